From an optimization exercise on the open Yosys and OpenROAD flow, aimed at small area; shortcuts taken in it are not production practice.
At most, simulation tests tie the RTL to the original design; equivalence was not proved.
Order is by start time. A run may have started before the one above it ended, and the first run may already hold edits.
Not every run is shown, and edits may drop behaviour that the tests do not exercise.
For runs 1 and 3, only the layout was checked, not whether the RTL still works.

`run.sh`:
```
#!/bin/bash
# synth_recipe.tcl (not shown) runs the flow's synth.tcl, then flattens the netlist and writes it again
# the make line also repeats each setting of config.mk as NAME=value (left out here)
make -C /OpenROAD-flow-scripts/flow DESIGN_CONFIG=/design/flow/config.mk WORK_HOME=/design/flow/orfs CLKGATE_MAP_FILE= SYNTH_SCRIPT=/design/flow/synth_recipe.tcl finish
```
`config.mk`:
```
export PLATFORM = sky130hd
export DESIGN_NAME = salu
export DESIGN_NICKNAME = salu
export VERILOG_FILES = /design/flow/design.v
export SDC_FILE = /design/flow/constraint.sdc
export NUM_CORES = 4
export LEC_CHECK = 0
export CAP_MARGIN = 20
export CORE_MARGIN = 2
export CORE_UTILIZATION = 35
export SLEW_MARGIN = 20
```
`constraint.sdc`:
```
create_clock -name core_clock -period 11.0 [get_ports {clk}]
set_input_delay 2.2000 -clock core_clock [delete_from_list [all_inputs] [get_ports {clk}]]
set_output_delay 2.2000 -clock core_clock [all_outputs]
set_load 0.01 [all_outputs]
```
`design.v`:
```
module dff (q, d, clk, rst);
   output         q;
   input          d;
   input          clk;
   input          rst;
   reg            state;
   assign q = state;
   always @(posedge clk or posedge rst)
   begin
      if (rst)
         state <= 1'b0;
      else
         state <= d;
   end
endmodule
module not1 (in1,out);
input in1;
output out;
assign out = ~in1;
endmodule
module nand2 (in1,in2,out);
input in1,in2;
output out;
assign out = ~(in1 & in2);
endmodule
module mux2_1(InA,InB,S,out);
input InA,InB,S;
output out;
wire a1,a2,n1;
not1 n5(S,n1);
nand2 n4(InA,n1,a1);
nand2 n2(InB,S,a2);
nand2 n3(a1,a2,out);
endmodule
module regfile(
	d_in, 
	wr_en, 
	d_out, 
	clk, 
	rst
);  
parameter BITWIDTH = 11;
input [BITWIDTH-1:0] d_in;
input wr_en, clk, rst;
output [BITWIDTH-1:0] d_out;
wire [BITWIDTH-1:0] out;
dff d1[BITWIDTH-1:0](.q(d_out), .d(out), .clk(clk), .rst(rst));
mux2_1 m1[BITWIDTH-1:0](.InA(d_out), .InB(d_in), .out(out), .S(wr_en));
endmodule
module salu_controller(
	control_en,
	dst_reg,
	opcode,
	alu_control,
	branch_on_cc,
	exec_en,
	vcc_en,
	scc_en,
	m0_en,
	sgpr_en,
	vcc_wordsel,
	exec_wordsel,
	exec_sgpr_cpy,
	snd_src_imm,
	bit64_op,
	rst
);
input [11:0] dst_reg;
input [31:0] opcode;
input control_en, rst;
output exec_en, vcc_en, scc_en, m0_en, exec_sgpr_cpy,
		snd_src_imm, bit64_op;
output [1:0] vcc_wordsel, exec_wordsel, sgpr_en;
output [5:0] branch_on_cc;
output [31:0] alu_control;
reg exec_en_dreg, vcc_en, scc_en, m0_en, exec_sgpr_cpy,
	snd_src_imm, bit64_op;
reg [1:0] vcc_ws_dreg, exec_ws_dreg, vcc_ws_op, exec_ws_op, sgpr_en;
reg [5:0] branch_on_cc;
reg [31:0] alu_control;
always@(*) begin
	if(~control_en | rst) begin
		alu_control <= 'd0;
		scc_en <= 1'b0;
		vcc_ws_op <= 2'b00;
		exec_ws_op <= 2'b00;
		exec_sgpr_cpy <= 1'b0;
		branch_on_cc <= 6'b000000;
		snd_src_imm <= 1'b0;
		bit64_op <= 1'b0;
	end
	else begin  
		alu_control <= opcode;
		casex(opcode[31:24])
			{8'h01} : begin
				scc_en <= 1'b0;
				vcc_ws_op <= 2'b00;
				exec_ws_op <= 2'b00;
				exec_sgpr_cpy <= 1'b0;
				branch_on_cc <= 6'b000000;
				snd_src_imm <= 1'b1;
				bit64_op <= 1'b0;
				casex(opcode[23:0])
					24'h000002 : begin branch_on_cc <= 6'b111111; end
					24'h000004 : begin branch_on_cc <= 6'b000001; end
					24'h000005 : begin branch_on_cc <= 6'b000010; end
					24'h000006 : begin branch_on_cc <= 6'b000100; end
					24'h000007 : begin branch_on_cc <= 6'b001000; end
					24'h000008 : begin branch_on_cc <= 6'b010000; end
					24'h000009 : begin branch_on_cc <= 6'b100000; end
					default : begin branch_on_cc <= 6'b000000; end
				endcase
			end
			{8'h02} : begin
				vcc_ws_op <= 2'b00;
				branch_on_cc <= 6'b000000;
				snd_src_imm <= 1'b0;
				casex(opcode[23:0])
					24'h000003 : begin
						scc_en <= 1'b0;
						exec_ws_op <= 2'b00;
						exec_sgpr_cpy <= 1'b0;
						bit64_op <= 1'b0;
					end
					24'h000004 : begin
						scc_en <= 1'b0;
						exec_ws_op <= 2'b00;
						exec_sgpr_cpy <= 1'b0;
						bit64_op <= 1'b1;
					end
					24'h000007 : begin
						scc_en <= 1'b1;
						exec_ws_op <= 2'b00;
						exec_sgpr_cpy <= 1'b0;
						bit64_op <= 1'b0;
					end
					24'h000024 : begin
						scc_en <= 1'b1;
						exec_ws_op <= 2'b11;
						exec_sgpr_cpy <= 1'b1;
						bit64_op <= 1'b1;
					end
					default : begin
						scc_en <= 1'b0;
						exec_ws_op <= 2'b00;
						exec_sgpr_cpy <= 1'b0;
						bit64_op <= 1'b0;
					end
				endcase
			end
			{8'h08} : begin
				vcc_ws_op <= 2'b00;
				exec_ws_op <= 2'b00;
				exec_sgpr_cpy <= 1'b0;
				branch_on_cc <= 6'b000000;
				snd_src_imm <= 1'b0;
				casex(opcode[23:0])
					24'h000000 : begin
						scc_en <= 1'b1;
						bit64_op <= 1'b0;
					end
					24'h000001 : begin
						scc_en <= 1'b1;
						bit64_op <= 1'b0;
					end
					24'h000002 : begin
						scc_en <= 1'b1;
						bit64_op <= 1'b0;
					end
					24'h000003 : begin
						scc_en <= 1'b1;
						bit64_op <= 1'b0;
					end
					24'h000007 : begin
						scc_en <= 1'b1;
						bit64_op <= 1'b0;
					end
					24'h000009 : begin
						scc_en <= 1'b1;
						bit64_op <= 1'b0;
					end
					24'h000008 : begin
						scc_en <= 1'b1;
						bit64_op <= 1'b0;
					end
					24'h00000E : begin
						scc_en <= 1'b1;
						bit64_op <= 1'b0;
					end
					24'h00000F : begin
						scc_en <= 1'b1;
						bit64_op <= 1'b1;
					end
					24'h000011 : begin
						scc_en <= 1'b1;
						bit64_op <= 1'b1;
					end
					24'h000010 : begin
						scc_en <= 1'b1;
						bit64_op <= 1'b0;
					end
					24'h000015 : begin
						scc_en <= 1'b1;
						bit64_op <= 1'b1;
					end
					24'h00001E : begin
						scc_en <= 1'b1;
						bit64_op <= 1'b0;
					end
					24'h000020 : begin
						scc_en <= 1'b1;
						bit64_op <= 1'b0;
					end
					24'h000022 : begin
						scc_en <= 1'b1;
						bit64_op <= 1'b0;
					end
					24'h000026 : begin
						scc_en <= 1'b0;
						bit64_op <= 1'b0;
					end
					default : begin
						scc_en <= 1'b0;
						bit64_op <= 1'b0;
					end
				endcase
			end
			{8'h04} : begin
				vcc_ws_op <= 2'b00;
				exec_ws_op <= 2'b00;
				exec_sgpr_cpy <= 1'b0;
				branch_on_cc <= 6'b000000;
				snd_src_imm <= 1'b0;
				bit64_op <= 1'b0;
				casex(opcode[23:0])
					24'h000000 : begin scc_en <= 1'b1; end
					24'h000001 : begin scc_en <= 1'b1; end
					24'h000002 : begin scc_en <= 1'b1; end
					24'h000003 : begin scc_en <= 1'b1; end
					24'h000004 : begin scc_en <= 1'b1; end
					24'h000005 : begin scc_en <= 1'b1; end
					24'h000006 : begin scc_en <= 1'b1; end
					24'h000007 : begin scc_en <= 1'b1; end
					24'h000008 : begin scc_en <= 1'b1; end
					24'h000009 : begin scc_en <= 1'b1; end
					24'h00000A : begin scc_en <= 1'b1; end
					24'h00000B : begin scc_en <= 1'b1; end
					default : begin scc_en <= 1'b0; end
				endcase
			end
			{8'h10} : begin
				vcc_ws_op <= 2'b00;
				exec_ws_op <= 2'b00;
				exec_sgpr_cpy <= 1'b0;
				branch_on_cc <= 6'b000000;
				snd_src_imm <= 1'b1;
				bit64_op <= 1'b0;
				casex(opcode[23:0])
					24'h000000 : begin scc_en <= 1'b0; end
					24'h00000F : begin scc_en <= 1'b1; end
					24'h000010 : begin scc_en <= 1'b1; end
					default : begin scc_en <= 1'b0; end
				endcase
			end
			default : begin
				scc_en <= 1'b0;
				vcc_ws_op <= 2'b00;
				exec_ws_op <= 2'b00;
				exec_sgpr_cpy <= 1'b0;
				branch_on_cc <= 6'b000000;
				snd_src_imm <= 1'b0;
				bit64_op <= 1'b0;
			end
		endcase
	end
end
always@(*) begin
	casex({control_en, dst_reg})
		{1'b1, 12'b110xxxxxxxxx} : begin
			sgpr_en <= bit64_op ? 2'b11 : 2'b01;
			exec_en_dreg <= 1'b0;
			exec_ws_dreg <= 2'b00;
			vcc_en  <= 1'b0;
			vcc_ws_dreg  <= 2'b00;
			m0_en   <= 1'b0;
		end
		{1'b1, 12'b111000000001} : begin
			sgpr_en <= 2'b00;
			exec_en_dreg <= 1'b0;
			exec_ws_dreg <= 2'b00;
			vcc_en  <= 1'b1;
			vcc_ws_dreg <= bit64_op ? 2'b11 : 2'b01;
			m0_en   <= 1'b0;
		end
		{1'b1, 12'b111000000010} : begin
			sgpr_en <= 2'b00;
			exec_en_dreg <= 1'b0;
			exec_ws_dreg <= 2'b00;
			vcc_en  <= 1'b1;
			vcc_ws_dreg <= bit64_op ? 2'b11 : 2'b10;
			m0_en   <= 1'b0;
		end
		{1'b1, 12'b111000001000} : begin
			sgpr_en <= 2'b00;
			exec_en_dreg <= 1'b1;
			exec_ws_dreg <= bit64_op ? 2'b11 : 2'b01;
			vcc_en  <= 1'b0;
			vcc_ws_dreg  <= 2'b00;
			m0_en   <= 1'b0;
		end
		{1'b1, 12'b111000010000} : begin
			sgpr_en <= 2'b00;
			exec_en_dreg <= 1'b1;
			exec_ws_dreg <= bit64_op ? 2'b11 : 2'b10;
			vcc_en  <= 1'b0;
			vcc_ws_dreg  <= 2'b00;
			m0_en   <= 1'b0;
		end
		{1'b1, 12'b111000000100} : begin
			sgpr_en <= 2'b00;
			exec_en_dreg <= 1'b0;
			exec_ws_dreg <= 2'b00;
			vcc_en  <= 1'b0;
			vcc_ws_dreg  <= 2'b00;
			m0_en <= 1'b1;
		end
		default : begin
			sgpr_en <= 2'b00;
			exec_en_dreg <= 1'b0;
			exec_ws_dreg <= 2'b00;
			vcc_en  <= 1'b0;
			vcc_ws_dreg  <= 2'b00;
			m0_en   <= 1'b0;
		end
	endcase
end
assign exec_wordsel = exec_ws_dreg | exec_ws_op;
assign vcc_wordsel = vcc_ws_dreg | vcc_ws_op;
assign exec_en = |exec_wordsel;
endmodule
module scalar_alu(
    s1,
    s2,
    exec,
    control,
    b64_op,
    out,
    scc_val
);
input[63:0] s1, s2, exec;
input[31:0] control;
input b64_op;
output[63:0] out;
output scc_val;
reg scc_val;
reg infogen;
reg [31:0] partial_sum, out_low, out_hi;
wire [31:0] s1_low, s2_low;
assign s1_low = s1[31:0];
assign s2_low = s2[31:0];
assign out = b64_op ? {out_hi, out_low} : {32'b0, out_low};
always@(*)
begin
    casex(control[31:24])
        {8'h01} : begin
            infogen     = 1'b0;
            partial_sum = 32'b0;
            out_hi = 32'b0;
            casex(control[23:0])
                24'h000002 : begin out_low = s1_low + s2_low*4 + 4; end
                24'h000004 : begin out_low = s1_low + s2_low*4 + 4; end
                24'h000005 : begin out_low = s1_low + s2_low*4 + 4; end
                24'h000006 : begin out_low = s1_low + s2_low*4 + 4; end
                24'h000008 : begin out_low = s1_low + s2_low*4 + 4; end
                default : begin out_low = 32'b0; end
            endcase
        end
        {8'h02} : begin
            infogen     = 1'b0;
            partial_sum = 32'b0;
            casex(control[23:0])
                24'h000003 : begin
                               out_low = s1_low;
                               out_hi = 32'b0;
                             end
                24'h000004 : begin {out_hi, out_low} = s1; end
                24'h000007 : begin
                               out_low = ~s1_low;
                               out_hi = 32'b0;
                             end
                24'h000024 : begin {out_hi, out_low} = s1 & exec; end
                default : begin
                               out_low = 32'b0;
                               out_hi = 32'b0;
                          end
            endcase
        end
        {8'h08} : begin
            casex(control[23:0])
                24'h000000 : begin
                    {infogen, out_low} = s1_low + s2_low;
                    partial_sum = 32'b0;
                    out_hi = 32'b0;
                end
                24'h000001 : begin
                    {infogen, out_low} = s1_low - s2_low;
                    partial_sum = 32'b0;
                    out_hi = 32'b0;
                end
                24'h000002 : begin
                    {infogen, out_low} = s1_low + s2_low;
                    partial_sum = s1_low[30:0] + s2_low[30:0];
                    out_hi = 32'b0;
                end
                24'h000003 : begin
                    {infogen, out_low} = s1_low - s2_low;
                    partial_sum = s1_low[30:0] + (~(s2_low[30:0])) + 31'b1;
                    out_hi = 32'b0;
                end
                24'h000007 : begin
                    out_low     = (s1_low < s2_low) ? s1_low : s2_low;
                    infogen     = s1_low < s2_low;
                    partial_sum = 32'b0;
                    out_hi = 32'b0;
                end
                24'h000008 : begin
                    out_low     = (s1_low > s2_low) ? s1_low : s2_low;
                    infogen     = s1_low > s2_low;
                    partial_sum = 32'b0;
                    out_hi = 32'b0;
                end
                24'h000009 : begin
                    out_low     = (s1_low > s2_low) ? s1_low : s2_low;
                    infogen     = s1_low > s2_low;
                    partial_sum = 32'b0;
                    out_hi = 32'b0;
                end
                24'h00000e : begin
                    out_low     = s1_low & s2_low;
                    infogen     = 1'b0;
                    partial_sum = 32'b0;
                    out_hi = 32'b0;
                end
                24'h00000f : begin
                    {out_hi, out_low} = s1 & s2;
                    infogen           = 1'b0;
                    partial_sum       = 32'b0;
                end
                24'h000011 : begin
                    {out_hi, out_low} = s1 | s2;
                    infogen           = 1'b0;
                    partial_sum       = 32'b0;
                end
                24'h000010 : begin
                    out_low     = s1_low | s2_low;
                    infogen     = 1'b0;
                    partial_sum = 32'b0;
                    out_hi = 32'b0;
                end
                24'h000015 : begin
                    {out_hi, out_low} = s1 & ~s2;
                    infogen           = 1'b0;
                    partial_sum       = 32'b0;
                end
                24'h00001e : begin
                    out_low     = s1_low << s2_low[4:0];
                    infogen     = 1'b0;
                    partial_sum = 32'b0;
                    out_hi = 32'b0;
                end
                24'h000020 : begin
                    out_low     = s1_low >> s2_low[4:0];
                    infogen     = 1'b0;
                    partial_sum = 32'b0;
                    out_hi = 32'b0;
                end
                24'h000022 : begin
                    out_low     = s1_low >>> s2_low[4:0];
                    infogen     = 1'b0;
                    partial_sum = 32'b0;
                    out_hi = 32'b0;
                end
                24'h000026 : begin
                    out_low     = s1_low * s2_low;
                    infogen     = 1'b0;
                    partial_sum = 32'b0;
                    out_hi = 32'b0;
                end
                default : begin
                    out_low     = 32'b0;
                    infogen     = 1'b0;
                    partial_sum = 32'b0;
                    out_hi = 32'b0;
                end
            endcase
        end
        {8'h04} : begin
            out_low     = 32'b0;
            partial_sum = 32'b0;
            casex(control[23:0])
                24'h000000 : begin infogen = s1_low == s2_low;
                                   out_hi = 32'b0;
                             end
                24'h000001 : begin infogen = s1_low != s2_low;
                                   out_hi = 32'b0;
                             end
                24'h000002 : begin
										if(s1_low[31] == 1'b1 & s2_low[31] == 1'b1)
											begin
												infogen = s1_low < s2_low;
                        out_hi = 32'b0;
                      end
										else if(s1_low[31] == 1'b1)
											begin
												infogen = 1'b0;
                        out_hi = 32'b0;
										  end
										else if(s2_low[31] == 1'b1)
											begin
												infogen = 1'b1;
                        out_hi = 32'b0;
											end
										else
											begin
												infogen = s1_low > s2_low;
                        out_hi = 32'b0;
											end
								end
                24'h000003 : begin
										if(s1_low[31] == 1'b1 & s2_low[31] == 1'b1)
											begin
												infogen = s1_low <= s2_low;
                        out_hi = 32'b0;
                      end
										else if(s1_low[31] == 1'b1)
											begin
												infogen = 1'b0;
                        out_hi = 32'b0;
										  end
										else if(s2_low[31] == 1'b1)
											begin
												infogen = 1'b1;
                        out_hi = 32'b0;
											end
										else
											begin
												infogen = s1_low >= s2_low;
                        out_hi = 32'b0;
											end
								end
                24'h000004 : begin
                    if (s1_low[31] == 1'b1 & s2_low[31] == 1'b1)
                      begin
                        infogen = s1_low > s2_low;
                        out_hi = 32'b0;
                      end
                    else if (s1_low[31] == 1'b1)
                      begin
                        infogen = 1'b1;
                        out_hi = 32'b0;
                      end
                    else if (s2_low[31] == 1'b1)
                      begin
                        infogen = 1'b0;
                        out_hi = 32'b0;
                      end
                    else
                      begin
                        infogen = s1_low < s2_low;
                        out_hi = 32'b0;
                      end
                end
                24'h000005 : begin
                    if (s1_low[31] == 1'b1 & s2_low[31] == 1'b1)
                      begin
                        infogen = s1_low >= s2_low;
                        out_hi = 32'b0;
                      end
                    else if (s1_low[31] == 1'b1)
                      begin
                        infogen = 1'b1;
                        out_hi = 32'b0;
                      end
                    else if (s2_low[31] == 1'b1)
                      begin
                        infogen = 1'b0;
                        out_hi = 32'b0;
                      end
                    else
                      begin
                        infogen = s1_low <= s2_low;
                        out_hi = 32'b0;
                      end
                end
                24'h000006 : begin infogen = s1_low == s2_low;
                                   out_hi = 32'b0;
														 end
                24'h000007 : begin infogen = s1_low != s2_low;
                                   out_hi = 32'b0;
														 end
                24'h000008 : begin infogen = s1_low > s2_low;
                                   out_hi = 32'b0;
														 end
                24'h000009 : begin infogen = s1_low >= s2_low;
                                   out_hi = 32'b0;
														 end
                24'h00000A : begin infogen = s1_low < s2_low;
                                   out_hi = 32'b0;
                             end
                24'h00000B : begin infogen = s1_low <= s2_low;
                                   out_hi = 32'b0;
                             end
                default : begin infogen = 1'b0;
                                out_hi = 32'b0;
                          end
            endcase
        end
        {8'h10} : begin
            casex(control[23:0])
                24'h000000 : begin
                    out_low = s2_low;
                    infogen = 1'b0;
                    partial_sum = 32'b0;
                    out_hi = 32'b0;
                end
                24'h00000F : begin
                    {infogen, out_low} = s1_low + s2_low;
                    partial_sum = s1_low[30:0] + s2_low[30:0];
                    out_hi = 32'b0;
                end
                24'h000010 : begin
                    {infogen, out_low} = s1_low * s2_low;
                    partial_sum = 32'b0;
                    out_hi = 32'b0;
                end
                default : begin
                    out_low = 32'b0;
                    infogen = 1'b0;
                    partial_sum = 32'b0;
                    out_hi = 32'b0;
                end
            endcase
        end
        default : begin
            out_low     = 32'b0;
            infogen     = 1'b0;
            partial_sum = 32'b0;
            out_hi = 32'b0;
        end
    endcase
end
always@(*)
begin
    scc_val = 1'b0;
    casex(control[31:24])
        {8'h02} : begin
            casex(control[23:0])
                24'h000007 : begin scc_val = (|out_low); end
                24'h000024 : begin scc_val = (|out); end
                default : begin scc_val = 1'b0; end
            endcase
        end
        {8'h08} : begin
            casex(control[23:0])
                24'h000000 : begin scc_val = infogen; end
                24'h000001 : begin scc_val = infogen; end
                24'h000002 : begin scc_val = partial_sum[31] ^ infogen; end
                24'h000003 : begin scc_val = partial_sum[31] ^ infogen; end
                24'h000007 : begin scc_val = infogen; end
                24'h000008 : begin scc_val = infogen; end
                24'h000009 : begin scc_val = infogen; end
                24'h00000E : begin scc_val = |out_low; end
                24'h00000F : begin scc_val = |out; end
                24'h000010 : begin scc_val = |out_low; end
                24'h000011 : begin scc_val = |out; end
                24'h000015 : begin scc_val = |out; end
                24'h00001E : begin scc_val = |out_low; end
                24'h000020 : begin scc_val = |out_low; end
                24'h000022 : begin scc_val = |out_low; end
                default : begin scc_val = 1'b0; end
            endcase
        end
        {8'h04} : begin
            casex(control[23:0])
                24'h000000 : begin scc_val = infogen; end
                24'h000005 : begin scc_val = infogen; end
                24'h000009 : begin scc_val = infogen; end
                24'h00000B : begin scc_val = infogen; end
                default : begin scc_val = 1'b0; end
            endcase
        end
        {8'h10} : begin
            casex(control[23:0])
                24'h00000F : begin scc_val = partial_sum[31] ^ infogen; end
                24'h000010 : begin scc_val = infogen; end
                default : begin scc_val = 1'b0; end
            endcase
        end
    endcase
end
endmodule
module salu(
      issue_source_reg1,
      issue_source_reg2,
      issue_dest_reg,
      issue_imm_value0,
      issue_imm_value1,
      issue_opcode,
      issue_wfid,
      issue_alu_select,
      exec_rd_exec_value,
      exec_rd_vcc_value,
      exec_rd_m0_value,
      exec_rd_scc_value,
      sgpr_source2_data,
      sgpr_source1_data,
      issue_instr_pc,
      exec_wr_exec_en,
      exec_wr_vcc_en,
      exec_wr_m0_en,
      exec_wr_scc_en,
      exec_wr_exec_value,
      exec_wr_vcc_value,
      exec_wr_m0_value,
      exec_wr_scc_value,
      exec_wr_wfid,
      exec_rd_en,
      exec_rd_wfid,
      sgpr_dest_data,
      sgpr_dest_addr,
      sgpr_dest_wr_en,
      sgpr_source2_addr,
      sgpr_source1_addr,
      sgpr_source1_rd_en,
      sgpr_source2_rd_en,
      issue_alu_ready,
      sgpr_instr_done_wfid,
      sgpr_instr_done,
      fetchwaveissue_branch_wfid,
      fetchwaveissue_branch_en,
      fetchwaveissue_branch_taken,
      fetch_branch_pc_value,
      tracemon_retire_pc,
      tracemon_exec_word_sel,
      tracemon_vcc_word_sel,
      clk,
      rst
 );
input clk;
input rst;
input issue_alu_select, exec_rd_scc_value;
input[5:0] issue_wfid;
input[11:0] issue_source_reg1, issue_source_reg2, issue_dest_reg;
input[15:0] issue_imm_value0;
input[31:0] issue_imm_value1, exec_rd_m0_value, issue_instr_pc, issue_opcode;
input[63:0] sgpr_source2_data, sgpr_source1_data,
            exec_rd_exec_value, exec_rd_vcc_value;
output exec_wr_exec_en, exec_wr_vcc_en, exec_wr_m0_en, exec_wr_scc_en,
         exec_wr_scc_value, exec_rd_en, sgpr_source1_rd_en, sgpr_source2_rd_en, issue_alu_ready, sgpr_instr_done,
         fetchwaveissue_branch_en, fetchwaveissue_branch_taken;
output [1:0] sgpr_dest_wr_en, tracemon_exec_word_sel, tracemon_vcc_word_sel;
output[5:0] exec_wr_wfid, exec_rd_wfid, sgpr_instr_done_wfid, fetchwaveissue_branch_wfid;
output[8:0] sgpr_dest_addr, sgpr_source2_addr, sgpr_source1_addr;
output[31:0] exec_wr_m0_value, fetch_branch_pc_value, tracemon_retire_pc;
output[63:0] exec_wr_exec_value, exec_wr_vcc_value, sgpr_dest_data;
wire alu_select_i, alu_select_ii, exec_en_i, vcc_en_i, scc_en_i,
      m0_en_i, branch_en, branch_taken, branch_taken_i, branch_en_i,
      branch_taken_ii, branch_en_ii, bit64_op, bit64_op_i;
wire [1:0] sgpr_en_i, vcc_wordsel, exec_wordsel, vcc_wordsel_i,
      exec_wordsel_i, vcc_wordsel_ii, exec_wordsel_ii;
wire [5:0] wfid_i, wfid_ii;
wire [5:0] branch_on_cc;
wire [11:0] source_reg1_i, source_reg2_i, dest_reg_i,
            dest_reg_ii, salu_dst_reg;
wire [15:0] imm_value0_i;
wire [31:0] exec_rd_val1, exec_rd_val2, instr_pc_i,
      instr_pc_ii, opcode_i, imm_value1_i;
wire [63:0] source2_value, source1_value, source1_value_i,
      source2_value_i, dest_data;
wire [63:0] exec_val_i, vcc_val_i, exec_val_ii, vcc_val_ii, alu_out;
wire [31:0] alu_control, alu_control_i;  
wire vccz, execz, exec_en, vcc_en, scc_en, m0_en, scc_data,
  exec_sgpr_cpy, exec_sgpr_cpy_i, exec_sgpr_cpy_ii, snd_src_imm;
wire [1:0] sgpr_en;
wire exec_rd1, vcc_rd1, sgpr_rd1, exec_rd2, vcc_rd2, sgpr_rd2;
assign sgpr_source1_addr = source_reg1_i[8:0];
assign sgpr_source2_addr = source_reg2_i[8:0];
assign sgpr_source1_rd_en = alu_select_i;
assign sgpr_source2_rd_en = alu_select_i;
assign exec_rd_wfid = wfid_i;
assign vccz  = ~(|exec_rd_vcc_value);
assign execz = ~(|exec_rd_exec_value);
assign branch_en = (|branch_on_cc);
assign branch_taken = (branch_on_cc[0] & ~exec_rd_scc_value) |
                      (branch_on_cc[1] & exec_rd_scc_value) |
                      (branch_on_cc[2] & vccz) |
                      (branch_on_cc[3] & ~vccz) |
                      (branch_on_cc[4] & execz) |
                      (branch_on_cc[5] & ~execz);
assign exec_rd_en =
      alu_select_i &&
      ((source_reg1_i[11] && source_reg1_i[10]) |
       (source_reg2_i[11] && source_reg2_i[10]) |
       branch_en);
assign sgpr_rd1 = ~source_reg1_i[9];
assign vcc_rd1 = (source_reg1_i[7:0] == 8'h01);
assign exec_rd1 = (source_reg1_i[7:0] == 8'h08);
assign source1_value[63:32] = bit64_op ?
      sgpr_rd1 ? sgpr_source1_data[63:32] :
               ((exec_rd1 ? exec_rd_exec_value[63:32] :
                         (vcc_rd1 ? exec_rd_vcc_value[63:32] : 32'b0)))
               : 32'b0;
assign source1_value[31:0] =
      branch_en ? instr_pc_i :
        source_reg1_i[11] ?
          (
            source_reg1_i[10] ?
            (source_reg1_i[9] ? exec_rd_val1 : sgpr_source1_data[31:0]) :
            32'b0
          ) : (source_reg1_i[10:0]==11'h7FF) ?
          imm_value1_i : { {22{source_reg1_i[9]}}, source_reg1_i[9:0] };
assign sgpr_rd2 = ~source_reg2_i[9];
assign vcc_rd2 = (source_reg2_i[7:0] == 8'h01);
assign exec_rd2 = (source_reg2_i[7:0] == 8'h08);
assign source2_value[63:32] = bit64_op ?
      sgpr_rd2 ? sgpr_source2_data[63:32] :
               ((exec_rd2 ? exec_rd_exec_value[63:32] :
                         (vcc_rd2 ? exec_rd_vcc_value[63:32] : 32'b0)))
               : 32'b0;
assign source2_value[31:0] =
      snd_src_imm ? { {16{imm_value0_i[15]}}, imm_value0_i } :
        source_reg2_i[11] ?
          (
            source_reg2_i[10] ?
            (source_reg2_i[9] ? exec_rd_val2 : sgpr_source2_data[31:0]) :
            32'b0
          ) : (source_reg2_i[10:0]==11'h7FF) ?
          imm_value1_i : { {22{source_reg2_i[9]}}, source_reg2_i[9:0] };
assign exec_rd_val1 =
      (source_reg1_i[7:0] == 8'h01) ? exec_rd_vcc_value[31:0]    :
      (source_reg1_i[7:0] == 8'h02) ? exec_rd_vcc_value[63:32]   :
      (source_reg1_i[7:0] == 8'h04) ? exec_rd_m0_value           :
      (source_reg1_i[7:0] == 8'h08) ? exec_rd_exec_value[31:0]   :
      (source_reg1_i[7:0] == 8'h10) ? exec_rd_exec_value[63:32]  :
      (source_reg1_i[7:0] == 8'h20) ? {31'b0, vccz}              :
      (source_reg1_i[7:0] == 8'h40) ? {31'b0, execz}             :
      (source_reg1_i[7:0] == 8'h80) ? {31'b0, exec_rd_scc_value} : 32'b0;
assign exec_rd_val2 =
      (source_reg2_i[7:0] == 8'h01) ? exec_rd_vcc_value[31:0]    :
      (source_reg2_i[7:0] == 8'h02) ? exec_rd_vcc_value[63:32]   :
      (source_reg2_i[7:0] == 8'h04) ? exec_rd_m0_value           :
      (source_reg2_i[7:0] == 8'h08) ? exec_rd_exec_value[31:0]   :
      (source_reg2_i[7:0] == 8'h10) ? exec_rd_exec_value[63:32]  :
      (source_reg2_i[7:0] == 8'h20) ? {31'b0, vccz}              :
      (source_reg2_i[7:0] == 8'h40) ? {31'b0, execz}             :
      (source_reg2_i[7:0] == 8'h80) ? {31'b0, exec_rd_scc_value} : 32'b0;
regfile #(155) salu_instr(
   { issue_alu_select, issue_wfid, issue_source_reg1,
     issue_source_reg2, issue_dest_reg, issue_imm_value0,
     issue_imm_value1, issue_opcode, issue_instr_pc },
   1'b1,
   { alu_select_i, wfid_i, source_reg1_i,
     source_reg2_i, dest_reg_i, imm_value0_i,
     imm_value1_i, opcode_i, instr_pc_i },
   clk, rst
);
regfile #(97) salu_decode(
   { alu_select_i, dest_reg_i, wfid_i,
     instr_pc_i, alu_control, exec_en, vcc_en, scc_en,
     m0_en, sgpr_en, vcc_wordsel, exec_wordsel,
     branch_en, branch_taken, exec_sgpr_cpy, bit64_op },
   1'b1,
   { alu_select_ii, dest_reg_ii, wfid_ii,
     instr_pc_ii, alu_control_i, exec_en_i, vcc_en_i, scc_en_i,
     m0_en_i, sgpr_en_i, vcc_wordsel_i, exec_wordsel_i,
     branch_en_i, branch_taken_i, exec_sgpr_cpy_i, bit64_op_i },
   clk, rst
);
regfile #(256) source_input(
    { source1_value, source2_value, exec_rd_exec_value, exec_rd_vcc_value },
    1'b1,
    { source1_value_i, source2_value_i, exec_val_i, vcc_val_i },
    clk, rst
);
regfile #(256) writeback(
    { instr_pc_ii, exec_en_i, vcc_en_i, scc_en_i, m0_en_i,
      sgpr_en_i, dest_reg_ii, wfid_ii, alu_out, scc_data,
      vcc_wordsel_i, exec_wordsel_i, exec_val_i, vcc_val_i,
      branch_en_i, branch_taken_i, exec_sgpr_cpy_i },
    1'b1,
    { tracemon_retire_pc, exec_wr_exec_en, exec_wr_vcc_en,
      exec_wr_scc_en, exec_wr_m0_en, sgpr_dest_wr_en,
      salu_dst_reg, sgpr_instr_done_wfid, dest_data,
      exec_wr_scc_value, vcc_wordsel_ii, exec_wordsel_ii,
      exec_val_ii, vcc_val_ii, fetchwaveissue_branch_en,
      fetchwaveissue_branch_taken, exec_sgpr_cpy_ii },
    clk, rst
);
salu_controller scontrol(
   alu_select_i, dest_reg_i, opcode_i, alu_control,
   branch_on_cc, exec_en, vcc_en, scc_en, m0_en, sgpr_en,
   vcc_wordsel, exec_wordsel, exec_sgpr_cpy, snd_src_imm,
   bit64_op, rst
);
scalar_alu salu_gpu(
   source1_value_i, source2_value_i, exec_val_i, alu_control_i,
   bit64_op_i, alu_out, scc_data
);
assign sgpr_dest_addr = salu_dst_reg[8:0];
assign sgpr_dest_data = exec_sgpr_cpy_ii ? exec_val_ii : dest_data;
assign exec_wr_exec_value = (exec_wordsel_ii == 2'b11) ?
          dest_data : (exec_wordsel_ii == 2'b10) ?
          {dest_data[31:0], exec_val_ii[31:0]} : (exec_wordsel_ii == 2'b01) ?
          {exec_val_ii[63:32], dest_data[31:0]} : exec_val_ii;
assign exec_wr_vcc_value = (vcc_wordsel_ii == 2'b11) ?
          dest_data : (vcc_wordsel_ii == 2'b10) ?
          {dest_data[31:0], vcc_val_ii[31:0]} : (vcc_wordsel_ii == 2'b01) ?
          {vcc_val_ii[63:32], dest_data[31:0]} : vcc_val_ii;
assign exec_wr_m0_value = dest_data[31:0];
assign exec_wr_wfid = sgpr_instr_done_wfid;
assign fetch_branch_pc_value = dest_data[31:0];
assign fetchwaveissue_branch_wfid = sgpr_instr_done_wfid;
assign sgpr_instr_done = exec_wr_exec_en | exec_wr_vcc_en | exec_wr_m0_en | exec_wr_scc_en | (|sgpr_dest_wr_en);
assign tracemon_exec_word_sel = exec_wordsel_ii;
assign tracemon_vcc_word_sel  = vcc_wordsel_ii;
assign issue_alu_ready = 1'b1;
endmodule
```
==> results of run 1 <==
## cell usage after synthesis, drive strengths merged, types with 132 or more instances
master	count
a21oi	417
a22oi	147
buf	239
clkbuf	377
dfrtp	757
fa	441
ha	279
inv	585
mux2	147
mux2i	132
nand2	566
nor2	730
o21ai	225
## flip-flops by register name, indices dropped and copies added (netlist names)
register / flops
salu_instr.d1.state: 155
salu_decode.d1.state: 93
source_input.d1.state: 256
writeback.d1.state: 253
## metal layers
metal / global-route usage / wire length, um / up-vias
met5: 0.00672 / 588 / -
met4: 0.292 / 32800 / 54
met3: 0.202 / 58700 / 1255
met2: 0.604 / 161000 / 5166
met1: 0.560 / 153000 / 31500
li1: - / - / 24100
## per-stage QoR
step	cell area [sq um]	cells	hold WS [ns]
CTS	74700	9554	0.336
finish	74900	9619	0.335
global route	74800	9580	0.349
detailed placement	71500	9397	0.335
global placement	71400	9394	0.331
floorplan	61300	6629	0.331
## logic make-up after synthesis
logic type / Yosys count
simple gates: 1885
compound gates: 1552
buf+inv: 1218
flops: 757
fa+ha+maj: 720
mux: 341
xor+xnor: 155
other cells: 1
## cell usage in the layout, fill, tap and decap left out, types with 37 or more instances in the layout
master / instances
a211oi_1: 72
a21o_1: 37
a21oi_1: 416
a221oi_1: 68
a222oi_1: 82
a22oi_1: 146
a31oi_1: 50
and3_1: 48
buf_4: 252
clkbuf_16: 90
clkdlybuf4s50_1: 801
dfrtp_1: 743
diode_2: 64
fa_1: 441
ha_1: 279
inv_1: 578
mux2_2: 146
mux2i_1: 130
mux4_2: 62
nand2_1: 565
nand2b_1: 39
nand3_1: 79
nand4_1: 55
nor2_1: 725
nor2b_1: 43
nor3_1: 100
nor4_1: 76
o211ai_1: 48
o21a_1: 55
o21ai_0: 222
o221ai_1: 56
o22ai_1: 57
xnor2_1: 124
## how the worst min path moves through the flow
| stage | from | end | cells after the start |
|---|---|---|---|
| after global placement | source_input.d1[63].state | writeback.d1[66].state | 0 |
| after detailed placement | source_input.d1[9].state | writeback.d1[12].state | 0 |
| final | source_input.d1[83].state | writeback.d1[86].state | 0 |
| after CTS | source_input.d1[83].state | writeback.d1[86].state | 0 |
| after global routing | source_input.d1[16].state | writeback.d1[19].state | 0 |
| after floorplan | salu_decode.d1[1].state | writeback.d1[0].state | 0 |
## layout make-up
class,instances,share of cell area
inverter,602,0.0303
clock inverter,37,0.00754
clock buffer,120,0.0348
tap,2325,0.0388
sequential,757,0.253
multi-input combinational,4654,0.499
timing repair buffer,1060,0.134
antenna,64,0.00214
## worst register-to-register path, delay by kind of cell (launching register included)
kind            cells  cell delay [ns]
simple gates        7             1.72
compound gates      5             1.97
xor+xnor            1             0.19
fa+ha+maj           9             4.29
buf+inv             6             1.07
flops               1             0.70
==> impl_metrics.env, run 1 <==
export IMPL_muxShareOfSynthArea=0.0715
export IMPL_syn_inst=6629
export IMPL_cts_root_buf="clkbuf_16"
export IMPL_fin_nets=8329
export IMPL_synth_edf_count=0
export IMPL_area_growth_pct=22.2
export IMPL_syn_area_per_cell_sq_um=9.24
export IMPL_gp_congestion=1.12
export IMPL_clkLatencyLatePin_ns=0.78
export IMPL_critPathRequiredTime_ns=11.65
export IMPL_vias=62100
export IMPL_antenna_found_initial=116
export IMPL_drt_pass1_iter_count=14
export IMPL_hp_class="flop to flop"
export IMPL_initial_core_util=0.352
export IMPL_num_rows=153
export IMPL_ctsResizeCount=0
export IMPL_hold_viol=0
export IMPL_drive_gt1_frac=0.102
export IMPL_drt_iter0_drc=10600
export IMPL_critPathLaunch="source_input.d1[140].state"
export IMPL_clkTransAtPathRegs_ns=0.08
export IMPL_endpoint="writeback.d1[135].state"
export IMPL_cp_num_cells=28
export IMPL_synth_xor_xnor_area_share=0.0222
export IMPL_grt_usage=0.444
export IMPL_cts_tree="built"
export IMPL_synth_seq_cells=757
export IMPL_timing_final_crit_share=0.913
export IMPL_rr_worst_depth=28
export IMPL_synth_distinct_cells=91
export IMPL_reg2reg_from="source_input.d1[140].state"
export IMPL_finalWirelength_um=406000
export IMPL_synth_seq_area_share=0.309
export IMPL_post_route_util=0.431
export IMPL_status="finished clean"
export IMPL_hold_buffers=0
export IMPL_crit_arrival_ns=10.70
export IMPL_regArea_sq_um=19000
export IMPL_synth_fa_ha_area_frac=0.201
export IMPL_fillers=17200
export IMPL_skew_ns=0.0654
export IMPL_die_area_sq_um=178000
export IMPL_wire_per_inst_um=42.2
export IMPL_worst_pin_slew_ns=1.44
export IMPL_core_area_sq_um=174000
export IMPL_cpLargestDelayFamily="adder cells"
export IMPL_cts_setup_buffers=0
export IMPL_io_pins=803
export IMPL_end_kind="flop"
export IMPL_r2r_setup_slack_ns=0.95
export IMPL_max_clock_freq_mhz=99.5
export IMPL_crit_fanout=10
export IMPL_synth_simple_gate_area_share=0.138
export IMPL_multi_input_area_sq_um=37400
export IMPL_grt_max_degree=149
export IMPL_criticalPathCategory="flop to flop"
export IMPL_synth_top_family_by_area="adder cells"
export IMPL_detailed_place_hpwl_um=323000
export IMPL_setup_slack_ns=0.954
export IMPL_fin_tns_setup_ns=0
export IMPL_netlist_area_leader_share=0.309
export IMPL_chipHeight_um=422
export IMPL_syn_nets=7795
export IMPL_start_kind="flop"
export IMPL_final_max_slew_viol_count=0
export IMPL_drc=0
export IMPL_grt_pass1_wl_um=538000
export IMPL_critPathMostFrequentCell="fa_1"
export IMPL_slowest_stage="o211ai_1"
export IMPL_slowest_delay_ns=0.83
export IMPL_die_x_um=422
export IMPL_min_period_ns=10.05
export IMPL_vias_per_cell=6.46
export IMPL_detail_route_antenna_nets=0
export IMPL_synthTopCellsByArea="dfrtp_1 31%, fa_1 14%, ha_1 5.7%"
export IMPL_synth_area_sq_um=61300
export IMPL_grt_pass1_vias=59600
export IMPL_clock_sinks=757
export IMPL_grt_overflow=0
export IMPL_cts_max_level=3
export IMPL_synth_top_cell_by_area="dfrtp_1"
export IMPL_slew_headroom=0.0412
export IMPL_path_buf_inv=6
export IMPL_r2r_end="writeback.d1[135].state"
export IMPL_cts_path_max_buffers=3
export IMPL_finalSetupViolCount=0
export IMPL_rsz0062_at_grt="false"
export IMPL_cap_violations=0
export IMPL_synth_warning_count=3
export IMPL_synthArstFlopShare=1.00
export IMPL_pre_cts_slack_ns=1.27
export IMPL_numPortBuffers=801
export IMPL_cts_made_buffers=88
export IMPL_synth_compound_area_frac=0.173
export IMPL_synth_ff_type="dfrtp_1"
Power of run 1 is not shown: the default activity estimate is doubtful for this run.
==> run 2: changes to the inputs <==
==> design.v (replaced) <==
module salu_mac(a, b, c, force_p1, force_m1, force_r1, force_k4, m);
input  [31:0] a, b, c;
input         force_p1, force_m1, force_r1, force_k4;
output [32:0] m;
wire [33:0] bx = {2'b00, b};
wire [34:0] ax = {2'b00, a, 1'b0};    
wire [16:0] one, two, neg;
wire [32:0] row [0:16];
genvar k, j;
generate
  for (k = 0; k <= 16; k = k + 1) begin : g_row
    wire b_hi = bx[2*k+1];
    wire b_md = bx[2*k];
    wire b_lo = (k == 0) ? 1'b0 : bx[2*k-1];
    wire e_one = b_md ^ b_lo;
    wire e_two = (b_hi & ~b_md & ~b_lo) | (~b_hi & b_md & b_lo);
    if (k == 0) begin : g_o0
      assign one[k] = e_one | force_p1 | force_m1;
      assign neg[k] = b_hi | force_m1;
    end else if (k == 1) begin : g_o1
      assign one[k] = e_one | force_r1;
      assign neg[k] = b_hi;
    end else begin : g_on
      assign one[k] = e_one;
      assign neg[k] = b_hi;
    end
    assign two[k] = e_two;
    for (j = 0; j <= 32; j = j + 1) begin : g_bit
      if (j < 2*k) begin : g_z
        assign row[k][j] = 1'b0;
      end else begin : g_pp
        assign row[k][j] = ((one[k] & ax[j-2*k+1]) | (two[k] & ax[j-2*k])) ^ neg[k];
      end
    end
  end
endgenerate
wire [32:0] negv;
generate
  for (j = 0; j <= 32; j = j + 1) begin : g_neg
    if (j % 2 == 0 && j < 32) begin : g_n
      if (j == 2) begin : g_n2
        assign negv[j] = neg[j/2] | force_k4;
      end else begin : g_nn
        assign negv[j] = neg[j/2];
      end
    end else begin : g_nz
      assign negv[j] = 1'b0;
    end
  end
endgenerate
assign m = row[0] + row[1] + row[2] + row[3] + row[4] + row[5] + row[6] + row[7] +
           row[8] + row[9] + row[10] + row[11] + row[12] + row[13] + row[14] +
           row[15] + row[16] + negv + {1'b0, c};
endmodule
module salu(
      issue_source_reg1,
      issue_source_reg2,
      issue_dest_reg,
      issue_imm_value0,
      issue_imm_value1,
      issue_opcode,
      issue_wfid,
      issue_alu_select,
      exec_rd_exec_value,
      exec_rd_vcc_value,
      exec_rd_m0_value,
      exec_rd_scc_value,
      sgpr_source2_data,
      sgpr_source1_data,
      issue_instr_pc,
      exec_wr_exec_en,
      exec_wr_vcc_en,
      exec_wr_m0_en,
      exec_wr_scc_en,
      exec_wr_exec_value,
      exec_wr_vcc_value,
      exec_wr_m0_value,
      exec_wr_scc_value,
      exec_wr_wfid,
      exec_rd_en,
      exec_rd_wfid,
      sgpr_dest_data,
      sgpr_dest_addr,
      sgpr_dest_wr_en,
      sgpr_source2_addr,
      sgpr_source1_addr,
      sgpr_source1_rd_en,
      sgpr_source2_rd_en,
      issue_alu_ready,
      sgpr_instr_done_wfid,
      sgpr_instr_done,
      fetchwaveissue_branch_wfid,
      fetchwaveissue_branch_en,
      fetchwaveissue_branch_taken,
      fetch_branch_pc_value,
      tracemon_retire_pc,
      tracemon_exec_word_sel,
      tracemon_vcc_word_sel,
      clk,
      rst
 );
input clk;
input rst;
input issue_alu_select, exec_rd_scc_value;
input[5:0] issue_wfid;
input[11:0] issue_source_reg1, issue_source_reg2, issue_dest_reg;
input[15:0] issue_imm_value0;
input[31:0] issue_imm_value1, exec_rd_m0_value, issue_instr_pc, issue_opcode;
input[63:0] sgpr_source2_data, sgpr_source1_data,
            exec_rd_exec_value, exec_rd_vcc_value;
output exec_wr_exec_en, exec_wr_vcc_en, exec_wr_m0_en, exec_wr_scc_en,
         exec_wr_scc_value, exec_rd_en, sgpr_source1_rd_en, sgpr_source2_rd_en, issue_alu_ready, sgpr_instr_done,
         fetchwaveissue_branch_en, fetchwaveissue_branch_taken;
output [1:0] sgpr_dest_wr_en, tracemon_exec_word_sel, tracemon_vcc_word_sel;
output[5:0] exec_wr_wfid, exec_rd_wfid, sgpr_instr_done_wfid, fetchwaveissue_branch_wfid;
output[8:0] sgpr_dest_addr, sgpr_source2_addr, sgpr_source1_addr;
output[31:0] exec_wr_m0_value, fetch_branch_pc_value, tracemon_retire_pc;
output[63:0] exec_wr_exec_value, exec_wr_vcc_value, sgpr_dest_data;
localparam [5:0]
  OP_NOP = 6'd0,
  OP_BR = 6'd1, OP_BR_SCC0 = 6'd2, OP_BR_SCC1 = 6'd3, OP_BR_VCCZ = 6'd4,
  OP_BR_VCCNZ = 6'd5, OP_BR_EXECZ = 6'd6, OP_BR_EXECNZ = 6'd7,
  OP_MOV32 = 6'd8, OP_MOV64 = 6'd9, OP_NOT32 = 6'd10, OP_SAVEEXEC = 6'd11,
  OP_ADD_U = 6'd12, OP_SUB_U = 6'd13, OP_ADD_I = 6'd14, OP_SUB_I = 6'd15,
  OP_MIN = 6'd16, OP_MAX = 6'd17, OP_AND32 = 6'd18, OP_AND64 = 6'd19,
  OP_OR32 = 6'd20, OP_OR64 = 6'd21, OP_ANDN2 = 6'd22, OP_SHL = 6'd23,
  OP_SHR = 6'd24, OP_MUL = 6'd25, OP_CMP_EQ = 6'd26, OP_CMP_LEI = 6'd27,
  OP_CMP_GEU = 6'd28, OP_CMP_LEU = 6'd29, OP_CMP_Z = 6'd30, OP_MOVK = 6'd31,
  OP_ADDK = 6'd32, OP_MULK = 6'd33;
localparam [2:0] D_NONE = 3'd0, D_SGPR = 3'd1, D_VLO = 3'd2, D_VHI = 3'd3,
                 D_ELO = 3'd4, D_EHI = 3'd5, D_M0 = 3'd6;
reg [5:0] op_dec;
wire [23:0] opn = issue_opcode[23:0];
always @(*) begin
  op_dec = OP_NOP;
  case (issue_opcode[31:24])
    8'h01: case (opn)
      24'h000002: op_dec = OP_BR;
      24'h000004: op_dec = OP_BR_SCC0;
      24'h000005: op_dec = OP_BR_SCC1;
      24'h000006: op_dec = OP_BR_VCCZ;
      24'h000007: op_dec = OP_BR_VCCNZ;
      24'h000008: op_dec = OP_BR_EXECZ;
      24'h000009: op_dec = OP_BR_EXECNZ;
      default:    op_dec = OP_NOP;
    endcase
    8'h02: case (opn)
      24'h000003: op_dec = OP_MOV32;
      24'h000004: op_dec = OP_MOV64;
      24'h000007: op_dec = OP_NOT32;
      24'h000024: op_dec = OP_SAVEEXEC;
      default:    op_dec = OP_NOP;
    endcase
    8'h08: case (opn)
      24'h000000: op_dec = OP_ADD_U;
      24'h000001: op_dec = OP_SUB_U;
      24'h000002: op_dec = OP_ADD_I;
      24'h000003: op_dec = OP_SUB_I;
      24'h000007: op_dec = OP_MIN;
      24'h000008: op_dec = OP_MAX;
      24'h000009: op_dec = OP_MAX;
      24'h00000E: op_dec = OP_AND32;
      24'h00000F: op_dec = OP_AND64;
      24'h000010: op_dec = OP_OR32;
      24'h000011: op_dec = OP_OR64;
      24'h000015: op_dec = OP_ANDN2;
      24'h00001E: op_dec = OP_SHL;
      24'h000020: op_dec = OP_SHR;
      24'h000022: op_dec = OP_SHR;
      24'h000026: op_dec = OP_MUL;
      default:    op_dec = OP_NOP;
    endcase
    8'h04: case (opn)
      24'h000000: op_dec = OP_CMP_EQ;
      24'h000005: op_dec = OP_CMP_LEI;
      24'h000009: op_dec = OP_CMP_GEU;
      24'h00000B: op_dec = OP_CMP_LEU;
      24'h000001, 24'h000002, 24'h000003, 24'h000004,
      24'h000006, 24'h000007, 24'h000008, 24'h00000A: op_dec = OP_CMP_Z;
      default:    op_dec = OP_NOP;
    endcase
    8'h10: case (opn)
      24'h000000: op_dec = OP_MOVK;
      24'h00000F: op_dec = OP_ADDK;
      24'h000010: op_dec = OP_MULK;
      default:    op_dec = OP_NOP;
    endcase
    default: op_dec = OP_NOP;
  endcase
end
reg [2:0] dk_dec;
always @(*) begin
  casez (issue_dest_reg)
    12'b110?????????: dk_dec = D_SGPR;
    12'hE01: dk_dec = D_VLO;
    12'hE02: dk_dec = D_VHI;
    12'hE08: dk_dec = D_ELO;
    12'hE10: dk_dec = D_EHI;
    12'hE04: dk_dec = D_M0;
    default: dk_dec = D_NONE;
  endcase
end
reg        v1;
reg [5:0]  op1, wfid1;
reg [2:0]  dk1;
reg [8:0]  da1;
reg [11:0] sr1, sr2;
reg [15:0] imm0_1;
reg [31:0] imm1_1, pc1;
always @(posedge clk or posedge rst)
  if (rst) v1 <= 1'b0;
  else     v1 <= issue_alu_select;
always @(posedge clk) begin
  op1    <= op_dec;
  dk1    <= dk_dec;
  da1    <= issue_dest_reg[8:0];
  wfid1  <= issue_wfid;
  sr1    <= issue_source_reg1;
  sr2    <= issue_source_reg2;
  imm0_1 <= issue_imm_value0;
  imm1_1 <= issue_imm_value1;
  pc1    <= issue_instr_pc;
end
assign sgpr_source1_addr  = sr1[8:0];
assign sgpr_source2_addr  = sr2[8:0];
assign sgpr_source1_rd_en = v1;
assign sgpr_source2_rd_en = v1;
assign exec_rd_wfid       = wfid1;
wire is_br1 = (op1[5:3] == 3'b000) & (op1 != OP_NOP);
assign exec_rd_en = v1 & ((sr1[11] & sr1[10]) | (sr2[11] & sr2[10]) | is_br1);
wire vccz  = ~(|exec_rd_vcc_value);
wire execz = ~(|exec_rd_exec_value);
wire sndimm1  = is_br1 | (op1 == OP_MOVK) | (op1 == OP_ADDK) | (op1 == OP_MULK);
wire bit64_1  = (op1 == OP_MOV64) | (op1 == OP_SAVEEXEC) | (op1 == OP_AND64) |
                (op1 == OP_OR64) | (op1 == OP_ANDN2);
wire saveex1  = (op1 == OP_SAVEEXEC);
wire xzero1   = (op1 == OP_MOVK);
wire yzero1   = (op1 == OP_MOV32) | (op1 == OP_MOV64);
function [31:0] special;
  input [7:0] s;
  input [63:0] vcc, exec;
  input [31:0] m0;
  input vz, ez, scc;
  begin
    case (s)
      8'h01: special = vcc[31:0];
      8'h02: special = vcc[63:32];
      8'h04: special = m0;
      8'h08: special = exec[31:0];
      8'h10: special = exec[63:32];
      8'h20: special = {31'b0, vz};
      8'h40: special = {31'b0, ez};
      8'h80: special = {31'b0, scc};
      default: special = 32'b0;
    endcase
  end
endfunction
function [31:0] srclo;
  input [11:0] s;
  input [31:0] sg, imm1, sp;
  begin
    if (s[11])
      srclo = s[10] ? (s[9] ? sp : sg) : 32'b0;
    else if (s[10:0] == 11'h7FF)
      srclo = imm1;
    else
      srclo = {{22{s[9]}}, s[9:0]};
  end
endfunction
function [31:0] srchi;
  input [11:0] s;
  input [31:0] sg, vcc, exec;
  begin
    if (~s[9])                srchi = sg;
    else if (s[7:0] == 8'h08) srchi = exec;
    else if (s[7:0] == 8'h01) srchi = vcc;
    else                      srchi = 32'b0;
  end
endfunction
wire [31:0] sp1 = special(sr1[7:0], exec_rd_vcc_value, exec_rd_exec_value,
                          exec_rd_m0_value, vccz, execz, exec_rd_scc_value);
wire [31:0] sp2 = special(sr2[7:0], exec_rd_vcc_value, exec_rd_exec_value,
                          exec_rd_m0_value, vccz, execz, exec_rd_scc_value);
wire [31:0] x_lo = is_br1 ? pc1 :
                   xzero1 ? 32'b0 :
                   srclo(sr1, sgpr_source1_data[31:0], imm1_1, sp1);
reg [31:0] x_hi;
always @(*) begin
  if (bit64_1)
    x_hi = srchi(sr1, sgpr_source1_data[63:32], exec_rd_vcc_value[63:32],
                 exec_rd_exec_value[63:32]);
  else case (dk1)
    D_VLO:   x_hi = exec_rd_vcc_value[63:32];
    D_VHI:   x_hi = exec_rd_vcc_value[31:0];
    D_ELO:   x_hi = exec_rd_exec_value[63:32];
    D_EHI:   x_hi = exec_rd_exec_value[31:0];
    default: x_hi = 32'b0;
  endcase
end
wire [31:0] y_lo = saveex1 ? exec_rd_exec_value[31:0] :
                   yzero1 ? 32'b0 :
                   sndimm1 ? {{16{imm0_1[15]}}, imm0_1} :
                   srclo(sr2, sgpr_source2_data[31:0], imm1_1, sp2);
wire [31:0] y_hi = saveex1 ? exec_rd_exec_value[63:32] :
                   (bit64_1 & ~yzero1) ?
                     srchi(sr2, sgpr_source2_data[63:32], exec_rd_vcc_value[63:32],
                           exec_rd_exec_value[63:32]) : 32'b0;
reg taken1;
always @(*) begin
  case (op1)
    OP_BR:        taken1 = 1'b1;
    OP_BR_SCC0:   taken1 = ~exec_rd_scc_value;
    OP_BR_SCC1:   taken1 = exec_rd_scc_value;
    OP_BR_VCCZ:   taken1 = vccz;
    OP_BR_VCCNZ:  taken1 = ~vccz;
    OP_BR_EXECZ:  taken1 = execz;
    OP_BR_EXECNZ: taken1 = ~execz;
    default:      taken1 = 1'b0;
  endcase
end
reg [5:0]  op2, wfid2;
reg [2:0]  dk2;
reg [8:0]  da2;
reg        taken2;
reg [31:0] pc2;
reg [63:0] x2, y2;
always @(posedge clk or posedge rst)
  if (rst) begin
    op2 <= OP_NOP;
    dk2 <= D_NONE;
  end else begin
    op2 <= v1 ? op1 : OP_NOP;
    dk2 <= v1 ? dk1 : D_NONE;
  end
always @(posedge clk) begin
  wfid2  <= wfid1;
  da2    <= da1;
  taken2 <= taken1;
  pc2    <= pc1;
  x2     <= {x_hi, x_lo};
  y2     <= {y_hi, y_lo};
end
wire [31:0] xl = x2[31:0], yl = y2[31:0];
wire o_br_t   = (op2 == OP_BR) | (op2 == OP_BR_SCC0) | (op2 == OP_BR_SCC1) |
                (op2 == OP_BR_VCCZ) | (op2 == OP_BR_EXECZ);
wire o_is_br  = (op2[5:3] == 3'b000) & (op2 != OP_NOP);
wire o_add    = (op2 == OP_ADD_U) | (op2 == OP_ADD_I) | (op2 == OP_ADDK);
wire o_sub    = (op2 == OP_SUB_U) | (op2 == OP_SUB_I) | (op2 == OP_MIN) |
                (op2 == OP_MAX) | (op2 == OP_CMP_EQ) | (op2 == OP_CMP_LEI) |
                (op2 == OP_CMP_GEU) | (op2 == OP_CMP_LEU) | (op2 == OP_CMP_Z);
wire o_mul    = (op2 == OP_MUL) | (op2 == OP_MULK);
wire o_shl    = (op2 == OP_SHL);
wire o_shr    = (op2 == OP_SHR);
wire o_bit64  = (op2 == OP_MOV64) | (op2 == OP_SAVEEXEC) | (op2 == OP_AND64) |
                (op2 == OP_OR64) | (op2 == OP_ANDN2);
wire o_saveex = (op2 == OP_SAVEEXEC);
wire o_and    = (op2 == OP_AND32) | (op2 == OP_AND64) | (op2 == OP_SAVEEXEC);
wire o_or     = (op2 == OP_OR32) | (op2 == OP_OR64) | (op2 == OP_MOV32) |
                (op2 == OP_MOV64) | (op2 == OP_MOVK);
wire o_andn   = (op2 == OP_ANDN2);
wire o_not    = (op2 == OP_NOT32);
wire o_minmax = (op2 == OP_MIN) | (op2 == OP_MAX);
wire o_mac_r  = o_br_t | o_add | (op2 == OP_SUB_U) | (op2 == OP_SUB_I) | o_mul | o_shl | o_shr;
wire [31:0] shdec = 32'b1 << yl[4:0];
wire [31:0] xrev;
genvar i;
generate
  for (i = 0; i < 32; i = i + 1) begin : g_rev
    assign xrev[i] = xl[31-i];
  end
endgenerate
wire [31:0] mac_a = (o_shl | o_shr) ? shdec : yl;
wire [31:0] mac_b = (o_mul | o_shl) ? xl : o_shr ? xrev : 32'b0;
wire [31:0] mac_c = (o_add | o_sub | o_br_t) ? xl : 32'b0;
wire [32:0] m;
salu_mac mac(
  .a(mac_a), .b(mac_b), .c(mac_c),
  .force_p1(o_add), .force_m1(o_sub), .force_r1(o_br_t), .force_k4(o_br_t),
  .m(m)
);
wire [31:0] mrev;
generate
  for (i = 0; i < 32; i = i + 1) begin : g_mrev
    assign mrev[i] = m[31-i];
  end
endgenerate
wire lt = m[32];                  
wire eq = ~(|m[31:0]);
wire ovf = m[31] ^ xl[31] ^ yl[31] ^ m[32];
wire pick_x = (op2 == OP_MIN) ? lt : ~lt;
reg [63:0] lg;
always @(*) begin
  if (o_and)       lg = x2 & y2;
  else if (o_or)   lg = x2 | y2;
  else if (o_andn) lg = x2 & ~y2;
  else if (o_not)  lg = ~x2;
  else if (o_minmax) lg = pick_x ? x2 : y2;
  else             lg = 64'b0;
end
wire [31:0] r_lo = o_mac_r ? (o_shr ? mrev : m[31:0]) : lg[31:0];
wire [31:0] r_hi = lg[63:32];
wire zlo = ~(|r_lo);
wire zhi = ~(|r_hi);
reg scc2, scc_en2;
always @(*) begin
  scc2 = 1'b0;
  scc_en2 = 1'b1;
  case (op2)
    OP_NOT32, OP_AND32, OP_OR32, OP_SHL, OP_SHR: scc2 = ~zlo;
    OP_AND64, OP_OR64, OP_ANDN2, OP_SAVEEXEC:    scc2 = ~(zlo & zhi);
    OP_ADD_U, OP_SUB_U, OP_MULK:                 scc2 = m[32];
    OP_ADD_I, OP_SUB_I, OP_ADDK:                 scc2 = ovf;
    OP_MIN:     scc2 = lt;
    OP_MAX:     scc2 = ~lt & ~eq;
    OP_CMP_EQ:  scc2 = eq;
    OP_CMP_LEI: scc2 = (xl[31] & yl[31]) ? ~lt :
                       xl[31] ? 1'b1 :
                       yl[31] ? 1'b0 : (lt | eq);
    OP_CMP_GEU: scc2 = ~lt;
    OP_CMP_LEU: scc2 = lt | eq;
    OP_CMP_Z:   scc2 = 1'b0;
    default:    scc_en2 = 1'b0;
  endcase
end
wire lo32 = ~o_bit64 & ((dk2 == D_VLO) | (dk2 == D_ELO));
wire hi32 = ~o_bit64 & ((dk2 == D_VHI) | (dk2 == D_EHI));
wire [63:0] wa = { lo32 ? x2[63:32] : hi32 ? r_lo : r_hi,
                   hi32 ? x2[63:32] : r_lo };
wire [63:0] wb = o_saveex ? y2 : {r_hi, r_lo};
wire [1:0] ws_full = o_bit64 ? 2'b11 : 2'b01;
wire [1:0] ws_high = o_bit64 ? 2'b11 : 2'b10;
wire [1:0] sgpr_en2 = (dk2 == D_SGPR) ? ws_full : 2'b00;
wire [1:0] vcc_ws2  = (dk2 == D_VLO) ? ws_full : (dk2 == D_VHI) ? ws_high : 2'b00;
wire [1:0] exec_ws2 = ((dk2 == D_ELO) ? ws_full : (dk2 == D_EHI) ? ws_high : 2'b00) |
                      {2{o_saveex}};
wire m0_en2 = (dk2 == D_M0);
reg [1:0]  sgpr_en3, vcc_ws3, exec_ws3;
reg        m0_en3, scc_en3, br_en3;
reg        scc3, taken3;
reg [5:0]  wfid3;
reg [8:0]  da3;
reg [31:0] pc3;
reg [63:0] wa3, wb3;
always @(posedge clk or posedge rst)
  if (rst) begin
    sgpr_en3 <= 2'b00;
    vcc_ws3  <= 2'b00;
    exec_ws3 <= 2'b00;
    m0_en3   <= 1'b0;
    scc_en3  <= 1'b0;
    br_en3   <= 1'b0;
  end else begin
    sgpr_en3 <= sgpr_en2;
    vcc_ws3  <= vcc_ws2;
    exec_ws3 <= exec_ws2;
    m0_en3   <= m0_en2;
    scc_en3  <= scc_en2;
    br_en3   <= o_is_br;
  end
always @(posedge clk) begin
  scc3   <= scc2;
  taken3 <= taken2;
  wfid3  <= wfid2;
  da3    <= da2;
  pc3    <= pc2;
  wa3    <= wa;
  wb3    <= wb;
end
assign exec_wr_exec_en = |exec_ws3;
assign exec_wr_vcc_en  = |vcc_ws3;
assign exec_wr_m0_en   = m0_en3;
assign exec_wr_scc_en  = scc_en3;
assign sgpr_dest_wr_en = sgpr_en3;
assign exec_wr_exec_value = wa3;
assign exec_wr_vcc_value  = wa3;
assign exec_wr_m0_value   = wa3[31:0];
assign exec_wr_scc_value  = scc3;
assign sgpr_dest_data     = wb3;
assign sgpr_dest_addr     = da3;
assign fetch_branch_pc_value = wb3[31:0];
assign exec_wr_wfid = wfid3;
assign sgpr_instr_done_wfid = wfid3;
assign fetchwaveissue_branch_wfid = wfid3;
assign sgpr_instr_done = (|exec_ws3) | (|vcc_ws3) | m0_en3 | scc_en3 | (|sgpr_en3);
assign fetchwaveissue_branch_en = br_en3;
assign fetchwaveissue_branch_taken = taken3;
assign tracemon_retire_pc = pc3;
assign tracemon_exec_word_sel = exec_ws3;
assign tracemon_vcc_word_sel = vcc_ws3;
assign issue_alu_ready = 1'b1;
endmodule
==> impl_metrics.env, run 2 <==
export IMPL_status="finished clean"
export IMPL_end_kind="flop"
export IMPL_synth_top_cell_by_area="dfxtp_1"
export IMPL_crit_arrival_ns=11.13
export IMPL_detail_route_antenna_nets=0
export IMPL_final_cell_area_sq_um=55900
export IMPL_wl_met3_um=30200
export IMPL_chipHeight_um=354
export IMPL_initial_core_util=0.353
export IMPL_cts_max_level=2
export IMPL_layout_common_cells="801 x clkdlybuf4s50_1, 558 x a21oi_1, 544 x o21ai_0"
export IMPL_hp_class="flop to flop"
export IMPL_synth_most_common_cell="a21oi_1"
export IMPL_syn_inst=5561
export IMPL_worst_pin_slew_ns=1.26
export IMPL_fin_nets=7008
export IMPL_timing_final_crit_share=0.963
export IMPL_synthTopCellsByArea="dfxtp_1 22%, fa_1 11%, a21oi_1 6.5%"
export IMPL_cts_tree="built"
export IMPL_routed_top_layer="met5"
export IMPL_path_buf_inv=9
export IMPL_grt_usage=0.417
export IMPL_cts_made_buffers=54
export IMPL_cts_path_max_buffers=3
export IMPL_synthArstFlopShare=0.0380
export IMPL_synth_seq_area_share=0.235
export IMPL_vias=50300
export IMPL_synth_ff_type="dfxtp_1"
export IMPL_crit_fanout=35
export IMPL_final_max_slew_viol_count=0
export IMPL_core_area_sq_um=122000
export IMPL_criticalPathCategory="flop to flop"
export IMPL_die_area_sq_um=126000
export IMPL_synth_edf_count=0
export IMPL_wire_per_inst_um=34.4
export IMPL_gp_congestion=1.05
export IMPL_detailed_place_hpwl_um=216000
export IMPL_ys_top_cells_by_count="562 x a21oi_1, 545 x o21ai_0, 499 x nor2_1"
export IMPL_wl_met1_um=104000
export IMPL_max_clock_freq_mhz=94.4
export IMPL_critPathRequiredTime_ns=11.53
export IMPL_clkTransAtPathRegs_ns=0.07
export IMPL_synth_distinct_cells=96
export IMPL_synth_seq_cells=500
export IMPL_die_x_um=354
export IMPL_grt_overflow=0
export IMPL_drc=0
export IMPL_hold_viol=0
export IMPL_critPathMostFrequentCell="fa_1"
export IMPL_syn_area_per_cell_sq_um=7.73
export IMPL_slowest_delay_ns=0.58
export IMPL_cpLargestDelayFamily="adder cells"
export IMPL_grt_pass1_wl_um=374000
export IMPL_grt_pass1_vias=47200
export IMPL_antenna_found_initial=42
export IMPL_grt_max_degree=83
export IMPL_dr_wl_met2_um=116000
export IMPL_hold_slack_ns=0.321
export IMPL_drt_pass1_iter_count=13
export IMPL_area_growth_pct=30.0
export IMPL_min_period_ns=10.59
export IMPL_vias_per_cell=6.37
export IMPL_cts_root_buf="clkbuf_16"
export IMPL_syn_nets=6354
export IMPL_synth_area_sq_um=43000
export IMPL_drive_gt1_frac=0.112
export IMPL_cap_violations=0
export IMPL_slew_headroom=0.151
export IMPL_dpl_cell_area_sq_um=53900
export IMPL_synth_warning_count=2
export IMPL_clock_sinks=500
export IMPL_skew_ns=0.0213
export IMPL_final_common_cell="clkdlybuf4s50_1"
export IMPL_num_rows=128
export IMPL_start_kind="flop"
export IMPL_numPortBuffers=801
export IMPL_netlist_area_leader_share=0.224
export IMPL_io_pins=803
export IMPL_slowest_stage="fa_1"
export IMPL_drt_iter0_drc=7738
export IMPL_clkLatencyLatePin_ns=0.66
export IMPL_finalSetupViolCount=0
export IMPL_finalWirelength_um=272000
export IMPL_hold_buffers=0
==> run 2: cell types whose count changed in the layout (fill, tap and decap cells not counted), moves of 142 or more <==
cell,previous run,this run
dfrtp_1,743,18
dfxtp_1,0,479
o21ai_0,222,544
inv_1,578,273
nor2_1,725,489
buf_4,252,459
fa_1,441,246
nand2_1,565,377
ha_1,279,101
o22ai_1,57,227
a21oi_1,416,558
==> run 2: final cells by class <==
class / count / area, sq um
Clock inverter: 23 / 225
Clock buffer: 76 / 1560
Tap cell: 1625 / 2030
Sequential cell: 500 / 10100
Inverter: 277 / 1040
Antenna cell: 21 / 52.6
Fill cell: 12300 / 65800
Multi-Input combinational cell: 4094 / 28900
Timing Repair Buffer: 1288 / 12000
==> run 2: worst reg2reg max path: cells and delay by family, from the launching register on <==
kind	cells	cell delay, ns
muxes	1	0.30
and+or+nand+nor	9	2.27
adders and majority gates	7	3.27
buffers and inverters	9	1.40
xor gates and xnor gates	2	0.37
DFF	1	0.44
AOI/OAI and AO/OA	11	2.42
==> run 2: final timing paths <==
| path | to | slack [ns] | depth (start not counted) | start |
|---|---|---|---|---|
| max | scc3 | 0.41 | 39 | op2[4] |
| min | pc3[4] | 0.32 | 0 | pc2[4] |
| max reg2reg | scc3 | 0.41 | 39 | op2[4] |
| min reg2reg | pc3[4] | 0.32 | 0 | pc2[4] |
| max in group asynchronous | op2[0] | 8.31 | 2 | rst |
| min in group asynchronous | v1 | 2.05 | 2 | rst |
==> run 2: what timing repair did <==
item,4_1_cts,5_1_grt
setup buffers,0,0
hold endpoints to repair,0,0
gates resized for setup,0,33
endpoints found under the setup margin,0,5
==> run 2: stage by stage <==
stage                     worst slack, ns  std cells  utilization  setup TNS, ns
final                               0.405       7904        0.459              0
after global routing             -0.00816       7886        0.459       -0.00816
after global placement              0.384       7784        0.443              0
after CTS                           0.293       7883        0.457              0
after detailed placement            0.355       7784        0.443              0
after floorplan                     0.767       5561            -              0
==> run 2: logic make-up after synthesis <==
| family | synth area share |
|---|---|
| AO/OA/AOI/OAI | 0.313 |
| XOR/XNOR | 0.0389 |
| adder cells (fa/ha/maj) | 0.144 |
| buffers and inverters | 0.100 |
| flip-flops | 0.235 |
| multiplexers | 0.0233 |
| other | 0.0000873 |
| AND/OR/NAND/NOR | 0.145 |
==> run 2: routing by layer <==
layer  GRT usage  vias up
met5           0        -
met4       0.266       32
met3       0.106      791
met2       0.622     3726
met1       0.535    24500
li1            -    21300
Power of run 2 is not shown: the default activity estimate is doubtful for this run.
==> run 3: changes to the inputs <==
--- a/design.v
+++ b/design.v
@@ -3,53 +3,941 @@
 input         force_p1, force_m1, force_r1, force_k4;
 output [32:0] m;
-wire [33:0] bx = {2'b00, b};
-wire [34:0] ax = {2'b00, a, 1'b0};    
-wire [16:0] one, two, neg;
-wire [32:0] row [0:16];
-genvar k, j;
-generate
-  for (k = 0; k <= 16; k = k + 1) begin : g_row
-    wire b_hi = bx[2*k+1];
-    wire b_md = bx[2*k];
-    wire b_lo = (k == 0) ? 1'b0 : bx[2*k-1];
-    wire e_one = b_md ^ b_lo;
-    wire e_two = (b_hi & ~b_md & ~b_lo) | (~b_hi & b_md & b_lo);
-    if (k == 0) begin : g_o0
-      assign one[k] = e_one | force_p1 | force_m1;
-      assign neg[k] = b_hi | force_m1;
-    end else if (k == 1) begin : g_o1
-      assign one[k] = e_one | force_r1;
-      assign neg[k] = b_hi;
-    end else begin : g_on
-      assign one[k] = e_one;
-      assign neg[k] = b_hi;
-    end
-    assign two[k] = e_two;
-    for (j = 0; j <= 32; j = j + 1) begin : g_bit
-      if (j < 2*k) begin : g_z
-        assign row[k][j] = 1'b0;
-      end else begin : g_pp
-        assign row[k][j] = ((one[k] & ax[j-2*k+1]) | (two[k] & ax[j-2*k])) ^ neg[k];
-      end
-    end
-  end
-endgenerate
-wire [32:0] negv;
-generate
-  for (j = 0; j <= 32; j = j + 1) begin : g_neg
-    if (j % 2 == 0 && j < 32) begin : g_n
-      if (j == 2) begin : g_n2
-        assign negv[j] = neg[j/2] | force_k4;
-      end else begin : g_nn
-        assign negv[j] = neg[j/2];
-      end
-    end else begin : g_nz
-      assign negv[j] = 1'b0;
-    end
-  end
-endgenerate
-assign m = row[0] + row[1] + row[2] + row[3] + row[4] + row[5] + row[6] + row[7] +
-           row[8] + row[9] + row[10] + row[11] + row[12] + row[13] + row[14] +
-           row[15] + row[16] + negv + {1'b0, c};
+wire e_one0 = b[0] ^ 1'b0;
+wire two0 = (b[1] & ~b[0] & ~1'b0) | (~b[1] & b[0] & 1'b0);
+wire e_neg0 = b[1] & ~(b[0] & 1'b0);
+wire one0 = e_one0 | force_p1 | force_m1;
+wire neg0 = e_neg0 | force_m1;
+wire e_one1 = b[2] ^ b[1];
+wire two1 = (b[3] & ~b[2] & ~b[1]) | (~b[3] & b[2] & b[1]);
+wire e_neg1 = b[3] & ~(b[2] & b[1]);
+wire one1 = e_one1 | force_r1;
+wire neg1 = e_neg1;
+wire e_one2 = b[4] ^ b[3];
+wire two2 = (b[5] & ~b[4] & ~b[3]) | (~b[5] & b[4] & b[3]);
+wire e_neg2 = b[5] & ~(b[4] & b[3]);
+wire one2 = e_one2;
+wire neg2 = e_neg2;
+wire e_one3 = b[6] ^ b[5];
+wire two3 = (b[7] & ~b[6] & ~b[5]) | (~b[7] & b[6] & b[5]);
+wire e_neg3 = b[7] & ~(b[6] & b[5]);
+wire one3 = e_one3;
+wire neg3 = e_neg3;
+wire e_one4 = b[8] ^ b[7];
+wire two4 = (b[9] & ~b[8] & ~b[7]) | (~b[9] & b[8] & b[7]);
+wire e_neg4 = b[9] & ~(b[8] & b[7]);
+wire one4 = e_one4;
+wire neg4 = e_neg4;
+wire e_one5 = b[10] ^ b[9];
+wire two5 = (b[11] & ~b[10] & ~b[9]) | (~b[11] & b[10] & b[9]);
+wire e_neg5 = b[11] & ~(b[10] & b[9]);
+wire one5 = e_one5;
+wire neg5 = e_neg5;
+wire e_one6 = b[12] ^ b[11];
+wire two6 = (b[13] & ~b[12] & ~b[11]) | (~b[13] & b[12] & b[11]);
+wire e_neg6 = b[13] & ~(b[12] & b[11]);
+wire one6 = e_one6;
+wire neg6 = e_neg6;
+wire e_one7 = b[14] ^ b[13];
+wire two7 = (b[15] & ~b[14] & ~b[13]) | (~b[15] & b[14] & b[13]);
+wire e_neg7 = b[15] & ~(b[14] & b[13]);
+wire one7 = e_one7;
+wire neg7 = e_neg7;
+wire e_one8 = b[16] ^ b[15];
+wire two8 = (b[17] & ~b[16] & ~b[15]) | (~b[17] & b[16] & b[15]);
+wire e_neg8 = b[17] & ~(b[16] & b[15]);
+wire one8 = e_one8;
+wire neg8 = e_neg8;
+wire e_one9 = b[18] ^ b[17];
+wire two9 = (b[19] & ~b[18] & ~b[17]) | (~b[19] & b[18] & b[17]);
+wire e_neg9 = b[19] & ~(b[18] & b[17]);
+wire one9 = e_one9;
+wire neg9 = e_neg9;
+wire e_one10 = b[20] ^ b[19];
+wire two10 = (b[21] & ~b[20] & ~b[19]) | (~b[21] & b[20] & b[19]);
+wire e_neg10 = b[21] & ~(b[20] & b[19]);
+wire one10 = e_one10;
+wire neg10 = e_neg10;
+wire e_one11 = b[22] ^ b[21];
+wire two11 = (b[23] & ~b[22] & ~b[21]) | (~b[23] & b[22] & b[21]);
+wire e_neg11 = b[23] & ~(b[22] & b[21]);
+wire one11 = e_one11;
+wire neg11 = e_neg11;
+wire e_one12 = b[24] ^ b[23];
+wire two12 = (b[25] & ~b[24] & ~b[23]) | (~b[25] & b[24] & b[23]);
+wire e_neg12 = b[25] & ~(b[24] & b[23]);
+wire one12 = e_one12;
+wire neg12 = e_neg12;
+wire e_one13 = b[26] ^ b[25];
+wire two13 = (b[27] & ~b[26] & ~b[25]) | (~b[27] & b[26] & b[25]);
+wire e_neg13 = b[27] & ~(b[26] & b[25]);
+wire one13 = e_one13;
+wire neg13 = e_neg13;
+wire e_one14 = b[28] ^ b[27];
+wire two14 = (b[29] & ~b[28] & ~b[27]) | (~b[29] & b[28] & b[27]);
+wire e_neg14 = b[29] & ~(b[28] & b[27]);
+wire one14 = e_one14;
+wire neg14 = e_neg14;
+wire e_one15 = b[30] ^ b[29];
+wire two15 = (b[31] & ~b[30] & ~b[29]) | (~b[31] & b[30] & b[29]);
+wire e_neg15 = b[31] & ~(b[30] & b[29]);
+wire one15 = e_one15;
+wire neg15 = e_neg15;
+wire e_one16 = 1'b0 ^ b[31];
+wire two16 = (1'b0 & ~1'b0 & ~b[31]) | (~1'b0 & 1'b0 & b[31]);
+wire e_neg16 = 1'b0 & ~(1'b0 & b[31]);
+wire one16 = e_one16;
+wire neg16 = e_neg16;
+wire pp0_0 = ((one0 & a[0])) ^ neg0;
+wire pp0_1 = ((one0 & a[1]) | (two0 & a[0])) ^ neg0;
+wire pp0_2 = ((one0 & a[2]) | (two0 & a[1])) ^ neg0;
+wire pp0_3 = ((one0 & a[3]) | (two0 & a[2])) ^ neg0;
+wire pp0_4 = ((one0 & a[4]) | (two0 & a[3])) ^ neg0;
+wire pp0_5 = ((one0 & a[5]) | (two0 & a[4])) ^ neg0;
+wire pp0_6 = ((one0 & a[6]) | (two0 & a[5])) ^ neg0;
+wire pp0_7 = ((one0 & a[7]) | (two0 & a[6])) ^ neg0;
+wire pp0_8 = ((one0 & a[8]) | (two0 & a[7])) ^ neg0;
+wire pp0_9 = ((one0 & a[9]) | (two0 & a[8])) ^ neg0;
+wire pp0_10 = ((one0 & a[10]) | (two0 & a[9])) ^ neg0;
+wire pp0_11 = ((one0 & a[11]) | (two0 & a[10])) ^ neg0;
+wire pp0_12 = ((one0 & a[12]) | (two0 & a[11])) ^ neg0;
+wire pp0_13 = ((one0 & a[13]) | (two0 & a[12])) ^ neg0;
+wire pp0_14 = ((one0 & a[14]) | (two0 & a[13])) ^ neg0;
+wire pp0_15 = ((one0 & a[15]) | (two0 & a[14])) ^ neg0;
+wire pp0_16 = ((one0 & a[16]) | (two0 & a[15])) ^ neg0;
+wire pp0_17 = ((one0 & a[17]) | (two0 & a[16])) ^ neg0;
+wire pp0_18 = ((one0 & a[18]) | (two0 & a[17])) ^ neg0;
+wire pp0_19 = ((one0 & a[19]) | (two0 & a[18])) ^ neg0;
+wire pp0_20 = ((one0 & a[20]) | (two0 & a[19])) ^ neg0;
+wire pp0_21 = ((one0 & a[21]) | (two0 & a[20])) ^ neg0;
+wire pp0_22 = ((one0 & a[22]) | (two0 & a[21])) ^ neg0;
+wire pp0_23 = ((one0 & a[23]) | (two0 & a[22])) ^ neg0;
+wire pp0_24 = ((one0 & a[24]) | (two0 & a[23])) ^ neg0;
+wire pp0_25 = ((one0 & a[25]) | (two0 & a[24])) ^ neg0;
+wire pp0_26 = ((one0 & a[26]) | (two0 & a[25])) ^ neg0;
+wire pp0_27 = ((one0 & a[27]) | (two0 & a[26])) ^ neg0;
+wire pp0_28 = ((one0 & a[28]) | (two0 & a[27])) ^ neg0;
+wire pp0_29 = ((one0 & a[29]) | (two0 & a[28])) ^ neg0;
+wire pp0_30 = ((one0 & a[30]) | (two0 & a[29])) ^ neg0;
+wire pp0_31 = ((one0 & a[31]) | (two0 & a[30])) ^ neg0;
+wire pp0_32 = ((two0 & a[31])) ^ neg0;
+wire pp1_0 = ((one1 & a[0])) ^ neg1;
+wire pp1_1 = ((one1 & a[1]) | (two1 & a[0])) ^ neg1;
+wire pp1_2 = ((one1 & a[2]) | (two1 & a[1])) ^ neg1;
+wire pp1_3 = ((one1 & a[3]) | (two1 & a[2])) ^ neg1;
+wire pp1_4 = ((one1 & a[4]) | (two1 & a[3])) ^ neg1;
+wire pp1_5 = ((one1 & a[5]) | (two1 & a[4])) ^ neg1;
+wire pp1_6 = ((one1 & a[6]) | (two1 & a[5])) ^ neg1;
+wire pp1_7 = ((one1 & a[7]) | (two1 & a[6])) ^ neg1;
+wire pp1_8 = ((one1 & a[8]) | (two1 & a[7])) ^ neg1;
+wire pp1_9 = ((one1 & a[9]) | (two1 & a[8])) ^ neg1;
+wire pp1_10 = ((one1 & a[10]) | (two1 & a[9])) ^ neg1;
+wire pp1_11 = ((one1 & a[11]) | (two1 & a[10])) ^ neg1;
+wire pp1_12 = ((one1 & a[12]) | (two1 & a[11])) ^ neg1;
+wire pp1_13 = ((one1 & a[13]) | (two1 & a[12])) ^ neg1;
+wire pp1_14 = ((one1 & a[14]) | (two1 & a[13])) ^ neg1;
+wire pp1_15 = ((one1 & a[15]) | (two1 & a[14])) ^ neg1;
+wire pp1_16 = ((one1 & a[16]) | (two1 & a[15])) ^ neg1;
+wire pp1_17 = ((one1 & a[17]) | (two1 & a[16])) ^ neg1;
+wire pp1_18 = ((one1 & a[18]) | (two1 & a[17])) ^ neg1;
+wire pp1_19 = ((one1 & a[19]) | (two1 & a[18])) ^ neg1;
+wire pp1_20 = ((one1 & a[20]) | (two1 & a[19])) ^ neg1;
+wire pp1_21 = ((one1 & a[21]) | (two1 & a[20])) ^ neg1;
+wire pp1_22 = ((one1 & a[22]) | (two1 & a[21])) ^ neg1;
+wire pp1_23 = ((one1 & a[23]) | (two1 & a[22])) ^ neg1;
+wire pp1_24 = ((one1 & a[24]) | (two1 & a[23])) ^ neg1;
+wire pp1_25 = ((one1 & a[25]) | (two1 & a[24])) ^ neg1;
+wire pp1_26 = ((one1 & a[26]) | (two1 & a[25])) ^ neg1;
+wire pp1_27 = ((one1 & a[27]) | (two1 & a[26])) ^ neg1;
+wire pp1_28 = ((one1 & a[28]) | (two1 & a[27])) ^ neg1;
+wire pp1_29 = ((one1 & a[29]) | (two1 & a[28])) ^ neg1;
+wire pp1_30 = ((one1 & a[30]) | (two1 & a[29])) ^ neg1;
+wire pp2_0 = ((one2 & a[0])) ^ neg2;
+wire pp2_1 = ((one2 & a[1]) | (two2 & a[0])) ^ neg2;
+wire pp2_2 = ((one2 & a[2]) | (two2 & a[1])) ^ neg2;
+wire pp2_3 = ((one2 & a[3]) | (two2 & a[2])) ^ neg2;
+wire pp2_4 = ((one2 & a[4]) | (two2 & a[3])) ^ neg2;
+wire pp2_5 = ((one2 & a[5]) | (two2 & a[4])) ^ neg2;
+wire pp2_6 = ((one2 & a[6]) | (two2 & a[5])) ^ neg2;
+wire pp2_7 = ((one2 & a[7]) | (two2 & a[6])) ^ neg2;
+wire pp2_8 = ((one2 & a[8]) | (two2 & a[7])) ^ neg2;
+wire pp2_9 = ((one2 & a[9]) | (two2 & a[8])) ^ neg2;
+wire pp2_10 = ((one2 & a[10]) | (two2 & a[9])) ^ neg2;
+wire pp2_11 = ((one2 & a[11]) | (two2 & a[10])) ^ neg2;
+wire pp2_12 = ((one2 & a[12]) | (two2 & a[11])) ^ neg2;
+wire pp2_13 = ((one2 & a[13]) | (two2 & a[12])) ^ neg2;
+wire pp2_14 = ((one2 & a[14]) | (two2 & a[13])) ^ neg2;
+wire pp2_15 = ((one2 & a[15]) | (two2 & a[14])) ^ neg2;
+wire pp2_16 = ((one2 & a[16]) | (two2 & a[15])) ^ neg2;
+wire pp2_17 = ((one2 & a[17]) | (two2 & a[16])) ^ neg2;
+wire pp2_18 = ((one2 & a[18]) | (two2 & a[17])) ^ neg2;
+wire pp2_19 = ((one2 & a[19]) | (two2 & a[18])) ^ neg2;
+wire pp2_20 = ((one2 & a[20]) | (two2 & a[19])) ^ neg2;
+wire pp2_21 = ((one2 & a[21]) | (two2 & a[20])) ^ neg2;
+wire pp2_22 = ((one2 & a[22]) | (two2 & a[21])) ^ neg2;
+wire pp2_23 = ((one2 & a[23]) | (two2 & a[22])) ^ neg2;
+wire pp2_24 = ((one2 & a[24]) | (two2 & a[23])) ^ neg2;
+wire pp2_25 = ((one2 & a[25]) | (two2 & a[24])) ^ neg2;
+wire pp2_26 = ((one2 & a[26]) | (two2 & a[25])) ^ neg2;
+wire pp2_27 = ((one2 & a[27]) | (two2 & a[26])) ^ neg2;
+wire pp2_28 = ((one2 & a[28]) | (two2 & a[27])) ^ neg2;
+wire pp3_0 = ((one3 & a[0])) ^ neg3;
+wire pp3_1 = ((one3 & a[1]) | (two3 & a[0])) ^ neg3;
+wire pp3_2 = ((one3 & a[2]) | (two3 & a[1])) ^ neg3;
+wire pp3_3 = ((one3 & a[3]) | (two3 & a[2])) ^ neg3;
+wire pp3_4 = ((one3 & a[4]) | (two3 & a[3])) ^ neg3;
+wire pp3_5 = ((one3 & a[5]) | (two3 & a[4])) ^ neg3;
+wire pp3_6 = ((one3 & a[6]) | (two3 & a[5])) ^ neg3;
+wire pp3_7 = ((one3 & a[7]) | (two3 & a[6])) ^ neg3;
+wire pp3_8 = ((one3 & a[8]) | (two3 & a[7])) ^ neg3;
+wire pp3_9 = ((one3 & a[9]) | (two3 & a[8])) ^ neg3;
+wire pp3_10 = ((one3 & a[10]) | (two3 & a[9])) ^ neg3;
+wire pp3_11 = ((one3 & a[11]) | (two3 & a[10])) ^ neg3;
+wire pp3_12 = ((one3 & a[12]) | (two3 & a[11])) ^ neg3;
+wire pp3_13 = ((one3 & a[13]) | (two3 & a[12])) ^ neg3;
+wire pp3_14 = ((one3 & a[14]) | (two3 & a[13])) ^ neg3;
+wire pp3_15 = ((one3 & a[15]) | (two3 & a[14])) ^ neg3;
+wire pp3_16 = ((one3 & a[16]) | (two3 & a[15])) ^ neg3;
+wire pp3_17 = ((one3 & a[17]) | (two3 & a[16])) ^ neg3;
+wire pp3_18 = ((one3 & a[18]) | (two3 & a[17])) ^ neg3;
+wire pp3_19 = ((one3 & a[19]) | (two3 & a[18])) ^ neg3;
+wire pp3_20 = ((one3 & a[20]) | (two3 & a[19])) ^ neg3;
+wire pp3_21 = ((one3 & a[21]) | (two3 & a[20])) ^ neg3;
+wire pp3_22 = ((one3 & a[22]) | (two3 & a[21])) ^ neg3;
+wire pp3_23 = ((one3 & a[23]) | (two3 & a[22])) ^ neg3;
+wire pp3_24 = ((one3 & a[24]) | (two3 & a[23])) ^ neg3;
+wire pp3_25 = ((one3 & a[25]) | (two3 & a[24])) ^ neg3;
+wire pp3_26 = ((one3 & a[26]) | (two3 & a[25])) ^ neg3;
+wire pp4_0 = ((one4 & a[0])) ^ neg4;
+wire pp4_1 = ((one4 & a[1]) | (two4 & a[0])) ^ neg4;
+wire pp4_2 = ((one4 & a[2]) | (two4 & a[1])) ^ neg4;
+wire pp4_3 = ((one4 & a[3]) | (two4 & a[2])) ^ neg4;
+wire pp4_4 = ((one4 & a[4]) | (two4 & a[3])) ^ neg4;
+wire pp4_5 = ((one4 & a[5]) | (two4 & a[4])) ^ neg4;
+wire pp4_6 = ((one4 & a[6]) | (two4 & a[5])) ^ neg4;
+wire pp4_7 = ((one4 & a[7]) | (two4 & a[6])) ^ neg4;
+wire pp4_8 = ((one4 & a[8]) | (two4 & a[7])) ^ neg4;
+wire pp4_9 = ((one4 & a[9]) | (two4 & a[8])) ^ neg4;
+wire pp4_10 = ((one4 & a[10]) | (two4 & a[9])) ^ neg4;
+wire pp4_11 = ((one4 & a[11]) | (two4 & a[10])) ^ neg4;
+wire pp4_12 = ((one4 & a[12]) | (two4 & a[11])) ^ neg4;
+wire pp4_13 = ((one4 & a[13]) | (two4 & a[12])) ^ neg4;
+wire pp4_14 = ((one4 & a[14]) | (two4 & a[13])) ^ neg4;
+wire pp4_15 = ((one4 & a[15]) | (two4 & a[14])) ^ neg4;
+wire pp4_16 = ((one4 & a[16]) | (two4 & a[15])) ^ neg4;
+wire pp4_17 = ((one4 & a[17]) | (two4 & a[16])) ^ neg4;
+wire pp4_18 = ((one4 & a[18]) | (two4 & a[17])) ^ neg4;
+wire pp4_19 = ((one4 & a[19]) | (two4 & a[18])) ^ neg4;
+wire pp4_20 = ((one4 & a[20]) | (two4 & a[19])) ^ neg4;
+wire pp4_21 = ((one4 & a[21]) | (two4 & a[20])) ^ neg4;
+wire pp4_22 = ((one4 & a[22]) | (two4 & a[21])) ^ neg4;
+wire pp4_23 = ((one4 & a[23]) | (two4 & a[22])) ^ neg4;
+wire pp4_24 = ((one4 & a[24]) | (two4 & a[23])) ^ neg4;
+wire pp5_0 = ((one5 & a[0])) ^ neg5;
+wire pp5_1 = ((one5 & a[1]) | (two5 & a[0])) ^ neg5;
+wire pp5_2 = ((one5 & a[2]) | (two5 & a[1])) ^ neg5;
+wire pp5_3 = ((one5 & a[3]) | (two5 & a[2])) ^ neg5;
+wire pp5_4 = ((one5 & a[4]) | (two5 & a[3])) ^ neg5;
+wire pp5_5 = ((one5 & a[5]) | (two5 & a[4])) ^ neg5;
+wire pp5_6 = ((one5 & a[6]) | (two5 & a[5])) ^ neg5;
+wire pp5_7 = ((one5 & a[7]) | (two5 & a[6])) ^ neg5;
+wire pp5_8 = ((one5 & a[8]) | (two5 & a[7])) ^ neg5;
+wire pp5_9 = ((one5 & a[9]) | (two5 & a[8])) ^ neg5;
+wire pp5_10 = ((one5 & a[10]) | (two5 & a[9])) ^ neg5;
+wire pp5_11 = ((one5 & a[11]) | (two5 & a[10])) ^ neg5;
+wire pp5_12 = ((one5 & a[12]) | (two5 & a[11])) ^ neg5;
+wire pp5_13 = ((one5 & a[13]) | (two5 & a[12])) ^ neg5;
+wire pp5_14 = ((one5 & a[14]) | (two5 & a[13])) ^ neg5;
+wire pp5_15 = ((one5 & a[15]) | (two5 & a[14])) ^ neg5;
+wire pp5_16 = ((one5 & a[16]) | (two5 & a[15])) ^ neg5;
+wire pp5_17 = ((one5 & a[17]) | (two5 & a[16])) ^ neg5;
+wire pp5_18 = ((one5 & a[18]) | (two5 & a[17])) ^ neg5;
+wire pp5_19 = ((one5 & a[19]) | (two5 & a[18])) ^ neg5;
+wire pp5_20 = ((one5 & a[20]) | (two5 & a[19])) ^ neg5;
+wire pp5_21 = ((one5 & a[21]) | (two5 & a[20])) ^ neg5;
+wire pp5_22 = ((one5 & a[22]) | (two5 & a[21])) ^ neg5;
+wire pp6_0 = ((one6 & a[0])) ^ neg6;
+wire pp6_1 = ((one6 & a[1]) | (two6 & a[0])) ^ neg6;
+wire pp6_2 = ((one6 & a[2]) | (two6 & a[1])) ^ neg6;
+wire pp6_3 = ((one6 & a[3]) | (two6 & a[2])) ^ neg6;
+wire pp6_4 = ((one6 & a[4]) | (two6 & a[3])) ^ neg6;
+wire pp6_5 = ((one6 & a[5]) | (two6 & a[4])) ^ neg6;
+wire pp6_6 = ((one6 & a[6]) | (two6 & a[5])) ^ neg6;
+wire pp6_7 = ((one6 & a[7]) | (two6 & a[6])) ^ neg6;
+wire pp6_8 = ((one6 & a[8]) | (two6 & a[7])) ^ neg6;
+wire pp6_9 = ((one6 & a[9]) | (two6 & a[8])) ^ neg6;
+wire pp6_10 = ((one6 & a[10]) | (two6 & a[9])) ^ neg6;
+wire pp6_11 = ((one6 & a[11]) | (two6 & a[10])) ^ neg6;
+wire pp6_12 = ((one6 & a[12]) | (two6 & a[11])) ^ neg6;
+wire pp6_13 = ((one6 & a[13]) | (two6 & a[12])) ^ neg6;
+wire pp6_14 = ((one6 & a[14]) | (two6 & a[13])) ^ neg6;
+wire pp6_15 = ((one6 & a[15]) | (two6 & a[14])) ^ neg6;
+wire pp6_16 = ((one6 & a[16]) | (two6 & a[15])) ^ neg6;
+wire pp6_17 = ((one6 & a[17]) | (two6 & a[16])) ^ neg6;
+wire pp6_18 = ((one6 & a[18]) | (two6 & a[17])) ^ neg6;
+wire pp6_19 = ((one6 & a[19]) | (two6 & a[18])) ^ neg6;
+wire pp6_20 = ((one6 & a[20]) | (two6 & a[19])) ^ neg6;
+wire pp7_0 = ((one7 & a[0])) ^ neg7;
+wire pp7_1 = ((one7 & a[1]) | (two7 & a[0])) ^ neg7;
+wire pp7_2 = ((one7 & a[2]) | (two7 & a[1])) ^ neg7;
+wire pp7_3 = ((one7 & a[3]) | (two7 & a[2])) ^ neg7;
+wire pp7_4 = ((one7 & a[4]) | (two7 & a[3])) ^ neg7;
+wire pp7_5 = ((one7 & a[5]) | (two7 & a[4])) ^ neg7;
+wire pp7_6 = ((one7 & a[6]) | (two7 & a[5])) ^ neg7;
+wire pp7_7 = ((one7 & a[7]) | (two7 & a[6])) ^ neg7;
+wire pp7_8 = ((one7 & a[8]) | (two7 & a[7])) ^ neg7;
+wire pp7_9 = ((one7 & a[9]) | (two7 & a[8])) ^ neg7;
+wire pp7_10 = ((one7 & a[10]) | (two7 & a[9])) ^ neg7;
+wire pp7_11 = ((one7 & a[11]) | (two7 & a[10])) ^ neg7;
+wire pp7_12 = ((one7 & a[12]) | (two7 & a[11])) ^ neg7;
+wire pp7_13 = ((one7 & a[13]) | (two7 & a[12])) ^ neg7;
+wire pp7_14 = ((one7 & a[14]) | (two7 & a[13])) ^ neg7;
+wire pp7_15 = ((one7 & a[15]) | (two7 & a[14])) ^ neg7;
+wire pp7_16 = ((one7 & a[16]) | (two7 & a[15])) ^ neg7;
+wire pp7_17 = ((one7 & a[17]) | (two7 & a[16])) ^ neg7;
+wire pp7_18 = ((one7 & a[18]) | (two7 & a[17])) ^ neg7;
+wire pp8_0 = ((one8 & a[0])) ^ neg8;
+wire pp8_1 = ((one8 & a[1]) | (two8 & a[0])) ^ neg8;
+wire pp8_2 = ((one8 & a[2]) | (two8 & a[1])) ^ neg8;
+wire pp8_3 = ((one8 & a[3]) | (two8 & a[2])) ^ neg8;
+wire pp8_4 = ((one8 & a[4]) | (two8 & a[3])) ^ neg8;
+wire pp8_5 = ((one8 & a[5]) | (two8 & a[4])) ^ neg8;
+wire pp8_6 = ((one8 & a[6]) | (two8 & a[5])) ^ neg8;
+wire pp8_7 = ((one8 & a[7]) | (two8 & a[6])) ^ neg8;
+wire pp8_8 = ((one8 & a[8]) | (two8 & a[7])) ^ neg8;
+wire pp8_9 = ((one8 & a[9]) | (two8 & a[8])) ^ neg8;
+wire pp8_10 = ((one8 & a[10]) | (two8 & a[9])) ^ neg8;
+wire pp8_11 = ((one8 & a[11]) | (two8 & a[10])) ^ neg8;
+wire pp8_12 = ((one8 & a[12]) | (two8 & a[11])) ^ neg8;
+wire pp8_13 = ((one8 & a[13]) | (two8 & a[12])) ^ neg8;
+wire pp8_14 = ((one8 & a[14]) | (two8 & a[13])) ^ neg8;
+wire pp8_15 = ((one8 & a[15]) | (two8 & a[14])) ^ neg8;
+wire pp8_16 = ((one8 & a[16]) | (two8 & a[15])) ^ neg8;
+wire pp9_0 = ((one9 & a[0])) ^ neg9;
+wire pp9_1 = ((one9 & a[1]) | (two9 & a[0])) ^ neg9;
+wire pp9_2 = ((one9 & a[2]) | (two9 & a[1])) ^ neg9;
+wire pp9_3 = ((one9 & a[3]) | (two9 & a[2])) ^ neg9;
+wire pp9_4 = ((one9 & a[4]) | (two9 & a[3])) ^ neg9;
+wire pp9_5 = ((one9 & a[5]) | (two9 & a[4])) ^ neg9;
+wire pp9_6 = ((one9 & a[6]) | (two9 & a[5])) ^ neg9;
+wire pp9_7 = ((one9 & a[7]) | (two9 & a[6])) ^ neg9;
+wire pp9_8 = ((one9 & a[8]) | (two9 & a[7])) ^ neg9;
+wire pp9_9 = ((one9 & a[9]) | (two9 & a[8])) ^ neg9;
+wire pp9_10 = ((one9 & a[10]) | (two9 & a[9])) ^ neg9;
+wire pp9_11 = ((one9 & a[11]) | (two9 & a[10])) ^ neg9;
+wire pp9_12 = ((one9 & a[12]) | (two9 & a[11])) ^ neg9;
+wire pp9_13 = ((one9 & a[13]) | (two9 & a[12])) ^ neg9;
+wire pp9_14 = ((one9 & a[14]) | (two9 & a[13])) ^ neg9;
+wire pp10_0 = ((one10 & a[0])) ^ neg10;
+wire pp10_1 = ((one10 & a[1]) | (two10 & a[0])) ^ neg10;
+wire pp10_2 = ((one10 & a[2]) | (two10 & a[1])) ^ neg10;
+wire pp10_3 = ((one10 & a[3]) | (two10 & a[2])) ^ neg10;
+wire pp10_4 = ((one10 & a[4]) | (two10 & a[3])) ^ neg10;
+wire pp10_5 = ((one10 & a[5]) | (two10 & a[4])) ^ neg10;
+wire pp10_6 = ((one10 & a[6]) | (two10 & a[5])) ^ neg10;
+wire pp10_7 = ((one10 & a[7]) | (two10 & a[6])) ^ neg10;
+wire pp10_8 = ((one10 & a[8]) | (two10 & a[7])) ^ neg10;
+wire pp10_9 = ((one10 & a[9]) | (two10 & a[8])) ^ neg10;
+wire pp10_10 = ((one10 & a[10]) | (two10 & a[9])) ^ neg10;
+wire pp10_11 = ((one10 & a[11]) | (two10 & a[10])) ^ neg10;
+wire pp10_12 = ((one10 & a[12]) | (two10 & a[11])) ^ neg10;
+wire pp11_0 = ((one11 & a[0])) ^ neg11;
+wire pp11_1 = ((one11 & a[1]) | (two11 & a[0])) ^ neg11;
+wire pp11_2 = ((one11 & a[2]) | (two11 & a[1])) ^ neg11;
+wire pp11_3 = ((one11 & a[3]) | (two11 & a[2])) ^ neg11;
+wire pp11_4 = ((one11 & a[4]) | (two11 & a[3])) ^ neg11;
+wire pp11_5 = ((one11 & a[5]) | (two11 & a[4])) ^ neg11;
+wire pp11_6 = ((one11 & a[6]) | (two11 & a[5])) ^ neg11;
+wire pp11_7 = ((one11 & a[7]) | (two11 & a[6])) ^ neg11;
+wire pp11_8 = ((one11 & a[8]) | (two11 & a[7])) ^ neg11;
+wire pp11_9 = ((one11 & a[9]) | (two11 & a[8])) ^ neg11;
+wire pp11_10 = ((one11 & a[10]) | (two11 & a[9])) ^ neg11;
+wire pp12_0 = ((one12 & a[0])) ^ neg12;
+wire pp12_1 = ((one12 & a[1]) | (two12 & a[0])) ^ neg12;
+wire pp12_2 = ((one12 & a[2]) | (two12 & a[1])) ^ neg12;
+wire pp12_3 = ((one12 & a[3]) | (two12 & a[2])) ^ neg12;
+wire pp12_4 = ((one12 & a[4]) | (two12 & a[3])) ^ neg12;
+wire pp12_5 = ((one12 & a[5]) | (two12 & a[4])) ^ neg12;
+wire pp12_6 = ((one12 & a[6]) | (two12 & a[5])) ^ neg12;
+wire pp12_7 = ((one12 & a[7]) | (two12 & a[6])) ^ neg12;
+wire pp12_8 = ((one12 & a[8]) | (two12 & a[7])) ^ neg12;
+wire pp13_0 = ((one13 & a[0])) ^ neg13;
+wire pp13_1 = ((one13 & a[1]) | (two13 & a[0])) ^ neg13;
+wire pp13_2 = ((one13 & a[2]) | (two13 & a[1])) ^ neg13;
+wire pp13_3 = ((one13 & a[3]) | (two13 & a[2])) ^ neg13;
+wire pp13_4 = ((one13 & a[4]) | (two13 & a[3])) ^ neg13;
+wire pp13_5 = ((one13 & a[5]) | (two13 & a[4])) ^ neg13;
+wire pp13_6 = ((one13 & a[6]) | (two13 & a[5])) ^ neg13;
+wire pp14_0 = ((one14 & a[0])) ^ neg14;
+wire pp14_1 = ((one14 & a[1]) | (two14 & a[0])) ^ neg14;
+wire pp14_2 = ((one14 & a[2]) | (two14 & a[1])) ^ neg14;
+wire pp14_3 = ((one14 & a[3]) | (two14 & a[2])) ^ neg14;
+wire pp14_4 = ((one14 & a[4]) | (two14 & a[3])) ^ neg14;
+wire pp15_0 = ((one15 & a[0])) ^ neg15;
+wire pp15_1 = ((one15 & a[1]) | (two15 & a[0])) ^ neg15;
+wire pp15_2 = ((one15 & a[2]) | (two15 & a[1])) ^ neg15;
+wire pp16_0 = one16 & a[0];
+wire s0, c0;
+salu_ha ha1(pp0_22, pp1_20, s0, c0);
+wire s1, c1;
+salu_ha ha2(pp0_23, pp1_21, s1, c1);
+wire s2, c2;
+salu_fa fa3(pp0_24, pp1_22, pp2_20, s2, c2);
+wire s3, c3;
+salu_ha ha4(pp3_18, pp4_16, s3, c3);
+wire s4, c4;
+salu_fa fa5(pp0_25, pp1_23, pp2_21, s4, c4);
+wire s5, c5;
+salu_ha ha6(pp3_19, pp4_17, s5, c5);
+wire s6, c6;
+salu_fa fa7(pp0_26, pp1_24, pp2_22, s6, c6);
+wire s7, c7;
+salu_fa fa8(pp3_20, pp4_18, pp5_16, s7, c7);
+wire s8, c8;
+salu_ha ha9(pp6_14, pp7_12, s8, c8);
+wire s9, c9;
+salu_fa fa10(pp0_27, pp1_25, pp2_23, s9, c9);
+wire s10, c10;
+salu_fa fa11(pp3_21, pp4_19, pp5_17, s10, c10);
+wire s11, c11;
+salu_ha ha12(pp6_15, pp7_13, s11, c11);
+wire s12, c12;
+salu_fa fa13(pp0_28, pp1_26, pp2_24, s12, c12);
+wire s13, c13;
+salu_fa fa14(pp3_22, pp4_20, pp5_18, s13, c13);
+wire s14, c14;
+salu_fa fa15(pp6_16, pp7_14, pp8_12, s14, c14);
+wire s15, c15;
+salu_ha ha16(pp9_10, pp10_8, s15, c15);
+wire s16, c16;
+salu_fa fa17(pp0_29, pp1_27, pp2_25, s16, c16);
+wire s17, c17;
+salu_fa fa18(pp3_23, pp4_21, pp5_19, s17, c17);
+wire s18, c18;
+salu_fa fa19(pp6_17, pp7_15, pp8_13, s18, c18);
+wire s19, c19;
+salu_ha ha20(pp9_11, pp10_9, s19, c19);
+wire s20, c20;
+salu_fa fa21(pp0_30, pp1_28, pp2_26, s20, c20);
+wire s21, c21;
+salu_fa fa22(pp3_24, pp4_22, pp5_20, s21, c21);
+wire s22, c22;
+salu_fa fa23(pp6_18, pp7_16, pp8_14, s22, c22);
+wire s23, c23;
+salu_fa fa24(pp9_12, pp10_10, pp11_8, s23, c23);
+wire s24, c24;
+salu_ha ha25(pp12_6, pp13_4, s24, c24);
+wire s25, c25;
+salu_fa fa26(pp0_31, pp1_29, pp2_27, s25, c25);
+wire s26, c26;
+salu_fa fa27(pp3_25, pp4_23, pp5_21, s26, c26);
+wire s27, c27;
+salu_fa fa28(pp6_19, pp7_17, pp8_15, s27, c27);
+wire s28, c28;
+salu_fa fa29(pp9_13, pp10_11, pp11_9, s28, c28);
+wire s29, c29;
+salu_ha ha30(pp12_7, pp13_5, s29, c29);
+wire s30, c30;
+salu_ha ha31(pp0_14, pp1_12, s30, c30);
+wire s31, c31;
+salu_ha ha32(pp0_15, pp1_13, s31, c31);
+wire s32, c32;
+salu_fa fa33(pp0_16, pp1_14, pp2_12, s32, c32);
+wire s33, c33;
+salu_ha ha34(pp3_10, pp4_8, s33, c33);
+wire s34, c34;
+salu_fa fa35(pp0_17, pp1_15, pp2_13, s34, c34);
+wire s35, c35;
+salu_ha ha36(pp3_11, pp4_9, s35, c35);
+wire s36, c36;
+salu_fa fa37(pp0_18, pp1_16, pp2_14, s36, c36);
+wire s37, c37;
+salu_fa fa38(pp3_12, pp4_10, pp5_8, s37, c37);
+wire s38, c38;
+salu_ha ha39(pp6_6, pp7_4, s38, c38);
+wire s39, c39;
+salu_fa fa40(pp0_19, pp1_17, pp2_15, s39, c39);
+wire s40, c40;
+salu_fa fa41(pp3_13, pp4_11, pp5_9, s40, c40);
+wire s41, c41;
+salu_ha ha42(pp6_7, pp7_5, s41, c41);
+wire s42, c42;
+salu_fa fa43(pp0_20, pp1_18, pp2_16, s42, c42);
+wire s43, c43;
+salu_fa fa44(pp3_14, pp4_12, pp5_10, s43, c43);
+wire s44, c44;
+salu_fa fa45(pp6_8, pp7_6, pp8_4, s44, c44);
+wire s45, c45;
+salu_ha ha46(pp9_2, pp10_0, s45, c45);
+wire s46, c46;
+salu_fa fa47(pp0_21, pp1_19, pp2_17, s46, c46);
+wire s47, c47;
+salu_fa fa48(pp3_15, pp4_13, pp5_11, s47, c47);
+wire s48, c48;
+salu_fa fa49(pp6_9, pp7_7, pp8_5, s48, c48);
+wire s49, c49;
+salu_ha ha50(pp9_3, pp10_1, s49, c49);
+wire s50, c50;
+salu_fa fa51(pp2_18, pp3_16, pp4_14, s50, c50);
+wire s51, c51;
+salu_fa fa52(pp5_12, pp6_10, pp7_8, s51, c51);
+wire s52, c52;
+salu_fa fa53(pp8_6, pp9_4, pp10_2, s52, c52);
+wire s53, c53;
+salu_fa fa54(pp11_0, neg11, c[22], s53, c53);
+wire s54, c54;
+salu_fa fa55(pp2_19, pp3_17, pp4_15, s54, c54);
+wire s55, c55;
+salu_fa fa56(pp5_13, pp6_11, pp7_9, s55, c55);
+wire s56, c56;
+salu_fa fa57(pp8_7, pp9_5, pp10_3, s56, c56);
+wire s57, c57;
+salu_fa fa58(pp11_1, c[23], c0, s57, c57);
+wire s58, c58;
+salu_fa fa59(pp5_14, pp6_12, pp7_10, s58, c58);
+wire s59, c59;
+salu_fa fa60(pp8_8, pp9_6, pp10_4, s59, c59);
+wire s60, c60;
+salu_fa fa61(pp11_2, pp12_0, neg12, s60, c60);
+wire s61, c61;
+salu_fa fa62(c[24], c1, s2, s61, c61);
+wire s62, c62;
+salu_fa fa63(pp5_15, pp6_13, pp7_11, s62, c62);
+wire s63, c63;
+salu_fa fa64(pp8_9, pp9_7, pp10_5, s63, c63);
+wire s64, c64;
+salu_fa fa65(pp11_3, pp12_1, c[25], s64, c64);
+wire s65, c65;
+salu_fa fa66(c2, c3, s4, s65, c65);
+wire s66, c66;
+salu_fa fa67(pp8_10, pp9_8, pp10_6, s66, c66);
+wire s67, c67;
+salu_fa fa68(pp11_4, pp12_2, pp13_0, s67, c67);
+wire s68, c68;
+salu_fa fa69(neg13, c[26], c4, s68, c68);
+wire s69, c69;
+salu_fa fa70(c5, s6, s7, s69, c69);
+wire s70, c70;
+salu_fa fa71(pp8_11, pp9_9, pp10_7, s70, c70);
+wire s71, c71;
+salu_fa fa72(pp11_5, pp12_3, pp13_1, s71, c71);
+wire s72, c72;
+salu_fa fa73(c[27], c6, c7, s72, c72);
+wire s73, c73;
+salu_fa fa74(c8, s9, s10, s73, c73);
+wire s74, c74;
+salu_fa fa75(pp11_6, pp12_4, pp13_2, s74, c74);
+wire s75, c75;
+salu_fa fa76(pp14_0, neg14, c[28], s75, c75);
+wire s76, c76;
+salu_fa fa77(c9, c10, c11, s76, c76);
+wire s77, c77;
+salu_fa fa78(s12, s13, s14, s77, c77);
+wire s78, c78;
+salu_fa fa79(pp11_7, pp12_5, pp13_3, s78, c78);
+wire s79, c79;
+salu_fa fa80(pp14_1, c[29], c12, s79, c79);
+wire s80, c80;
+salu_fa fa81(c13, c14, c15, s80, c80);
+wire s81, c81;
+salu_fa fa82(s16, s17, s18, s81, c81);
+wire s82, c82;
+salu_fa fa83(pp14_2, pp15_0, neg15, s82, c82);
+wire s83, c83;
+salu_fa fa84(c[30], c16, c17, s83, c83);
+wire s84, c84;
+salu_fa fa85(c18, c19, s20, s84, c84);
+wire s85, c85;
+salu_fa fa86(s21, s22, s23, s85, c85);
+wire s86, c86;
+salu_fa fa87(pp14_3, pp15_1, c[31], s86, c86);
+wire s87, c87;
+salu_fa fa88(c20, c21, c22, s87, c87);
+wire s88, c88;
+salu_fa fa89(c23, c24, s25, s88, c88);
+wire s89, c89;
+salu_fa fa90(s26, s27, s28, s89, c89);
+wire s90, c90;
+salu_ha ha91(pp0_8, pp1_6, s90, c90);
+wire s91, c91;
+salu_ha ha92(pp0_9, pp1_7, s91, c91);
+wire s92, c92;
+salu_fa fa93(pp0_10, pp1_8, pp2_6, s92, c92);
+wire s93, c93;
+salu_ha ha94(pp3_4, pp4_2, s93, c93);
+wire s94, c94;
+salu_fa fa95(pp0_11, pp1_9, pp2_7, s94, c94);
+wire s95, c95;
+salu_ha ha96(pp3_5, pp4_3, s95, c95);
+wire s96, c96;
+salu_fa fa97(pp0_12, pp1_10, pp2_8, s96, c96);
+wire s97, c97;
+salu_fa fa98(pp3_6, pp4_4, pp5_2, s97, c97);
+wire s98, c98;
+salu_ha ha99(pp6_0, neg6, s98, c98);
+wire s99, c99;
+salu_fa fa100(pp0_13, pp1_11, pp2_9, s99, c99);
+wire s100, c100;
+salu_fa fa101(pp3_7, pp4_5, pp5_3, s100, c100);
+wire s101, c101;
+salu_ha ha102(pp6_1, c[13], s101, c101);
+wire s102, c102;
+salu_fa fa103(pp2_10, pp3_8, pp4_6, s102, c102);
+wire s103, c103;
+salu_fa fa104(pp5_4, pp6_2, pp7_0, s103, c103);
+wire s104, c104;
+salu_fa fa105(neg7, c[14], s30, s104, c104);
+wire s105, c105;
+salu_fa fa106(pp2_11, pp3_9, pp4_7, s105, c105);
+wire s106, c106;
+salu_fa fa107(pp5_5, pp6_3, pp7_1, s106, c106);
+wire s107, c107;
+salu_fa fa108(c[15], c30, s31, s107, c107);
+wire s108, c108;
+salu_fa fa109(pp5_6, pp6_4, pp7_2, s108, c108);
+wire s109, c109;
+salu_fa fa110(pp8_0, neg8, c[16], s109, c109);
+wire s110, c110;
+salu_fa fa111(c31, s32, s33, s110, c110);
+wire s111, c111;
+salu_fa fa112(pp5_7, pp6_5, pp7_3, s111, c111);
+wire s112, c112;
+salu_fa fa113(pp8_1, c[17], c32, s112, c112);
+wire s113, c113;
+salu_fa fa114(c33, s34, s35, s113, c113);
+wire s114, c114;
+salu_fa fa115(pp8_2, pp9_0, neg9, s114, c114);
+wire s115, c115;
+salu_fa fa116(c[18], c34, c35, s115, c115);
+wire s116, c116;
+salu_fa fa117(s36, s37, s38, s116, c116);
+wire s117, c117;
+salu_fa fa118(pp8_3, pp9_1, c[19], s117, c117);
+wire s118, c118;
+salu_fa fa119(c36, c37, c38, s118, c118);
+wire s119, c119;
+salu_fa fa120(s39, s40, s41, s119, c119);
+wire s120, c120;
+salu_fa fa121(neg10, c[20], c39, s120, c120);
+wire s121, c121;
+salu_fa fa122(c40, c41, s42, s121, c121);
+wire s122, c122;
+salu_fa fa123(s43, s44, s45, s122, c122);
+wire s123, c123;
+salu_fa fa124(c[21], c42, c43, s123, c123);
+wire s124, c124;
+salu_fa fa125(c44, c45, s46, s124, c124);
+wire s125, c125;
+salu_fa fa126(s47, s48, s49, s125, c125);
+wire s126, c126;
+salu_fa fa127(s0, c46, c47, s126, c126);
+wire s127, c127;
+salu_fa fa128(c48, c49, s50, s127, c127);
+wire s128, c128;
+salu_fa fa129(s51, s52, s53, s128, c128);
+wire s129, c129;
+salu_fa fa130(s1, c50, c51, s129, c129);
+wire s130, c130;
+salu_fa fa131(c52, c53, s54, s130, c130);
+wire s131, c131;
+salu_fa fa132(s55, s56, s57, s131, c131);
+wire s132, c132;
+salu_fa fa133(s3, c54, c55, s132, c132);
+wire s133, c133;
+salu_fa fa134(c56, c57, s58, s133, c133);
+wire s134, c134;
+salu_fa fa135(s59, s60, s61, s134, c134);
+wire s135, c135;
+salu_fa fa136(s5, c58, c59, s135, c135);
+wire s136, c136;
+salu_fa fa137(c60, c61, s62, s136, c136);
+wire s137, c137;
+salu_fa fa138(s63, s64, s65, s137, c137);
+wire s138, c138;
+salu_fa fa139(s8, c62, c63, s138, c138);
+wire s139, c139;
+salu_fa fa140(c64, c65, s66, s139, c139);
+wire s140, c140;
+salu_fa fa141(s67, s68, s69, s140, c140);
+wire s141, c141;
+salu_fa fa142(s11, c66, c67, s141, c141);
+wire s142, c142;
+salu_fa fa143(c68, c69, s70, s142, c142);
+wire s143, c143;
+salu_fa fa144(s71, s72, s73, s143, c143);
+wire s144, c144;
+salu_fa fa145(s15, c70, c71, s144, c144);
+wire s145, c145;
+salu_fa fa146(c72, c73, s74, s145, c145);
+wire s146, c146;
+salu_fa fa147(s75, s76, s77, s146, c146);
+wire s147, c147;
+salu_fa fa148(s19, c74, c75, s147, c147);
+wire s148, c148;
+salu_fa fa149(c76, c77, s78, s148, c148);
+wire s149, c149;
+salu_fa fa150(s79, s80, s81, s149, c149);
+wire s150, c150;
+salu_fa fa151(s24, c78, c79, s150, c150);
+wire s151, c151;
+salu_fa fa152(c80, c81, s82, s151, c151);
+wire s152, c152;
+salu_fa fa153(s83, s84, s85, s152, c152);
+wire s153, c153;
+salu_fa fa154(s29, c82, c83, s153, c153);
+wire s154, c154;
+salu_fa fa155(c84, c85, s86, s154, c154);
+wire s155, c155;
+salu_fa fa156(s87, s88, s89, s155, c155);
+wire s156, c156;
+salu_ha ha157(pp0_2, pp1_0, s156, c156);
+wire s157, c157;
+salu_ha ha158(pp0_4, pp1_2, s157, c157);
+wire s158, c158;
+salu_ha ha159(pp0_5, pp1_3, s158, c158);
+wire s159, c159;
+salu_fa fa160(pp0_6, pp1_4, pp2_2, s159, c159);
+wire s160, c160;
+salu_ha ha161(pp3_0, neg3, s160, c160);
+wire s161, c161;
+salu_fa fa162(pp0_7, pp1_5, pp2_3, s161, c161);
+wire s162, c162;
+salu_ha ha163(pp3_1, c[7], s162, c162);
+wire s163, c163;
+salu_fa fa164(pp2_4, pp3_2, pp4_0, s163, c163);
+wire s164, c164;
+salu_fa fa165(neg4, c[8], s90, s164, c164);
+wire s165, c165;
+salu_fa fa166(pp2_5, pp3_3, pp4_1, s165, c165);
+wire s166, c166;
+salu_fa fa167(c[9], c90, s91, s166, c166);
+wire s167, c167;
+salu_fa fa168(pp5_0, neg5, c[10], s167, c167);
+wire s168, c168;
+salu_fa fa169(c91, s92, s93, s168, c168);
+wire s169, c169;
+salu_fa fa170(pp5_1, c[11], c92, s169, c169);
+wire s170, c170;
+salu_fa fa171(c93, s94, s95, s170, c170);
+wire s171, c171;
+salu_fa fa172(c[12], c94, c95, s171, c171);
+wire s172, c172;
+salu_fa fa173(s96, s97, s98, s172, c172);
+wire s173, c173;
+salu_fa fa174(c96, c97, c98, s173, c173);
+wire s174, c174;
+salu_fa fa175(s99, s100, s101, s174, c174);
+wire s175, c175;
+salu_fa fa176(c99, c100, c101, s175, c175);
+wire s176, c176;
+salu_fa fa177(s102, s103, s104, s176, c176);
+wire s177, c177;
+salu_fa fa178(c102, c103, c104, s177, c177);
+wire s178, c178;
+salu_fa fa179(s105, s106, s107, s178, c178);
+wire s179, c179;
+salu_fa fa180(c105, c106, c107, s179, c179);
+wire s180, c180;
+salu_fa fa181(s108, s109, s110, s180, c180);
+wire s181, c181;
+salu_fa fa182(c108, c109, c110, s181, c181);
+wire s182, c182;
+salu_fa fa183(s111, s112, s113, s182, c182);
+wire s183, c183;
+salu_fa fa184(c111, c112, c113, s183, c183);
+wire s184, c184;
+salu_fa fa185(s114, s115, s116, s184, c184);
+wire s185, c185;
+salu_fa fa186(c114, c115, c116, s185, c185);
+wire s186, c186;
+salu_fa fa187(s117, s118, s119, s186, c186);
+wire s187, c187;
+salu_fa fa188(c117, c118, c119, s187, c187);
+wire s188, c188;
+salu_fa fa189(s120, s121, s122, s188, c188);
+wire s189, c189;
+salu_fa fa190(c120, c121, c122, s189, c189);
+wire s190, c190;
+salu_fa fa191(s123, s124, s125, s190, c190);
+wire s191, c191;
+salu_fa fa192(c123, c124, c125, s191, c191);
+wire s192, c192;
+salu_fa fa193(s126, s127, s128, s192, c192);
+wire s193, c193;
+salu_fa fa194(c126, c127, c128, s193, c193);
+wire s194, c194;
+salu_fa fa195(s129, s130, s131, s194, c194);
+wire s195, c195;
+salu_fa fa196(c129, c130, c131, s195, c195);
+wire s196, c196;
+salu_fa fa197(s132, s133, s134, s196, c196);
+wire s197, c197;
+salu_fa fa198(c132, c133, c134, s197, c197);
+wire s198, c198;
+salu_fa fa199(s135, s136, s137, s198, c198);
+wire s199, c199;
+salu_fa fa200(c135, c136, c137, s199, c199);
+wire s200, c200;
+salu_fa fa201(s138, s139, s140, s200, c200);
+wire s201, c201;
+salu_fa fa202(c138, c139, c140, s201, c201);
+wire s202, c202;
+salu_fa fa203(s141, s142, s143, s202, c202);
+wire s203, c203;
+salu_fa fa204(c141, c142, c143, s203, c203);
+wire s204, c204;
+salu_fa fa205(s144, s145, s146, s204, c204);
+wire s205, c205;
+salu_fa fa206(c144, c145, c146, s205, c205);
+wire s206, c206;
+salu_fa fa207(s147, s148, s149, s206, c206);
+wire s207, c207;
+salu_fa fa208(c147, c148, c149, s207, c207);
+wire s208, c208;
+salu_fa fa209(s150, s151, s152, s208, c208);
+wire s209, c209;
+salu_fa fa210(c150, c151, c152, s209, c209);
+wire s210, c210;
+salu_fa fa211(s153, s154, s155, s210, c210);
+wire s211, c211;
+salu_ha ha212(neg1, force_k4, s211, c211);
+wire s212, c212;
+salu_fa fa213(pp0_3, pp1_1, c[3], s212, c212);
+wire s213, c213;
+salu_fa fa214(pp2_0, neg2, c[4], s213, c213);
+wire s214, c214;
+salu_fa fa215(pp2_1, c[5], c157, s214, c214);
+wire s215, c215;
+salu_fa fa216(c[6], c158, s159, s215, c215);
+wire s216, c216;
+salu_fa fa217(c159, c160, s161, s216, c216);
+wire s217, c217;
+salu_fa fa218(c161, c162, s163, s217, c217);
+wire s218, c218;
+salu_fa fa219(c163, c164, s165, s218, c218);
+wire s219, c219;
+salu_fa fa220(c165, c166, s167, s219, c219);
+wire s220, c220;
+salu_fa fa221(c167, c168, s169, s220, c220);
+wire s221, c221;
+salu_fa fa222(c169, c170, s171, s221, c221);
+wire s222, c222;
+salu_fa fa223(c171, c172, s173, s222, c222);
+wire s223, c223;
+salu_fa fa224(c173, c174, s175, s223, c223);
+wire s224, c224;
+salu_fa fa225(c175, c176, s177, s224, c224);
+wire s225, c225;
+salu_fa fa226(c177, c178, s179, s225, c225);
+wire s226, c226;
+salu_fa fa227(c179, c180, s181, s226, c226);
+wire s227, c227;
+salu_fa fa228(c181, c182, s183, s227, c227);
+wire s228, c228;
+salu_fa fa229(c183, c184, s185, s228, c228);
+wire s229, c229;
+salu_fa fa230(c185, c186, s187, s229, c229);
+wire s230, c230;
+salu_fa fa231(c187, c188, s189, s230, c230);
+wire s231, c231;
+salu_fa fa232(c189, c190, s191, s231, c231);
+wire s232, c232;
+salu_fa fa233(c191, c192, s193, s232, c232);
+wire s233, c233;
+salu_fa fa234(c193, c194, s195, s233, c233);
+wire s234, c234;
+salu_fa fa235(c195, c196, s197, s234, c234);
+wire s235, c235;
+salu_fa fa236(c197, c198, s199, s235, c235);
+wire s236, c236;
+salu_fa fa237(c199, c200, s201, s236, c236);
+wire s237, c237;
+salu_fa fa238(c201, c202, s203, s237, c237);
+wire s238, c238;
+salu_fa fa239(c203, c204, s205, s238, c238);
+wire s239, c239;
+salu_fa fa240(c205, c206, s207, s239, c239);
+wire s240, c240;
+salu_fa fa241(c207, c208, s209, s240, c240);
+wire s241, c241;
+salu_ha ha242(pp0_0, neg0, s241, c241);
+wire s242, c242;
+salu_ha ha243(pp0_1, c[1], s242, c242);
+wire s243, c243;
+salu_fa fa244(c[2], s156, s211, s243, c243);
+wire s244, c244;
+salu_fa fa245(c156, c211, s212, s244, c244);
+wire s245, c245;
+salu_fa fa246(s157, c212, s213, s245, c245);
+wire s246, c246;
+salu_fa fa247(s158, c213, s214, s246, c246);
+wire s247, c247;
+salu_fa fa248(s160, c214, s215, s247, c247);
+wire s248, c248;
+salu_fa fa249(s162, c215, s216, s248, c248);
+wire s249, c249;
+salu_fa fa250(s164, c216, s217, s249, c249);
+wire s250, c250;
+salu_fa fa251(s166, c217, s218, s250, c250);
+wire s251, c251;
+salu_fa fa252(s168, c218, s219, s251, c251);
+wire s252, c252;
+salu_fa fa253(s170, c219, s220, s252, c252);
+wire s253, c253;
+salu_fa fa254(s172, c220, s221, s253, c253);
+wire s254, c254;
+salu_fa fa255(s174, c221, s222, s254, c254);
+wire s255, c255;
+salu_fa fa256(s176, c222, s223, s255, c255);
+wire s256, c256;
+salu_fa fa257(s178, c223, s224, s256, c256);
+wire s257, c257;
+salu_fa fa258(s180, c224, s225, s257, c257);
+wire s258, c258;
+salu_fa fa259(s182, c225, s226, s258, c258);
+wire s259, c259;
+salu_fa fa260(s184, c226, s227, s259, c259);
+wire s260, c260;
+salu_fa fa261(s186, c227, s228, s260, c260);
+wire s261, c261;
+salu_fa fa262(s188, c228, s229, s261, c261);
+wire s262, c262;
+salu_fa fa263(s190, c229, s230, s262, c262);
+wire s263, c263;
+salu_fa fa264(s192, c230, s231, s263, c263);
+wire s264, c264;
+salu_fa fa265(s194, c231, s232, s264, c264);
+wire s265, c265;
+salu_fa fa266(s196, c232, s233, s265, c265);
+wire s266, c266;
+salu_fa fa267(s198, c233, s234, s266, c266);
+wire s267, c267;
+salu_fa fa268(s200, c234, s235, s267, c267);
+wire s268, c268;
+salu_fa fa269(s202, c235, s236, s268, c268);
+wire s269, c269;
+salu_fa fa270(s204, c236, s237, s269, c269);
+wire s270, c270;
+salu_fa fa271(s206, c237, s238, s270, c270);
+wire s271, c271;
+salu_fa fa272(s208, c238, s239, s271, c271);
+wire s272, c272;
+salu_fa fa273(s210, c239, s240, s272, c272);
+wire [31:0] r1 = {c271, c270, c269, c268, c267, c266, c265, c264, c263, c262, c261, c260, c259, c258, c257, c256, c255, c254, c253, c252, c251, c250, c249, c248, c247, c246, c245, c244, c243, c242, c241, c[0]};
+wire [31:0] r2 = {s272, s271, s270, s269, s268, s267, s266, s265, s264, s263, s262, s261, s260, s259, s258, s257, s256, s255, s254, s253, s252, s251, s250, s249, s248, s247, s246, s245, s244, s243, s242, s241};
+wire [32:0] fs = r1 + r2;
+assign m[31:0] = fs[31:0];
+assign m[32] = fs[32] ^ pp0_32 ^ pp1_30 ^ pp2_28 ^ pp3_26 ^ pp4_24 ^ pp5_22 ^ pp6_20 ^ pp7_18 ^ pp8_16 ^ pp9_14 ^ pp10_12 ^ pp11_10 ^ pp12_8 ^ pp13_6 ^ pp14_4 ^ pp15_2 ^ pp16_0 ^ c25 ^ c26 ^ c27 ^ c28 ^ c29 ^ c86 ^ c87 ^ c88 ^ c89 ^ c153 ^ c154 ^ c155 ^ c209 ^ c210 ^ c240 ^ c272;
+endmodule
+module salu_fa(a, b, c, s, co);
+input a, b, c;
+output s, co;
+assign s = a ^ b ^ c;
+assign co = (a & b) | (a & c) | (b & c);
+endmodule
+module salu_ha(a, b, s, co);
+input a, b;
+output s, co;
+assign s = a ^ b;
+assign co = a & b;
 endmodule
 module salu(
@@ -237,73 +1125,67 @@
 wire xzero1   = (op1 == OP_MOVK);
 wire yzero1   = (op1 == OP_MOV32) | (op1 == OP_MOV64);
-function [31:0] special;
-  input [7:0] s;
-  input [63:0] vcc, exec;
-  input [31:0] m0;
-  input vz, ez, scc;
-  begin
-    case (s)
-      8'h01: special = vcc[31:0];
-      8'h02: special = vcc[63:32];
-      8'h04: special = m0;
-      8'h08: special = exec[31:0];
-      8'h10: special = exec[63:32];
-      8'h20: special = {31'b0, vz};
-      8'h40: special = {31'b0, ez};
-      8'h80: special = {31'b0, scc};
-      default: special = 32'b0;
-    endcase
-  end
-endfunction
-function [31:0] srclo;
-  input [11:0] s;
-  input [31:0] sg, imm1, sp;
-  begin
-    if (s[11])
-      srclo = s[10] ? (s[9] ? sp : sg) : 32'b0;
-    else if (s[10:0] == 11'h7FF)
-      srclo = imm1;
-    else
-      srclo = {{22{s[9]}}, s[9:0]};
-  end
-endfunction
-function [31:0] srchi;
-  input [11:0] s;
-  input [31:0] sg, vcc, exec;
-  begin
-    if (~s[9])                srchi = sg;
-    else if (s[7:0] == 8'h08) srchi = exec;
-    else if (s[7:0] == 8'h01) srchi = vcc;
-    else                      srchi = 32'b0;
-  end
-endfunction
-wire [31:0] sp1 = special(sr1[7:0], exec_rd_vcc_value, exec_rd_exec_value,
-                          exec_rd_m0_value, vccz, execz, exec_rd_scc_value);
-wire [31:0] sp2 = special(sr2[7:0], exec_rd_vcc_value, exec_rd_exec_value,
-                          exec_rd_m0_value, vccz, execz, exec_rd_scc_value);
-wire [31:0] x_lo = is_br1 ? pc1 :
-                   xzero1 ? 32'b0 :
-                   srclo(sr1, sgpr_source1_data[31:0], imm1_1, sp1);
-reg [31:0] x_hi;
-always @(*) begin
-  if (bit64_1)
-    x_hi = srchi(sr1, sgpr_source1_data[63:32], exec_rd_vcc_value[63:32],
-                 exec_rd_exec_value[63:32]);
-  else case (dk1)
-    D_VLO:   x_hi = exec_rd_vcc_value[63:32];
-    D_VHI:   x_hi = exec_rd_vcc_value[31:0];
-    D_ELO:   x_hi = exec_rd_exec_value[63:32];
-    D_EHI:   x_hi = exec_rd_exec_value[31:0];
-    default: x_hi = 32'b0;
-  endcase
-end
-wire [31:0] y_lo = saveex1 ? exec_rd_exec_value[31:0] :
-                   yzero1 ? 32'b0 :
-                   sndimm1 ? {{16{imm0_1[15]}}, imm0_1} :
-                   srclo(sr2, sgpr_source2_data[31:0], imm1_1, sp2);
-wire [31:0] y_hi = saveex1 ? exec_rd_exec_value[63:32] :
-                   (bit64_1 & ~yzero1) ?
-                     srchi(sr2, sgpr_source2_data[63:32], exec_rd_vcc_value[63:32],
-                           exec_rd_exec_value[63:32]) : 32'b0;
+wire [31:0] vcc_lo = exec_rd_vcc_value[31:0],  vcc_hi = exec_rd_vcc_value[63:32];
+wire [31:0] exe_lo = exec_rd_exec_value[31:0], exe_hi = exec_rd_exec_value[63:32];
+wire [31:0] m0v = exec_rd_m0_value;
+wire s1_sg  = (sr1[11:9] == 3'b110);
+wire s1_sp  = (sr1[11:9] == 3'b111);
+wire s1_lit = ~sr1[11] & (sr1[10:0] == 11'h7FF);
+wire s1_inl = ~sr1[11] & ~s1_lit;
+wire s2_sg  = (sr2[11:9] == 3'b110);
+wire s2_sp  = (sr2[11:9] == 3'b111);
+wire s2_lit = ~sr2[11] & (sr2[10:0] == 11'h7FF);
+wire s2_inl = ~sr2[11] & ~s2_lit;
+wire xn = ~is_br1 & ~xzero1;
+wire xs_pc  = is_br1;
+wire xs_sg  = xn & s1_sg;
+wire xs_imm = xn & s1_lit;
+wire xs_inl = xn & s1_inl;
+wire xs_vl  = xn & s1_sp & (sr1[7:0] == 8'h01);
+wire xs_vh  = xn & s1_sp & (sr1[7:0] == 8'h02);
+wire xs_m0  = xn & s1_sp & (sr1[7:0] == 8'h04);
+wire xs_el  = xn & s1_sp & (sr1[7:0] == 8'h08);
+wire xs_eh  = xn & s1_sp & (sr1[7:0] == 8'h10);
+wire xs_vz  = xn & s1_sp & (sr1[7:0] == 8'h20);
+wire xs_ez  = xn & s1_sp & (sr1[7:0] == 8'h40);
+wire xs_sc  = xn & s1_sp & (sr1[7:0] == 8'h80);
+wire [31:0] inl1 = {{22{sr1[9]}}, sr1[9:0]};
+wire [31:0] x_lo = ({32{xs_pc}} & pc1) | ({32{xs_sg}} & sgpr_source1_data[31:0]) |
+                   ({32{xs_imm}} & imm1_1) | ({32{xs_inl}} & inl1) |
+                   ({32{xs_vl}} & vcc_lo) | ({32{xs_vh}} & vcc_hi) | ({32{xs_m0}} & m0v) |
+                   ({32{xs_el}} & exe_lo) | ({32{xs_eh}} & exe_hi) |
+                   {31'b0, (xs_vz & vccz) | (xs_ez & execz) | (xs_sc & exec_rd_scc_value)};
+wire xh_sg = bit64_1 & ~sr1[9];
+wire xh_eh = (bit64_1 & sr1[9] & (sr1[7:0] == 8'h08)) | (~bit64_1 & (dk1 == D_ELO));
+wire xh_vh = (bit64_1 & sr1[9] & (sr1[7:0] == 8'h01)) | (~bit64_1 & (dk1 == D_VLO));
+wire xh_vl = ~bit64_1 & (dk1 == D_VHI);
+wire xh_el = ~bit64_1 & (dk1 == D_EHI);
+wire [31:0] x_hi = ({32{xh_sg}} & sgpr_source1_data[63:32]) | ({32{xh_eh}} & exe_hi) |
+                   ({32{xh_vh}} & vcc_hi) | ({32{xh_vl}} & vcc_lo) | ({32{xh_el}} & exe_lo);
+wire yn = ~saveex1 & ~yzero1 & ~sndimm1;
+wire ys_k   = sndimm1;
+wire ys_sg  = yn & s2_sg;
+wire ys_imm = yn & s2_lit;
+wire ys_inl = yn & s2_inl;
+wire ys_vl  = yn & s2_sp & (sr2[7:0] == 8'h01);
+wire ys_vh  = yn & s2_sp & (sr2[7:0] == 8'h02);
+wire ys_m0  = yn & s2_sp & (sr2[7:0] == 8'h04);
+wire ys_el  = (yn & s2_sp & (sr2[7:0] == 8'h08)) | saveex1;
+wire ys_eh  = yn & s2_sp & (sr2[7:0] == 8'h10);
+wire ys_vz  = yn & s2_sp & (sr2[7:0] == 8'h20);
+wire ys_ez  = yn & s2_sp & (sr2[7:0] == 8'h40);
+wire ys_sc  = yn & s2_sp & (sr2[7:0] == 8'h80);
+wire [31:0] inl2 = {{22{sr2[9]}}, sr2[9:0]};
+wire [31:0] y_lo = ({32{ys_k}} & {{16{imm0_1[15]}}, imm0_1}) |
+                   ({32{ys_sg}} & sgpr_source2_data[31:0]) |
+                   ({32{ys_imm}} & imm1_1) | ({32{ys_inl}} & inl2) |
+                   ({32{ys_vl}} & vcc_lo) | ({32{ys_vh}} & vcc_hi) | ({32{ys_m0}} & m0v) |
+                   ({32{ys_el}} & exe_lo) | ({32{ys_eh}} & exe_hi) |
+                   {31'b0, (ys_vz & vccz) | (ys_ez & execz) | (ys_sc & exec_rd_scc_value)};
+wire yhn = bit64_1 & ~yzero1 & ~saveex1;
+wire yh_sg = yhn & ~sr2[9];
+wire yh_eh = (yhn & sr2[9] & (sr2[7:0] == 8'h08)) | saveex1;
+wire yh_vh = yhn & sr2[9] & (sr2[7:0] == 8'h01);
+wire [31:0] y_hi = ({32{yh_sg}} & sgpr_source2_data[63:32]) | ({32{yh_eh}} & exe_hi) |
+                   ({32{yh_vh}} & vcc_hi);
 reg taken1;
 always @(*) begin
@@ -370,7 +1252,7 @@
   end
 endgenerate
-wire [31:0] mac_a = (o_shl | o_shr) ? shdec : yl;
-wire [31:0] mac_b = (o_mul | o_shl) ? xl : o_shr ? xrev : 32'b0;
-wire [31:0] mac_c = (o_add | o_sub | o_br_t) ? xl : 32'b0;
+wire [31:0] mac_a = ({32{o_shl | o_shr}} & shdec) | ({32{~(o_shl | o_shr)}} & yl);
+wire [31:0] mac_b = ({32{o_mul | o_shl}} & xl) | ({32{o_shr}} & xrev);
+wire [31:0] mac_c = {32{o_add | o_sub | o_br_t}} & xl;
 wire [32:0] m;
 salu_mac mac(
@@ -389,15 +1271,20 @@
 wire ovf = m[31] ^ xl[31] ^ yl[31] ^ m[32];
 wire pick_x = (op2 == OP_MIN) ? lt : ~lt;
-reg [63:0] lg;
-always @(*) begin
-  if (o_and)       lg = x2 & y2;
-  else if (o_or)   lg = x2 | y2;
-  else if (o_andn) lg = x2 & ~y2;
-  else if (o_not)  lg = ~x2;
-  else if (o_minmax) lg = pick_x ? x2 : y2;
-  else             lg = 64'b0;
-end
-wire [31:0] r_lo = o_mac_r ? (o_shr ? mrev : m[31:0]) : lg[31:0];
-wire [31:0] r_hi = lg[63:32];
+wire o_or_hi = o_or | ~o_bit64;
+wire t11_lo = o_and | o_or | o_minmax;
+wire t10_lo = o_or | o_andn | (o_minmax & pick_x);
+wire t01_lo = o_or | o_not | (o_minmax & ~pick_x);
+wire t00_lo = o_not;
+wire t11_hi = o_and | o_or_hi;
+wire t10_hi = o_or_hi | o_andn;
+wire t01_hi = o_or_hi;
+wire [31:0] xh = x2[63:32], yh = y2[63:32];
+wire [31:0] l_lo = ({32{t11_lo}} & xl & yl) | ({32{t10_lo}} & xl & ~yl) |
+                   ({32{t01_lo}} & ~xl & yl) | ({32{t00_lo}} & ~xl & ~yl);
+wire [31:0] l_hi = ({32{t11_hi}} & xh & yh) | ({32{t10_hi}} & xh & ~yh) |
+                   ({32{t01_hi}} & ~xh & yh);
+wire [31:0] r_lo = ({32{o_mac_r & ~o_shr}} & m[31:0]) | ({32{o_shr}} & mrev) |
+                   ({32{~o_mac_r}} & l_lo);
+wire [31:0] r_hi = l_hi;
 wire zlo = ~(|r_lo);
 wire zhi = ~(|r_hi);
@@ -423,9 +1310,7 @@
   endcase
 end
-wire lo32 = ~o_bit64 & ((dk2 == D_VLO) | (dk2 == D_ELO));
 wire hi32 = ~o_bit64 & ((dk2 == D_VHI) | (dk2 == D_EHI));
-wire [63:0] wa = { lo32 ? x2[63:32] : hi32 ? r_lo : r_hi,
-                   hi32 ? x2[63:32] : r_lo };
-wire [63:0] wb = o_saveex ? y2 : {r_hi, r_lo};
+wire [63:0] wa = ({64{hi32}} & {r_lo, r_hi}) | ({64{~hi32}} & {r_hi, r_lo});
+wire [63:0] wb = ({64{o_saveex}} & y2) | ({64{~o_saveex}} & {r_hi, r_lo});
 wire [1:0] ws_full = o_bit64 ? 2'b11 : 2'b01;
 wire [1:0] ws_high = o_bit64 ? 2'b11 : 2'b10;
==> flow/run.sh (new file) <==
#!/bin/bash
# The standard layout, with the smallest buffer on the ports instead of
# ORFS's default choice; each step's full log stays in orfs/logs/.
set -euo pipefail
export BUFFER_PORTS_ARGS="-buffer_cell sky130_fd_sc_hd__buf_1"
bash standard.sh finish > standard_make.log 2>&1
==> standard.sh (new file) <==
#!/bin/bash
# synth_recipe.tcl (not shown) runs the flow's synth.tcl, then flattens the netlist and writes it again
# the make line also repeats each setting of config.mk as NAME=value (left out here)
make -C /OpenROAD-flow-scripts/flow DESIGN_CONFIG=/design/flow/config.mk WORK_HOME=/design/flow/orfs CLKGATE_MAP_FILE= SYNTH_SCRIPT=/design/flow/synth_recipe.tcl "${@:-finish}"
--- a/config.mk
+++ b/config.mk
@@ -10,2 +10,4 @@
 export CORE_UTILIZATION = 35
 export SLEW_MARGIN = 20
+export SYNTH_HIERARCHICAL = 1
+export SYNTH_MINIMUM_KEEP_SIZE = 0
removed: run.sh
==> impl_metrics.env, run 3 <==
export IMPL_chipHeight_um=325
export IMPL_wire_per_inst_um=35.7
export IMPL_cts_path_max_buffers=3
export IMPL_min_period_ns=10.48
export IMPL_synth_edf_count=0
export IMPL_min_path_cells=0
export IMPL_num_rows=117
export IMPL_finalSetupViolCount=0
export IMPL_syn_inst=3966
export IMPL_routed_top_layer="met5"
export IMPL_synth_warning_count=7
export IMPL_area_growth_pct=18.5
export IMPL_cts_made_buffers=56
export IMPL_drt_iter0_drc=6437
export IMPL_netlist_area_leader_share=0.268
export IMPL_cts_tree="built"
export IMPL_cpLargestDelayFamily="adder cells"
export IMPL_synth_seq_area_share=0.281
export IMPL_wl_met1_um=78500
export IMPL_criticalPathCategory="flop to flop"
export IMPL_wl_met3_um=28000
export IMPL_slew_headroom=0.156
export IMPL_detailed_place_hpwl_um=174000
export IMPL_synth_seq_cells=500
export IMPL_end_kind="flop"
export IMPL_grt_max_degree=106
export IMPL_max_clock_freq_mhz=95.4
export IMPL_die_x_um=325
export IMPL_initial_core_util=0.353
export IMPL_rr_worst_depth=35
export IMPL_fin_nets=5350
export IMPL_crit_fanout=13
export IMPL_io_pins=803
export IMPL_path_buf_inv=4
export IMPL_slowest_stage="fa_1"
export IMPL_vias_per_cell=6.28
export IMPL_grt_overflow=0
export IMPL_clkLatencyLatePin_ns=0.70
export IMPL_worst_pin_slew_ns=1.26
export IMPL_start_kind="flop"
export IMPL_ys_top_cells_by_count="481 x dfxtp_1, 387 x a22oi_1, 357 x nand2_1"
export IMPL_final_max_slew_viol_count=0
export IMPL_cp_num_cells=35
export IMPL_regArea_sq_um=10100
export IMPL_cap_violations=0
export IMPL_synth_top_cell_by_area="dfxtp_1"
export IMPL_synth_area_sq_um=36000
export IMPL_grt_usage=0.391
export IMPL_critPathRequiredTime_ns=11.55
export IMPL_cts_root_buf="clkbuf_16"
export IMPL_clock_sinks=500
export IMPL_clkTransAtPathRegs_ns=0.07
export IMPL_core_area_sq_um=102000
export IMPL_rsz0062_at_grt="false"
export IMPL_die_area_sq_um=105000
export IMPL_hp_class="flop to flop"
export IMPL_fin_tns_setup_ns=0
export IMPL_numPortBuffers=801
export IMPL_status="finished clean"
export IMPL_critPathMostFrequentCell="xnor2_1"
export IMPL_fillers=10500
export IMPL_synth_distinct_cells=103
export IMPL_antenna_found_initial=82
export IMPL_hold_buffers=0
export IMPL_crit_arrival_ns=11.03
export IMPL_vias=38000
export IMPL_synth_ff_type="dfxtp_1"
export IMPL_skew_ns=0.0498
export IMPL_gp_congestion=1.04
export IMPL_layout_common_cells="801 x buf_1, 481 x dfxtp_1, 386 x a22oi_1"
export IMPL_finalWirelength_um=216000
export IMPL_synthTopCellsByArea="dfxtp_1 27%, fa_1 13%, a22oi_1 8.1%"
export IMPL_dr_wl_met2_um=91800
export IMPL_drive_gt1_frac=0.0990
export IMPL_drc=0
export IMPL_grt_pass1_wl_um=289000
export IMPL_timing_final_crit_share=0.953
export IMPL_syn_nets=4735
export IMPL_slowest_delay_ns=0.58
export IMPL_synthArstFlopShare=0.0380
export IMPL_detail_route_antenna_nets=0
export IMPL_final_common_cell="buf_1"
export IMPL_multi_input_area_sq_um=23400
export IMPL_grt_pass1_vias=35500
export IMPL_hold_viol=0
export IMPL_syn_area_per_cell_sq_um=9.07
export IMPL_drt_pass1_iter_count=14
export IMPL_synth_most_common_cell="dfxtp_1"
export IMPL_cts_max_level=2
-- run 3: cell count changes in the layout (fill, tap and decap cells not counted), moves of 196 or more --
cell | previous run | this run
a22oi_1 | 163 | 386
xnor2_1 | 120 | 316
a21oi_1 | 558 | 187
buf_1 | 0 | 801
inv_1 | 273 | 70
o22ai_1 | 227 | 3
o21ai_0 | 544 | 152
clkdlybuf4s50_1 | 801 | 0
buf_4 | 459 | 235
nor2_1 | 489 | 214
-- run 3: cell families (layout without fill, tap and decap cells) --
family	after synthesis	after routing	share of synthesized area
other	1	51	0.000104
xor gates and xnor gates	353	353	0.0869
buffers and inverters	574	1233	0.0798
and+or+nand+nor	1002	1003	0.139
AOI/OAI and AO/OA	1193	1193	0.245
adders and majority gates	323	323	0.163
muxes	20	20	0.00560
DFF	500	500	0.281
-- run 3: layer usage --
metal  vias up  GRT usage
met5         -          0
met4        42      0.261
met3       687      0.146
met2      2946      0.582
met1     18600      0.468
li1      15700          -
-- run 3: metrics by stage --
step / area, sq um / worst slack (ns) / util / cells / hold WS, ns
detailed placement: 40400 / 0.183 / 0.396 / 5888 / 0.312
global route: 42600 / 0.00766 / 0.418 / 6019 / 0.327
global placement: 40400 / 0.194 / 0.396 / 5888 / 0.310
CTS: 42400 / 0.0987 / 0.416 / 5991 / 0.324
finish: 42600 / 0.521 / 0.418 / 6044 / 0.292
floorplan: 36000 / 0.572 / - / 3966 / 0.310
-- run 3: worst paths after layout --
kind                       startpoint  endpoint  slack, ns
setup / recovery               op2[3]      scc3       0.52
hold / removal                 pc2[0]    pc3[0]       0.29
setup reg to reg               op2[3]      scc3       0.52
hold reg to reg                pc2[0]    pc3[0]       0.29
max in group asynchronous         rst    op2[5]       8.80
min in group asynchronous         rst        v1       1.65
-- run 3: timing repair --
item | CTS | global route
endpoints found under the setup margin | 0 | 15
endpoints found under the hold margin | 0 | 0
gates resized for setup | 0 | 18
buffers inserted | 0 | 2
-- run 3: modules after synthesis, one instance, submodules excluded --
module	cells inside	cell area, sq um	flip-flops and latches	times used
salu	2636	23100	500	1
salu_ha	1	12.5	0	32
salu_fa	1	20.0	0	241
salu_mac	1057	7700	0	1
-- run 3: layout make-up --
type,count,share of cell area
Tap cell,1368,0.0402
Clock inverter,24,0.00922
Multi-Input combinational cell,2893,0.548
Timing Repair Buffer,1047,0.117
Sequential cell,500,0.237
Inverter,83,0.00740
Clock buffer,79,0.0382
Antenna cell,50,0.00294
Power of run 3 is not shown: the default activity estimate is doubtful for this run.
==> run 4: changes to the inputs <==
--- a/design.v
+++ b/design.v
@@ -925,7 +925,123 @@
 wire [31:0] r1 = {c271, c270, c269, c268, c267, c266, c265, c264, c263, c262, c261, c260, c259, c258, c257, c256, c255, c254, c253, c252, c251, c250, c249, c248, c247, c246, c245, c244, c243, c242, c241, c[0]};
 wire [31:0] r2 = {s272, s271, s270, s269, s268, s267, s266, s265, s264, s263, s262, s261, s260, s259, s258, s257, s256, s255, s254, s253, s252, s251, s250, s249, s248, s247, s246, s245, s244, s243, s242, s241};
-wire [32:0] fs = r1 + r2;
-assign m[31:0] = fs[31:0];
-assign m[32] = fs[32] ^ pp0_32 ^ pp1_30 ^ pp2_28 ^ pp3_26 ^ pp4_24 ^ pp5_22 ^ pp6_20 ^ pp7_18 ^ pp8_16 ^ pp9_14 ^ pp10_12 ^ pp11_10 ^ pp12_8 ^ pp13_6 ^ pp14_4 ^ pp15_2 ^ pp16_0 ^ c25 ^ c26 ^ c27 ^ c28 ^ c29 ^ c86 ^ c87 ^ c88 ^ c89 ^ c153 ^ c154 ^ c155 ^ c209 ^ c210 ^ c240 ^ c272;
+wire [31:0] gp = r1 & r2;
+wire [31:0] pp = r1 ^ r2;
+wire g_1_0 = gp[1] | (pp[1] & gp[0]);
+wire p_1_0 = pp[1] & pp[0];
+wire g_3_2 = gp[3] | (pp[3] & gp[2]);
+wire p_3_2 = pp[3] & pp[2];
+wire g_5_4 = gp[5] | (pp[5] & gp[4]);
+wire p_5_4 = pp[5] & pp[4];
+wire g_7_6 = gp[7] | (pp[7] & gp[6]);
+wire p_7_6 = pp[7] & pp[6];
+wire g_9_8 = gp[9] | (pp[9] & gp[8]);
+wire p_9_8 = pp[9] & pp[8];
+wire g_11_10 = gp[11] | (pp[11] & gp[10]);
+wire p_11_10 = pp[11] & pp[10];
+wire g_13_12 = gp[13] | (pp[13] & gp[12]);
+wire p_13_12 = pp[13] & pp[12];
+wire g_15_14 = gp[15] | (pp[15] & gp[14]);
+wire p_15_14 = pp[15] & pp[14];
+wire g_17_16 = gp[17] | (pp[17] & gp[16]);
+wire p_17_16 = pp[17] & pp[16];
+wire g_19_18 = gp[19] | (pp[19] & gp[18]);
+wire p_19_18 = pp[19] & pp[18];
+wire g_21_20 = gp[21] | (pp[21] & gp[20]);
+wire p_21_20 = pp[21] & pp[20];
+wire g_23_22 = gp[23] | (pp[23] & gp[22]);
+wire p_23_22 = pp[23] & pp[22];
+wire g_25_24 = gp[25] | (pp[25] & gp[24]);
+wire p_25_24 = pp[25] & pp[24];
+wire g_27_26 = gp[27] | (pp[27] & gp[26]);
+wire p_27_26 = pp[27] & pp[26];
+wire g_29_28 = gp[29] | (pp[29] & gp[28]);
+wire p_29_28 = pp[29] & pp[28];
+wire g_31_30 = gp[31] | (pp[31] & gp[30]);
+wire p_31_30 = pp[31] & pp[30];
+wire g_3_0 = g_3_2 | (p_3_2 & g_1_0);
+wire p_3_0 = p_3_2 & p_1_0;
+wire g_7_4 = g_7_6 | (p_7_6 & g_5_4);
+wire p_7_4 = p_7_6 & p_5_4;
+wire g_11_8 = g_11_10 | (p_11_10 & g_9_8);
+wire p_11_8 = p_11_10 & p_9_8;
+wire g_15_12 = g_15_14 | (p_15_14 & g_13_12);
+wire p_15_12 = p_15_14 & p_13_12;
+wire g_19_16 = g_19_18 | (p_19_18 & g_17_16);
+wire p_19_16 = p_19_18 & p_17_16;
+wire g_23_20 = g_23_22 | (p_23_22 & g_21_20);
+wire p_23_20 = p_23_22 & p_21_20;
+wire g_27_24 = g_27_26 | (p_27_26 & g_25_24);
+wire p_27_24 = p_27_26 & p_25_24;
+wire g_31_28 = g_31_30 | (p_31_30 & g_29_28);
+wire p_31_28 = p_31_30 & p_29_28;
+wire g_7_0 = g_7_4 | (p_7_4 & g_3_0);
+wire p_7_0 = p_7_4 & p_3_0;
+wire g_15_8 = g_15_12 | (p_15_12 & g_11_8);
+wire p_15_8 = p_15_12 & p_11_8;
+wire g_23_16 = g_23_20 | (p_23_20 & g_19_16);
+wire p_23_16 = p_23_20 & p_19_16;
+wire g_31_24 = g_31_28 | (p_31_28 & g_27_24);
+wire p_31_24 = p_31_28 & p_27_24;
+wire g_15_0 = g_15_8 | (p_15_8 & g_7_0);
+wire p_15_0 = p_15_8 & p_7_0;
+wire g_31_16 = g_31_24 | (p_31_24 & g_23_16);
+wire p_31_16 = p_31_24 & p_23_16;
+wire g_31_0 = g_31_16 | (p_31_16 & g_15_0);
+wire p_31_0 = p_31_16 & p_15_0;
+wire g_23_0 = g_23_16 | (p_23_16 & g_15_0);
+wire p_23_0 = p_23_16 & p_15_0;
+wire g_11_0 = g_11_8 | (p_11_8 & g_7_0);
+wire p_11_0 = p_11_8 & p_7_0;
+wire g_19_0 = g_19_16 | (p_19_16 & g_15_0);
+wire p_19_0 = p_19_16 & p_15_0;
+wire g_27_0 = g_27_24 | (p_27_24 & g_23_0);
+wire p_27_0 = p_27_24 & p_23_0;
+wire g_5_0 = g_5_4 | (p_5_4 & g_3_0);
+wire p_5_0 = p_5_4 & p_3_0;
+wire g_9_0 = g_9_8 | (p_9_8 & g_7_0);
+wire p_9_0 = p_9_8 & p_7_0;
+wire g_13_0 = g_13_12 | (p_13_12 & g_11_0);
+wire p_13_0 = p_13_12 & p_11_0;
+wire g_17_0 = g_17_16 | (p_17_16 & g_15_0);
+wire p_17_0 = p_17_16 & p_15_0;
+wire g_21_0 = g_21_20 | (p_21_20 & g_19_0);
+wire p_21_0 = p_21_20 & p_19_0;
+wire g_25_0 = g_25_24 | (p_25_24 & g_23_0);
+wire p_25_0 = p_25_24 & p_23_0;
+wire g_29_0 = g_29_28 | (p_29_28 & g_27_0);
+wire p_29_0 = p_29_28 & p_27_0;
+wire g_2_0 = gp[2] | (pp[2] & g_1_0);
+wire p_2_0 = pp[2] & p_1_0;
+wire g_4_0 = gp[4] | (pp[4] & g_3_0);
+wire p_4_0 = pp[4] & p_3_0;
+wire g_6_0 = gp[6] | (pp[6] & g_5_0);
+wire p_6_0 = pp[6] & p_5_0;
+wire g_8_0 = gp[8] | (pp[8] & g_7_0);
+wire p_8_0 = pp[8] & p_7_0;
+wire g_10_0 = gp[10] | (pp[10] & g_9_0);
+wire p_10_0 = pp[10] & p_9_0;
+wire g_12_0 = gp[12] | (pp[12] & g_11_0);
+wire p_12_0 = pp[12] & p_11_0;
+wire g_14_0 = gp[14] | (pp[14] & g_13_0);
+wire p_14_0 = pp[14] & p_13_0;
+wire g_16_0 = gp[16] | (pp[16] & g_15_0);
+wire p_16_0 = pp[16] & p_15_0;
+wire g_18_0 = gp[18] | (pp[18] & g_17_0);
+wire p_18_0 = pp[18] & p_17_0;
+wire g_20_0 = gp[20] | (pp[20] & g_19_0);
+wire p_20_0 = pp[20] & p_19_0;
+wire g_22_0 = gp[22] | (pp[22] & g_21_0);
+wire p_22_0 = pp[22] & p_21_0;
+wire g_24_0 = gp[24] | (pp[24] & g_23_0);
+wire p_24_0 = pp[24] & p_23_0;
+wire g_26_0 = gp[26] | (pp[26] & g_25_0);
+wire p_26_0 = pp[26] & p_25_0;
+wire g_28_0 = gp[28] | (pp[28] & g_27_0);
+wire p_28_0 = pp[28] & p_27_0;
+wire g_30_0 = gp[30] | (pp[30] & g_29_0);
+wire p_30_0 = pp[30] & p_29_0;
+wire [32:0] cy = {g_31_0, g_30_0, g_29_0, g_28_0, g_27_0, g_26_0, g_25_0, g_24_0, g_23_0, g_22_0, g_21_0, g_20_0, g_19_0, g_18_0, g_17_0, g_16_0, g_15_0, g_14_0, g_13_0, g_12_0, g_11_0, g_10_0, g_9_0, g_8_0, g_7_0, g_6_0, g_5_0, g_4_0, g_3_0, g_2_0, g_1_0, gp[0], 1'b0};
+assign m[31:0] = pp ^ cy[31:0];
+assign m[32] = cy[32] ^ pp0_32 ^ pp1_30 ^ pp2_28 ^ pp3_26 ^ pp4_24 ^ pp5_22 ^ pp6_20 ^ pp7_18 ^ pp8_16 ^ pp9_14 ^ pp10_12 ^ pp11_10 ^ pp12_8 ^ pp13_6 ^ pp14_4 ^ pp15_2 ^ pp16_0 ^ c25 ^ c26 ^ c27 ^ c28 ^ c29 ^ c86 ^ c87 ^ c88 ^ c89 ^ c153 ^ c154 ^ c155 ^ c209 ^ c210 ^ c240 ^ c272;
 endmodule
 module salu_fa(a, b, c, s, co);
@@ -1188,4 +1304,27 @@
 wire [31:0] y_hi = ({32{yh_sg}} & sgpr_source2_data[63:32]) | ({32{yh_eh}} & exe_hi) |
                    ({32{yh_vh}} & vcc_hi);
+wire br_t1   = (op1 == OP_BR) | (op1 == OP_BR_SCC0) | (op1 == OP_BR_SCC1) |
+               (op1 == OP_BR_VCCZ) | (op1 == OP_BR_EXECZ);
+wire add1    = (op1 == OP_ADD_U) | (op1 == OP_ADD_I) | (op1 == OP_ADDK);
+wire sub1    = (op1 == OP_SUB_U) | (op1 == OP_SUB_I) | (op1 == OP_MIN) |
+               (op1 == OP_MAX) | (op1 == OP_CMP_EQ) | (op1 == OP_CMP_LEI) |
+               (op1 == OP_CMP_GEU) | (op1 == OP_CMP_LEU) | (op1 == OP_CMP_Z);
+wire shl1    = (op1 == OP_SHL);
+wire shr1    = (op1 == OP_SHR);
+wire mul1    = (op1 == OP_MUL) | (op1 == OP_MULK);
+wire macr1   = br_t1 | add1 | (op1 == OP_SUB_U) | (op1 == OP_SUB_I) | mul1 | shl1 | shr1;
+wire [10:0] mc1 = {
+  shr1,                                                       
+  saveex1,                                                    
+  ~bit64_1 & ((dk1 == D_VHI) | (dk1 == D_EHI)),               
+  ~macr1,                                                     
+  macr1 & ~shr1,                                              
+  br_t1,                                                      
+  sub1,                                                       
+  add1,                                                       
+  add1 | sub1 | br_t1,                                        
+  shl1 | shr1,                                                
+  mul1 | shl1                                                 
+};
 reg taken1;
 always @(*) begin
@@ -1207,4 +1346,5 @@
 reg [31:0] pc2;
 reg [63:0] x2, y2;
+reg [10:0] mc2;
 always @(posedge clk or posedge rst)
   if (rst) begin
@@ -1221,4 +1361,5 @@
   pc2    <= pc1;
   x2     <= {x_hi, x_lo};
+  mc2    <= mc1;
   y2     <= {y_hi, y_lo};
 end
@@ -1237,5 +1378,5 @@
                 (op2 == OP_OR64) | (op2 == OP_ANDN2);
 wire o_saveex = (op2 == OP_SAVEEXEC);
-wire o_and    = (op2 == OP_AND32) | (op2 == OP_AND64) | (op2 == OP_SAVEEXEC);
+wire o_and    = (op2 == OP_AND32) | (op2 == OP_AND64);
 wire o_or     = (op2 == OP_OR32) | (op2 == OP_OR64) | (op2 == OP_MOV32) |
                 (op2 == OP_MOV64) | (op2 == OP_MOVK);
@@ -1252,11 +1393,11 @@
   end
 endgenerate
-wire [31:0] mac_a = ({32{o_shl | o_shr}} & shdec) | ({32{~(o_shl | o_shr)}} & yl);
-wire [31:0] mac_b = ({32{o_mul | o_shl}} & xl) | ({32{o_shr}} & xrev);
-wire [31:0] mac_c = {32{o_add | o_sub | o_br_t}} & xl;
+wire [31:0] mac_a = ({32{mc2[1]}} & shdec) | ({32{~mc2[1]}} & yl);
+wire [31:0] mac_b = ({32{mc2[0]}} & xl) | ({32{mc2[10]}} & xrev);
+wire [31:0] mac_c = {32{mc2[2]}} & xl;
 wire [32:0] m;
 salu_mac mac(
   .a(mac_a), .b(mac_b), .c(mac_c),
-  .force_p1(o_add), .force_m1(o_sub), .force_r1(o_br_t), .force_k4(o_br_t),
+  .force_p1(mc2[3]), .force_m1(mc2[4]), .force_r1(mc2[5]), .force_k4(mc2[5]),
   .m(m)
 );
@@ -1272,11 +1413,11 @@
 wire pick_x = (op2 == OP_MIN) ? lt : ~lt;
 wire o_or_hi = o_or | ~o_bit64;
-wire t11_lo = o_and | o_or | o_minmax;
+wire t11_lo = o_and | o_or | o_minmax | o_saveex;
 wire t10_lo = o_or | o_andn | (o_minmax & pick_x);
-wire t01_lo = o_or | o_not | (o_minmax & ~pick_x);
+wire t01_lo = o_or | o_not | (o_minmax & ~pick_x) | o_saveex;
 wire t00_lo = o_not;
-wire t11_hi = o_and | o_or_hi;
+wire t11_hi = o_and | o_or_hi | o_saveex;
 wire t10_hi = o_or_hi | o_andn;
-wire t01_hi = o_or_hi;
+wire t01_hi = o_or_hi | o_saveex;
 wire [31:0] xh = x2[63:32], yh = y2[63:32];
 wire [31:0] l_lo = ({32{t11_lo}} & xl & yl) | ({32{t10_lo}} & xl & ~yl) |
@@ -1284,9 +1425,14 @@
 wire [31:0] l_hi = ({32{t11_hi}} & xh & yh) | ({32{t10_hi}} & xh & ~yh) |
                    ({32{t01_hi}} & ~xh & yh);
-wire [31:0] r_lo = ({32{o_mac_r & ~o_shr}} & m[31:0]) | ({32{o_shr}} & mrev) |
-                   ({32{~o_mac_r}} & l_lo);
+wire [31:0] r_lo = ({32{mc2[6]}} & m[31:0]) | ({32{mc2[10]}} & mrev) |
+                   ({32{mc2[7]}} & l_lo);
 wire [31:0] r_hi = l_hi;
-wire zlo = ~(|r_lo);
-wire zhi = ~(|r_hi);
+wire hi32 = mc2[8];
+wire [63:0] wa = ({64{hi32}} & {r_lo, r_hi}) | ({64{~hi32 & ~mc2[9]}} & {r_hi, r_lo}) |
+                ({64{mc2[9]}} & x2 & y2);
+wire [63:0] wb = {r_hi, r_lo};
+wire zlo = ~(|wa[31:0]);
+wire zhi = ~(|wa[63:32]);
+wire z32 = hi32 ? zhi : zlo;
 reg scc2, scc_en2;
 always @(*) begin
@@ -1294,5 +1440,6 @@
   scc_en2 = 1'b1;
   case (op2)
-    OP_NOT32, OP_AND32, OP_OR32, OP_SHL, OP_SHR: scc2 = ~zlo;
+    OP_NOT32, OP_AND32, OP_OR32: scc2 = ~z32;
+    OP_SHL, OP_SHR: scc2 = ~eq;
     OP_AND64, OP_OR64, OP_ANDN2, OP_SAVEEXEC:    scc2 = ~(zlo & zhi);
     OP_ADD_U, OP_SUB_U, OP_MULK:                 scc2 = m[32];
@@ -1310,7 +1457,4 @@
   endcase
 end
-wire hi32 = ~o_bit64 & ((dk2 == D_VHI) | (dk2 == D_EHI));
-wire [63:0] wa = ({64{hi32}} & {r_lo, r_hi}) | ({64{~hi32}} & {r_hi, r_lo});
-wire [63:0] wb = ({64{o_saveex}} & y2) | ({64{~o_saveex}} & {r_hi, r_lo});
 wire [1:0] ws_full = o_bit64 ? 2'b11 : 2'b01;
 wire [1:0] ws_high = o_bit64 ? 2'b11 : 2'b10;
==> flow/run.sh (replaced) <==
#!/bin/bash
# The standard layout (standard.sh), with these changes to how it is made:
#  - ABC maps the logic with an area-oriented recipe (flow/abc_area_map.script)
#    in place of ORFS's speed recipe; everything else in synthesis is unchanged;
#  - the port buffers that global placement inserts use the smallest buffer;
#  - clock tree synthesis uses clkbuf_8 with smaller sink clusters and no
#    dummy loads.
# Each step's full log stays in orfs/logs/; make's own output goes to
# standard_make.log.
set -euo pipefail
here=$(pwd)
rm -rf "$here/scripts"
cp -r "$FLOW_HOME/scripts" "$here/scripts"
cp "$here/flow/abc_area_map.script" "$here/scripts/abc_speed.script"
export BUFFER_PORTS_ARGS="-buffer_cell sky130_fd_sc_hd__buf_1"
export CTS_ARGS="-sink_clustering_enable -repair_clock_nets -dont_use_dummy_load -buf_list sky130_fd_sc_hd__clkbuf_8 -sink_clustering_size 14 -sink_clustering_max_diameter 50"
bash standard.sh SCRIPTS_DIR="$here/scripts" finish > standard_make.log 2>&1
==> flow/abc_area_map.script (new file) <==
&get -n
&st
&dch
&nf -a
&st
&syn2
&dch
&nf -a
&st
&syn2
&dch
&nf -a
&put
topo
stime -c
==> impl_metrics.env, run 4 <==
export IMPL_numPortBuffers=801
export IMPL_cts_path_max_buffers=3
export IMPL_synth_area_sq_um=33700
export IMPL_fin_tns_setup_ns=0
export IMPL_crit_arrival_ns=11.03
export IMPL_end_kind="flop"
export IMPL_use_met1=0.489
export IMPL_cts_max_level=3
export IMPL_slowest_stage="fa_1"
export IMPL_initial_core_util=0.354
export IMPL_synth_edf_count=0
export IMPL_gp_congestion=1.07
export IMPL_skew_ns=0.122
export IMPL_start_kind="flop"
export IMPL_io_pins=803
export IMPL_critPathLaunch="mc2[0]"
export IMPL_timing_final_crit_share=0.953
export IMPL_layout_common_cells="801 x buf_1, 488 x dfxtp_1, 433 x a22oi_1"
export IMPL_drt_iter0_drc=6057
export IMPL_synth_distinct_cells=63
export IMPL_syn_inst=3443
export IMPL_ys_top_cells_by_count="492 x dfxtp_1, 433 x a22oi_1, 304 x xnor2_1"
export IMPL_grt_pass1_wl_um=268000
export IMPL_min_from="pc2[8]"
export IMPL_finalSetupViolCount=0
export IMPL_finalWirelength_um=196000
export IMPL_core_area_sq_um=95200
export IMPL_met2_usage=0.566
export IMPL_grtUsageMet3=0.117
export IMPL_synth_most_common_cell="dfxtp_1"
export IMPL_final_common_cell="buf_1"
export IMPL_hold_viol=0
export IMPL_wire_per_inst_um=34.6
export IMPL_antenna_found_initial=41
export IMPL_setup_slack_ns=0.520
export IMPL_synth_seq_area_share=0.307
export IMPL_worst_pin_slew_ns=1.23
export IMPL_cts_setup_buffers=0
export IMPL_hold_buffers=0
export IMPL_vias=36200
export IMPL_die_x_um=314
export IMPL_final_max_slew_viol_count=0
export IMPL_crit_fanout=21
export IMPL_synth_top_cell_by_area="dfxtp_1"
export IMPL_reg2reg_from="mc2[0]"
export IMPL_cts_tree="built"
export IMPL_synth_ff_type="dfxtp_1"
export IMPL_critPathRequiredTime_ns=11.55
export IMPL_slew_headroom=0.175
export IMPL_rsz0062_at_grt="false"
export IMPL_cap_violations=0
export IMPL_clkTransAtPathRegs_ns=0.07
export IMPL_grt_pass1_vias=34300
export IMPL_synthTopCellsByArea="dfxtp_1 29%, fa_1 15%, a22oi_1 9.7%"
export IMPL_slowest_delay_ns=0.59
export IMPL_top_usage_layer="met2"
export IMPL_num_rows=113
export IMPL_synthArstFlopShare=0.0372
export IMPL_fillers=9647
export IMPL_pre_cts_slack_ns=0.283
export IMPL_status="finished clean"
export IMPL_clkLatencyLatePin_ns=0.76
export IMPL_hp_class="flop to flop"
export IMPL_max_clock_freq_mhz=95.4
export IMPL_netlist_area_leader_share=0.292
export IMPL_chipHeight_um=314
export IMPL_fin_nets=5166
export IMPL_synth_seq_cells=511
export IMPL_detailed_place_hpwl_um=156000
export IMPL_grt_usage=0.385
export IMPL_critPathMostFrequentCell="xnor2_1"
export IMPL_syn_area_per_cell_sq_um=9.78
export IMPL_syn_nets=4226
export IMPL_criticalPathCategory="flop to flop"
export IMPL_min_period_ns=10.48
export IMPL_vias_per_cell=6.38
export IMPL_cts_made_buffers=69
export IMPL_grt_overflow=0
export IMPL_area_growth_pct=18.9
export IMPL_cts_root_buf="clkbuf_8"
export IMPL_drive_gt1_frac=0.0769
export IMPL_synth_warning_count=7
export IMPL_clock_sinks=511
export IMPL_drt_pass1_iter_count=11
export IMPL_die_area_sq_um=98700
export IMPL_grt_max_degree=67
export IMPL_detail_route_antenna_nets=0
export IMPL_drc=0
run 4: routing by layer:
metal,wire [um],vias to the layer above
li1,-,14800
met1,73800,17700
met2,82500,3076
met3,24700,619
met4,14900,14
met5,186,-
run 4: timing repair:
| action | in CTS | in global routing |
|---|---|---|
| gates resized for setup | 0 | 4 |
| endpoints found under the hold margin | 0 | 0 |
| endpoints found under the setup margin | 0 | 1 |
run 4: cells by family (layout without fill, tap and decap cells):
group,Yosys count,in the layout,synth area share
xor gates and xnor gates,340,340,0.0888
AOI/OAI and AO/OA,1089,1089,0.241
muxes,8,8,0.00238
DFF,511,511,0.307
other,1,26,0.000111
buffers and inverters,273,1211,0.0483
and+or+nand+nor,884,884,0.130
adders and majority gates,337,337,0.182
run 4: Yosys stat by module (local to each module, per instance):
module    flops+latches  cells
salu                511   2327
salu_ha               0      1
salu_mac              0    843
salu_fa               0      1
run 4: path summary, 6_finish.rpt:
path                       slack (ns)  cells after the start    endpoint
min reg2reg                      0.32                      0      pc3[8]
max                              0.52                     32        scc3
max reg2reg                      0.52                     32        scc3
min in group asynchronous        1.45                      2     scc_en3
min                              0.32                      0      pc3[8]
max in group asynchronous        9.12                      2  vcc_ws3[0]
run 4: cell type report:
type / count / area [sq um] / area share
Clock buffer: 69 / 950 / 0.0237
Multi-Input combinational cell: 2659 / 21900 / 0.548
Tap cell: 1265 / 1580 / 0.0395
Inverter: 113 / 424 / 0.0106
Sequential cell: 511 / 10300 / 0.258
Antenna cell: 25 / 62.6 / 0.00156
Timing Repair Buffer: 1029 / 4740 / 0.118
run 4: critical path, delay by kind of cell (launching register included):
kind / cells / cell delay, ns
flip-flops: 1 / 0.56
buffers and inverters: 5 / 1.83
XOR/XNOR: 8 / 1.76
adder cells (fa/ha/maj): 7 / 2.95
AO/OA/AOI/OAI: 7 / 1.80
AND/OR/NAND/NOR: 5 / 1.44
run 4: through the flow:
stage	std cells	cell area, sq um	utilization	hold WS (ns)
2_1_floorplan	3443	33700	-	0.310
3_3_place_gp	5576	39000	0.410	0.310
3_5_place_dp	5576	39000	0.410	0.312
4_1_cts	5645	39900	0.420	0.319
5_1_grt	5667	40000	0.421	0.316
6_report	5671	40000	0.421	0.318
Power of run 4 is not shown: the default activity estimate is doubtful for this run.
==> run 5: changes to the inputs <==
--- a/config.mk
+++ b/config.mk
@@ -8,5 +8,5 @@
 export CAP_MARGIN = 20
 export CORE_MARGIN = 2
-export CORE_UTILIZATION = 35
+export CORE_UTILIZATION = 50
 export SLEW_MARGIN = 20
 export SYNTH_HIERARCHICAL = 1
==> impl_metrics.env, run 5 <==
export IMPL_netlist_area_leader_share=0.292
export IMPL_syn_nets=4226
export IMPL_min_path_cells=0
export IMPL_cts_made_buffers=59
export IMPL_worst_pin_slew_ns=1.17
export IMPL_cpLargestDelayFamily="compound AO/OA/AOI/OAI gates"
export IMPL_synthArstFlopShare=0.0372
export IMPL_rr_worst_depth=29
export IMPL_chipHeight_um=264
export IMPL_skew_ns=0.103
export IMPL_cap_violations=0
export IMPL_clock_sinks=511
export IMPL_timing_final_crit_share=0.976
export IMPL_antenna_found_initial=41
export IMPL_grt_max_degree=68
export IMPL_grt_pass1_wl_um=252000
export IMPL_finalSetupViolCount=0
export IMPL_min_period_ns=10.74
export IMPL_cts_max_level=2
export IMPL_detail_route_antenna_nets=0
export IMPL_final_max_slew_viol_count=0
export IMPL_io_pins=803
export IMPL_clkLatencyLatePin_ns=0.75
export IMPL_core_area_sq_um=66900
export IMPL_synth_area_sq_um=33700
export IMPL_cts_setup_buffers=0
export IMPL_ys_top_cells_by_count="492 x dfxtp_1, 433 x a22oi_1, 304 x xnor2_1"
export IMPL_status="finished clean"
export IMPL_syn_inst=3443
export IMPL_grt_usage=0.509
export IMPL_die_x_um=264
export IMPL_critPathMostFrequentCell="fa_1"
export IMPL_crit_arrival_ns=11.28
export IMPL_grt_pass1_vias=33100
export IMPL_numPortBuffers=801
export IMPL_fillers=6224
export IMPL_area_growth_pct=16.0
export IMPL_cts_tree="built"
export IMPL_synth_top_cell_by_area="dfxtp_1"
export IMPL_synth_ff_type="dfxtp_1"
export IMPL_hold_viol=0
export IMPL_wire_per_inst_um=35.2
export IMPL_synth_seq_cells=511
export IMPL_drt_iter0_drc=7220
export IMPL_grt_overflow=0
export IMPL_hp_class="flop to flop"
export IMPL_synth_seq_area_share=0.307
export IMPL_slowest_stage="o22ai_2"
export IMPL_final_common_cell="buf_1"
export IMPL_synth_most_common_cell="dfxtp_1"
export IMPL_synth_distinct_cells=63
export IMPL_max_clock_freq_mhz=93.1
export IMPL_synth_edf_count=0
export IMPL_vias_per_cell=6.95
export IMPL_pre_cts_slack_ns=-0.125
export IMPL_drt_pass1_iter_count=18
export IMPL_cts_path_max_buffers=3
export IMPL_rsz0062_at_grt="false"
export IMPL_drc=0
export IMPL_crit_fanout=23
export IMPL_fin_nets=5107
export IMPL_slowest_delay_ns=0.87
export IMPL_synth_warning_count=7
export IMPL_path_buf_inv=1
export IMPL_layout_common_cells="801 x buf_1, 489 x dfxtp_1, 433 x a22oi_1"
export IMPL_hold_slack_ns=0.296
export IMPL_vias=36300
export IMPL_num_rows=95
export IMPL_end_kind="flop"
export IMPL_initial_core_util=0.503
export IMPL_clkTransAtPathRegs_ns=0.09
export IMPL_start_kind="flop"
export IMPL_syn_area_per_cell_sq_um=9.78
export IMPL_criticalPathCategory="flop to flop"
export IMPL_finalWirelength_um=184000
export IMPL_cp_num_cells=29
export IMPL_drive_gt1_frac=0.0655
export IMPL_die_area_sq_um=69500
export IMPL_cts_root_buf="clkbuf_8"
export IMPL_setup_slack_ns=0.259
export IMPL_synthTopCellsByArea="dfxtp_1 29%, fa_1 15%, a22oi_1 9.7%"
export IMPL_slew_headroom=0.223
export IMPL_critPathRequiredTime_ns=11.53
export IMPL_detailed_place_hpwl_um=148000
export IMPL_gp_congestion=1.11
==> run 5: metal layers <==
metal	global-route usage	vias to the layer above	routed length, um
li1	-	14700	-
met1	0.654	17500	66800
met2	0.713	3341	74100
met3	0.254	707	32000
met4	0.225	28	10600
met5	0.0173	-	375
==> run 5: logic make-up after synthesis <==
family          count (synthesis)  synth area share
xor+xnor                      340            0.0888
other cells                     1          0.000111
buf+inv                       273            0.0483
mux                             8           0.00238
simple gates                  884             0.130
compound gates               1089             0.241
flops                         511             0.307
fa+ha+maj                     337             0.182
==> run 5: final timing paths <==
check | from | end | slack [ns]
worst max-delay path | mc2[1] | scc3 | 0.26
worst min-delay path | da1[0] | da2[0] | 0.30
worst max register to register | mc2[1] | scc3 | 0.26
worst min register to register | da1[0] | da2[0] | 0.30
max in group asynchronous | rst | dk2[2] | 9.09
min in group asynchronous | rst | v1 | 1.48
==> run 5: cell type report <==
type | count | area (sq um) | area share
multi-input combinational | 2659 | 22000 | 0.562
inverter | 113 | 424 | 0.0109
tap | 873 | 1090 | 0.0279
clock buffer | 59 | 812 | 0.0208
sequential | 511 | 10300 | 0.264
timing repair buffer | 980 | 4410 | 0.113
antenna | 24 | 60.1 | 0.00154
==> run 5: what timing repair did <==
action                                  4_1_cts  5_1_grt
hold buffers                                  0        0
gates cloned                                  0        0
endpoints found under the setup margin        1        1
resized for setup                             2        3
pin swaps                                     0        0
==> run 5: stage by stage <==
step                 util  TNS, ns  instance area (sq um)  instances
CTS                 0.583        0                  39000       5195
finish              0.584        0                  39100       5219
global placement    0.571  -0.0675                  38200       5136
floorplan               -        0                  33700       3443
global route        0.584        0                  39100       5204
detailed placement  0.571   -0.125                  38200       5136
==> run 5: worst reg2reg max path: cells and delay by family, from the launching register on <==
kind	cells	cell delay (ns)
compound gates	12	4.26
buf+inv	1	0.20
xor+xnor	2	0.74
simple gates	8	2.18
fa+ha+maj	6	2.74
flops	1	0.45
==> run 5: modules after synthesis, one instance, submodules excluded <==
module	area, sq um	cells
salu_mac	6800	843
salu_fa	20.0	1
salu_ha	12.5	1
salu	21700	2327
Power of run 5 is not shown: the default activity estimate is doubtful for this run.
==> run 6: changes to the inputs <==
--- a/config.mk
+++ b/config.mk
@@ -8,5 +8,5 @@
 export CAP_MARGIN = 20
 export CORE_MARGIN = 2
-export CORE_UTILIZATION = 50
+export CORE_UTILIZATION = 60
 export SLEW_MARGIN = 20
 export SYNTH_HIERARCHICAL = 1
==> impl_metrics.env, run 6 <==
export IMPL_status="finished clean"
export IMPL_synth_top_cell_by_area="dfxtp_1"
export IMPL_synth_most_common_cell="dfxtp_1"
export IMPL_cts_path_max_buffers=3
export IMPL_syn_nets=4226
export IMPL_timing_final_crit_share=0.980
export IMPL_syn_area_per_cell_sq_um=9.78
export IMPL_critPathMostFrequentCell="fa_1"
export IMPL_area_growth_pct=15.6
export IMPL_finalSetupViolCount=0
export IMPL_fin_nets=5108
export IMPL_die_area_sq_um=58100
export IMPL_detail_route_antenna_nets=0
export IMPL_final_max_slew_viol_count=0
export IMPL_r2r_end="scc3"
export IMPL_die_x_um=241
export IMPL_final_common_cell="buf_1"
export IMPL_min_from="da2[4]"
export IMPL_cts_root_buf="clkbuf_8"
export IMPL_clkLatencyLatePin_ns=0.72
export IMPL_chipHeight_um=241
export IMPL_hp_class="flop to flop"
export IMPL_min_path_cells=0
export IMPL_drc=0
export IMPL_synthArstFlopShare=0.0372
export IMPL_netlist_area_leader_share=0.292
export IMPL_path_buf_inv=4
export IMPL_r2r_setup_slack_ns=0.22
export IMPL_critPathRequiredTime_ns=11.54
export IMPL_crit_fanout=20
export IMPL_stdcell_count=5115
export IMPL_grt_pass1_vias=33800
export IMPL_synth_ff_type="dfxtp_1"
export IMPL_core_area_sq_um=55300
export IMPL_antenna_found_initial=35
export IMPL_grt_pass1_wl_um=243000
export IMPL_drt_iter0_drc=8646
export IMPL_cts_made_buffers=53
export IMPL_grt_usage=0.594
export IMPL_worst_pin_slew_ns=1.33
export IMPL_cts_tree="built"
export IMPL_vias_per_cell=7.38
export IMPL_clock_sinks=511
export IMPL_rr_worst_depth=31
export IMPL_numPortBuffers=801
export IMPL_crit_arrival_ns=11.32
export IMPL_hold_buffers=0
export IMPL_hold_slack_ns=0.288
export IMPL_grt_overflow=0
export IMPL_gp_congestion=1.15
export IMPL_syn_inst=3443
export IMPL_slowest_stage="a2111oi_1"
export IMPL_synth_seq_cells=511
export IMPL_synth_edf_count=0
export IMPL_vias=37800
export IMPL_drt_pass1_iter_count=22
export IMPL_cts_max_level=2
export IMPL_criticalPathCategory="flop to flop"
export IMPL_start_kind="flop"
export IMPL_slew_headroom=0.113
export IMPL_skew_ns=0.0905
export IMPL_synth_warning_count=7
export IMPL_pre_cts_slack_ns=0.316
export IMPL_grt_max_degree=68
export IMPL_wire_per_inst_um=35.0
export IMPL_synth_seq_area_share=0.307
export IMPL_dp_cells=5016
export IMPL_layout_common_cells="801 x buf_1, 487 x dfxtp_1, 433 x a22oi_1"
export IMPL_synthTopCellsByArea="dfxtp_1 29%, fa_1 15%, a22oi_1 9.7%"
export IMPL_clkTransAtPathRegs_ns=0.08
export IMPL_end_kind="flop"
export IMPL_synth_area_sq_um=33700
export IMPL_slowest_delay_ns=0.61
export IMPL_finalWirelength_um=179000
export IMPL_cpLargestDelayFamily="compound AO/OA/AOI/OAI gates"
export IMPL_cts_setup_buffers=0
export IMPL_cp_num_cells=31
export IMPL_initial_core_util=0.609
export IMPL_detailed_place_hpwl_um=142000
export IMPL_fin_tns_setup_ns=0
export IMPL_max_clock_freq_mhz=92.8
export IMPL_hold_viol=0
export IMPL_ys_top_cells_by_count="492 x dfxtp_1, 433 x a22oi_1, 304 x xnor2_1"
export IMPL_num_rows=86
export IMPL_drive_gt1_frac=0.0666
export IMPL_cap_violations=0
export IMPL_setup_slack_ns=0.220
export IMPL_min_period_ns=10.78
export IMPL_io_pins=803
export IMPL_reg2reg_from="mc2[0]"
export IMPL_holdPathEnd="da3[4]"
export IMPL_synth_distinct_cells=63
==> run 6: cell types whose count changed in the layout (fill, tap and decap cells not counted), moves of 3 or more <==
cell / before / now
buf_4: 174 / 182
clkbuf_8: 59 / 53
buf_12: 5 / 2
dfxtp_2: 2 / 5
diode_2: 24 / 44
nor4_1: 56 / 53
nor4_2: 5 / 8
==> run 6: cells by family after synthesis <==
logic type	count (synthesis)	share of synthesized area
flops	511	0.307
compound gates	1089	0.241
buf+inv	273	0.0483
simple gates	884	0.130
fa+ha+maj	337	0.182
mux	8	0.00238
other cells	1	0.000111
xor+xnor	340	0.0888
==> run 6: final cells by class <==
| class | count | area [sq um] |
|---|---|---|
| multi-input cells | 2659 | 22000 |
| inverters | 113 | 424 |
| repair buffers | 987 | 4430 |
| flip-flops and latches | 511 | 10300 |
| diodes | 44 | 110 |
| clock buffers | 53 | 729 |
| well taps | 748 | 936 |
| fillers | 4587 | 16400 |
==> run 6: repair_timing <==
action	in CTS	in global routing
endpoints found under the setup margin	0	1
resized for setup	0	3
hold endpoints to repair	0	0
==> run 6: through the flow <==
step                      area, sq um  utilization
after floorplan                 33700            -
after global placement          38000        0.688
after detailed placement        38000        0.688
after CTS                       38800        0.701
after global routing            38900        0.703
final                           38900        0.704
==> run 6: how the worst max path moves through the flow <==
stage | from | endpoint | slack [ns]
after floorplan | mc2[10] | scc3 | 0.22
after global placement | mc2[10] | scc3 | 0.51
after detailed placement | mc2[10] | scc3 | 0.32
after CTS | mc2[10] | scc3 | 0.32
after global routing | mc2[0] | scc3 | -0.13
final | mc2[0] | scc3 | 0.22
==> run 6: routing by layer <==
| layer | wire (um) | vias up | GRT usage |
|---|---|---|---|
| li1 | - | 14700 | - |
| met1 | 57300 | 17800 | 0.683 |
| met2 | 67800 | 4160 | 0.774 |
| met3 | 38400 | 1097 | 0.424 |
| met4 | 14800 | 28 | 0.359 |
| met5 | 929 | - | 0.130 |
==> run 6: per-module statistics from Yosys, one instance, submodules excluded <==
module,flip-flops and latches,area [sq um],times used
salu_mac,0,6800,1
salu,511,21700,1
salu_ha,0,12.5,32
salu_fa,0,20.0,241
Power of run 6 is not shown: the default activity estimate is doubtful for this run.
==> run 7: changes to the inputs <==
--- a/flow/run.sh
+++ b/flow/run.sh
@@ -14,4 +14,4 @@
 cp "$here/flow/abc_area_map.script" "$here/scripts/abc_speed.script"
 export BUFFER_PORTS_ARGS="-buffer_cell sky130_fd_sc_hd__buf_1"
-export CTS_ARGS="-sink_clustering_enable -repair_clock_nets -dont_use_dummy_load -buf_list sky130_fd_sc_hd__clkbuf_8 -sink_clustering_size 14 -sink_clustering_max_diameter 50"
+export CTS_ARGS="-sink_clustering_enable -repair_clock_nets -dont_use_dummy_load -buf_list sky130_fd_sc_hd__clkbuf_8 -sink_clustering_size 18 -sink_clustering_max_diameter 60"
 bash standard.sh SCRIPTS_DIR="$here/scripts" finish > standard_make.log 2>&1
--- a/config.mk
+++ b/config.mk
@@ -8,5 +8,5 @@
 export CAP_MARGIN = 20
 export CORE_MARGIN = 2
-export CORE_UTILIZATION = 60
+export CORE_UTILIZATION = 50
 export SLEW_MARGIN = 20
 export SYNTH_HIERARCHICAL = 1
==> impl_metrics.env, run 7 <==
export IMPL_synth_ff_type="dfxtp_1"
export IMPL_vias=36100
export IMPL_critPathMostFrequentCell="fa_1"
export IMPL_synth_edf_count=0
export IMPL_wire_per_inst_um=35.4
export IMPL_stdcell_count=5202
export IMPL_hold_buffers=0
export IMPL_synth_top_cell_by_area="dfxtp_1"
export IMPL_area_growth_pct=15.4
export IMPL_grt_usage=0.509
export IMPL_synth_top_family_by_area="compound AO/OA/AOI/OAI gates"
export IMPL_dp_cells=5136
export IMPL_fillers=6261
export IMPL_critPathLaunch="mc2[10]"
export IMPL_syn_area_per_cell_sq_um=9.78
export IMPL_max_clock_freq_mhz=93.6
export IMPL_clock_sinks=511
export IMPL_synth_most_common_cell="dfxtp_1"
export IMPL_min_period_ns=10.68
export IMPL_num_rows=95
export IMPL_drt_pass1_iter_count=12
export IMPL_synth_area_sq_um=33700
export IMPL_min_path_cells=0
export IMPL_rsz0062_at_grt="false"
export IMPL_rr_worst_depth=31
export IMPL_r2r_end="scc3"
export IMPL_final_common_cell="buf_1"
export IMPL_cts_setup_buffers=0
export IMPL_die_area_sq_um=69500
export IMPL_detail_route_antenna_nets=0
export IMPL_clkTransAtPathRegs_ns=0.09
export IMPL_skew_ns=0.0865
export IMPL_cts_root_buf="clkbuf_8"
export IMPL_synth_distinct_cells=63
export IMPL_cts_max_level=2
export IMPL_drc=0
export IMPL_finalSetupViolCount=0
export IMPL_synth_compound_area_frac=0.241
export IMPL_setup_slack_ns=0.318
export IMPL_cts_path_max_buffers=3
export IMPL_synth_xor_xnor_area_share=0.0888
export IMPL_crit_arrival_ns=11.20
export IMPL_grt_pass1_vias=33100
export IMPL_initial_core_util=0.503
export IMPL_synth_warning_count=7
export IMPL_hp_class="flop to flop"
export IMPL_status="finished clean"
export IMPL_grt_max_degree=68
export IMPL_chipHeight_um=264
export IMPL_synthTopCellsByArea="dfxtp_1 29%, fa_1 15%, a22oi_1 9.7%"
export IMPL_vias_per_cell=6.94
export IMPL_numPortBuffers=801
export IMPL_drt_iter0_drc=7060
export IMPL_critPathRequiredTime_ns=11.52
export IMPL_timing_final_crit_share=0.971
export IMPL_antenna_found_initial=41
export IMPL_criticalPathCategory="flop to flop"
export IMPL_die_x_um=264
export IMPL_pre_cts_slack_ns=-0.125
export IMPL_finalWirelength_um=184000
export IMPL_syn_nets=4226
export IMPL_r2r_setup_slack_ns=0.32
export IMPL_end_kind="flop"
export IMPL_min_from="da2[0]"
export IMPL_fin_nets=5091
export IMPL_final_max_slew_viol_count=0
export IMPL_synth_simple_gate_area_share=0.130
export IMPL_ys_top_cells_by_count="492 x dfxtp_1, 433 x a22oi_1, 304 x xnor2_1"
export IMPL_syn_inst=3443
export IMPL_synth_seq_area_share=0.307
export IMPL_cts_made_buffers=43
export IMPL_synth_seq_cells=511
export IMPL_drive_gt1_frac=0.0620
export IMPL_slew_headroom=0.212
export IMPL_gp_congestion=1.11
export IMPL_clkLatencyLatePin_ns=0.71
export IMPL_detailed_place_hpwl_um=148000
export IMPL_reg2reg_from="mc2[10]"
export IMPL_netlist_area_leader_share=0.292
export IMPL_slowest_stage="dfxtp_4"
export IMPL_holdPathEnd="da3[0]"
export IMPL_cts_tree="built"
export IMPL_hold_viol=0
export IMPL_muxShareOfSynthArea=0.00238
export IMPL_hold_slack_ns=0.310
export IMPL_grt_pass1_wl_um=252000
export IMPL_cap_violations=0
export IMPL_slowest_delay_ns=0.56
export IMPL_post_route_util=0.581
export IMPL_synth_fa_ha_area_frac=0.182
export IMPL_start_kind="flop"
export IMPL_crit_fanout=33
export IMPL_worst_pin_slew_ns=1.18
export IMPL_core_area_sq_um=66900
export IMPL_synthArstFlopShare=0.0372
export IMPL_grt_overflow=0
export IMPL_io_pins=803
export IMPL_layout_common_cells="801 x buf_1, 489 x dfxtp_1, 433 x a22oi_1"
[run 7: kinds of logic (layout without fill, tap and decap cells)]
logic type | count (synthesis) | in the layout
compound gates | 1089 | 1089
xor+xnor | 340 | 340
fa+ha+maj | 337 | 337
buf+inv | 273 | 1136
flops | 511 | 511
mux | 8 | 8
other cells | 1 | 24
simple gates | 884 | 884
[run 7: through the flow]
stage	TNS, ns	instance area (sq um)
final	0	38900
after global routing	0	38800
after CTS	0	38800
after detailed placement	-0.125	38200
after global placement	-0.0675	38200
after floorplan	0	33700
[run 7: critical path: cells and delay by family (launching register included)]
kind                     cells  cell delay, ns
flip-flops                   1            0.56
AO/OA/AOI/OAI               16            4.69
AND/OR/NAND/NOR              6            1.78
buffers and inverters        1            0.19
XOR/XNOR                     2            0.62
adder cells (fa/ha/maj)      6            2.67
[run 7: timing repair]
item	in CTS	in global routing
resized for setup	2	3
endpoints found under the hold margin	0	0
endpoints found under the setup margin	1	1
[run 7: area by class of cell]
| class | instances | area [sq um] | share of cell area |
|---|---|---|---|
| Inverter | 113 | 424 | 0.0109 |
| Sequential cell | 511 | 10300 | 0.266 |
| Multi-Input combinational cell | 2659 | 22000 | 0.565 |
| Tap cell | 873 | 1090 | 0.0281 |
| Antenna cell | 23 | 57.6 | 0.00148 |
| Clock buffer | 43 | 592 | 0.0152 |
| Timing Repair Buffer | 980 | 4410 | 0.114 |
[run 7: how the worst max path moves through the flow]
| stage | endpoint | slack, ns | cells after the start |
|---|---|---|---|
| after floorplan | scc3 | 0.22 | 30 |
| after global placement | scc3 | -0.07 | 31 |
| after detailed placement | scc3 | -0.12 | 31 |
| after CTS | scc3 | 0.15 | 31 |
| after global routing | scc3 | 0.07 | 31 |
| final | scc3 | 0.32 | 31 |
[run 7: routing by layer]
layer	share of wire	vias up	track usage
met5	0.0010	-	0
met4	0.057	28	0.214
met3	0.18	705	0.269
met2	0.41	3333	0.719
met1	0.36	17400	0.645
li1	-	14600	-
[run 7: modules after synthesis, one instance, submodules excluded]
module	flops+latches	area, sq um
salu_fa	0	20.0
salu	511	21700
salu_mac	0	6800
salu_ha	0	12.5
Power of run 7 is not shown: the default activity estimate is doubtful for this run.
==> run 8: changes to the inputs <==
--- a/design.v
+++ b/design.v
@@ -1240,5 +1240,6 @@
 wire saveex1  = (op1 == OP_SAVEEXEC);
 wire xzero1   = (op1 == OP_MOVK);
-wire yzero1   = (op1 == OP_MOV32) | (op1 == OP_MOV64);
+wire yzero1   = (op1 == OP_MOV32) | (op1 == OP_MOV64) | (op1 == OP_NOT32);
+wire yones1   = (op1 == OP_NOT32);
 wire [31:0] vcc_lo = exec_rd_vcc_value[31:0],  vcc_hi = exec_rd_vcc_value[63:32];
 wire [31:0] exe_lo = exec_rd_exec_value[31:0], exe_hi = exec_rd_exec_value[63:32];
@@ -1297,5 +1298,6 @@
                    ({32{ys_vl}} & vcc_lo) | ({32{ys_vh}} & vcc_hi) | ({32{ys_m0}} & m0v) |
                    ({32{ys_el}} & exe_lo) | ({32{ys_eh}} & exe_hi) |
-                   {31'b0, (ys_vz & vccz) | (ys_ez & execz) | (ys_sc & exec_rd_scc_value)};
+                   {31'b0, (ys_vz & vccz) | (ys_ez & execz) | (ys_sc & exec_rd_scc_value)} |
+                   {32{yones1}};
 wire yhn = bit64_1 & ~yzero1 & ~saveex1;
 wire yh_sg = yhn & ~sr2[9];
@@ -1416,5 +1418,5 @@
 wire t10_lo = o_or | o_andn | (o_minmax & pick_x);
 wire t01_lo = o_or | o_not | (o_minmax & ~pick_x) | o_saveex;
-wire t00_lo = o_not;
+wire t00_lo = 1'b0;
 wire t11_hi = o_and | o_or_hi | o_saveex;
 wire t10_hi = o_or_hi | o_andn;
==> impl_metrics.env, run 8 <==
export IMPL_hold_buffers=0
export IMPL_holdPathEnd="pc3[22]"
export IMPL_area_growth_pct=15.2
export IMPL_antenna_found_initial=49
export IMPL_synth_xor_xnor_area_share=0.0894
export IMPL_synth_ff_type="dfxtp_1"
export IMPL_r2r_setup_slack_ns=-0.08
export IMPL_drc=0
export IMPL_grt_pass1_wl_um=260000
export IMPL_finalWirelength_um=193000
export IMPL_grtUsageMet3=0.305
export IMPL_hp_class="flop to flop"
export IMPL_synthTopCellsByArea="dfxtp_1 29%, fa_1 15%, a22oi_1 9.2%"
export IMPL_met2_usage=0.746
export IMPL_synth_fa_ha_area_frac=0.183
export IMPL_detailed_place_hpwl_um=155000
export IMPL_synth_distinct_cells=66
export IMPL_synth_edf_count=0
export IMPL_vias_per_cell=7.13
export IMPL_hold_viol=0
export IMPL_use_met1=0.631
export IMPL_critPathRequiredTime_ns=11.57
export IMPL_syn_nets=4143
export IMPL_gp_congestion=1.12
export IMPL_clkLatencyLatePin_ns=0.75
export IMPL_synth_top_family_by_area="compound AO/OA/AOI/OAI gates"
export IMPL_grt_overflow=0
export IMPL_min_path_cells=0
export IMPL_fin_nets=4998
export IMPL_rr_worst_depth=29
export IMPL_path_buf_inv=2
export IMPL_worst_pin_slew_ns=1.28
export IMPL_die_area_sq_um=69200
export IMPL_grt_pass1_vias=33500
export IMPL_cap_violations=0
export IMPL_post_route_util=0.585
export IMPL_slowest_delay_ns=1.06
export IMPL_max_clock_freq_mhz=90.3
export IMPL_setup_slack_ns=-0.0796
export IMPL_top_usage_layer="met2"
export IMPL_pre_cts_slack_ns=0.0437
export IMPL_final_max_slew_viol_count=0
export IMPL_cpLargestDelayFamily="adder cells"
export IMPL_detail_route_antenna_nets=0
export IMPL_cts_path_max_buffers=3
export IMPL_timing_final_crit_share=1.01
export IMPL_vias=36400
export IMPL_cts_tree="built"
export IMPL_numPortBuffers=801
export IMPL_clock_sinks=511
export IMPL_drive_gt1_frac=0.0622
export IMPL_end_kind="flop"
export IMPL_synth_top_cell_by_area="dfxtp_1"
export IMPL_io_pins=803
export IMPL_grt_max_degree=67
export IMPL_drt_pass1_iter_count=13
export IMPL_num_rows=94
export IMPL_drt_iter0_drc=8235
export IMPL_start_kind="flop"
export IMPL_synth_simple_gate_area_share=0.121
export IMPL_crit_arrival_ns=11.65
export IMPL_so_faults="setup timing"
export IMPL_initial_core_util=0.508
export IMPL_grt_usage=0.532
export IMPL_final_common_cell="buf_1"
export IMPL_critPathMostFrequentCell="fa_1"
export IMPL_synth_area_sq_um=33600
export IMPL_muxShareOfSynthArea=0.000634
export IMPL_skew_ns=0.123
export IMPL_synth_most_common_cell="dfxtp_1"
export IMPL_rsz0062_at_grt="false"
export IMPL_status="finished with violations"
export IMPL_layout_common_cells="801 x buf_1, 487 x dfxtp_1, 411 x a22oi_1"
export IMPL_syn_inst=3360
export IMPL_r2r_end="scc3"
export IMPL_reg2reg_from="y2[0]"
export IMPL_slowest_stage="nor4_1"
export IMPL_synth_seq_cells=511
export IMPL_netlist_area_leader_share=0.293
export IMPL_synthArstFlopShare=0.0372
export IMPL_chipHeight_um=263
export IMPL_core_area_sq_um=66100
export IMPL_clkTransAtPathRegs_ns=0.10
export IMPL_synth_compound_area_frac=0.249
export IMPL_wire_per_inst_um=37.8
export IMPL_min_period_ns=11.08
export IMPL_hold_slack_ns=0.279
export IMPL_cts_made_buffers=42
export IMPL_cts_root_buf="clkbuf_8"
export IMPL_die_x_um=263
export IMPL_criticalPathCategory="flop to flop"
export IMPL_synth_seq_area_share=0.308
export IMPL_cts_setup_buffers=0
export IMPL_synth_warning_count=7
export IMPL_syn_area_per_cell_sq_um=9.99
export IMPL_ys_top_cells_by_count="492 x dfxtp_1, 412 x a22oi_1, 307 x xnor2_1"
export IMPL_slew_headroom=0.137
export IMPL_crit_fanout=9
export IMPL_min_from="pc2[22]"
export IMPL_cts_max_level=2
export IMPL_finalSetupViolCount=1
## run 8: changes by cell type after synthesis, moves of 22 or more
cell / change
a21boi_0: -30
a211oi_1: -26
nor2_1: -80
nand3_1: -29
o221ai_1: +24
a222oi_1: +23
a32o_1: +25
a22o_1: +22
## run 8: final cells by class
type | instances | area, sq um
Multi-Input combinational cell | 2576 | 21900
Clock buffer | 42 | 578
Antenna cell | 28 | 70.1
Inverter | 113 | 424
Timing Repair Buffer | 971 | 4320
Sequential cell | 511 | 10300
Tap cell | 864 | 1080
Fill cell | 6006 | 27400
## run 8: worst max path at each step
stage | from | end | slack (ns) | cells after the start
final | y2[0] | scc3 | -0.08 | 29
after global routing | mc2[10] | scc3 | 0.05 | 31
after detailed placement | mc2[0] | scc3 | 0.04 | 32
after floorplan | mc2[10] | scc3 | 0.08 | 30
after global placement | y2[0] | scc3 | 0.12 | 30
after CTS | mc2[0] | scc3 | 0.007 | 32
## run 8: timing repair
action / in CTS / in global routing
resized for setup: 0 / 7
hold endpoints to repair: 0 / 0
endpoints found under the setup margin: 0 / 1
## run 8: cells by family after synthesis
family	count (synthesis)
DFF	511
and+or+nand+nor	790
xor gates and xnor gates	341
adders and majority gates	337
buffers and inverters	273
other	1
muxes	2
AOI/OAI and AO/OA	1105
## run 8: per-stage QoR
stage / cells / area (sq um) / TNS, ns
2_1_floorplan: 3360 / 33600 / 0
3_3_place_gp: 5034 / 38000 / 0
3_5_place_dp: 5034 / 38000 / 0
4_1_cts: 5076 / 38500 / 0
5_1_grt: 5085 / 38600 / 0
6_report: 5105 / 38700 / -0.0796
## run 8: metal layers
| layer | vias up | share of wire |
|---|---|---|
| li1 | 14500 | - |
| met1 | 17400 | 0.34 |
| met2 | 3564 | 0.40 |
| met3 | 851 | 0.18 |
| met4 | 48 | 0.077 |
| met5 | - | 0.0036 |
## run 8: per-module statistics from Yosys, one instance, submodules excluded
module	cells inside	flip-flops and latches	times used	area, sq um
salu_ha	1	0	32	12.5
salu	2244	511	1	21500
salu_fa	1	0	241	20.0
salu_mac	843	0	1	6800
## run 8: worst register-to-register path: cells and delay by family, from the launching register on
kind / cells / cell delay [ns]
AND/OR/NAND/NOR: 9 / 3.04
adder cells (fa/ha/maj): 7 / 3.21
XOR/XNOR: 2 / 0.68
buffers and inverters: 2 / 0.51
flip-flops: 1 / 0.65
AO/OA/AOI/OAI: 9 / 2.93
Power of run 8 is not shown: the default activity estimate is doubtful for this run.

==> re-timing with driven ports <==
The flow's constraints put no driver on any port. The routed layouts listed below were extracted and timed again, unchanged, in two steps. Step 1 sets driving cells, clkbuf_16 on the clock port and buf_2 on the other inputs (assumed; they add their load-dependent delay and slew). Step 2 moves the port delays by t, midway between the first and last clock arrival at a register: inputs arrive t later, outputs are due t later. That takes back most of the time a late clock gives input paths. Three values: ideal, step 1, step 2; two values: the first two.
run | shift t [ns] | setup slack, ns | worst setup path at the end | clock arrival spread, ns | cell pins on the clock port's net
run 1 | 0.853 | 0.954 / 0.954 / 0.954 | register to register | 0.066 / 0.066 | 1
run 2 | 0.732 | 0.405 / 0.405 / 0.405 | register to register | 0.025 / 0.025 | 1
run 3 | 0.762 | 0.521 / 0.521 / 0.521 | register to register | 0.051 / 0.052 | 1
run 4 | 0.772 | 0.520 / 0.520 / 0.520 | register to register | 0.123 / 0.123 | 1
run 5 | 0.770 | 0.259 / 0.259 / 0.259 | register to register | 0.108 / 0.107 | 1
run 6 | 0.748 | 0.220 / 0.220 / 0.220 | register to register | 0.094 / 0.095 | 1
run 7 | 0.742 | 0.318 / 0.318 / 0.318 | register to register | 0.091 / 0.091 | 1
run 8 | 0.755 | -0.080 / -0.080 / -0.080 | register to register | 0.125 / 0.125 | 1
